From an optimization exercise on the open Yosys and OpenROAD flow, aimed at small area, a short achievable clock period and few clock cycles; shortcuts taken in it are not production practice. Function was checked by simulation only, so behaviour that the tests miss may differ from the original. Order is by start time. A run may have started before the one above it ended, and the first run may already hold edits. The series may have gaps, and a smaller design here may also do less where the tests do not look.

==> flow/design.v <==
`timescale 1ns / 1ps
module register(clk,rst,en,d,q);
	parameter WIDTH = 16;
	input clk;
	input rst;
	input en;
	input [WIDTH-1:0] d;
	output reg [WIDTH-1:0] q;
always @(posedge clk) begin
	if(rst)
		q <= 0;
	else if(en)
		q <= d;
end
endmodule
`timescale 1ns / 1ps
module SignExtend(
	input [8:0] imm,
	output [15:0] sgnimm
    );
assign sgnimm = {{7{imm[8]}},imm};
endmodule
`timescale 1ns / 1ps
module multiplier(
	input [15:0] X,Y,
	output [31:0] SignedResult
   );
	wire [31:0] MR;
	wire [15:0] MX,MY;
	assign MX = X[15]?-X:X;
	assign MY = Y[15]?-Y:Y;
	assign MR = MX*MY;
	assign SignedResult = (X[15]^Y[15])?-MR:MR;
endmodule
`timescale 1ns / 1ps
module divider(
	input [31:0] X,
	input [15:0] Y,
	output [31:0] Q,
	output [15:0] R
	);
	wire [31:0] UQ;
	wire [15:0] UR;
	wire [31:0] MX;
	wire [15:0] MY;
	assign MX = X[31]?-X:X;
	assign MY = Y[15]?-Y:Y;
	assign UQ = (MY == 0) ? 32'hFFFFFFFF : MX/MY;
	assign Q = (X[31]^Y[15])?-UQ:UQ;
	assign UR = (MY == 0) ? MX[15:0] : MX%MY;
	assign R = X[31]?-UR:UR;
endmodule
`timescale 1ns / 1ps
module pow(
	input clk,rst,
	input start,
	output reg ready,
	input [15:0] base,expo,
	output [31:0] result,
	output reg Cflag,Oflag
    );
reg is_idle,is_idle_nxt;
reg [47:0] tmp_res,tmp_res_nxt,tmp_tmp;
reg [15:0] base_reg,base_nxt,expo_reg,expo_nxt;
assign result = tmp_res[31:0];
reg Oflag_nxt;
always @(posedge clk) begin
	if(rst) begin
		is_idle <= 1;
		tmp_res <= 0;
		base_reg <= 0;
		expo_reg <= 0;
		Oflag <= 0;
	end else begin
		is_idle <= is_idle_nxt;
		tmp_res <= tmp_res_nxt;
		base_reg <= base_nxt;
		expo_reg <= expo_nxt;
		Oflag <= Oflag_nxt;
	end
end
always @(*) begin
	is_idle_nxt = is_idle;
	base_nxt = base_reg;
	expo_nxt = expo_reg;
	Oflag_nxt = Oflag;
	tmp_res_nxt = tmp_res;
	Cflag = 0;
	ready = 0;
	tmp_tmp = 0;
	if(is_idle) begin
		ready = 0;
		if(start) begin
			is_idle_nxt = 0;
			base_nxt = base;
			expo_nxt = expo;
			tmp_res_nxt = 1;
			Oflag_nxt = 0;
		end
	end else begin  
		if(expo_reg == 0 || expo_reg[15]) begin
			if((expo_reg == 0 && base_reg == 0) || expo_reg[15])
				Cflag = 1; 
			ready=1;
			is_idle_nxt = 1;
		end else begin
			expo_nxt = expo_reg - 1;
			tmp_tmp = (tmp_res[47]?-tmp_res:tmp_res) * {32'b0,(base_reg[15]?-base_reg:base_reg)};
			tmp_res_nxt = (tmp_res[47] ^ base_reg[15])?-tmp_tmp:tmp_tmp;
			if((tmp_res_nxt&48'hFFFF80000000) != 0 && (tmp_res_nxt&48'hFFFF80000000) != 48'hFFFF80000000)
				Oflag_nxt = 1;
		end
	end
end
endmodule
`timescale 1ns / 1ps
module sqrt(
	input clk,rst,
	input start,
	output reg ready,
	input [31:0] initial_nr,
	output [15:0] result,
	output reg Cflag,Oflag
    );
reg [1:0] state_reg,state_nxt;
reg [63:0] operand,operand_nxt;
reg [15:0] res_tmp,res_tmp_nxt;
reg [7:0] cnt,cnt_nxt;
assign result = res_tmp;
always @(posedge clk) begin
	if(rst) begin
		state_reg <= 0;
		operand <= 0;
		res_tmp <= 0;
		cnt <= 0;
	end else begin
		state_reg <= state_nxt;
		operand <= operand_nxt;
		res_tmp <= res_tmp_nxt;
		cnt <= cnt_nxt;
	end
end
always @(*) begin
	state_nxt = state_reg;
	operand_nxt = operand;
	res_tmp_nxt = res_tmp;
	cnt_nxt = cnt;
	ready = 0;
	Cflag = 0;
	Oflag = 0;
	case(state_reg)
		0: begin
			if(start) begin
				state_nxt = 1;
				operand_nxt = {32'b0,initial_nr};
				res_tmp_nxt = 0;
				cnt_nxt = 16;
			end
		end
		1: begin
			operand_nxt = operand<<2;
			if(cnt == 0 || (cnt == 16 && operand[31])) begin
				if(operand[31])
					Cflag = 1;
				state_nxt = 0;
				Oflag = res_tmp[15];
				ready = 1;
			end else
				state_nxt = 2;
		end
		2: begin
			cnt_nxt = cnt - 1;
			if(operand[63:32] >= {14'b0,res_tmp,2'b01}) begin
				operand_nxt[63:32] = operand[63:32] - {14'b0,res_tmp,2'b01};
				res_tmp_nxt = {res_tmp[14:0],1'b1};
			end else begin
				res_tmp_nxt = {res_tmp[14:0],1'b0};
			end
			state_nxt = 1;
		end
	endcase
end
endmodule
`timescale 1ns / 1ps
module ALU(
	input clk,
	input rst,
	input [15:0] srcA,
	input [15:0] srcB,
	input [15:0] extra_X,
	output [15:0] res,
	output reg [15:0] extra_res,
	input [4:0] opsel,
	output reg ready,
	input Cflag,Oflag,
	output reg [3:0] flag_next
    );
reg [16:0] res_ext;
reg [16:0] shift_aid;
reg [15:0] shift_amount;
wire [16:0] sign_srcA;
assign res = res_ext[15:0];
wire [31:0] mul_result;
wire [31:0] div_result;
wire [15:0] mod_result;
assign sign_srcA = {16{srcA[15]}};
multiplier mul(srcA,srcB,mul_result);
divider    div({extra_X,srcA},srcB,div_result,mod_result);
wire pow_ready,pow_C,pow_O;
wire [31:0] pow_result;
pow p(.clk(clk), .rst(rst), 
	.start(opsel == 14),
	.ready(pow_ready),
	.base(srcA),.expo(srcB),
	.result(pow_result),
	.Cflag(pow_C),
	.Oflag(pow_O));
wire sqrt_ready,sqrt_C,sqrt_O;
wire [15:0] sqrt_result;
sqrt sq(.clk(clk), .rst(rst), 
	.start(opsel == 13),
	.ready(sqrt_ready),
	.initial_nr({extra_X,srcA}),
	.result(sqrt_result),
	.Cflag(sqrt_C),
	.Oflag(sqrt_O));
always @(*) begin
	extra_res = 0;
	res_ext = 0;
	ready = 1;
	flag_next[1] = Cflag;
	flag_next[0] = Oflag;
	flag_next[3] = 0;
	flag_next[2] = 0;
	shift_aid = 0;
	shift_amount = srcB;
	if(opsel[3] == 1)
		shift_amount = srcB & 16'h000f;
	case(opsel)
		0: res_ext = {1'b0,srcB};
		1: begin
			res_ext = srcA + srcB;
			flag_next[1] = res_ext[16];
			flag_next[0] = (srcA[15]&srcB[15]&(~res_ext[15]))|((~srcA[15])&(~srcB[15])&res_ext[15]);
			flag_next[3] = (res_ext == 0);
			flag_next[2] = res_ext[15];
		end
		2: begin
			res_ext = srcA - srcB;
			flag_next[1] = res_ext[16];
			flag_next[0] = (srcA[15]&(~srcB[15])&(~res_ext[15]))|((~srcA[15])&srcB[15]&res_ext[15]);
			flag_next[3] = (res_ext == 0);
			flag_next[2] = res_ext[15];
		end
		3: begin
			res_ext = srcA + 1;
			flag_next[1] = res_ext[16];
			flag_next[0] = (~srcA[15])&res_ext[15];
			flag_next[3] = (res_ext == 0);
			flag_next[2] = res_ext[15];
		end
		4: begin
			res_ext = srcA - 1;
			flag_next[1] = res_ext[16];
			flag_next[0] = srcA[15]&(~res_ext[15]);
			flag_next[3] = (res_ext == 0);
			flag_next[2] = res_ext[15];
		end
		8: begin
			res_ext = {1'b0, srcA & srcB};
			flag_next[3] = (res_ext == 0);
			flag_next[2] = res_ext[15];
		end
		9: begin
			res_ext = {1'b0, srcA | srcB};
			flag_next[3] = (res_ext == 0);
			flag_next[2] = res_ext[15];
		end
		10: begin
			res_ext = {1'b0, srcA ^ srcB};
			flag_next[3] = (res_ext == 0);
			flag_next[2] = res_ext[15];
		end
		11: begin
			res_ext = {1'b0, ~srcA};
			flag_next[3] = (res_ext == 0);
			flag_next[2] = res_ext[15];
		end
		12: begin
			res_ext = {1'b0,-srcA};
			flag_next[3] = (res_ext == 0);
			flag_next[2] = res_ext[15];
		end
		5: begin
			res_ext = {1'b0,mul_result[15:0]};
			extra_res = mul_result[31:16];
			flag_next[3] = (mul_result == 0);
			flag_next[2] = mul_result[31];
			flag_next[0] = (mul_result[31:15] == 0) || (mul_result[31:15] == 17'h1ffff);
			flag_next[1] = (mul_result[31:15] == 0) || (mul_result[31:15] == 17'h1ffff);
		end
		6: begin
			res_ext = {1'b0,div_result[15:0]};
			extra_res = div_result[31:16];
			flag_next[3] = (div_result == 0);
			flag_next[2] = div_result[31];
			flag_next[0] = ({extra_X,srcA} == 32'h80000000) && (srcB  == 16'hffff);
			flag_next[1] = (srcB == 0);
		end
		7: begin
			res_ext = {1'b0,mod_result};
			flag_next[3] = (mod_result == 0);
			flag_next[2] = mod_result[15];
			flag_next[0] = ({extra_X,srcA} == 32'h80000000) && (srcB  == 16'hffff);
			flag_next[1] = (srcB == 0);
		end
		14: begin
			ready = pow_ready;
			res_ext = {1'b0,pow_result[15:0]};
			extra_res = pow_result[31:16];
			flag_next[3] = (pow_result == 0);
			flag_next[2] = pow_result[31];
			flag_next[0] = pow_O;
			flag_next[1] = pow_C;
		end
		13: begin
			ready = sqrt_ready;
			res_ext = {1'b0,sqrt_result};
			flag_next[3] = (sqrt_result == 0);
			flag_next[2] = sqrt_result[15];
			flag_next[0] = sqrt_O;
			flag_next[1] = sqrt_C;
		end
		16, 24: begin
			shift_aid = ({srcA,1'b0}>>shift_amount);
			res_ext = shift_aid[16:1];
			flag_next[3] = (res_ext == 0);
			flag_next[2] = res_ext[15];
			flag_next[0] = (res_ext[15] != srcA[15]);
			flag_next[1] = shift_aid[0];
		end
		17, 25: begin
			shift_aid = ({1'b0,srcA}<<shift_amount);
			res_ext = shift_aid[15:0];
			flag_next[3] = (res_ext == 0);
			flag_next[2] = res_ext[15];
			flag_next[0] = (res_ext[15] != srcA[15]);
			flag_next[1] = shift_aid[16];
		end
		18, 26: begin
			shift_aid = ({srcA,1'b0}>>shift_amount) | (sign_srcA<<(16-shift_amount));
			res_ext = shift_aid[16:1];
			flag_next[3] = (res_ext == 0);
			flag_next[2] = res_ext[15];
			flag_next[0] = (res_ext[15] != srcA[15]);
			flag_next[1] = shift_aid[0];
		end
		19, 27: begin
			shift_aid = ({1'b0,srcA}<<shift_amount) | (sign_srcA>>(16-shift_amount));
			res_ext = shift_aid[15:0];
			flag_next[3] = (res_ext == 0);
			flag_next[2] = res_ext[15];
			flag_next[0] = (res_ext[15] != srcA[15]);
			flag_next[1] = shift_aid[16];
		end
		20, 28: begin
			res_ext = {1'b0,(srcA>>shift_amount)|(srcA<<(16-shift_amount))};
			flag_next[3] = (res_ext == 0);
			flag_next[2] = res_ext[15];
			flag_next[0] = (res_ext[15] != srcA[15]);
			flag_next[1] = res_ext[15];
		end
		21, 29: begin
			res_ext = {1'b0,(srcA<<shift_amount)|(srcA>>(16-shift_amount))};
			flag_next[3] = (res_ext == 0);
			flag_next[2] = res_ext[15];
			flag_next[0] = (res_ext[15] != srcA[15]);
			flag_next[1] = res_ext[0];
		end
		22, 30: begin
			res_ext = ({Cflag,srcA}>>shift_amount) | ({Cflag,srcA}<<(17-shift_amount));
			flag_next[1] = res_ext[16];
			flag_next[3] = (res_ext[15:0] == 0);
			flag_next[2] = res_ext[15];
			flag_next[0] = (res_ext[15] != srcA[15]);
		end
		23, 31: begin
			res_ext = ({Cflag,srcA}<<shift_amount) | ({Cflag,srcA}>>(17-shift_amount));
			flag_next[1] = res_ext[16];
			flag_next[3] = (res_ext[15:0] == 0);
			flag_next[2] = res_ext[15];
			flag_next[0] = (res_ext[15] != srcA[15]);
		end
	endcase
end
endmodule
`timescale 1ns / 1ps
module controlUnit(
	input [15:0] instr,
	output reg branch,
	output reg ret,
	output reg loadPC,
	output reg push,
	output reg op_stack,
	output reg [4:0] opsel,
	output reg [1:0] sel_srcA,
	output reg [1:0] sel_srcB,
	input ready,
	output reg [1:0] data_addr_sel,
	output reg wr_to_data_mem,
	output reg [1:0] mem_data_wr_sel,
	output reg reg_from_mem,
	output reg extra_write_X,
	output reg wr_X,
	output reg wr_Y,
	output reg wr_ACC,
	output reg save_flags,
	input [3:0] flags
);
always @(*) begin
	branch = 0;
	ret = 0;
	loadPC = ready;
	push = 0;
	op_stack = 0;
	opsel = 0;
	sel_srcA = 0;
	sel_srcB = 0;
	data_addr_sel = 0;
	wr_to_data_mem = 0;
	mem_data_wr_sel = 0;
	reg_from_mem = 0;
	extra_write_X = 0;
	wr_X = 0;
	wr_Y = 0;
	wr_ACC = 0;
	save_flags = 0;
	case(instr[15:10])
		0: begin   end
		1: begin
			if(instr[9]) begin  
				push = 1;
				op_stack = 1;
				data_addr_sel = 3;
				mem_data_wr_sel = instr[8:7];
				wr_to_data_mem = ready;
			end else begin  
				push = 0;
				op_stack = 1;
				data_addr_sel = 2;
				reg_from_mem = 1;
				if(instr[8:7] == 0)
					wr_X = ready;
				else if(instr[8:7] == 1)
					wr_Y = ready;
				else
					wr_ACC = ready;
			end
		end
		2: begin
			data_addr_sel = 1;
			reg_from_mem = 1;
			if(instr[9] == 0)
				wr_X = ready;
			else
				wr_Y = ready;
		end
		3: begin
			data_addr_sel = 1;
			if(instr[9] == 0)
				mem_data_wr_sel = 0;
			else
				mem_data_wr_sel = 1;
			wr_to_data_mem = ready;
		end
		4: begin
			data_addr_sel = 0;
			opsel = 1;
			sel_srcB = 3;
			reg_from_mem = 1;
			if(instr[9] == 0) begin
				wr_X = ready;
				sel_srcA = 1;
			end else begin
				wr_Y = ready;
				sel_srcA = 0;
			end
		end
		5: begin
			data_addr_sel = 0;
			opsel = 1;
			sel_srcB = 3;
			if(instr[9] == 0) begin
				mem_data_wr_sel = 0;
				sel_srcA = 1;
			end else begin
				mem_data_wr_sel = 1;
				sel_srcA = 0;
			end
			wr_to_data_mem = ready;
		end
		6: begin
			opsel = 0;
			sel_srcB = 3;
			reg_from_mem = 0;
			if(instr[9] == 0)
				wr_X = ready;
			else
				wr_Y = ready;
		end
		7: begin
			opsel = 0;
			reg_from_mem = 0;
			sel_srcB = instr[7:6];
			if(instr[9:8] == 2'b00) begin
				wr_X = ready;
			end else if (instr[9:8] == 2'b01) begin
				wr_Y = ready;
			end else begin
				wr_ACC = ready;
			end
		end
		8: begin
			opsel = 13;
			sel_srcA = 2;
			reg_from_mem = 0; wr_ACC = ready; save_flags = ready;
		end
		9: begin
			opsel = 14;
			sel_srcA = 2;
			sel_srcB = instr[9:8];
			wr_X = 1;
			extra_write_X = 1;
			reg_from_mem = 0; wr_ACC = ready; save_flags = ready;
		end
		16: branch = 1;
		17: branch = flags[3];
		18: branch = ~flags[3];
		19: branch = (flags[2] != flags[0]);
		20: branch = ((flags[3]==0) && (flags[0] == flags[2]));
		21: branch = ((flags[3]==1) || (flags[0] != flags[2]));
		22: branch = (flags[2] == flags[0]);
		23: branch = flags[1];
		24: branch = flags[0];
		30: begin
			push = 1;
			op_stack = 1;
			data_addr_sel = 3;
			mem_data_wr_sel = 3;
			wr_to_data_mem = ready;
			branch = 1;
		end
		31: begin
			push = 0;
			op_stack = 1;
			data_addr_sel = 2;
			ret = 1;
		end
		32: begin
			opsel = 1;
			if(instr[9] == 0)
				sel_srcA = 0;
			else
				sel_srcA = 1;
			sel_srcB = 3;
			reg_from_mem = 0; wr_ACC = ready; save_flags = ready;
		end
		33: begin
			opsel = 1;
			sel_srcA = 2;
			sel_srcB = 3;
			reg_from_mem = 0; wr_ACC = ready; save_flags = ready;
		end
		34: begin
			opsel = 1;
			sel_srcA = instr[9:8];
			sel_srcB = instr[7:6];
			reg_from_mem = 0; wr_ACC = ready; save_flags = ready;
		end
		36: begin
			opsel = 	2;
			if(instr[9] == 0)
				sel_srcA = 0;
			else
				sel_srcA = 1;
			sel_srcB = 3;
			reg_from_mem = 0; wr_ACC = ready; save_flags = ready;
		end
		37: begin
			opsel = 2;
			sel_srcA = 2;
			sel_srcB = 3;
			reg_from_mem = 0; wr_ACC = ready; save_flags = ready;
		end
		38: begin
			opsel = 2;
			sel_srcA = instr[9:8];
			sel_srcB = instr[7:6];
			reg_from_mem = 0; wr_ACC = ready; save_flags = ready;
		end
		40: begin  
			opsel = {1'b1,instr[4] | instr[1] | instr[0],instr[9:7]};
			sel_srcA = instr[6:5];
			if(instr[4]==1) begin
				sel_srcB = 3;
			end else begin
				sel_srcB = instr[3:2];
			end
			reg_from_mem = 0; wr_ACC = ready; save_flags = ready;
		end
		42: begin
			opsel = 3;
			sel_srcA = instr[9:8];
			if(instr[9:8] == 2'b00)
				wr_X = ready;
			else if(instr[9:8] == 2'b01)
				wr_Y = ready;
			else
				wr_ACC = ready;
			reg_from_mem = 0;
			save_flags = ready;
		end
		43: begin
			opsel = 4;
			sel_srcA = instr[9:8];
			if(instr[9:8] == 2'b00)
				wr_X = ready;
			else if(instr[9:8] == 2'b01)
				wr_Y = ready;
			else
				wr_ACC = ready;
			reg_from_mem = 0;
			save_flags = ready;
		end
		44: begin
			opsel = 5;
			sel_srcA = instr[9:8];
			sel_srcB = instr[7:6];
			wr_X = 1;
			extra_write_X = 1;
			reg_from_mem = 0; wr_ACC = ready; save_flags = ready;
		end
		45: begin
			opsel = 5;
			sel_srcA = 2;  sel_srcB = 3;
			wr_X = 1;
			extra_write_X = 1;
			reg_from_mem = 0; wr_ACC = ready; save_flags = ready;
		end
		46: begin
			opsel = 6;
			sel_srcA = instr[9:8];
			sel_srcB = instr[7:6];
			wr_X = 1;
			extra_write_X = 1;
			reg_from_mem = 0; wr_ACC = ready; save_flags = ready;
		end
		47: begin
			opsel = 6;
			sel_srcA = 2;  sel_srcB = 3;
			wr_X = 1;
			extra_write_X = 1;
			reg_from_mem = 0; wr_ACC = ready; save_flags = ready;
		end
		48: begin
			opsel = 7;
			sel_srcA = instr[9:8];
			sel_srcB = instr[7:6];
			reg_from_mem = 0; wr_ACC = ready; save_flags = ready;
		end
		49: begin
			opsel = 7;
			sel_srcA = 2;  sel_srcB = 3;
			reg_from_mem = 0; wr_ACC = ready; save_flags = ready;
		end
		50: begin
			opsel = 8;
			sel_srcA = instr[9:8];
			sel_srcB = instr[7:6];
			reg_from_mem = 0; wr_ACC = ready; save_flags = ready;
		end
		51: begin
			opsel = 8;
			sel_srcA = 2;  sel_srcB = 3;
			reg_from_mem = 0; wr_ACC = ready; save_flags = ready;
		end
		52: begin
			opsel = 9;
			sel_srcA = instr[9:8];
			sel_srcB = instr[7:6];
			reg_from_mem = 0; wr_ACC = ready; save_flags = ready;
		end
		53: begin
			opsel = 9;
			sel_srcA = 2;  sel_srcB = 3;
			reg_from_mem = 0; wr_ACC = ready; save_flags = ready;
		end
		54: begin
			opsel = 10;
			sel_srcA = instr[9:8];
			sel_srcB = instr[7:6];
			reg_from_mem = 0; wr_ACC = ready; save_flags = ready;
		end
		55: begin
			opsel = 10;
			sel_srcA = 2;  sel_srcB = 3;
			reg_from_mem = 0; wr_ACC = ready; save_flags = ready;
		end
		56: begin
			opsel = 11;
			sel_srcA = instr[9:8];
			reg_from_mem = 0; wr_ACC = ready; save_flags = ready;
		end
		57: begin
			opsel = 12;
			sel_srcA = instr[9:8];
			reg_from_mem = 0; wr_ACC = ready; save_flags = ready;
		end
		58: begin
			opsel = 	2;
			if(instr[9] == 0)
				sel_srcA = 0;
			else
				sel_srcA = 1;
			sel_srcB = 3;
			reg_from_mem = 0; wr_ACC = 0; save_flags = ready;
		end
		59: begin
			opsel = 2;
			sel_srcA = 2;
			sel_srcB = 3;
			reg_from_mem = 0; wr_ACC = 0; save_flags = ready;
		end
		60: begin
			opsel = 2;
			sel_srcA = instr[9:8];
			sel_srcB = instr[7:6];
			reg_from_mem = 0; wr_ACC = 0; save_flags = ready;
		end
		61: begin
			opsel = 	8;
			if(instr[9] == 0)
				sel_srcA = 0;
			else
				sel_srcA = 1;
			sel_srcB = 3;
			reg_from_mem = 0; wr_ACC = 0; save_flags = ready;
		end
		62: begin
			opsel = 8;
			sel_srcA = 2;
			sel_srcB = 3;
			reg_from_mem = 0; wr_ACC = 0; save_flags = ready;
		end
		63: begin
			opsel = 8;
			sel_srcA = instr[9:8];
			sel_srcB = instr[7:6];
			reg_from_mem = 0; wr_ACC = 0; save_flags = ready;
		end
	endcase
end
endmodule
`timescale 1ns / 1ps
module cpu(
	input clk,rst,
	output [9:0] instr_Addr,
	input [15:0] instr,
	output reg [8:0] data_Addr,
	output reg [15:0] write_data,
	input [15:0] read_data,
	output write_enable
    );
wire [15:0] sign_Imm;
wire [8:0] immediate;
assign immediate = instr[8:0];
SignExtend sgex(
	.imm(immediate),
	.sgnimm(sign_Imm)
);
wire [3:0] flag_reg,flag_next;
wire save_flags;
register #(4) FlagReg(clk,rst,save_flags,flag_next,flag_reg);
reg [15:0] srcA,srcB;
wire [15:0] res,extra_res;
reg [8:0] SP_next;
wire [8:0] SP_reg;
wire branch,ret,loadPC,reg_from_mem;
wire push,op_stack,wr_X,wr_Y,wr_ACC,extra_write_X;
wire [1:0] sel_srcA,sel_srcB,data_addr_sel,mem_data_wr_sel;
wire [4:0] opsel;
wire ready;
controlUnit cu(
	.instr(instr),
	.branch(branch),
	.ret(ret),
	.loadPC(loadPC),
	.push(push),
	.op_stack(op_stack),
	.opsel(opsel),
	.sel_srcA(sel_srcA),
	.sel_srcB(sel_srcB),
	.ready(ready),
	.data_addr_sel(data_addr_sel),
	.wr_to_data_mem(write_enable),
	.mem_data_wr_sel(mem_data_wr_sel),
	.reg_from_mem(reg_from_mem),
	.extra_write_X(extra_write_X),
	.wr_X(wr_X),
	.wr_Y(wr_Y),
	.wr_ACC(wr_ACC),
	.save_flags(save_flags),
	.flags(flag_reg)
);
wire [15:0] X_reg,Y_reg,ACC_reg;
reg [15:0] reg_next;
register X  (clk,rst,wr_X, extra_write_X?extra_res:reg_next  ,X_reg);
register Y  (clk,rst,wr_Y,reg_next,Y_reg);
register ACC(clk,rst,wr_ACC,reg_next,ACC_reg);
always @(*) begin
	if(reg_from_mem)
		reg_next = read_data;
	else
		reg_next = res;
end
wire [9:0] PC_reg,PC_reg_plus_1;
reg [9:0] PC_next;
wire [9:0] PC_branch;
assign PC_reg_plus_1 = PC_reg + 1;
register #(10) PC(clk,rst,loadPC,PC_next,PC_reg);
assign instr_Addr = PC_reg;
assign PC_branch = instr[9:0];
always @(*) begin
	PC_next = PC_reg_plus_1;
	if(ret)
		PC_next = read_data[9:0];
	else if(branch)
		PC_next = PC_branch;
end
ALU alu(
	.clk(clk),.rst(rst),
	.srcA(srcA),
	.srcB(srcB),
	.extra_X(X_reg),
	.res(res),
	.extra_res(extra_res),
	.opsel(opsel),
	.ready(ready),
	.Cflag(flag_reg[1]),
	.Oflag(flag_reg[0]),
	.flag_next(flag_next)
);
always @(*) begin
	case(sel_srcA)
		0: srcA = X_reg;
		1: srcA = Y_reg;
		2: srcA = ACC_reg;
		3: srcA = sign_Imm;
	endcase
	case(sel_srcB)
		0: srcB = X_reg;
		1: srcB = Y_reg;
		2: srcB = ACC_reg;
		3: srcB = sign_Imm;
	endcase
end
always @(*) begin
	case(mem_data_wr_sel)
		0: write_data = X_reg;
		1: write_data = Y_reg;
		2: write_data = ACC_reg;
		3: write_data = {6'b0,PC_reg_plus_1};
	endcase
	if(push)
		SP_next = SP_reg - 1;
	else
		SP_next = SP_reg + 1;
	case(data_addr_sel)
		0: data_Addr = res[8:0];
		1: data_Addr = instr[8:0];
		2: data_Addr = SP_reg;
		3: data_Addr = SP_next;
	endcase
end
register #(9) SP (clk,rst,op_stack,SP_next,SP_reg);
endmodule
==> flow/run.sh <==
#!/bin/bash
# synth_recipe.tcl (not shown) runs the flow's synth.tcl, then flattens the netlist and writes it again
# the make line also repeats each setting of config.mk as NAME=value (left out here)
make -C /OpenROAD-flow-scripts/flow DESIGN_CONFIG=/design/flow/config.mk WORK_HOME=/design/flow/orfs CLKGATE_MAP_FILE= SYNTH_SCRIPT=/design/flow/synth_recipe.tcl finish
==> flow/config.mk <==
export PLATFORM = sky130hd
export DESIGN_NAME = cpu
export DESIGN_NICKNAME = cpu
export VERILOG_FILES = /design/flow/design.v
export SDC_FILE = /design/flow/constraint.sdc
export NUM_CORES = 4
export LEC_CHECK = 0
export CAP_MARGIN = 20
export CORE_MARGIN = 2
export CORE_UTILIZATION = 40
export SLEW_MARGIN = 20
==> flow/constraint.sdc <==
create_clock -name core_clock -period 165.0 [get_ports {clk}]
set_input_delay 33.0000 -clock core_clock [delete_from_list [all_inputs] [get_ports {clk}]]
set_output_delay 33.0000 -clock core_clock [all_outputs]
set_load 0.01 [all_outputs]
==> results of run 1 <==
worst min path at each step:
| stage | slack [ns] | endpoint | cells past startpoint | startpoint |
|---|---|---|---|---|
| 2_1_floorplan | 0.43 | alu.sq.operand[11] | 2 | alu.sq.operand[11] |
| 3_3_place_gp | 0.44 | alu.sq.operand[9] | 2 | alu.sq.operand[9] |
layout by cell type, fill, tap and decap left out, types with 92 or more instances in the layout:
master    Yosys  routed
a21o_1      127     125
a21oi_1     678     620
buf_4         7     946
dfxtp_1     243     240
fa_1        726     725
ha_1        676     653
inv_1      1002     989
mux2_2       97      92
mux2i_1     110     106
nand2_1    1412    1384
nand3_1     226     208
nand4_1      95      95
nor2_1     1233    1177
nor2b_1     123     110
nor3_1      407     393
o211ai_1     97      97
o21a_1      275     271
o21ai_0     515     469
o31ai_1     177     161
xnor2_1     404     371
xor2_1      149     144
Yosys cell counts, drive strengths merged, types with 18 or more instances:
master,number
a2111oi,26
a211o,23
a211oi,97
a21boi,29
a21o,127
a21oi,681
a221oi,48
a22oi,69
a31o,21
a31oi,95
and2,61
and3,66
buf,113
clkbuf,457
clkinv,18
dfxtp,243
fa,726
ha,676
inv,1012
mux2,104
mux2i,111
nand2,1414
nand2b,78
nand3,233
nand4,97
nor2,1238
nor2b,123
nor3,421
nor3b,21
nor4,101
o2111ai,26
o211ai,100
o21a,275
o21ai,561
o21bai,67
o221ai,36
o22ai,53
o311ai,19
o31ai,182
o41ai,24
or2,80
or3,98
or4,40
xnor2,405
xor2,149
per-layer routing:
| layer | vias up | routed length [um] | track usage, % |
|---|---|---|---|
| met2 | 4592 | 165200 | 56.86 |
| met5 | - | 78 | 0 |
| met3 | 1289 | 34110 | 7.331 |
| met1 | 43070 | 145800 | 44.76 |
| li1 | 39080 | - | - |
| met4 | 12 | 27200 | 21.13 |
final cells by class:
cell class	count	area share [%]
multi-input combinational	9079	76.62
tap	2624	3.552
antenna	11	0.02978
sequential	243	5.268
timing repair buffer	1072	9.217
inverter	1030	4.191
clock buffer	42	0.9585
clock inverter	14	0.1679
stage by stage:
stage          util (%)  instance area (sq um)  instances  hold WS (ns)
6_report          47.35                  92420      14120        0.4547
5_1_grt           47.33                  92390      14100        0.4876
4_1_cts           45.29                  88400      13860        0.4572
3_5_place_dp      44.65                  87150      13790        0.4475
3_3_place_gp      44.62                  87090      13790        0.4418
2_1_floorplan         -                  79570      10920        0.4315
kinds of logic after synthesis:
| kind of cell | Yosys count |
|---|---|
| AO/OA/AOI/OAI | 2762 |
| XOR/XNOR | 554 |
| adder cells (fa/ha/maj) | 1403 |
| buffers and inverters | 1600 |
| flip-flops | 243 |
| multiplexers | 224 |
| AND/OR/NAND/NOR | 4136 |
timing repair:
action	4_1_cts	5_1_grt
gates resized for setup	33	487
endpoints found under the setup margin	9	9
pin swaps	12	279
buffers inserted	11	240
cloned	0	6
hold buffers	0	0
==> flow_summary.ini, run 1 <==
[worst_setup_path]
critical_path_class = input port to primary output
end_kind = primary output
critPathBufInv = 38
worstReg2RegEnd = FlagReg.q[3]
critical_path.startpoint_type = input port
crit_family = compound AO/OA/AOI/OAI gates
reg2reg_slack_ns = 65.69
critPathMaxStageDelay_ns = 0.63
cp_data_arrival_time_ns = 129.76
startpoint = instr[12]
path_depth = 548
crit_required_ns = 132.00
cp_common_cell = o21a_1
timing.rr.start = X.q[10]
crit_fanout = 13
r2r_cells = 548
crit_end = data_Addr[8]
crit_slowest_cell = or4b_4

[floorplan]
io_pins = 70
die_area_sq_um = 200400
die_y_um = 447.7
design.core.area_sq_um = 195200
die_x_um = 447.7
rows = 162
initial_utilization_pct = 40.34

[clock_tree]
tritoncts = done
cts_made_buffers = 30
clkTransAtPathRegs_ns = 0.07
htree_num_levels = 1
clockBufferDepth = 3
clock_latency_ns = 0.66
cts.sinks = 243
cts-root-buf = clkbuf_16

[synth]
synth_nets = 12360
synth-edff-count = 0
synth_top_area_share_pct = 18.46
ys_types = 141
synth_top_family_by_area = adder cells
synth_compound_area_share_pct = 23.47
yosysTopAreaCell = fa_1
syn_area_per_cell_sq_um = 7.209
ys_seq_area_share_pct = 6.178
ys_async_sr_fraction_pct = 0
yosys-top-cells-area = fa_1 18%, ha_1 11%, nand2_1 6.7%, dfxtp_1 6.2%, nor2_1 5.9%
ys_seq_elements = 243
synth_adder_area_share_pct = 29.21
ys.warnings.count = 9
synthXorXnorAreaFrac_pct = 6.172
synthMuxAreaShare_pct = 3.165
synthesis.area_sq_um = 78740
syn_inst = 10920
synthFlopType = dfxtp_1
yosys.area_share.simple_pct = 24.06

[cells_and_area]
top_register = alu.sq.operand
area_growth_pct = 17.38
largest_register_ffs = 64
fillerInstances = 19450
multi_input_area_sq_um = 70810
ff_latch_area_sq_um = 4868
layout.nets = 12890
drive_gt1_share_pct = 15.98
top_regs = alu.sq.operand: 64 flops, alu.p.tmp_res: 48 flops

[routing]
dr.pass1.iters = 6
ant_nets = 0
wl_um = 372400
num_vias = 88040
drc = 0
vias_per_cell = 6.237
initialDrtViolationCount = 8382
wl_per_cell_um = 26.38

[place]
gp_congestion = 1.109
port_buffers = 69
dp_slack_ns = -1.625
hpwl_um = 288800

[sta]
max_freq_mhz = 6.144
clock_skew_ns = 0.08347
fin_crit_ns = 162.76
worst-slew-pin-transition_ns = 1.339
post-route-period-util_pct = 98.65
report.final.hold_viol_count = 0
maxSlewViolCount = 0
finalWorstSetupSlack_ns = 2.235
tns_ns = 0
rsz0062_at_grt = true
setup_viol = 0
relSlewSlack_pct = 10.75

[grt]
grt_max_degree = 86
grt_pass1_vias = 85300
grt_pass1_wl_um = 547100
gr-total-overflow = 0
track_usage_pct = 35.81
grt_antenna_before_repair = 18

[worst_hold_path]
min_path_type = flip-flop to flip-flop
hold_depth = 2
whs_endpoint = alu.sq.operand[15]
min-delay-start = alu.sq.operand[15]

[job]
cap_violations = 0

[run_status]
status = no timing/DRC/antenna violations
Power of run 1 is not shown: the default activity estimate is doubtful for this run.
==> run 2: changes to the inputs <==
==> flow/design.v (replaced) <==
`timescale 1ns / 1ps
module cpu(
	input clk,rst,
	output [9:0] instr_Addr,
	input [15:0] instr,
	output reg [8:0] data_Addr,
	output reg [15:0] write_data,
	input [15:0] read_data,
	output write_enable
    );
localparam DS = 8;           
localparam DN = 32/DS;       
localparam SS = 4;           
localparam SN = 16/SS;       
integer i;
reg [9:0]  PC;
reg [15:0] IR;
reg [15:0] X, Y, ACC;
reg [3:0]  FL;               
reg [8:0]  SP;
reg        we_r;
reg        e_mem;            
assign instr_Addr   = PC;
assign write_enable = we_r;
reg        busy;
reg [2:0]  cnt;
reg        ph;               
reg        po;               
reg [16:0] R;
reg [31:0] Aq;
reg [15:0] Q;
wire [5:0]  op  = IR[15:10];
wire [15:0] imm = {{7{IR[8]}}, IR[8:0]};
wire isRI = (op==6'd32) | (op==6'd36) | (op==6'd58) | (op==6'd61);
wire isAI = (op==6'd33) | (op==6'd37) | (op==6'd59) | (op==6'd62) | (op==6'd45) |
            (op==6'd47) | (op==6'd49) | (op==6'd51) | (op==6'd53) | (op==6'd55);
wire isSH = (op==6'd40);
wire isDIV = (op==6'd46) | (op==6'd47) | (op==6'd48) | (op==6'd49);
wire isRAD = (op==6'd8);
wire isPOW = (op==6'd9);
reg [1:0] aS, bS;
always @(*) begin
	if (isRI)                 aS = {1'b0, IR[9]};
	else if (isAI | isRAD | isPOW) aS = 2'd2;
	else if (isSH)            aS = IR[6:5];
	else                      aS = IR[9:8];
	if (isRI | isAI | (op==6'd6)) bS = 2'd3;
	else if (isSH)            bS = IR[4] ? 2'd3 : IR[3:2];
	else if (isPOW)           bS = IR[9:8];
	else                      bS = IR[7:6];
end
reg [15:0] srcA, srcB;
always @(*) begin
	case (aS)
		2'd0: srcA = X;
		2'd1: srcA = Y;
		2'd2: srcA = ACC;
		default: srcA = imm;
	endcase
	case (bS)
		2'd0: srcB = X;
		2'd1: srcB = Y;
		2'd2: srcB = ACC;
		default: srcB = imm;
	endcase
end
reg        a_inv, a_cin, a_zero;
reg [15:0] a_opb;
always @(*) begin
	a_inv = 1'b0; a_cin = 1'b0; a_zero = 1'b0; a_opb = srcB;
	case (op)
		6'd36, 6'd37, 6'd38, 6'd58, 6'd59, 6'd60: begin a_inv = 1'b1; a_cin = 1'b1; end
		6'd42: begin a_opb = 16'd1; end
		6'd43: begin a_opb = 16'd1; a_inv = 1'b1; a_cin = 1'b1; end
		6'd57: begin a_opb = srcA; a_inv = 1'b1; a_cin = 1'b1; a_zero = 1'b1; end
		default: ;
	endcase
end
wire [16:0] sum = {1'b0, (a_zero ? 16'd0 : srcA)} + {a_inv, a_opb ^ {16{a_inv}}} + {16'd0, a_cin};
wire        sh_m = IR[4] | IR[1] | IR[0];
wire [15:0] shift_amount = sh_m ? (srcB & 16'h000f) : srcB;
wire [16:0] sign_srcA = {16{srcA[15]}};
reg  [16:0] shift_aid;
reg  [16:0] sh_res;
reg         sh_c;
always @(*) begin
	shift_aid = 17'd0;
	sh_res = 17'd0;
	sh_c = 1'b0;
	case (IR[9:7])
		3'd0: begin
			shift_aid = ({srcA,1'b0}>>shift_amount);
			sh_res = shift_aid[16:1];
			sh_c = shift_aid[0];
		end
		3'd1: begin
			shift_aid = ({1'b0,srcA}<<shift_amount);
			sh_res = shift_aid[15:0];
			sh_c = shift_aid[16];
		end
		3'd2: begin
			shift_aid = ({srcA,1'b0}>>shift_amount) | (sign_srcA<<(16-shift_amount));
			sh_res = shift_aid[16:1];
			sh_c = shift_aid[0];
		end
		3'd3: begin
			shift_aid = ({1'b0,srcA}<<shift_amount) | (sign_srcA>>(16-shift_amount));
			sh_res = shift_aid[15:0];
			sh_c = shift_aid[16];
		end
		3'd4: begin
			sh_res = {1'b0,(srcA>>shift_amount)|(srcA<<(16-shift_amount))};
			sh_c = sh_res[15];
		end
		3'd5: begin
			sh_res = {1'b0,(srcA<<shift_amount)|(srcA>>(16-shift_amount))};
			sh_c = sh_res[0];
		end
		3'd6: begin
			sh_res = ({FL[1],srcA}>>shift_amount) | ({FL[1],srcA}<<(17-shift_amount));
			sh_c = sh_res[16];
		end
		default: begin
			sh_res = ({FL[1],srcA}<<shift_amount) | ({FL[1],srcA}>>(17-shift_amount));
			sh_c = sh_res[16];
		end
	endcase
end
reg signed [16:0] ma, mb;
always @(*) begin
	if (busy) begin
		ma = ph ? {X[15], X} : {1'b0, ACC};
		mb = {Q[15], Q};
	end else begin
		ma = {srcA[15], srcA};
		mb = isPOW ? {srcA[15], srcA} : {srcB[15], srcB};
	end
end
wire signed [33:0] mp = ma * mb;
wire [31:0] mhi = mp[31:0] + {{15{R[16]}}, R};
wire [31:0] dvd = {X, srcA};
wire [31:0] MX  = X[15] ? -dvd : dvd;
wire [15:0] MY  = srcB[15] ? -srcB : srcB;
reg  [15:0] dr;
reg  [31:0] da;
reg  [17:0] dt;
always @(*) begin
	dr = busy ? R[15:0] : 16'd0;
	da = busy ? Aq : MX;
	for (i = 0; i < DS; i = i + 1) begin
		dt = {1'b0, dr, da[31]} - {2'b0, MY};
		if (!dt[17]) dr = dt[15:0];
		else         dr = {dr[14:0], da[31]};
		da = {da[30:0], ~dt[17]};
	end
end
wire [31:0] quo = (X[15] ^ srcB[15]) ? -da : da;
wire [15:0] rem = X[15] ? -dr : dr;
wire        d_ovf = (dvd == 32'h80000000) && (srcB == 16'hffff);
wire        d_z   = (srcB == 16'd0);
reg  [16:0] sr;
reg  [31:0] sa;
reg  [15:0] sq;
reg  [19:0] st;
always @(*) begin
	sr = busy ? R : 17'd0;
	sa = busy ? Aq : {X, ACC};
	sq = busy ? Q : 16'd0;
	for (i = 0; i < SS; i = i + 1) begin
		st = {1'b0, sr, sa[31:30]} - {2'b0, sq, 2'b01};
		if (!st[19]) sr = st[16:0];
		else         sr = {sr[14:0], sa[31:30]};
		sq = {sq[14:0], ~st[19]};
		sa = {sa[29:0], 2'b00};
	end
end
reg [15:0] X_n, Y_n, ACC_n;
reg [3:0]  FL_n;
reg [8:0]  SP_n;
reg        e_fin;
wire [15:0] logic_and = srcA & srcB;
wire [15:0] logic_or  = srcA | srcB;
wire [15:0] logic_xor = srcA ^ srcB;
wire        pe_neg  = srcB[15];
wire        pe_z    = (srcB == 16'd0);
wire        pe_one  = (srcB == 16'd1);
wire        pe_two  = (srcB == 16'd2);
wire        acc_z   = (ACC == 16'd0);
wire        hi_ovf  = ~((mhi[31:15] == 17'd0) || (mhi[31:15] == 17'h1ffff));
always @(*) begin
	X_n = X; Y_n = Y; ACC_n = ACC; FL_n = FL; SP_n = SP;
	e_fin = 1'b1;
	case (op)
		6'd1: if (IR[9]) SP_n = SP - 9'd1;
		      else begin
			SP_n = SP + 9'd1;
			case (IR[8:7])
				2'd0: X_n = read_data;
				2'd1: Y_n = read_data;
				default: ACC_n = read_data;
			endcase
		      end
		6'd2, 6'd4: if (IR[9]) Y_n = read_data; else X_n = read_data;
		6'd6: if (IR[9]) Y_n = imm; else X_n = imm;
		6'd7: case (IR[9:8])
				2'd0: X_n = srcB;
				2'd1: Y_n = srcB;
				default: ACC_n = srcB;
		      endcase
		6'd30: SP_n = SP - 9'd1;
		6'd31: SP_n = SP + 9'd1;
		6'd32, 6'd33, 6'd34: begin
			ACC_n = sum[15:0];
			FL_n = {sum == 17'd0, sum[15], sum[16],
			        (srcA[15]&srcB[15]&(~sum[15]))|((~srcA[15])&(~srcB[15])&sum[15])};
		end
		6'd36, 6'd37, 6'd38, 6'd58, 6'd59, 6'd60: begin
			if (op[4:3] == 2'b00) ACC_n = sum[15:0];
			FL_n = {sum == 17'd0, sum[15], sum[16],
			        (srcA[15]&(~srcB[15])&(~sum[15]))|((~srcA[15])&srcB[15]&sum[15])};
		end
		6'd42, 6'd43: begin
			case (IR[9:8])
				2'd0: X_n = sum[15:0];
				2'd1: Y_n = sum[15:0];
				default: ACC_n = sum[15:0];
			endcase
			FL_n = {sum == 17'd0, sum[15], sum[16],
			        op[0] ? (srcA[15] & ~sum[15]) : (~srcA[15] & sum[15])};
		end
		6'd40: begin
			ACC_n = sh_res[15:0];
			FL_n = {sh_res[15:0] == 16'd0, sh_res[15], sh_c, sh_res[15] != srcA[15]};
		end
		6'd50, 6'd51, 6'd61, 6'd62, 6'd63: begin
			if (op[4] == 1'b1 && op[3] == 1'b0) ACC_n = logic_and;
			FL_n = {logic_and == 16'd0, logic_and[15], FL[1:0]};
		end
		6'd52, 6'd53: begin
			ACC_n = logic_or;
			FL_n = {logic_or == 16'd0, logic_or[15], FL[1:0]};
		end
		6'd54, 6'd55: begin
			ACC_n = logic_xor;
			FL_n = {logic_xor == 16'd0, logic_xor[15], FL[1:0]};
		end
		6'd56: begin
			ACC_n = ~srcA;
			FL_n = {srcA == 16'hffff, ~srcA[15], FL[1:0]};
		end
		6'd57: begin
			ACC_n = sum[15:0];
			FL_n = {sum[15:0] == 16'd0, sum[15], FL[1:0]};
		end
		6'd44, 6'd45: begin
			X_n = mp[31:16]; ACC_n = mp[15:0];
			FL_n = {mp[31:0] == 32'd0, mp[31],
			        (mp[31:15] == 17'd0) || (mp[31:15] == 17'h1ffff),
			        (mp[31:15] == 17'd0) || (mp[31:15] == 17'h1ffff)};
		end
		6'd46, 6'd47: begin
			e_fin = (DN == 1) || (busy && cnt == DN-1);
			if (e_fin) begin
				X_n = quo[31:16]; ACC_n = quo[15:0];
				FL_n = {quo == 32'd0, quo[31], d_z, d_ovf};
			end
		end
		6'd48, 6'd49: begin
			e_fin = (DN == 1) || (busy && cnt == DN-1);
			if (e_fin) begin
				ACC_n = rem;
				FL_n = {rem == 16'd0, rem[15], d_z, d_ovf};
			end
		end
		6'd8: begin
			e_fin = X[15] || (SN == 1) || (busy && cnt == SN-1);
			if (e_fin) begin
				ACC_n = X[15] ? 16'd0 : sq;
				FL_n = X[15] ? 4'b1010 : {sq == 16'd0, sq[15], 1'b0, sq[15]};
			end
		end
		6'd9: begin
			if (!busy) begin
				if (pe_neg) begin
					X_n = 16'd0; ACC_n = 16'd1; FL_n = 4'b0010;
				end else if (pe_z) begin
					X_n = 16'd0; ACC_n = 16'd1; FL_n = {1'b0, 1'b0, acc_z, 1'b0};
				end else if (pe_one) begin
					X_n = {16{ACC[15]}}; ACC_n = ACC;
					FL_n = {acc_z, ACC[15], acc_z, 1'b0};
				end else begin
					X_n = mp[31:16]; ACC_n = mp[15:0];
					FL_n = {mp[31:0] == 32'd0, mp[31], acc_z, 1'b0};
				end
				e_fin = pe_neg | pe_z | pe_one | pe_two;
			end else if (!ph) begin
				ACC_n = mp[15:0];
				e_fin = 1'b0;
			end else begin
				X_n = mhi[15:0];
				e_fin = (Aq[15:0] == 16'd1);
				if (e_fin) FL_n = {{mhi[15:0], ACC} == 32'd0, mhi[15], Q == 16'd0, po | hi_ovf};
			end
		end
		default: ;
	endcase
end
wire [5:0] iop = instr[15:10];
wire       ret_stall = (iop == 6'd31) & e_mem;
wire       Zn = FL_n[3], Nn = FL_n[2], Cn = FL_n[1], On = FL_n[0];
reg        take;
always @(*) begin
	case (iop)
		6'd16: take = 1'b1;
		6'd17: take = Zn;
		6'd18: take = ~Zn;
		6'd19: take = (Nn != On);
		6'd20: take = ~Zn & (On == Nn);
		6'd21: take = Zn | (On != Nn);
		6'd22: take = (Nn == On);
		6'd23: take = Cn;
		6'd24: take = On;
		6'd30: take = 1'b1;
		default: take = 1'b0;
	endcase
end
wire [9:0]  PC1 = PC + 10'd1;
wire [15:0] st_data = instr[9] ? Y_n : X_n;
wire [8:0]  b_addr = (instr[9] ? X_n[8:0] : Y_n[8:0]) + instr[8:0];
reg  [8:0]  da_n;
reg  [15:0] wd_n;
always @(*) begin
	case (iop)
		6'd1:  da_n = instr[9] ? SP_n - 9'd1 : SP_n;
		6'd2, 6'd3: da_n = instr[8:0];
		6'd4, 6'd5: da_n = b_addr;
		6'd30: da_n = SP_n - 9'd1;
		6'd31: da_n = SP_n + 9'd1;
		default: da_n = SP_n;
	endcase
	if (iop == 6'd30) wd_n = {6'd0, PC1};
	else if (iop == 6'd1)
		case (instr[8:7])
			2'd0: wd_n = X_n;
			2'd1: wd_n = Y_n;
			2'd2: wd_n = ACC_n;
			default: wd_n = {6'd0, PC1};
		endcase
	else wd_n = st_data;
end
wire we_n  = ((iop == 6'd1) & instr[9]) | (iop == 6'd3) | (iop == 6'd5) | (iop == 6'd30);
wire mem_n = (iop == 6'd1) | (iop == 6'd2) | (iop == 6'd3) | (iop == 6'd4) | (iop == 6'd5) | (iop == 6'd30);
always @(posedge clk) begin
	if (rst) begin
		PC <= 10'd0; IR <= 16'd0;
		X <= 16'd0; Y <= 16'd0; ACC <= 16'd0; FL <= 4'd0; SP <= 9'd0;
		we_r <= 1'b0; e_mem <= 1'b0; data_Addr <= 9'd0; write_data <= 16'd0;
		busy <= 1'b0; cnt <= 3'd0; ph <= 1'b0; po <= 1'b0;
	end else begin
		X <= X_n; Y <= Y_n; ACC <= ACC_n; FL <= FL_n; SP <= SP_n;
		if (e_fin) begin
			if (ret_stall) begin
				IR <= 16'd0;
				we_r <= 1'b0;
				e_mem <= 1'b0;
				data_Addr <= SP_n;
			end else begin
				IR <= instr;
				PC <= (iop == 6'd31) ? read_data[9:0] : take ? instr[9:0] : PC1;
				we_r <= we_n;
				e_mem <= mem_n;
				data_Addr <= da_n;
				write_data <= wd_n;
			end
		end
		if (e_fin) begin
			busy <= 1'b0; cnt <= 3'd0; ph <= 1'b0;
		end else begin
			busy <= 1'b1; cnt <= cnt + 3'd1;
		end
		if (isDIV) begin
			R <= {1'b0, dr}; Aq <= da;
		end
		if (isRAD) begin
			R <= sr; Aq <= sa; Q <= sq;
		end
		if (isPOW) begin
			if (!busy) begin
				Q <= ACC; Aq[15:0] <= srcB - 16'd2; po <= 1'b0;
			end else if (!ph) begin
				R <= mp[32:16]; ph <= 1'b1;
			end else begin
				po <= po | hi_ovf; Aq[15:0] <= Aq[15:0] - 16'd1; ph <= 1'b0;
			end
		end
	end
end
endmodule
==> run 2 against run 1 <==
Against the previous run: critical path depth decreased by 373; clock-buffer cell count is 24 lower; register-to-register slack gained 56 ns; non-clock buffer count decreased by 714; fmax grew to 3.8 times the previous value; critical endpoint is now data_Addr[8].
==> flow_summary.ini, run 2 <==
[cells_and_area]
top_regs = Aq: 32 flops, R: 17 flops
final_cell_mix = 873 x nor2_1, 866 x nand2_1, 657 x a21oi_1, 570 x o21ai_0, 515 x inv_1
largest_register_ffs = 32
area_growth_pct = 8.084
fin_cells = 8909
fin_util_pct = 43.61
final_common_cell = nor2_1
layout.nets = 7955
drive_gt1_share_pct = 7.519
top_register = Aq

[worst_setup_path]
timing.rr.start = IR[10]
critical_path.startpoint_type = flip-flop
cp_common_cell = o21ai_0
crit_required_ns = 165.38
reg2reg_slack_ns = 121.76
critical_path_class = flip-flop to flip-flop
crit_fanout = 37
worstReg2RegEnd = data_Addr[8]
crit_slowest_cell = or4_1
critPathMaxStageDelay_ns = 0.92
r2r_cells = 175
cp_data_arrival_time_ns = 43.63
end_kind = flip-flop

[sta]
setup_viol = 0
worst-slew-pin-transition_ns = 1.357
tns_ns = 0
fin_crit_ns = 43.24
clock_skew_ns = 0.02310
rsz0062_at_grt = false
maxSlewViolCount = 0
report.final.hold_viol_count = 0
post-route-period-util_pct = 26.21
max_freq_mhz = 23.13
relSlewSlack_pct = 9.252
finalWorstSetupSlack_ns = 121.76

[routing]
ant_nets = 0
num_vias = 61080
dr.pass1.iters = 9
drc = 0
vias_per_cell = 6.856
wl_um = 296400
initialDrtViolationCount = 9869
wl_per_cell_um = 33.27

[synth]
synth_nets = 8013
ys_types = 119
synth_top_area_share_pct = 11.86
yosysTopAreaCell = fa_1
synth_most_common_cell = nor2_1
ys_seq_area_share_pct = 8.572
synthesis.area_sq_um = 50800
synth-edff-count = 65
synthFlopType = dfxtp_1
ys_seq_elements = 185
syn_area_per_cell_sq_um = 6.965
syn_inst = 7293
ys.warnings.count = 1
yosys-top-cells-area = fa_1 12%, ha_1 9.5%, nor2_1 6.5%, a21oi_1 6.5%, nand2_1 6.4%
synth_common_cells = 879 x nor2_1, 868 x nand2_1, 659 x a21oi_1
ys_async_sr_fraction_pct = 0

[floorplan]
rows = 130
die_area_sq_um = 129900
initial_utilization_pct = 40.35
die_y_um = 360.4
io_pins = 70
die_x_um = 360.4
design.core.area_sq_um = 125900

[clock_tree]
clockBufferDepth = 2
clock_latency_ns = 0.52
cts_made_buffers = 17
htree_num_levels = 4
hold_buffers = 0
clkTransAtPathRegs_ns = 0.09
cts.sinks = 185
post_cts_buffers = 0
cts-root-buf = clkbuf_16
tritoncts = done
post_cts_resized = 0

[worst_hold_path]
hold_depth = 1
whs_endpoint = cnt[0]
min-delay-start = cnt[0]
min_path_type = flip-flop to flip-flop

[place]
hpwl_um = 226500
dp_cells = 8863
dp_slack_ns = 122.92
port_buffers = 69
gp_congestion = 1.190

[grt]
grt_max_degree = 124
track_usage_pct = 43.92
gr-total-overflow = 0
grt_pass1_wl_um = 414600
grt_antenna_before_repair = 34
grt_pass1_vias = 55610

[job]
cap_violations = 0

[run_status]
status = no timing/DRC/antenna violations
[run 2: cells by family after synthesis]
kind of cell,after synthesis,share of synthesized area (%)
buffers and inverters,979,7.321
adder cells (fa/ha/maj),686,21.35
flip-flops,185,8.572
XOR/XNOR,361,6.254
multiplexers,241,5.128
AND/OR/NAND/NOR,2531,22.38
AO/OA/AOI/OAI,2310,29.00
[run 2: worst max-delay path by stage]
stage / from / endpoint
finish: IR[10] / data_Addr[8]
global route: IR[12] / data_Addr[8]
CTS: IR[12] / data_Addr[8]
detailed placement: IR[10] / data_Addr[8]
global placement: IR[10] / data_Addr[8]
floorplan: instr[9] / data_Addr[8]
[run 2: per-layer routing]
metal	up-vias	track usage, %	routed length (um)
met5	-	0.5179	408
met4	38	29.24	24880
met3	1227	15.37	40200
met2	4635	61.42	117000
met1	29300	56.55	113900
li1	25890	-	-
[run 2: metrics by stage]
| step | hold slack (ns) | cell area, sq um |
|---|---|---|
| 2_1_floorplan | 0.4084 | 50800 |
| 3_3_place_gp | 0.4178 | 54230 |
| 3_5_place_dp | 0.4293 | 54230 |
| 4_1_cts | 0.4416 | 54820 |
| 5_1_grt | 0.4743 | 54880 |
| 6_report | 0.4355 | 54900 |
[run 2: cell type report]
class / instances / area, sq um
antenna: 11 / 27.53
clock buffer: 18 / 429.2
clock inverter: 14 / 153.9
fill: 13280 / 70990
inverter: 544 / 2042
multi-input combinational: 6129 / 42950
sequential: 185 / 4363
tap: 1650 / 2064
timing repair buffer: 358 / 2873
[run 2: critical path, delay by kind of cell (launching register included)]
| family | cells | cell delay [ns] |
|---|---|---|
| compound gates | 111 | 23.65 |
| simple gates | 36 | 10.37 |
| xor+xnor | 3 | 0.59 |
| mux | 7 | 3.01 |
| fa+ha+maj | 11 | 3.12 |
| flops | 1 | 0.51 |
| buf+inv | 7 | 1.83 |
Testbench counts for the RTL of run 2, summed over its fixed seeds: cycles 33,786.
Power of run 2 is left out: the tool's default activity adds up to more than one toggle a clock period on the data nets, which glitch-free logic cannot reach.
==> run 3: changes to the inputs <==
==> flow/design.v (replaced) <==
`timescale 1ns / 1ps
module cpu(
	input clk,rst,
	output [9:0] instr_Addr,
	input [15:0] instr,
	output reg [8:0] data_Addr,
	output reg [15:0] write_data,
	input [15:0] read_data,
	output write_enable
    );
localparam DS = 4;           
localparam SS = 4;           
localparam SN = 16/SS;       
integer i;
reg [9:0]  PC;
reg [15:0] IR;
reg [15:0] X, Y, ACC;
reg [3:0]  FL;               
reg [8:0]  SP;
reg        we_r;
reg        e_mem;            
reg        kill;             
assign instr_Addr   = PC;
assign write_enable = we_r;
reg        busy;
reg [2:0]  cnt;
reg        ph;               
reg        po;               
reg [16:0] R;
reg [31:0] Aq;
reg [15:0] Q;
wire [5:0]  op  = kill ? 6'd0 : IR[15:10];
wire [15:0] imm = {{7{IR[8]}}, IR[8:0]};
wire isRI = (op==6'd32) | (op==6'd36) | (op==6'd58) | (op==6'd61);
wire isAI = (op==6'd33) | (op==6'd37) | (op==6'd59) | (op==6'd62) | (op==6'd45) |
            (op==6'd47) | (op==6'd49) | (op==6'd51) | (op==6'd53) | (op==6'd55);
wire c_sh  = (op==6'd40);
wire c_pop = (op==6'd1) & ~IR[9];
wire c_psh = (op==6'd1) & IR[9];
wire c_ld  = (op==6'd2) | (op==6'd4);
wire c_mvi = (op==6'd6);
wire c_mvr = (op==6'd7);
wire c_rad = (op==6'd8);
wire c_pow = (op==6'd9);
wire c_jmp = (op==6'd30);
wire c_ret = (op==6'd31);
wire c_add = (op==6'd32) | (op==6'd33) | (op==6'd34);
wire c_sub = (op==6'd36) | (op==6'd37) | (op==6'd38);
wire c_cmp = (op==6'd58) | (op==6'd59) | (op==6'd60);
wire c_inc = (op==6'd42);
wire c_dec = (op==6'd43);
wire c_mul = (op==6'd44) | (op==6'd45);
wire c_div = (op==6'd46) | (op==6'd47);
wire c_mod = (op==6'd48) | (op==6'd49);
wire c_and = (op==6'd50) | (op==6'd51);
wire c_or  = (op==6'd52) | (op==6'd53);
wire c_xor = (op==6'd54) | (op==6'd55);
wire c_not = (op==6'd56);
wire c_neg = (op==6'd57);
wire c_tst = (op==6'd61) | (op==6'd62) | (op==6'd63);
wire isDIV = c_div | c_mod;
reg [1:0] aS, bS;
always @(*) begin
	if (isRI)                 aS = {1'b0, IR[9]};
	else if (isAI | c_rad | c_pow) aS = 2'd2;
	else if (c_sh)            aS = IR[6:5];
	else                      aS = IR[9:8];
	if (isRI | isAI | c_mvi)  bS = 2'd3;
	else if (c_sh)            bS = IR[4] ? 2'd3 : IR[3:2];
	else if (c_pow)           bS = IR[9:8];
	else                      bS = IR[7:6];
end
reg [15:0] srcA, srcB;
always @(*) begin
	case (aS)
		2'd0: srcA = X;
		2'd1: srcA = Y;
		2'd2: srcA = ACC;
		default: srcA = imm;
	endcase
	case (bS)
		2'd0: srcB = X;
		2'd1: srcB = Y;
		2'd2: srcB = ACC;
		default: srcB = imm;
	endcase
end
wire        a_inv = c_sub | c_cmp | c_dec | c_neg;
wire [15:0] a_opa = c_neg ? 16'd0 : srcA;
wire [15:0] a_opb = (c_inc | c_dec) ? 16'd1 : c_neg ? srcA : srcB;
wire [15:0] a_b2  = a_opb ^ {16{a_inv}};
wire [16:0] sum = {1'b0, a_opa} + {a_inv, a_b2} + {16'd0, a_inv};
wire        a_ovf = (srcA[15] == a_b2[15]) & (sum[15] != srcA[15]);
wire [2:0]  sh_md = IR[9:7];
wire        sh_m  = IR[4] | IR[1] | IR[0];
wire [4:0]  sh_n  = sh_m ? {1'b0, srcB[3:0]} : (srcB[15:5] != 11'd0) ? 5'd31 : srcB[4:0];
wire        sh_s  = srcA[15];
wire [4:0]  sh_k  = sh_md[0] ? 5'd17 - sh_n : sh_n;
reg  [33:0] sh_w;
always @(*) begin
	case (sh_md)
		3'd0: sh_w = {17'd0, srcA, 1'b0};
		3'd1: sh_w = {1'b0, srcA, 17'd0};
		3'd2: sh_w = {{17{sh_s}}, srcA, 1'b0};
		3'd3: sh_w = {1'b0, srcA, {17{sh_s}}};
		3'd4: sh_w = {2'b00, srcA, srcA};
		3'd5: sh_w = {1'b0, srcA, srcA, 1'b0};
		default: sh_w = {FL[1], srcA, FL[1], srcA};
	endcase
end
wire [33:0] sh_wk = sh_w >> sh_k;
wire [16:0] sh_o  = sh_wk[16:0];
wire        sh_z  = (sh_n >= 5'd18) | ((sh_n == 5'd17) & ~(sh_md[2] & sh_md[1]));
reg  [15:0] sh_res;
reg         sh_c;
always @(*) begin
	case (sh_md)
		3'd0, 3'd2: begin sh_res = sh_o[16:1]; sh_c = sh_o[0]; end
		3'd4: begin sh_res = sh_o[15:0]; sh_c = sh_o[15]; end
		3'd5: begin sh_res = sh_o[15:0]; sh_c = sh_o[0]; end
		default: begin sh_res = sh_o[15:0]; sh_c = sh_o[16]; end
	endcase
	if (sh_md == 3'd2 && sh_n == 5'd16) sh_res[15] = 1'b0;
	if (sh_z) begin sh_res = 16'd0; sh_c = 1'b0; end
end
wire        pe_neg = srcB[15];
wire        pe_le0 = pe_neg | (srcB == 16'd0);
wire        pe_le1 = pe_le0 | (srcB == 16'd1);
wire        pe_le2 = pe_le1 | (srcB == 16'd2);
reg  [16:0] ma, mb;
reg  [33:0] madd;
always @(*) begin
	if (busy) begin
		ma = ph ? {X[15], X} : {1'b0, ACC};
		mb = {Q[15], Q};
		madd = ph ? {{17{R[16]}}, R} : 34'd0;
	end else begin
		ma = (c_pow & pe_le0) ? 17'd1 : {srcA[15], srcA};
		mb = c_pow ? (pe_le1 ? 17'd1 : {srcA[15], srcA}) : {srcB[15], srcB};
		madd = 34'd0;
	end
end
reg [33:0] ms, mc, mrow, mns, mnc, mp;
reg        mcy;
integer    mi, mj;
always @(*) begin
	ms = madd; mc = 34'd0;
	for (mj = 0; mj < 17; mj = mj + 1) begin
		mrow = 34'd0;
		for (mi = 0; mi < 17; mi = mi + 1) begin
			if ((mi == 16) ^ (mj == 16)) mrow[mi+mj] = ~(ma[mi] & mb[mj]);
			else mrow[mi+mj] = ma[mi] & mb[mj];
		end
		if (mj == 0) begin mrow[17] = 1'b1; mrow[33] = 1'b1; end
		mns = ms ^ mc ^ mrow;
		mnc = ((ms & mc) | (ms & mrow) | (mc & mrow)) << 1;
		ms = mns; mc = mnc;
	end
	mcy = 1'b0;
	for (mi = 0; mi < 34; mi = mi + 1) begin
		mp[mi] = ms[mi] ^ mc[mi] ^ mcy;
		mcy = (ms[mi] & mc[mi]) | (mcy & (ms[mi] ^ mc[mi]));
	end
end
wire m_fit = (mp[31:15] == 17'd0) || (mp[31:15] == 17'h1ffff);
function [31:0] cneg32;          
	input [31:0] x; input s;
	integer k; reg p;
	begin
		p = 1'b0;
		for (k = 0; k < 32; k = k + 1) begin
			cneg32[k] = x[k] ^ (s & p);
			p = p | x[k];
		end
	end
endfunction
function [15:0] cneg16;
	input [15:0] x; input s;
	integer k; reg p;
	begin
		p = 1'b0;
		for (k = 0; k < 16; k = k + 1) begin
			cneg16[k] = x[k] ^ (s & p);
			p = p | x[k];
		end
	end
endfunction
wire [31:0] dvd = {X, srcA};
wire [31:0] MX  = cneg32(dvd, X[15]);
wire [15:0] MY  = cneg16(srcB, srcB[15]);
wire        sk16 = MX[31:16] < MY;
wire        sk24 = (MX[31:24] == 8'd0) && (MX[23:8] < MY);
reg  [15:0] dr;
reg  [31:0] da;
reg  [17:0] dt;
always @(*) begin
	if (busy) begin
		dr = R[15:0]; da = Aq;
	end else if (sk24) begin
		dr = MX[23:8]; da = {MX[7:0], 24'd0};
	end else if (sk16) begin
		dr = MX[31:16]; da = {MX[15:0], 16'd0};
	end else begin
		dr = 16'd0; da = MX;
	end
	for (i = 0; i < DS; i = i + 1) begin
		dt = {1'b0, dr, da[31]} - {2'b0, MY};
		if (!dt[17]) dr = dt[15:0];
		else         dr = {dr[14:0], da[31]};
		da = {da[30:0], ~dt[17]};
	end
end
wire [31:0] quo = cneg32(da, X[15] ^ srcB[15]);
wire [15:0] rem = cneg16(dr, X[15]);
wire        d_ovf = (dvd == 32'h80000000) && (srcB == 16'hffff);
wire        d_z   = (srcB == 16'd0);
wire [2:0]  d_first = sk24 ? 3'd1 : sk16 ? 3'd3 : 3'd7;
reg  [16:0] sr;
reg  [31:0] sa;
reg  [15:0] sq;
reg  [19:0] st;
always @(*) begin
	sr = busy ? R : 17'd0;
	sa = busy ? Aq : {X, ACC};
	sq = busy ? Q : 16'd0;
	for (i = 0; i < SS; i = i + 1) begin
		st = {1'b0, sr, sa[31:30]} - {2'b0, sq, 2'b01};
		if (!st[19]) sr = st[16:0];
		else         sr = {sr[14:0], sa[31:30]};
		sq = {sq[14:0], ~st[19]};
		sa = {sa[29:0], 2'b00};
	end
end
reg e_fin;
always @(*) begin
	if (isDIV)      e_fin = busy && cnt == 3'd0;
	else if (c_rad) e_fin = X[15] || (busy && cnt == SN-1);
	else if (c_pow) e_fin = busy ? (ph && Aq[15:0] == 16'd3) : pe_le2;
	else            e_fin = 1'b1;
end
wire s_sum = c_add | c_sub | c_cmp | c_inc | c_dec | c_neg;
wire s_and = c_and | c_tst;
wire [15:0] alu16 = ({16{s_sum}} & sum[15:0]) |
                    ({16{c_sh}}  & sh_res[15:0]) |
                    ({16{s_and}} & (srcA & srcB)) |
                    ({16{c_or}}  & (srcA | srcB)) |
                    ({16{c_xor}} & (srcA ^ srcB)) |
                    ({16{c_not}} & ~srcA);
wire pow_st = c_pow & ~busy;
wire pow_p0 = c_pow & busy & ~ph;
wire pow_p1 = c_pow & busy & ph;
wire s_mp   = c_mul | pow_st;                    
wire rad_x  = X[15];
wire [15:0] vA = ({16{s_sum | c_sh | s_and | c_or | c_xor | c_not}} & alu16) |
                 ({16{s_mp | pow_p0}} & mp[15:0]) |
                 ({16{c_div}} & quo[15:0]) |
                 ({16{c_mod}} & rem) |
                 ({16{c_rad & ~rad_x}} & sq) |
                 ({16{pow_p1}} & ACC);
wire [15:0] vX = ({16{s_mp}} & mp[31:16]) |
                 ({16{c_div}} & quo[31:16]) |
                 ({16{pow_p1}} & mp[15:0]);
wire is32 = s_mp | c_div | pow_p1;
wire d_x   = IR[9:8] == 2'd0;
wire d_y   = IR[9:8] == 2'd1;
wire d_a   = IR[9];
wire p_x   = IR[8:7] == 2'd0;
wire p_y   = IR[8:7] == 2'd1;
wire wX_rd = (c_pop & p_x) | (c_ld & ~IR[9]);
wire wY_rd = (c_pop & p_y) | (c_ld & IR[9]);
wire wA_rd = c_pop & ~p_x & ~p_y;
wire wX_b  = (c_mvi & ~IR[9]) | (c_mvr & d_x);
wire wY_b  = (c_mvi & IR[9]) | (c_mvr & d_y);
wire wA_b  = c_mvr & d_a;
wire wX_s  = (c_inc | c_dec) & d_x;
wire wY_s  = (c_inc | c_dec) & d_y;
wire wA_v  = ((c_inc | c_dec) & d_a) | c_add | c_sub | c_sh | c_and | c_or | c_xor |
             c_not | c_neg | c_mul | pow_st | pow_p0 | ((c_div | c_mod | c_rad) & e_fin);
wire wX_v  = c_mul | pow_st | pow_p1 | (c_div & e_fin);
wire hX    = ~(wX_rd | wX_b | wX_s | wX_v);
wire hY    = ~(wY_rd | wY_b | wY_s);
wire hA    = ~(wA_rd | wA_b | wA_v);
wire [15:0] X_alt = ({16{wX_b}} & srcB) | ({16{wX_s}} & sum[15:0]) | ({16{wX_v}} & vX) | ({16{hX}} & X);
wire [15:0] Y_alt = ({16{wY_b}} & srcB) | ({16{wY_s}} & sum[15:0]) | ({16{hY}} & Y);
wire [15:0] A_alt = ({16{wA_b}} & srcB) | ({16{wA_v}} & vA) | ({16{hA}} & ACC);
wire [15:0] X_n   = ({16{wX_rd}} & read_data) | ({16{wX_b}} & srcB) | ({16{wX_s}} & sum[15:0]) |
                    ({16{wX_v}} & vX) | ({16{hX}} & X);
wire [15:0] Y_n   = ({16{wY_rd}} & read_data) | ({16{wY_b}} & srcB) | ({16{wY_s}} & sum[15:0]) |
                    ({16{hY}} & Y);
wire [15:0] ACC_n = ({16{wA_rd}} & read_data) | ({16{wA_b}} & srcB) | ({16{wA_v}} & vA) |
                    ({16{hA}} & ACC);
wire f_ar  = c_add | c_sub | c_cmp | c_inc | c_dec;
wire f_lg  = s_and | c_or | c_xor | c_not | c_neg;
wire f_set = f_ar | f_lg | c_sh | c_mul | (isDIV & e_fin) | (c_rad & e_fin) | (c_pow & e_fin);
wire vz16  = (vA == 16'd0);
wire vzx   = (vX == 16'd0);
wire f_Z   = vz16 & (~is32 | vzx) & ~(f_ar & sum[16]);
wire f_N   = is32 ? vX[15] : vA[15];
wire f_C   = (f_ar & sum[16]) | (c_sh & sh_c) | (c_mul & m_fit) | (isDIV & d_z) |
             (c_rad & rad_x) | (pow_st & (pe_neg | (ACC == 16'd0))) | (pow_p1 & (Q == 16'd0)) |
             (f_lg & FL[1]);
wire f_O   = (f_ar & a_ovf) | (c_sh & (sh_res[15] != srcA[15])) | (c_mul & m_fit) |
             (isDIV & d_ovf) | (c_rad & ~rad_x & sq[15]) | (pow_p1 & (po | ~m_fit)) |
             (f_lg & FL[0]);
wire [3:0] FL_n = f_set ? {f_Z, f_N, f_C, f_O} : FL;
wire       sp_dec = c_psh | c_jmp;
wire [8:0] SP_n = SP + {{8{sp_dec}}, sp_dec | c_pop | c_ret};
wire [5:0] iop = instr[15:10];
wire       ret_stall = (iop == 6'd31) & e_mem;
wire       Zn = FL_n[3], Nn = FL_n[2], Cn = FL_n[1], On = FL_n[0];
reg        take;
always @(*) begin
	case (iop)
		6'd16: take = 1'b1;
		6'd17: take = Zn;
		6'd18: take = ~Zn;
		6'd19: take = (Nn != On);
		6'd20: take = ~Zn & (On == Nn);
		6'd21: take = Zn | (On != Nn);
		6'd22: take = (Nn == On);
		6'd23: take = Cn;
		6'd24: take = On;
		6'd30: take = 1'b1;
		default: take = 1'b0;
	endcase
end
wire [9:0]  PC1 = PC + 10'd1;
wire        i_psh = (iop == 6'd1) & instr[9];
wire        i_st  = (iop == 6'd3) | (iop == 6'd5);
wire        rX = i_psh ? (instr[8:7] == 2'd0) : i_st & ~instr[9];
wire        rY = i_psh ? (instr[8:7] == 2'd1) : i_st &  instr[9];
wire        rA = i_psh & (instr[8:7] == 2'd2);
wire        rP = (iop == 6'd30) | (i_psh & (instr[8:7] == 2'd3));
wire        rd_hit = (rX & wX_rd) | (rY & wY_rd) | (rA & wA_rd);
wire [15:0] wd_reg = ({16{rX}} & X_alt) | ({16{rY}} & Y_alt) | ({16{rA}} & A_alt) | ({16{rP}} & {6'd0, PC1});
wire [15:0] wd_n   = rd_hit ? read_data : wd_reg;
wire        b_hit  = instr[9] ? wX_rd : wY_rd;
wire [8:0]  b_reg  = (instr[9] ? X_alt[8:0] : Y_alt[8:0]) + instr[8:0];
wire [8:0]  b_rd   = read_data[8:0] + instr[8:0];
wire [8:0]  b_addr = b_hit ? b_rd : b_reg;
wire [8:0]  sp_m1  = SP_n - 9'd1;
wire [8:0]  sp_p1  = SP_n + 9'd1;
reg  [8:0]  da_n;
always @(*) begin
	case (iop)
		6'd1:  da_n = instr[9] ? sp_m1 : SP_n;
		6'd2, 6'd3: da_n = instr[8:0];
		6'd4, 6'd5: da_n = b_addr;
		6'd30: da_n = sp_m1;
		6'd31: da_n = e_mem ? SP_n : sp_p1;
		default: da_n = SP_n;
	endcase
end
wire we_n  = ((iop == 6'd1) & instr[9]) | (iop == 6'd3) | (iop == 6'd5) | (iop == 6'd30);
wire mem_n = (iop == 6'd1) | (iop == 6'd2) | (iop == 6'd3) | (iop == 6'd4) | (iop == 6'd5) | (iop == 6'd30);
always @(posedge clk) begin
	if (rst) begin
		PC <= 10'd0; IR <= 16'd0;
		X <= 16'd0; Y <= 16'd0; ACC <= 16'd0; FL <= 4'd0; SP <= 9'd0;
		we_r <= 1'b0; e_mem <= 1'b0; kill <= 1'b0; data_Addr <= 9'd0; write_data <= 16'd0;
		busy <= 1'b0; cnt <= 3'd0; ph <= 1'b0; po <= 1'b0;
	end else begin
		X <= X_n; Y <= Y_n; ACC <= ACC_n; FL <= FL_n; SP <= SP_n;
		if (e_fin) begin
			IR <= instr;
			kill <= ret_stall;
			PC <= ret_stall ? PC : (iop == 6'd31) ? read_data[9:0] : take ? instr[9:0] : PC1;
			we_r <= we_n;
			e_mem <= mem_n;
			data_Addr <= da_n;
			write_data <= wd_n;
		end
		if (e_fin) begin
			busy <= 1'b0; cnt <= 3'd0; ph <= 1'b0;
		end else begin
			busy <= 1'b1;
			if (isDIV) cnt <= busy ? cnt - 3'd1 : d_first - 3'd1;
			else       cnt <= cnt + 3'd1;
		end
		if (isDIV) begin
			R <= {1'b0, dr}; Aq <= da;
		end
		if (c_rad) begin
			R <= sr; Aq <= sa; Q <= sq;
		end
		if (c_pow) begin
			if (!busy) begin
				Q <= ACC; Aq[15:0] <= srcB; po <= 1'b0;
			end else if (!ph) begin
				R <= mp[32:16]; ph <= 1'b1;
			end else begin
				po <= po | ~m_fit; Aq[15:0] <= Aq[15:0] - 16'd1; ph <= 1'b0;
			end
		end
	end
end
endmodule
--- a/flow/config.mk
+++ b/flow/config.mk
@@ -5,6 +5,7 @@
 export SDC_FILE = /design/flow/constraint.sdc
 export NUM_CORES = 4
 export LEC_CHECK = 0
+export ABC_AREA = 1
 export CAP_MARGIN = 20
 export CORE_MARGIN = 2
 export CORE_UTILIZATION = 40
==> run 3 against run 2 <==
Against the previous run: die area down 26%; critical endpoint unchanged; critical path depth decreased by 153; fmax is 16% higher; clock-buffer cell count fell by 1.
==> flow_summary.ini, run 3 <==
[place]
dpl_cell_area_sq_um = 39730
hpwl_um = 142200
port_buffers = 69
gp_congestion = 1.142

[grt]
gr-total-overflow = 0
track_usage_pct = 36.04
grtUsageMet2_pct = 53.28
grt_max_degree = 64
grt_pass1_wl_um = 260100
top_usage_layer = met2
grtUsageMet1_pct = 47.20
global_route.usage.met3_pct = 9.592
grt_antenna_before_repair = 8
grt_pass1_vias = 38620

[floorplan]
initial_utilization_pct = 40.33
io_pins = 70
rows = 112
design.core.area_sq_um = 93190
die_area_sq_um = 96440
die_y_um = 310.5
die_x_um = 310.5

[cells_and_area]
fin_util_pct = 43.31
area_growth_pct = 7.387
layout.nets = 6240
fin_area_sq_um = 40360
final_common_cell = nand2_1
ff_latch_area_sq_um = 4379
drive_gt1_share_pct = 5.447
final_cell_mix = 1301 x nand2_1, 774 x inv_1, 554 x o21ai_0, 431 x nor2_1, 318 x a21oi_1
top_register = Aq
multi_input_area_sq_um = 29150
top_regs = Aq: 32 flops, R: 17 flops
largest_register_ffs = 32
fillerInstances = 10040

[synth]
yosysTopAreaCell = fa_1
ys_seq_elements = 186
syn_area_per_cell_sq_um = 6.593
yosys-top-cells-area = fa_1 15%, nand2_1 13%, ha_1 9.0%, inv_1 7.7%, o21ai_0 7.4%
ys_seq_area_share_pct = 11.64
ys_async_sr_fraction_pct = 0
synth-edff-count = 65
syn_inst = 5701
ys_types = 78
synth_top_area_share_pct = 14.75
synthFlopType = dfxtp_1
synthesis.area_sq_um = 37590
synth_most_common_cell = nand2_1
synth_common_cells = 1301 x nand2_1, 775 x inv_1, 556 x o21ai_0
ys.warnings.count = 1
synth_nets = 6281

[routing]
vias_per_cell = 6.053
num_vias = 41970
dr.pass1.iters = 9
initialDrtViolationCount = 6481
drc = 0
ant_nets = 0
wl_per_cell_um = 25.80
wl_um = 178900

[worst_setup_path]
end_kind = flip-flop
worstReg2RegEnd = data_Addr[8]
critPathBufInv = 6
reg2reg_slack_ns = 138.43
crit_chain = clkdlybuf4s50_1, inv_1, o21ai_0, clkinv_1, a22oi_1, ha_1, inv_1, fa_1, o31ai_1, inv_1, nor2_1, nor2_1, nor2_1, nor2_1, nor2_1, o21ai_0, nand2_1, xor2_1, inv_1, nor2_1, o21ai_0, a32o_1
cp_data_arrival_time_ns = 37.80
critical_path.startpoint_type = input port
crit_slowest_cell = clkdlybuf4s50_1
timing.rr.start = IR[10]
critical_path_class = input port to flip-flop
crit_fanout = 18
cp_common_cell = nor2_1
critPathMaxStageDelay_ns = 0.90
crit_family = buffers and inverters
crit_required_ns = 165.42
r2r_cells = 156

[sta]
clock_skew_ns = 0.02314
fin_crit_ns = 37.38
rsz0062_at_grt = false
relSlewSlack_pct = 23.68
setup_viol = 0
post-route-period-util_pct = 22.66
worst-slew-pin-transition_ns = 1.141
maxSlewViolCount = 0
max_freq_mhz = 26.75
report.final.hold_viol_count = 0
whs_ns = 0.4721
tns_ns = 0

[job]
cap_violations = 0

[clock_tree]
clkTransAtPathRegs_ns = 0.08
cts_made_buffers = 17
post_cts_buffers = 0
cts.sinks = 186
tritoncts = done
clockBufferDepth = 2
hold_buffers = 0
htree_num_levels = 4
post_cts_resized = 0
clock_latency_ns = 0.53
cts-root-buf = clkbuf_16

[worst_hold_path]
hold_depth = 1
min-delay-start = write_data[5]
whs_endpoint = write_data[5]
min_path_type = flip-flop to flip-flop

[run_status]
status = no timing/DRC/antenna violations
==> run 3: cell count changes after synthesis, moves of 144 or more <==
cell	previous run	this run
nand3_1	122	300
inv_1	516	775
mux2i_1	161	17
nor2_1	879	435
clkbuf_1	358	186
xnor2_1	268	67
a21oi_1	659	318
nand2_1	868	1301
==> run 3: layout make-up <==
type / instances / share of cell area, %
timing repair buffer: 184 / 3.850
clock buffer: 17 / 1.054
clock inverter: 15 / 0.4340
tap: 1254 / 3.887
antenna: 7 / 0.04340
inverter: 823 / 7.663
multi-input combinational: 4448 / 72.22
sequential: 186 / 10.85
==> run 3: stage by stage <==
step	worst slack (ns)	instances
6_report	127.62	6934
3_5_place_dp	127.17	6894
5_1_grt	127.16	6927
3_3_place_gp	127.36	6894
2_1_floorplan	128.97	5701
4_1_cts	127.71	6926
==> run 3: per-layer routing <==
| layer | share of wire [%] | up-vias |
|---|---|---|
| li1 | - | 18960 |
| met1 | 40 | 19990 |
| met2 | 42 | 2434 |
| met3 | 11 | 582 |
| met4 | 6.9 | 6 |
| met5 | 0.022 | - |
==> run 3: cell families (layout without fill, tap and decap cells) <==
group | count (synthesis) | in the layout | share of synthesized area (%)
AND/OR/NAND/NOR | 2297 | 2297 | 26.40
AO/OA/AOI/OAI | 1386 | 1386 | 22.05
buffers and inverters | 1067 | 1039 | 11.04
adder cells (fa/ha/maj) | 547 | 547 | 23.73
XOR/XNOR | 201 | 201 | 4.684
flip-flops | 186 | 186 | 11.64
multiplexers | 17 | 17 | 0.4527
other | 0 | 7 | 0
==> run 3: worst max path at each step <==
| stage | from | to | slack (ns) | cells past startpoint |
|---|---|---|---|---|
| CTS | instr[9] | data_Addr[8] | 127.71 | 22 |
| floorplan | instr[9] | data_Addr[8] | 128.97 | 22 |
| finish | instr[9] | data_Addr[8] | 127.62 | 22 |
| detailed placement | instr[9] | data_Addr[8] | 127.17 | 22 |
| global placement | instr[9] | data_Addr[8] | 127.36 | 22 |
| global route | instr[9] | data_Addr[8] | 127.16 | 23 |
Power of run 3 is left out for the same reason.
==> run 4: changes to the inputs <==
--- a/flow/design.v
+++ b/flow/design.v
@@ -28,7 +28,6 @@
 reg        po;               
 reg [16:0] R;
 reg [31:0] Aq;
-reg [15:0] Q;
 wire [5:0]  op  = kill ? 6'd0 : IR[15:10];
 wire [15:0] imm = {{7{IR[8]}}, IR[8:0]};
 wire isRI = (op==6'd32) | (op==6'd36) | (op==6'd58) | (op==6'd61);
@@ -89,7 +88,17 @@
 wire [15:0] a_opa = c_neg ? 16'd0 : srcA;
 wire [15:0] a_opb = (c_inc | c_dec) ? 16'd1 : c_neg ? srcA : srcB;
 wire [15:0] a_b2  = a_opb ^ {16{a_inv}};
-wire [16:0] sum = {1'b0, a_opa} + {a_inv, a_b2} + {16'd0, a_inv};
+reg  [16:0] sum;
+reg         a_cy;
+integer     ai;
+always @(*) begin                
+	a_cy = a_inv;
+	for (ai = 0; ai < 16; ai = ai + 1) begin
+		sum[ai] = a_opa[ai] ^ a_b2[ai] ^ a_cy;
+		a_cy = (a_opa[ai] & a_b2[ai]) | (a_cy & (a_opa[ai] ^ a_b2[ai]));
+	end
+	sum[16] = a_inv ^ a_cy;
+end
 wire        a_ovf = (srcA[15] == a_b2[15]) & (sum[15] != srcA[15]);
 wire [2:0]  sh_md = IR[9:7];
 wire        sh_m  = IR[4] | IR[1] | IR[0];
@@ -127,16 +136,16 @@
 wire        pe_le0 = pe_neg | (srcB == 16'd0);
 wire        pe_le1 = pe_le0 | (srcB == 16'd1);
 wire        pe_le2 = pe_le1 | (srcB == 16'd2);
-reg  [16:0] ma, mb;
+reg  [15:0] ma, mb;
 reg  [33:0] madd;
 always @(*) begin
 	if (busy) begin
-		ma = ph ? {X[15], X} : {1'b0, ACC};
-		mb = {Q[15], Q};
-		madd = ph ? {{17{R[16]}}, R} : 34'd0;
+		ma = ph ? X : ACC;
+		mb = Aq[31:16];
+		madd = ph ? {{17{R[16]}}, R} : (ACC[15] ? {{2{Aq[31]}}, Aq[31:16], 16'd0} : 34'd0);
 	end else begin
-		ma = (c_pow & pe_le0) ? 17'd1 : {srcA[15], srcA};
-		mb = c_pow ? (pe_le1 ? 17'd1 : {srcA[15], srcA}) : {srcB[15], srcB};
+		ma = (c_pow & pe_le0) ? 16'd1 : srcA;
+		mb = c_pow ? (pe_le1 ? 16'd1 : srcA) : srcB;
 		madd = 34'd0;
 	end
 end
@@ -145,13 +154,13 @@
 integer    mi, mj;
 always @(*) begin
 	ms = madd; mc = 34'd0;
-	for (mj = 0; mj < 17; mj = mj + 1) begin
+	for (mj = 0; mj < 16; mj = mj + 1) begin
 		mrow = 34'd0;
-		for (mi = 0; mi < 17; mi = mi + 1) begin
-			if ((mi == 16) ^ (mj == 16)) mrow[mi+mj] = ~(ma[mi] & mb[mj]);
+		for (mi = 0; mi < 16; mi = mi + 1) begin
+			if ((mi == 15) ^ (mj == 15)) mrow[mi+mj] = ~(ma[mi] & mb[mj]);
 			else mrow[mi+mj] = ma[mi] & mb[mj];
 		end
-		if (mj == 0) begin mrow[17] = 1'b1; mrow[33] = 1'b1; end
+		if (mj == 0) begin mrow[16] = 1'b1; mrow[31] = 1'b1; mrow[32] = 1'b1; mrow[33] = 1'b1; end
 		mns = ms ^ mc ^ mrow;
 		mnc = ((ms & mc) | (ms & mrow) | (mc & mrow)) << 1;
 		ms = mns; mc = mnc;
@@ -190,47 +199,54 @@
 wire [15:0] MY  = cneg16(srcB, srcB[15]);
 wire        sk16 = MX[31:16] < MY;
 wire        sk24 = (MX[31:24] == 8'd0) && (MX[23:8] < MY);
-reg  [15:0] dr;
-reg  [31:0] da;
-reg  [17:0] dt;
+reg  [16:0] e_r0, e_r;
+reg  [31:0] e_a0;
+reg  [15:0] e_q;
+reg  [3:0]  e_qd;
+reg  [18:0] e_m, e_d;
+reg  [19:0] e_t;
+reg         e_ge;
+integer     j;
 always @(*) begin
 	if (busy) begin
-		dr = R[15:0]; da = Aq;
+		e_r0 = R; e_a0 = Aq;
+	end else if (c_rad) begin
+		e_r0 = 17'd0; e_a0 = {X, ACC};
 	end else if (sk24) begin
-		dr = MX[23:8]; da = {MX[7:0], 24'd0};
+		e_r0 = {1'b0, MX[23:8]}; e_a0 = {MX[7:0], 24'd0};
 	end else if (sk16) begin
-		dr = MX[31:16]; da = {MX[15:0], 16'd0};
+		e_r0 = {1'b0, MX[31:16]}; e_a0 = {MX[15:0], 16'd0};
 	end else begin
-		dr = 16'd0; da = MX;
+		e_r0 = 17'd0; e_a0 = MX;
 	end
-	for (i = 0; i < DS; i = i + 1) begin
-		dt = {1'b0, dr, da[31]} - {2'b0, MY};
-		if (!dt[17]) dr = dt[15:0];
-		else         dr = {dr[14:0], da[31]};
-		da = {da[30:0], ~dt[17]};
+	e_q = busy ? ACC : 16'd0;
+	e_r = e_r0;
+	e_qd = 4'd0;
+	for (j = 0; j < DS; j = j + 1) begin
+		if (c_rad) begin
+			e_m = {e_r[16:0], e_a0[31-2*j], e_a0[30-2*j]};
+			e_d = {1'b0, e_q, 2'b01};
+		end else begin
+			e_m = {2'b00, e_r[15:0], e_a0[31-j]};
+			e_d = {3'b000, MY};
+		end
+		e_t  = {1'b0, e_m} - {1'b0, e_d};
+		e_ge = ~e_t[19];
+		e_r  = e_ge ? e_t[16:0] : e_m[16:0];
+		e_q  = {e_q[14:0], e_ge};
+		e_qd = {e_qd[2:0], e_ge};
 	end
 end
+wire [31:0] da = {e_a0[27:0], e_qd};
+wire [15:0] dr = e_r[15:0];
+wire [15:0] sq = e_q;
+wire [31:0] sa = {e_a0[23:0], 8'd0};
+wire [16:0] sr = e_r;
 wire [31:0] quo = cneg32(da, X[15] ^ srcB[15]);
 wire [15:0] rem = cneg16(dr, X[15]);
 wire        d_ovf = (dvd == 32'h80000000) && (srcB == 16'hffff);
 wire        d_z   = (srcB == 16'd0);
 wire [2:0]  d_first = sk24 ? 3'd1 : sk16 ? 3'd3 : 3'd7;
-reg  [16:0] sr;
-reg  [31:0] sa;
-reg  [15:0] sq;
-reg  [19:0] st;
-always @(*) begin
-	sr = busy ? R : 17'd0;
-	sa = busy ? Aq : {X, ACC};
-	sq = busy ? Q : 16'd0;
-	for (i = 0; i < SS; i = i + 1) begin
-		st = {1'b0, sr, sa[31:30]} - {2'b0, sq, 2'b01};
-		if (!st[19]) sr = st[16:0];
-		else         sr = {sr[14:0], sa[31:30]};
-		sq = {sq[14:0], ~st[19]};
-		sa = {sa[29:0], 2'b00};
-	end
-end
 reg e_fin;
 always @(*) begin
 	if (isDIV)      e_fin = busy && cnt == 3'd0;
@@ -275,7 +291,7 @@
 wire wX_s  = (c_inc | c_dec) & d_x;
 wire wY_s  = (c_inc | c_dec) & d_y;
 wire wA_v  = ((c_inc | c_dec) & d_a) | c_add | c_sub | c_sh | c_and | c_or | c_xor |
-             c_not | c_neg | c_mul | pow_st | pow_p0 | ((c_div | c_mod | c_rad) & e_fin);
+             c_not | c_neg | c_mul | pow_st | pow_p0 | ((c_div | c_mod) & e_fin) | c_rad;
 wire wX_v  = c_mul | pow_st | pow_p1 | (c_div & e_fin);
 wire hX    = ~(wX_rd | wX_b | wX_s | wX_v);
 wire hY    = ~(wY_rd | wY_b | wY_s);
@@ -283,12 +299,9 @@
 wire [15:0] X_alt = ({16{wX_b}} & srcB) | ({16{wX_s}} & sum[15:0]) | ({16{wX_v}} & vX) | ({16{hX}} & X);
 wire [15:0] Y_alt = ({16{wY_b}} & srcB) | ({16{wY_s}} & sum[15:0]) | ({16{hY}} & Y);
 wire [15:0] A_alt = ({16{wA_b}} & srcB) | ({16{wA_v}} & vA) | ({16{hA}} & ACC);
-wire [15:0] X_n   = ({16{wX_rd}} & read_data) | ({16{wX_b}} & srcB) | ({16{wX_s}} & sum[15:0]) |
-                    ({16{wX_v}} & vX) | ({16{hX}} & X);
-wire [15:0] Y_n   = ({16{wY_rd}} & read_data) | ({16{wY_b}} & srcB) | ({16{wY_s}} & sum[15:0]) |
-                    ({16{hY}} & Y);
-wire [15:0] ACC_n = ({16{wA_rd}} & read_data) | ({16{wA_b}} & srcB) | ({16{wA_v}} & vA) |
-                    ({16{hA}} & ACC);
+wire [15:0] X_n   = X_alt | ({16{wX_rd}} & read_data);
+wire [15:0] Y_n   = Y_alt | ({16{wY_rd}} & read_data);
+wire [15:0] ACC_n = A_alt | ({16{wA_rd}} & read_data);
 wire f_ar  = c_add | c_sub | c_cmp | c_inc | c_dec;
 wire f_lg  = s_and | c_or | c_xor | c_not | c_neg;
 wire f_set = f_ar | f_lg | c_sh | c_mul | (isDIV & e_fin) | (c_rad & e_fin) | (c_pow & e_fin);
@@ -297,7 +310,7 @@
 wire f_Z   = vz16 & (~is32 | vzx) & ~(f_ar & sum[16]);
 wire f_N   = is32 ? vX[15] : vA[15];
 wire f_C   = (f_ar & sum[16]) | (c_sh & sh_c) | (c_mul & m_fit) | (isDIV & d_z) |
-             (c_rad & rad_x) | (pow_st & (pe_neg | (ACC == 16'd0))) | (pow_p1 & (Q == 16'd0)) |
+             (c_rad & rad_x) | (pow_st & (pe_neg | (ACC == 16'd0))) | (pow_p1 & (Aq[31:16] == 16'd0)) |
              (f_lg & FL[1]);
 wire f_O   = (f_ar & a_ovf) | (c_sh & (sh_res[15] != srcA[15])) | (c_mul & m_fit) |
              (isDIV & d_ovf) | (c_rad & ~rad_x & sq[15]) | (pow_p1 & (po | ~m_fit)) |
@@ -334,10 +347,10 @@
 wire        rd_hit = (rX & wX_rd) | (rY & wY_rd) | (rA & wA_rd);
 wire [15:0] wd_reg = ({16{rX}} & X_alt) | ({16{rY}} & Y_alt) | ({16{rA}} & A_alt) | ({16{rP}} & {6'd0, PC1});
 wire [15:0] wd_n   = rd_hit ? read_data : wd_reg;
-wire        b_hit  = instr[9] ? wX_rd : wY_rd;
-wire [8:0]  b_reg  = (instr[9] ? X_alt[8:0] : Y_alt[8:0]) + instr[8:0];
+wire [8:0]  b_x    = X_alt[8:0] + instr[8:0];
+wire [8:0]  b_y    = Y_alt[8:0] + instr[8:0];
 wire [8:0]  b_rd   = read_data[8:0] + instr[8:0];
-wire [8:0]  b_addr = b_hit ? b_rd : b_reg;
+wire [8:0]  b_addr = instr[9] ? (wX_rd ? b_rd : b_x) : (wY_rd ? b_rd : b_y);
 wire [8:0]  sp_m1  = SP_n - 9'd1;
 wire [8:0]  sp_p1  = SP_n + 9'd1;
 reg  [8:0]  da_n;
@@ -381,11 +394,11 @@
 			R <= {1'b0, dr}; Aq <= da;
 		end
 		if (c_rad) begin
-			R <= sr; Aq <= sa; Q <= sq;
+			R <= sr; Aq <= sa;
 		end
 		if (c_pow) begin
 			if (!busy) begin
-				Q <= ACC; Aq[15:0] <= srcB; po <= 1'b0;
+				Aq[31:16] <= ACC; Aq[15:0] <= srcB; po <= 1'b0;
 			end else if (!ph) begin
 				R <= mp[32:16]; ph <= 1'b1;
 			end else begin
==> run 4 against run 3 <==
Against the previous run: design area decreased by 4.9%; synthesized cell count decreased by 2.8%; non-clock buffer count is 6 higher; core utilization increased by 0.074 points; clock skew rose by 0.0047 ns; routed wire length increased by 8.5%; die area decreased by 4.8%; final cell count down 3.7%; sequential share of layout area shrank 0.71 points; clock-buffer cell count up 2.
==> flow_summary.ini, run 4 <==
[floorplan]
rows = 109
die_x_um = 303.0
initial_utilization_pct = 40.40
io_pins = 70
die_y_um = 303.0
design.core.area_sq_um = 88510
die_area_sq_um = 91800

[sta]
max_freq_mhz = 27.53
whs_ns = 0.4744
maxSlewViolCount = 0
rsz0062_at_grt = false
fin_crit_ns = 36.32
relSlewSlack_pct = 15.33
post-route-period-util_pct = 22.02
setup_viol = 0
clock_skew_ns = 0.02781
finalWorstSetupSlack_ns = 128.68
tns_ns = 0
worst-slew-pin-transition_ns = 1.267
report.final.hold_viol_count = 0

[cells_and_area]
top_register = Aq
final_cell_mix = 1221 x nand2_1, 713 x inv_1, 535 x o21ai_0, 476 x nor2_1, 341 x a21oi_1
layout.nets = 6010
area_growth_pct = 7.405
final_common_cell = nand2_1
top_regs = Aq: 32 flops, R: 17 flops
drive_gt1_share_pct = 6.719
fin_area_sq_um = 38400
largest_register_ffs = 32
fillerInstances = 9560

[job]
cap_violations = 0

[routing]
ant_nets = 0
dr.pass1.iters = 7
drc = 0
num_vias = 41700
wl_per_cell_um = 29.06
initialDrtViolationCount = 6498
wl_um = 194000
vias_per_cell = 6.245

[worst_hold_path]
min_path_type = flip-flop to flip-flop

[synth]
syn_inst = 5543
synth_top_area_share_pct = 15.56
synth_common_cells = 1222 x nand2_1, 716 x inv_1, 536 x o21ai_0
synth-edff-count = 49
synthesis.area_sq_um = 35760
synth_nets = 6059
ys_seq_area_share_pct = 10.89
yosysTopAreaCell = fa_1
yosys-top-cells-area = fa_1 16%, nand2_1 13%, inv_1 7.5%, o21ai_0 7.5%, ha_1 7.1%
synth_most_common_cell = nand2_1
ys_types = 75
syn_area_per_cell_sq_um = 6.451
ys_seq_elements = 170
ys.warnings.count = 1
ys_async_sr_fraction_pct = 0
synthFlopType = dfxtp_1

[clock_tree]
clock_latency_ns = 0.49
post_cts_resized = 0
hold_buffers = 0
cts.sinks = 170
tritoncts = done
clockBufferDepth = 2
cts-root-buf = clkbuf_16
clkTransAtPathRegs_ns = 0.08
post_cts_buffers = 0
cts_made_buffers = 17
htree_num_levels = 4

[grt]
track_usage_pct = 41.43
grt_pass1_vias = 37660
grt_antenna_before_repair = 15
grt_pass1_wl_um = 273600
gr-total-overflow = 0
grt_max_degree = 80

[place]
hpwl_um = 155400
dpl_cell_area_sq_um = 37800
port_buffers = 69
gp_congestion = 1.114
dp_slack_ns = 127.97

[worst_setup_path]
crit_fanout = 29
end_kind = flip-flop
critical_path_class = input port to flip-flop
cp_data_arrival_time_ns = 36.69
crit_required_ns = 165.36
critical_path.startpoint_type = input port

[run_status]
status = no timing/DRC/antenna violations
==> run 4: cell types whose count changed in the layout (fill, tap and decap cells not counted), moves of 23 or more <==
| cell | previous run | this run |
|---|---|---|
| a21oi_1 | 318 | 341 |
| a22oi_1 | 59 | 35 |
| ha_1 | 269 | 204 |
| nand2_2 | 24 | 51 |
| inv_1 | 774 | 713 |
| nor2_1 | 431 | 476 |
| xnor2_1 | 67 | 37 |
| nand2_1 | 1301 | 1221 |
==> run 4: per-layer routing <==
| layer | vias to the layer above | global-route usage, % | routed length [um] |
|---|---|---|---|
| li1 | 18380 | - | - |
| met1 | 20010 | 59.28 | 82710 |
| met2 | 2857 | 57.92 | 76480 |
| met3 | 435 | 11.22 | 24740 |
| met4 | 14 | 17.71 | 10010 |
| met5 | - | 0 | 90 |
==> run 4: through the flow <==
step           instances  utilization (%)
3_3_place_gp        6640            42.71
6_report            6677            43.39
3_5_place_dp        6640            42.71
2_1_floorplan       5543                -
5_1_grt             6672            43.37
4_1_cts             6672            43.36
==> run 4: path summary, 6_finish.rpt <==
path	start	endpoint	slack (ns)	cells after the start
max	instr[9]	write_data[6]	128.68	9
min	data_Addr[1]	data_Addr[1]	0.47	2
max reg2reg	kill	PC[2]	138.92	80
min reg2reg	data_Addr[1]	data_Addr[1]	0.47	2
==> run 4: worst max-delay path: stages <==
cell,delay (ns)
clkdlybuf4s50_1,0.77
inv_1,0.41
nor2_1,0.34
inv_1,0.16
o32ai_4,0.64
nand2_1,0.14
nand3_1,0.80
a21oi_1,0.17
a22o_1,0.24
==> run 4: kinds of logic (layout without fill, tap and decap cells) <==
kind of cell	count (synthesis)	in the layout	share of synthesized area (%)
and+or+nand+nor	2299	2299	28.01
muxes	23	23	0.6439
AOI/OAI and AO/OA	1391	1391	22.96
DFF	170	170	10.89
other	0	5	0
buffers and inverters	1029	993	11.14
xor gates and xnor gates	149	149	3.650
adders and majority gates	482	482	22.70
==> run 4: cell type report <==
class	count	area, sq um	share of cell area, %
well taps	1165	1458	3.796
repair buffers	190	1599	4.164
clock inverters	13	133.9	0.3486
clock buffers	19	442.9	1.153
flip-flops and latches	170	3895	10.14
multi-input cells	4344	27960	72.81
diodes	5	12.51	0.03258
inverters	771	2902	7.555
Testbench counts for the RTL of run 4, summed over its fixed seeds: cycles 34,444.
Power of run 4 is left out for the same reason.
==> run 5: changes to the inputs <==
--- a/flow/design.v
+++ b/flow/design.v
@@ -338,12 +338,12 @@
 	endcase
 end
 wire [9:0]  PC1 = PC + 10'd1;
-wire        i_psh = (iop == 6'd1) & instr[9];
-wire        i_st  = (iop == 6'd3) | (iop == 6'd5);
-wire        rX = i_psh ? (instr[8:7] == 2'd0) : i_st & ~instr[9];
-wire        rY = i_psh ? (instr[8:7] == 2'd1) : i_st &  instr[9];
-wire        rA = i_psh & (instr[8:7] == 2'd2);
-wire        rP = (iop == 6'd30) | (i_psh & (instr[8:7] == 2'd3));
+wire        i_j   = iop[4];
+wire        i_st  = iop[1] | iop[2];
+wire        rX = ~i_j & (i_st ? ~instr[9] : (instr[8:7] == 2'd0));
+wire        rY = ~i_j & (i_st ?  instr[9] : (instr[8:7] == 2'd1));
+wire        rA = ~i_j & ~i_st & (instr[8:7] == 2'd2);
+wire        rP = i_j | (~i_st & (instr[8:7] == 2'd3));
 wire        rd_hit = (rX & wX_rd) | (rY & wY_rd) | (rA & wA_rd);
 wire [15:0] wd_reg = ({16{rX}} & X_alt) | ({16{rY}} & Y_alt) | ({16{rA}} & A_alt) | ({16{rP}} & {6'd0, PC1});
 wire [15:0] wd_n   = rd_hit ? read_data : wd_reg;
--- a/flow/config.mk
+++ b/flow/config.mk
@@ -6,7 +6,7 @@
 export NUM_CORES = 4
 export LEC_CHECK = 0
 export ABC_AREA = 1
-export CAP_MARGIN = 20
+export CAP_MARGIN = 30
 export CORE_MARGIN = 2
 export CORE_UTILIZATION = 40
 export SLEW_MARGIN = 20
==> run 5 against run 4 <==
Against the previous run: global-route usage down 0.28 points; die area is 0.48% higher; via count decreased by 0.15%; worst hold slack barely moved; routed wire length increased by 0.63%; clock skew shrank 0.011 ns; clock-buffer cell count decreased by 1; first-iteration DRC count shrank 2.6%; flip-flop and latch count stayed put.
==> flow_summary.ini, run 5 <==
[sta]
maxSlewViolCount = 0
tns_ns = 0
post-route-period-util_pct = 21.75
rsz0062_at_grt = false
worst-slew-pin-transition_ns = 1.075
setup_viol = 0
clock_skew_ns = 0.01711
fin_crit_ns = 35.88
report.final.hold_viol_count = 0
max_freq_mhz = 27.87
relSlewSlack_pct = 27.57

[worst_setup_path]
cp_data_arrival_time_ns = 36.27
critical_path.startpoint_type = input port
r2r_cells = 127
crit_fanout = 7
critical_path_class = input port to flip-flop
timing.rr.start = kill
crit_required_ns = 165.39
reg2reg_slack_ns = 138.62
worstReg2RegEnd = PC[7]
end_kind = flip-flop

[cells_and_area]
ff_latch_area_sq_um = 3896
top_regs = Aq: 32 flops, R: 17 flops
fillerInstances = 9637
fin_area_sq_um = 38550
largest_register_ffs = 32
area_growth_pct = 7.306
fin_util_pct = 43.49
top_register = Aq
layout.nets = 6039
fin_cells = 6706
final_common_cell = nand2_1
multi_input_area_sq_um = 28110
drive_gt1_share_pct = 6.900
final_cell_mix = 1300 x nand2_1, 686 x inv_1, 529 x o21ai_0, 489 x nor2_1, 336 x a21oi_1

[floorplan]
rows = 109
die_x_um = 303.7
die_area_sq_um = 92240
initial_utilization_pct = 40.53
die_y_um = 303.7
design.core.area_sq_um = 88650
io_pins = 70

[synth]
yosysTopAreaCell = fa_1
ys_async_sr_fraction_pct = 0
synth_nets = 6089
synthesis.area_sq_um = 35930
synth-edff-count = 49
synth_top_area_share_pct = 15.49
ys.warnings.count = 1
syn_inst = 5573
yosys-top-cells-area = fa_1 15%, nand2_1 14%, o21ai_0 7.4%, inv_1 7.2%, ha_1 7.1%
ys_seq_area_share_pct = 10.84
ys_types = 81
synthFlopType = dfxtp_1
ys_seq_elements = 170
syn_area_per_cell_sq_um = 6.447
synth_common_cells = 1300 x nand2_1, 687 x inv_1, 529 x o21ai_0
synth_most_common_cell = nand2_1

[place]
dp_cells = 6664
gp_congestion = 1.123
dpl_cell_area_sq_um = 37880
port_buffers = 69
hpwl_um = 157400

[routing]
initialDrtViolationCount = 6332
wl_per_cell_um = 29.12
dr.pass1.iters = 9
drc = 0
wl_um = 195300
ant_nets = 0
vias_per_cell = 6.208
num_vias = 41630

[worst_hold_path]
hold_depth = 2
min-delay-start = data_Addr[2]
whs_endpoint = data_Addr[2]
min_path_type = flip-flop to flip-flop

[clock_tree]
clockBufferDepth = 2
hold_buffers = 0
tritoncts = done
cts-root-buf = clkbuf_16
cts.sinks = 170
clock_latency_ns = 0.48
cts_made_buffers = 17
post_cts_buffers = 0
htree_num_levels = 4
post_cts_resized = 0
clkTransAtPathRegs_ns = 0.08

[grt]
grt_pass1_vias = 37960
grt_antenna_before_repair = 21
track_usage_pct = 41.15
gr-total-overflow = 0
grt_max_degree = 56
grt_pass1_wl_um = 277100

[run_status]
status = no timing/DRC/antenna violations

[job]
cap_violations = 0
-- run 5: critical path, stage by stage --
cell and delay [ns]:
clkdlybuf4s50_1 0.72, inv_1 0.23, fa_1 0.48, o21ai_0 0.29, a21oi_1 0.11, o21ai_0 0.20
and2_1 0.17, nor2_1 0.04, nor2_1 0.09, nor2_1 0.06, xor2_1 0.16, xor2_1 0.17
nand2_1 0.07, a22oi_1 0.17, a21oi_1 0.08, o31ai_1 0.20
-- run 5: how the worst max path moves through the flow --
stage	depth (start not counted)	from	slack, ns	to
2_1_floorplan	13	instr[14]	129.22	PC[0]
3_3_place_gp	9	instr[9]	128.47	write_data[10]
3_5_place_dp	16	instr[1]	128.61	data_Addr[8]
4_1_cts	16	instr[1]	129.13	data_Addr[8]
5_1_grt	16	instr[1]	128.59	data_Addr[8]
6_report	16	instr[1]	129.12	data_Addr[8]
-- run 5: logic make-up after synthesis --
kind of cell,share of synthesized area (%)
adders and majority gates,22.59
and+or+nand+nor,29.21
DFF,10.84
AOI/OAI and AO/OA,22.27
xor gates and xnor gates,3.632
buffers and inverters,11.17
muxes,0.2786
-- run 5: layer usage --
layer  part of all wire (%)  global-route usage, %
met1                     43                  58.86
met2                     39                  57.32
met3                     13                  12.42
met4                    4.5                  16.05
met5                  0.053                      0
-- run 5: through the flow --
stage	worst slack (ns)	hold WS, ns
2_1_floorplan	129.22	0.4528
3_3_place_gp	128.47	0.4623
3_5_place_dp	128.61	0.4463
4_1_cts	129.13	0.4846
5_1_grt	128.59	0.5012
6_report	129.12	0.4746
-- run 5: area by class of cell --
class	count	area share [%]
diodes	5	0.03245
clock buffers	18	1.139
clock inverters	14	0.4057
inverters	746	7.305
multi-input cells	4393	72.92
flip-flops and latches	170	10.11
well taps	1165	3.781
repair buffers	195	4.313
Testbench counts for the RTL of run 5, summed over its fixed seeds: cycles 34,444.
Power of run 5 is left out for the same reason.
==> run 6: changes to the inputs <==
==> flow/flow/run.sh (new file) <==
#!/bin/bash
# The standard layout (standard.sh, unchanged synthesis and steps), with one
# difference: the buffer that ORFS puts on every input and output port is a
# sky130_fd_sc_hd__buf_4 instead of the default choice. make's full output goes
# to standard.log here; each ORFS step keeps its own log under orfs/logs/.
set -euo pipefail
export BUFFER_PORTS_ARGS="-buffer_cell sky130_fd_sc_hd__buf_4"
bash standard.sh > standard.log 2>&1
==> flow/standard.sh (new file) <==
#!/bin/bash
# synth_recipe.tcl (not shown) runs the flow's synth.tcl, then flattens the netlist and writes it again
# the make line also repeats each setting of config.mk as NAME=value (left out here)
make -C /OpenROAD-flow-scripts/flow DESIGN_CONFIG=/design/flow/config.mk WORK_HOME=/design/flow/orfs CLKGATE_MAP_FILE= SYNTH_SCRIPT=/design/flow/synth_recipe.tcl "${@:-finish}"
removed: flow/run.sh
==> run 6 against run 5 <==
Against the previous run: area after synthesis did not move; fmax increased by 1.6%; sequential share of layout area rose by 0.058 points; core utilization is 0.25 points lower; critical endpoint is now write_data[11]; final cell count shrank 0.25%; clock skew decreased by 0.0022 ns; critical path type unchanged; worst hold slack better by 0.0055 ns; via count is 0.25% lower.
==> flow_summary.ini, run 6 <==
[run_status]
status = no timing/DRC/antenna violations

[synth]
synth_nets = 6089
syn_area_per_cell_sq_um = 6.447
ys_seq_elements = 170
ys_types = 81
ys_async_sr_fraction_pct = 0
ys_seq_area_share_pct = 10.84
syn_inst = 5573
ys.warnings.count = 1
yosysTopAreaCell = fa_1
synth-edff-count = 49
synth_top_area_share_pct = 15.49
yosys-top-cells-area = fa_1 15%, nand2_1 14%, o21ai_0 7.4%, inv_1 7.2%, ha_1 7.1%
synth_common_cells = 1300 x nand2_1, 687 x inv_1, 529 x o21ai_0
synthFlopType = dfxtp_1
synth_most_common_cell = nand2_1
synthesis.area_sq_um = 35930

[sta]
setup_viol = 0
rsz0062_at_grt = false
post-route-period-util_pct = 21.41
report.final.hold_viol_count = 0
fin_crit_ns = 35.32
maxSlewViolCount = 0
worst-slew-pin-transition_ns = 1.079
max_freq_mhz = 28.31
clock_skew_ns = 0.01486
tns_ns = 0
relSlewSlack_pct = 27.29

[place]
gp_congestion = 1.158
hpwl_um = 147600
port_buffers = 69

[routing]
initialDrtViolationCount = 6453
vias_per_cell = 6.209
num_vias = 41530
drc = 0
wl_um = 184300
dr.pass1.iters = 10
ant_nets = 0
wl_per_cell_um = 27.56

[floorplan]
design.core.area_sq_um = 88650
die_area_sq_um = 92240
rows = 109
die_x_um = 303.7
initial_utilization_pct = 40.53
io_pins = 70
die_y_um = 303.7

[worst_setup_path]
crit_chain = buf_4, clkinv_2, nand2_1, clkinv_1, buf_16, a22o_1
crit_fanout = 36
crit_slowest_cell = nand2_1
critical_path_class = input port to flip-flop
critPathMaxStageDelay_ns = 0.74
critical_path.startpoint_type = input port
critPathBufInv = 4
crit_family = buffers and inverters
cp_data_arrival_time_ns = 35.70
crit_required_ns = 165.38
end_kind = flip-flop

[clock_tree]
cts-root-buf = clkbuf_16
post_cts_resized = 0
post_cts_buffers = 0
tritoncts = done
cts.sinks = 170
clockBufferDepth = 2
hold_buffers = 0
clock_latency_ns = 0.49
cts_made_buffers = 17
clkTransAtPathRegs_ns = 0.08
htree_num_levels = 4

[grt]
grtUsageMet2_pct = 53.27
grt_max_degree = 75
grtUsageMet1_pct = 55.06
grt_antenna_before_repair = 10
track_usage_pct = 38.76
grt_pass1_vias = 37760
top_usage_layer = met1
grt_pass1_wl_um = 265500
gr-total-overflow = 0
global_route.usage.met3_pct = 11.60

[cells_and_area]
largest_register_ffs = 32
drive_gt1_share_pct = 7.879
final_cell_mix = 1300 x nand2_1, 686 x inv_1, 529 x o21ai_0, 488 x nor2_1, 336 x a21oi_1
area_growth_pct = 6.690
top_regs = Aq: 32 flops, R: 17 flops
top_register = Aq
fillerInstances = 9541
layout.nets = 6024
final_common_cell = nand2_1

[worst_hold_path]
min_path_type = flip-flop to flip-flop

[job]
cap_violations = 0
-- run 6: path summary, 6_finish.rpt --
path | from | endpoint | slack [ns] | cells after the start
worst max-delay path | rst | write_data[11] | 129.68 | 6
worst max register to register | kill | data_Addr[8] | 138.03 | 122
worst min-delay path | data_Addr[0] | data_Addr[0] | 0.48 | 2
worst min register to register | data_Addr[0] | data_Addr[0] | 0.48 | 2
-- run 6: routing by layer --
layer,part of all wire [%],wire length (um)
met1,43,78570
met2,38,70760
met3,13,24230
met4,5.8,10740
met5,0.022,41
-- run 6: logic make-up after synthesis --
family / after synthesis / synth area share [%]
AOI/OAI and AO/OA: 1359 / 22.27
xor gates and xnor gates: 149 / 3.632
adders and majority gates: 482 / 22.59
buffers and inverters: 1010 / 11.17
DFF: 170 / 10.84
muxes: 10 / 0.2786
and+or+nand+nor: 2393 / 29.21
-- run 6: cell type report --
type                       instances  area, sq um  share of cell area [%]
tap                             1165         1458                   3.803
antenna                            3        7.507                 0.01958
clock inverter                    15        186.4                  0.4863
multi-input combinational       4393        28100                   73.30
clock buffer                      17        425.4                   1.110
inverter                         746         2816                   7.347
timing repair buffer             180         1445                   3.770
sequential                       170         3896                   10.16
-- run 6: metrics by stage --
stage / area [sq um] / hold WS, ns / setup slack, ns / utilization, % / std cells
after floorplan: 35930 / 0.4528 / 129.22 / - / 5573
after global placement: 37530 / 0.4587 / 128.72 / 42.33 / 6642
after detailed placement: 37630 / 0.4499 / 128.66 / 42.45 / 6650
after CTS: 38250 / 0.4781 / 129.16 / 43.14 / 6682
after global routing: 38330 / 0.4994 / 129.46 / 43.23 / 6686
final: 38330 / 0.4801 / 129.68 / 43.24 / 6689
-- run 6: worst reg2reg max path, delay by kind of cell, from the launching register on --
family          cells  cell delay, ns
xor+xnor            3            0.98
fa+ha+maj           6            2.03
flops               1            0.47
compound gates     41            8.79
simple gates       57            9.88
buf+inv            15            4.72
Power of run 6 is left out for the same reason.
==> run 7: changes to the inputs <==
==> flow/flow/run.sh (replaced) <==
#!/bin/bash
# The standard layout (standard.sh, unchanged synthesis and steps), with two
# differences in how the layout is made:
#  - the buffer that ORFS puts on every input and output port is a
#    sky130_fd_sc_hd__buf_4 instead of the default choice;
#  - ORFS's timing repair (floorplan, CTS and global-route steps) aims for
#    130.5 ns of setup slack (SETUP_SLACK_MARGIN) instead of 0. The SDC is
#    the standard flow's, at the design's 165 ns period; the margin only makes the
#    resizer also work on paths longer than 34.5 ns.
# make's full output goes to standard.log here; each ORFS step keeps its own
# log under orfs/logs/.
set -euo pipefail
export BUFFER_PORTS_ARGS="-buffer_cell sky130_fd_sc_hd__buf_4"
export SETUP_SLACK_MARGIN=130.5
bash standard.sh > standard.log 2>&1
==> run 7 against run 6 <==
Against the previous run: clock-buffer cell count unchanged; flip-flop and latch count unchanged; register-to-register slack improved by 1.3 ns; fmax increased by 1.1%; die area unchanged; design area increased by 1.4%; first-iteration DRC count decreased by 3.1%; routed wire length increased by 4.7%; critical endpoint is now data_Addr[8].
==> flow_summary.ini, run 7 <==
[grt]
grt_pass1_vias = 38120
grt_antenna_before_repair = 15
grt_pass1_wl_um = 274700
gr-total-overflow = 0
grt_max_degree = 70
track_usage_pct = 40.49

[routing]
dr.pass1.iters = 9
wl_um = 192900
ant_nets = 0
drc = 0
wl_per_cell_um = 28.70
num_vias = 41870
initialDrtViolationCount = 6256
vias_per_cell = 6.229

[cells_and_area]
final_common_cell = nand2_1
top_regs = Aq: 32 flops, R: 17 flops
top_register = Aq
area_growth_pct = 8.201
largest_register_ffs = 32
layout.nets = 6055
final_cell_mix = 1294 x nand2_1, 677 x inv_1, 511 x o21ai_0, 484 x nor2_1, 330 x a21oi_1
drive_gt1_share_pct = 9.348

[sta]
report.final.hold_viol_count = 0
setup_viol = 0
whs_ns = 0.4762
rsz0062_at_grt = true
fin_crit_ns = 34.93
post-route-period-util_pct = 21.17
maxSlewViolCount = 0
clock_skew_ns = 0.02031
max_freq_mhz = 28.63
worst-slew-pin-transition_ns = 1.169
tns_ns = 0
relSlewSlack_pct = 21.85

[synth]
synthesis.area_sq_um = 35930
synthFlopType = dfxtp_1
yosys-top-cells-area = fa_1 15%, nand2_1 14%, o21ai_0 7.4%, inv_1 7.2%, ha_1 7.1%
ys.warnings.count = 1
synth_most_common_cell = nand2_1
synth_top_area_share_pct = 15.49
yosysTopAreaCell = fa_1
ys_seq_area_share_pct = 10.84
synth_nets = 6089
ys_types = 81
syn_inst = 5573
synth-edff-count = 49
synth_common_cells = 1300 x nand2_1, 687 x inv_1, 529 x o21ai_0
syn_area_per_cell_sq_um = 6.447
ys_seq_elements = 170
ys_async_sr_fraction_pct = 0

[worst_setup_path]
crit_family = compound AO/OA/AOI/OAI gates
critical_path.startpoint_type = input port
critPathMaxStageDelay_ns = 0.37
crit_chain = buf_12, ha_2, fa_2, nand3_1, nand2_1, a21oi_2, o21ai_1, a21o_1, a21oi_1, xor2_1, a21oi_1, a22oi_2, a21oi_2, o31ai_1
timing.rr.start = kill
critPathBufInv = 1
r2r_cells = 123
crit_fanout = 5
cp_data_arrival_time_ns = 35.32
worstReg2RegEnd = PC[6]
crit_slowest_cell = fa_2
end_kind = flip-flop
crit_required_ns = 165.39
reg2reg_slack_ns = 139.36
critical_path_class = input port to flip-flop

[clock_tree]
tritoncts = done
cts_made_buffers = 17
cts.sinks = 170
htree_num_levels = 4
clock_latency_ns = 0.49
hold_buffers = 0
cts-root-buf = clkbuf_16
clockBufferDepth = 2
clkTransAtPathRegs_ns = 0.08

[floorplan]
design.core.area_sq_um = 88650
die_x_um = 303.7
io_pins = 70
initial_utilization_pct = 40.53
die_area_sq_um = 92240
die_y_um = 303.7
rows = 109

[place]
gp_congestion = 1.121
port_buffers = 69
hpwl_um = 153200

[worst_hold_path]
whs_endpoint = data_Addr[0]
min_path_type = flip-flop to flip-flop
hold_depth = 2
min-delay-start = data_Addr[0]

[run_status]
status = no timing/DRC/antenna violations

[job]
cap_violations = 0
==> run 7: cell counts after synthesis <==
Identical to the previous run, type by type.
==> run 7: timing repair <==
item	CTS	global route
setup endpoints to repair	37	35
cloned	1	2
hold endpoints to repair	0	0
gates resized for setup	25	23
pin swaps	23	27
buffers inserted	10	20
==> run 7: per-layer routing <==
| metal | part of all wire [%] | up-vias | global-route usage [%] |
|---|---|---|---|
| met1 | 42 | 20060 | 56.68 |
| met5 | 0.050 | - | 0 |
| met4 | 5.2 | 14 | 17.97 |
| met3 | 13 | 484 | 12.71 |
| li1 | - | 18500 | - |
| met2 | 40 | 2817 | 56.54 |
==> run 7: area by class of cell <==
class | count | area, sq um
fillers | 9631 | 49770
diodes | 5 | 12.51
clock inverters | 15 | 206.4
flip-flops and latches | 170 | 3896
inverters | 746 | 2839
repair buffers | 209 | 1643
multi-input cells | 4394 | 28390
well taps | 1165 | 1458
repair inverters | 1 | 7.507
clock buffers | 17 | 425.4
==> run 7: cells by family after synthesis <==
family,count (synthesis),share of synthesized area [%]
buf+inv,1010,11.17
flops,170,10.84
simple gates,2393,29.21
compound gates,1359,22.27
xor+xnor,149,3.632
fa+ha+maj,482,22.59
mux,10,0.2786
==> run 7: worst max-delay path by stage <==
| stage | start | endpoint | slack, ns | cells after the start |
|---|---|---|---|---|
| after floorplan | instr[0] | data_Addr[8] | 130.02 | 16 |
| after detailed placement | rst | write_data[11] | 128.89 | 5 |
| after global routing | instr[3] | data_Addr[8] | 129.95 | 16 |
| after global placement | rst | write_data[0] | 128.98 | 5 |
| after CTS | instr[0] | data_Addr[8] | 130.10 | 17 |
| final | instr[0] | data_Addr[8] | 130.08 | 14 |
==> run 7: per-stage QoR <==
step                      instance area (sq um)  instances  setup slack (ns)  util (%)
after global routing                      38860       6717            129.95     43.84
after global placement                    37690       6644            128.98     42.52
final                                     38880       6722            130.08     43.85
after CTS                                 38560       6691            130.10     43.50
after detailed placement                  37750       6648            128.89     42.58
after floorplan                           36120       5573            130.02         -
==> run 7: tightest hold or removal path, stage by stage (launching register included) <==
cell,delay (ns)
dfxtp_1,0.32
nand2_1,0.06
o21ai_1,0.06
Power of run 7 is left out for the same reason.
==> run 8: changes to the inputs <==
--- a/flow/design.v
+++ b/flow/design.v
@@ -350,20 +350,19 @@
 wire [8:0]  b_x    = X_alt[8:0] + instr[8:0];
 wire [8:0]  b_y    = Y_alt[8:0] + instr[8:0];
 wire [8:0]  b_rd   = read_data[8:0] + instr[8:0];
-wire [8:0]  b_addr = instr[9] ? (wX_rd ? b_rd : b_x) : (wY_rd ? b_rd : b_y);
 wire [8:0]  sp_m1  = SP_n - 9'd1;
 wire [8:0]  sp_p1  = SP_n + 9'd1;
-reg  [8:0]  da_n;
-always @(*) begin
-	case (iop)
-		6'd1:  da_n = instr[9] ? sp_m1 : SP_n;
-		6'd2, 6'd3: da_n = instr[8:0];
-		6'd4, 6'd5: da_n = b_addr;
-		6'd30: da_n = sp_m1;
-		6'd31: da_n = e_mem ? SP_n : sp_p1;
-		default: da_n = SP_n;
-	endcase
-end
+wire        i_b    = (iop == 6'd4) | (iop == 6'd5);
+wire        a_bx   = i_b &  instr[9] & ~wX_rd;
+wire        a_by   = i_b & ~instr[9] & ~wY_rd;
+wire        a_brd  = i_b & (instr[9] ? wX_rd : wY_rd);
+wire        a_imm  = (iop == 6'd2) | (iop == 6'd3);
+wire        a_m1   = ((iop == 6'd1) & instr[9]) | (iop == 6'd30);
+wire        a_p1   = (iop == 6'd31) & ~e_mem;
+wire        a_sp   = ~(i_b | a_imm | a_m1 | a_p1);
+wire [8:0]  da_n   = ({9{a_bx}} & b_x) | ({9{a_by}} & b_y) | ({9{a_brd}} & b_rd) |
+                     ({9{a_imm}} & instr[8:0]) | ({9{a_m1}} & sp_m1) | ({9{a_p1}} & sp_p1) |
+                     ({9{a_sp}} & SP_n);
 wire we_n  = ((iop == 6'd1) & instr[9]) | (iop == 6'd3) | (iop == 6'd5) | (iop == 6'd30);
 wire mem_n = (iop == 6'd1) | (iop == 6'd2) | (iop == 6'd3) | (iop == 6'd4) | (iop == 6'd5) | (iop == 6'd30);
 always @(posedge clk) begin
==> flow/flow/run.sh (replaced) <==
#!/bin/bash
# The standard layout (standard.sh, unchanged synthesis and steps), with one
# difference: the buffer that ORFS puts on every input and output port is a
# sky130_fd_sc_hd__buf_4 instead of the default choice. make's full output goes
# to standard.log here; each ORFS step keeps its own log under orfs/logs/.
set -euo pipefail
export BUFFER_PORTS_ARGS="-buffer_cell sky130_fd_sc_hd__buf_4"
bash standard.sh > standard.log 2>&1
==> run 8 against run 7 <==
Against the previous run: setup slack got worse by 0.77 ns; clock skew fell by 0.0070 ns; critical path depth rose by 1; final cell count fell by 2.0%; core utilization fell by 0.42 points; critical path type unchanged; critical endpoint is now data_Addr[6].
==> flow_summary.ini, run 8 <==
[synth]
ys.warnings.count = 1
yosysTopAreaCell = fa_1
synth_common_cells = 1219 x nand2_1, 671 x inv_1, 574 x nor2_1
synth_nets = 5975
synth_top_area_share_pct = 15.80
syn_inst = 5459
ys_types = 72
synthFlopType = dfxtp_1
syn_area_per_cell_sq_um = 6.453
ys_seq_area_share_pct = 11.05
synth-edff-count = 49
ys_seq_elements = 170
synth_most_common_cell = nand2_1
ys_async_sr_fraction_pct = 0
synthesis.area_sq_um = 35230
yosys-top-cells-area = fa_1 16%, nand2_1 13%, ha_1 7.2%, inv_1 7.1%, o21ai_0 7.1%

[grt]
track_usage_pct = 41.39
grt_max_degree = 68
gr-total-overflow = 0
grt_antenna_before_repair = 11
grt_pass1_vias = 37600
grt_pass1_wl_um = 271500

[sta]
max_freq_mhz = 28.02
tns_ns = 0
setup_viol = 0
fin_crit_ns = 35.69
worst-slew-pin-transition_ns = 1.123
rsz0062_at_grt = false
clock_skew_ns = 0.01331
report.final.hold_viol_count = 0
maxSlewViolCount = 0
relSlewSlack_pct = 24.32
post-route-period-util_pct = 21.63

[cells_and_area]
area_growth_pct = 7.310
top_register = Aq
drive_gt1_share_pct = 7.468
top_regs = Aq: 32 flops, R: 17 flops
layout.nets = 5926
final_common_cell = nand2_1
final_cell_mix = 1218 x nand2_1, 670 x inv_1, 570 x nor2_1, 499 x o21ai_0, 305 x a21oi_1
largest_register_ffs = 32
fin_util_pct = 43.44

[worst_setup_path]
crit_slowest_cell = nor2_1
critical_path_class = input port to flip-flop
cp_data_arrival_time_ns = 36.04
end_kind = flip-flop
crit_fanout = 12
crit_chain = buf_4, inv_1, nor2_1, inv_1, nor3_1, buf_4, inv_1, nor2_1, inv_1, nand2_1, nor2_1, inv_1, o211ai_1, a2111oi_0, o21ai_0
crit_required_ns = 165.35
critPathMaxStageDelay_ns = 0.45
cp_common_cell = inv_1
critPathBufInv = 7
critical_path.startpoint_type = input port
crit_family = simple AND/OR/NAND/NOR gates

[job]
cap_violations = 0

[routing]
wl_per_cell_um = 29.04
vias_per_cell = 6.259
dr.pass1.iters = 8
drc = 0
initialDrtViolationCount = 6471
wl_um = 191200
num_vias = 41220
ant_nets = 0

[place]
gp_congestion = 1.129
hpwl_um = 152700
port_buffers = 69

[floorplan]
die_area_sq_um = 90460
design.core.area_sq_um = 87020
io_pins = 70
die_x_um = 300.8
die_y_um = 300.8
initial_utilization_pct = 40.48
rows = 108

[clock_tree]
tritoncts = done
clockBufferDepth = 2
htree_num_levels = 4
cts-root-buf = clkbuf_16
cts.sinks = 170
cts_made_buffers = 17
hold_buffers = 0
clkTransAtPathRegs_ns = 0.09
clock_latency_ns = 0.49
post_cts_buffers = 0
post_cts_resized = 0

[worst_hold_path]
min_path_type = flip-flop to flip-flop

[run_status]
status = no timing/DRC/antenna violations
## run 8: cell types whose count changed after synthesis, sizes merged, moves of 13 or more
| cell | previous run | this run |
|---|---|---|
| nand4 | 55 | 73 |
| nand3 | 341 | 278 |
| a32oi | 10 | 23 |
| nor2 | 526 | 601 |
| nand2 | 1363 | 1271 |
| inv | 716 | 693 |
| o221ai | 39 | 53 |
| o21ai | 577 | 542 |
| a21oi | 346 | 318 |
## run 8: stage by stage
step / cell area, sq um / worst slack, ns / cells / hold WS (ns)
finish: 37800 / 129.31 / 6586 / 0.4742
detailed placement: 37100 / 128.35 / 6543 / 0.4564
global placement: 37030 / 128.40 / 6535 / 0.4522
CTS: 37730 / 128.89 / 6575 / 0.4689
floorplan: 35230 / 129.48 / 5459 / 0.4441
global route: 37780 / 129.16 / 6578 / 0.5302
## run 8: area by class of cell
type | count | area [sq um]
Timing Repair Buffer | 187 | 1436
Inverter | 733 | 2756
Clock inverter | 15 | 206.4
Sequential cell | 170 | 3895
Tap cell | 1155 | 1445
Fill cell | 9524 | 49220
Antenna cell | 8 | 20.02
Multi-Input combinational cell | 4301 | 27620
Clock buffer | 17 | 425.4
## run 8: worst min-delay path: stages, from the launching register on
cell and delay [ns]:
dfxtp_1 0.32, nand2_1 0.06, a21oi_1 0.06
## run 8: worst paths after layout
kind,from,end,slack (ns),cells after the start
min,po,po,0.47,2
max reg2reg,IR[10],PC[9],139.50,81
max,instr[14],data_Addr[6],129.31,15
min reg2reg,po,po,0.47,2
## run 8: cell families after synthesis
logic type,after synthesis,share of synthesized area [%]
AOI/OAI and AO/OA,1308,22.27
xor gates and xnor gates,149,3.726
adders and majority gates,482,23.04
buffers and inverters,988,10.74
DFF,170,11.05
muxes,20,0.5683
and+or+nand+nor,2342,28.59
## run 8: routing by layer
metal / part of all wire, % / vias up / GRT usage (%)
met2: 39 / 2716 / 57.09
met4: 5.1 / 8 / 18.01
met1: 43 / 19880 / 58.69
met5: 0.025 / - / 0
met3: 13 / 482 / 12.94
li1: - / 18130 / -
Testbench counts for the RTL of run 8, summed over its fixed seeds: cycles 34,444.
Power of run 8 is left out for the same reason.
==> run 9: changes to the inputs <==
--- a/flow/design.v
+++ b/flow/design.v
@@ -198,7 +198,6 @@
 wire [31:0] MX  = cneg32(dvd, X[15]);
 wire [15:0] MY  = cneg16(srcB, srcB[15]);
 wire        sk16 = MX[31:16] < MY;
-wire        sk24 = (MX[31:24] == 8'd0) && (MX[23:8] < MY);
 reg  [16:0] e_r0, e_r;
 reg  [31:0] e_a0;
 reg  [15:0] e_q;
@@ -212,8 +211,6 @@
 		e_r0 = R; e_a0 = Aq;
 	end else if (c_rad) begin
 		e_r0 = 17'd0; e_a0 = {X, ACC};
-	end else if (sk24) begin
-		e_r0 = {1'b0, MX[23:8]}; e_a0 = {MX[7:0], 24'd0};
 	end else if (sk16) begin
 		e_r0 = {1'b0, MX[31:16]}; e_a0 = {MX[15:0], 16'd0};
 	end else begin
@@ -246,7 +243,7 @@
 wire [15:0] rem = cneg16(dr, X[15]);
 wire        d_ovf = (dvd == 32'h80000000) && (srcB == 16'hffff);
 wire        d_z   = (srcB == 16'd0);
-wire [2:0]  d_first = sk24 ? 3'd1 : sk16 ? 3'd3 : 3'd7;
+wire [2:0]  d_first = sk16 ? 3'd3 : 3'd7;
 reg e_fin;
 always @(*) begin
 	if (isDIV)      e_fin = busy && cnt == 3'd0;
==> run 9 against run 8 <==
Against the previous run: still clean on timing, DRC and antenna; via count fell by 4.3%; non-clock buffer count shrank 17; worst hold slack got worse by 0.0074 ns; global-route usage down 2.2 points; synthesized cell count shrank 2.2%; die area is 1.9% lower; clock-buffer cell count rose by 5; critical path type unchanged.
==> flow_summary.ini, run 9 <==
[clock_tree]
clkTransAtPathRegs_ns = 0.08
tritoncts = done
hold_buffers = 0
htree_num_levels = 4
cts.sinks = 170
post_cts_buffers = 0
cts_made_buffers = 17
post_cts_resized = 0
clock_latency_ns = 0.52
clockBufferDepth = 2
cts-root-buf = clkbuf_16

[worst_setup_path]
crit_required_ns = 165.41
startpoint = instr[0]
crit_fanout = 6
timing.rr.start = kill
crit_family = compound AO/OA/AOI/OAI gates
cp_data_arrival_time_ns = 35.69
reg2reg_slack_ns = 138.12
cp_common_cell = nor2_1
crit_chain = buf_4, ha_1, fa_1, nand2_1, inv_1, o21ai_0, nand2_1, a21oi_1, nor2_1, nor2_1, nor2_1, or2_2, a21oi_1, xnor2_1, a221oi_1, o2111ai_1, nor2_1, a21oi_1
path_depth = 18
worstReg2RegEnd = PC[0]
critPathBufInv = 2
end_kind = flip-flop
r2r_cells = 127
critPathMaxStageDelay_ns = 0.39
critical_path.startpoint_type = input port
crit_slowest_cell = fa_1
crit_end = data_Addr[8]
critical_path_class = input port to flip-flop

[routing]
wl_um = 177800
initialDrtViolationCount = 5548
ant_nets = 0
drc = 0
vias_per_cell = 6.122
num_vias = 39470
dr.pass1.iters = 6
wl_per_cell_um = 27.58

[floorplan]
die_y_um = 297.8
die_x_um = 297.8
initial_utilization_pct = 40.43
design.core.area_sq_um = 85410
die_area_sq_um = 88690
rows = 107
io_pins = 70

[synth]
ys_seq_elements = 170
synth_top_area_share_pct = 16.12
ys.warnings.count = 1
yosysTopAreaCell = fa_1
synth_common_cells = 1261 x nand2_1, 690 x inv_1, 525 x nor2_1
synth_most_common_cell = nand2_1
ys_types = 79
synth-edff-count = 49
synthesis.area_sq_um = 34530
yosys-top-cells-area = fa_1 16%, nand2_1 14%, inv_1 7.5%, dfxtp_1 7.0%, ha_1 6.9%
syn_area_per_cell_sq_um = 6.468
synth_nets = 5841
syn_inst = 5339
ys_async_sr_fraction_pct = 0
ys_seq_area_share_pct = 11.28
synthFlopType = dfxtp_1

[cells_and_area]
area_growth_pct = 7.019
largest_register_ffs = 32
top_register = Aq
final_common_cell = nand2_1
layout.nets = 5790
top_regs = Aq: 32 flops, R: 17 flops
drive_gt1_share_pct = 7.489
fillerInstances = 9395
final_cell_mix = 1261 x nand2_1, 688 x inv_1, 519 x nor2_1, 453 x o21ai_0, 283 x a21oi_1

[sta]
report.final.hold_viol_count = 0
tns_ns = 0
rsz0062_at_grt = false
clock_skew_ns = 0.02252
max_freq_mhz = 28.34
fin_crit_ns = 35.29
setup_viol = 0
post-route-period-util_pct = 21.39
maxSlewViolCount = 0
relSlewSlack_pct = 28.13
worst-slew-pin-transition_ns = 1.070

[grt]
track_usage_pct = 39.24
grt_pass1_wl_um = 256100
grt_max_degree = 71
grt_antenna_before_repair = 7
gr-total-overflow = 0
grt_pass1_vias = 36320

[worst_hold_path]
min_path_type = flip-flop to flip-flop

[place]
gp_congestion = 1.080
hpwl_um = 142000
port_buffers = 69

[run_status]
status = no timing/DRC/antenna violations

[job]
cap_violations = 0
## run 9: changes by cell type after synthesis, sizes merged, moves of 13 or more
cell,previous run,this run
nor2,601,553
o21ai,542,504
nand2,1271,1308
o211ai,50,24
a21oi,318,295
inv,693,715
ha,204,190
o22ai,87,73
a211oi,21,8
## run 9: metal layers
metal | share of wire, % | up-vias | track usage, % | routed length [um]
li1 | - | 17630 | - | -
met1 | 43 | 18970 | 55.26 | 75870
met2 | 40 | 2418 | 54.69 | 70680
met3 | 12 | 441 | 11.63 | 22100
met4 | 5.1 | 10 | 17.84 | 9097
met5 | 0.048 | - | 0 | 86
## run 9: through the flow
stage / hold WS [ns] / util (%) / std cells / setup WS, ns / cell area (sq um)
floorplan: 0.4507 / - / 5339 / 129.69 / 34530
global placement: 0.4433 / 42.50 / 6408 / 129.25 / 36300
detailed placement: 0.4558 / 42.51 / 6410 / 129.21 / 36310
CTS: 0.4696 / 43.24 / 6442 / 129.76 / 36930
global route: 0.5060 / 43.26 / 6446 / 129.39 / 36950
finish: 0.4668 / 43.26 / 6447 / 129.71 / 36950
## run 9: kinds of logic after synthesis
group,after synthesis,synth area share (%)
muxes,12,0.3479
xor gates and xnor gates,139,3.526
buffers and inverters,990,11.02
and+or+nand+nor,2342,29.45
AOI/OAI and AO/OA,1218,21.38
DFF,170,11.28
adders and majority gates,468,23.00
## run 9: worst min-delay path by stage
stage / startpoint / endpoint / depth (start not counted)
3_3_place_gp: we_r / we_r / 2
2_1_floorplan: e_mem / e_mem / 2
3_5_place_dp: data_Addr[3] / data_Addr[3] / 2
5_1_grt: data_Addr[3] / data_Addr[3] / 2
4_1_cts: data_Addr[3] / data_Addr[3] / 2
6_report: data_Addr[3] / data_Addr[3] / 2
## run 9: area by class of cell
| type | count | area, sq um | share of cell area (%) |
|---|---|---|---|
| clock buffer | 22 | 494.2 | 1.337 |
| tap | 1144 | 1431 | 3.873 |
| clock inverter | 10 | 123.9 | 0.3352 |
| timing repair buffer | 170 | 1271 | 3.440 |
| multi-input combinational | 4179 | 26900 | 72.81 |
| inverter | 750 | 2829 | 7.655 |
| sequential | 170 | 3895 | 10.54 |
| antenna | 2 | 5.005 | 0.01354 |
## run 9: worst min-delay path: stages (launching register included)
cell and delay [ns]:
dfxtp_1 0.33, nand2_1 0.06, nand2_1 0.04
Testbench counts for the RTL of run 9, summed over its fixed seeds: cycles 34,718.
Power of run 9 is left out for the same reason.
==> run 10: changes to the inputs <==
--- a/flow/design.v
+++ b/flow/design.v
@@ -341,27 +341,26 @@
 wire        rY = ~i_j & (i_st ?  instr[9] : (instr[8:7] == 2'd1));
 wire        rA = ~i_j & ~i_st & (instr[8:7] == 2'd2);
 wire        rP = i_j | (~i_st & (instr[8:7] == 2'd3));
-wire        rd_hit = (rX & wX_rd) | (rY & wY_rd) | (rA & wA_rd);
-wire [15:0] wd_reg = ({16{rX}} & X_alt) | ({16{rY}} & Y_alt) | ({16{rA}} & A_alt) | ({16{rP}} & {6'd0, PC1});
-wire [15:0] wd_n   = rd_hit ? read_data : wd_reg;
+wire [15:0] wd_n   = ({16{rX}} & X_alt) | ({16{rY}} & Y_alt) | ({16{rA}} & A_alt) | ({16{rP}} & {6'd0, PC1});
 wire [8:0]  b_x    = X_alt[8:0] + instr[8:0];
 wire [8:0]  b_y    = Y_alt[8:0] + instr[8:0];
-wire [8:0]  b_rd   = read_data[8:0] + instr[8:0];
 wire [8:0]  sp_m1  = SP_n - 9'd1;
 wire [8:0]  sp_p1  = SP_n + 9'd1;
 wire        i_b    = (iop == 6'd4) | (iop == 6'd5);
-wire        a_bx   = i_b &  instr[9] & ~wX_rd;
-wire        a_by   = i_b & ~instr[9] & ~wY_rd;
-wire        a_brd  = i_b & (instr[9] ? wX_rd : wY_rd);
+wire        a_bx   = i_b &  instr[9];
+wire        a_by   = i_b & ~instr[9];
 wire        a_imm  = (iop == 6'd2) | (iop == 6'd3);
 wire        a_m1   = ((iop == 6'd1) & instr[9]) | (iop == 6'd30);
 wire        a_p1   = (iop == 6'd31) & ~e_mem;
 wire        a_sp   = ~(i_b | a_imm | a_m1 | a_p1);
-wire [8:0]  da_n   = ({9{a_bx}} & b_x) | ({9{a_by}} & b_y) | ({9{a_brd}} & b_rd) |
+wire [8:0]  da_n   = ({9{a_bx}} & b_x) | ({9{a_by}} & b_y) |
                      ({9{a_imm}} & instr[8:0]) | ({9{a_m1}} & sp_m1) | ({9{a_p1}} & sp_p1) |
                      ({9{a_sp}} & SP_n);
 wire we_n  = ((iop == 6'd1) & instr[9]) | (iop == 6'd3) | (iop == 6'd5) | (iop == 6'd30);
 wire mem_n = (iop == 6'd1) | (iop == 6'd2) | (iop == 6'd3) | (iop == 6'd4) | (iop == 6'd5) | (iop == 6'd30);
+wire ld_hz = (i_b & (instr[9] ? wX_rd : wY_rd)) |
+             (we_n & ((rX & wX_rd) | (rY & wY_rd) | (rA & wA_rd)));
+wire f_hold = ret_stall | ld_hz;
 always @(posedge clk) begin
 	if (rst) begin
 		PC <= 10'd0; IR <= 16'd0;
@@ -372,10 +371,10 @@
 		X <= X_n; Y <= Y_n; ACC <= ACC_n; FL <= FL_n; SP <= SP_n;
 		if (e_fin) begin
 			IR <= instr;
-			kill <= ret_stall;
-			PC <= ret_stall ? PC : (iop == 6'd31) ? read_data[9:0] : take ? instr[9:0] : PC1;
-			we_r <= we_n;
-			e_mem <= mem_n;
+			kill <= f_hold;
+			PC <= f_hold ? PC : (iop == 6'd31) ? read_data[9:0] : take ? instr[9:0] : PC1;
+			we_r <= we_n & ~ld_hz;
+			e_mem <= mem_n & ~ld_hz;
 			data_Addr <= da_n;
 			write_data <= wd_n;
 		end
==> run 10 against run 9 <==
Against the previous run: design area fell by 0.39%; synthesized cell count fell by 0.58%; register-to-register slack improved by 0.73 ns; core utilization barely moved.
==> flow_summary.ini, run 10 <==
[worst_setup_path]
timing.rr.start = kill
reg2reg_slack_ns = 138.85
crit_chain = buf_4, inv_1, nor2_1, nand3_1, nor2_1, inv_1, nor2_1, nor2_1, nand2_1, inv_1, nand2_1, o2111ai_1, a221oi_1, a21oi_1
crit_family = simple AND/OR/NAND/NOR gates
startpoint = instr[14]
worstReg2RegEnd = data_Addr[8]
critical_path_class = input port to flip-flop
cp_data_arrival_time_ns = 36.25
crit_end = data_Addr[6]
critical_path.startpoint_type = input port
end_kind = flip-flop
crit_slowest_cell = nor2_1
crit_fanout = 12
crit_required_ns = 165.38
critPathBufInv = 4
cp_common_cell = nor2_1
path_depth = 14
r2r_cells = 138
critPathMaxStageDelay_ns = 0.69

[routing]
wl_per_cell_um = 28.10
num_vias = 39440
wl_um = 180600
wl_met1_um = 76260
drc = 0
maxUsedRoutingLayer = met5
initialDrtViolationCount = 5622
wl_met3_um = 22520
wl_met2_um = 71410
dr.pass1.iters = 6
vias_per_cell = 6.135
ant_nets = 0

[grt]
grt_antenna_before_repair = 8
track_usage_pct = 39.83
grt_pass1_vias = 36720
grt_max_degree = 88
grt_pass1_wl_um = 259200
gr-total-overflow = 0

[cells_and_area]
top_regs = Aq: 32 flops, R: 17 flops
area_growth_pct = 7.224
final_cell_mix = 1113 x nand2_1, 723 x inv_1, 548 x nor2_1, 533 x o21ai_0, 283 x a21oi_1
fin_cells = 6428
layout.nets = 5761
final_common_cell = nand2_1
drive_gt1_share_pct = 7.820
fillerInstances = 9367
top_register = Aq
largest_register_ffs = 32

[synth]
syn_area_per_cell_sq_um = 6.467
synth_most_common_cell = nand2_1
yosysTopAreaCell = fa_1
yosys-top-cells-area = fa_1 16%, nand2_1 12%, inv_1 7.9%, o21ai_0 7.8%, dfxtp_1 7.1%
synth_top_area_share_pct = 16.15
synthesis.area_sq_um = 34330
synth_common_cells = 1113 x nand2_1, 725 x inv_1, 554 x nor2_1
synth_nets = 5801
ys_seq_elements = 170
syn_inst = 5308
ys_async_sr_fraction_pct = 0
ys.warnings.count = 1
ys_types = 80
ys_seq_area_share_pct = 11.34
synthFlopType = dfxtp_1
synth-edff-count = 49

[clock_tree]
post_cts_buffers = 0
clock_latency_ns = 0.53
tritoncts = done
hold_buffers = 0
clockBufferDepth = 2
cts_made_buffers = 17
htree_num_levels = 4
cts.sinks = 170
cts-root-buf = clkbuf_16
clkTransAtPathRegs_ns = 0.09
post_cts_resized = 0

[worst_hold_path]
hold_depth = 2
min_path_type = flip-flop to flip-flop

[sta]
max_freq_mhz = 27.88
maxSlewViolCount = 0
rsz0062_at_grt = false
relSlewSlack_pct = 24.31
fin_crit_ns = 35.87
tns_ns = 0
post-route-period-util_pct = 21.74
report.final.hold_viol_count = 0
setup_viol = 0
clock_skew_ns = 0.03632
worst-slew-pin-transition_ns = 1.123

[run_status]
status = no timing/DRC/antenna violations

[place]
port_buffers = 69
gp_congestion = 1.065
hpwl_um = 142900
dp_cells = 6389

[floorplan]
design.core.area_sq_um = 85150
die_area_sq_um = 88180
rows = 107
io_pins = 70
initial_utilization_pct = 40.32
die_x_um = 297.0
die_y_um = 297.0

[job]
cap_violations = 0
[run 10: cell count changes after synthesis, sizes merged, moves of 16 or more]
| cell | change |
|---|---|
| a221oi | -20 |
| a22oi | +21 |
| a31oi | +16 |
| inv | +30 |
| nand2 | -147 |
| nor2 | +28 |
| o21ai | +90 |
[run 10: how the worst min path moves through the flow]
| stage | from | endpoint |
|---|---|---|
| floorplan | po | po |
| global placement | po | po |
| detailed placement | po | po |
| CTS | po | po |
| global route | po | po |
| finish | po | po |
[run 10: layer usage]
layer  GRT usage, %  vias up
met5         0.3247        -
met4          19.13        8
met3          12.50      520
met2          55.65     2451
met1          55.13    18920
li1               -    17540
[run 10: cells by family (layout without fill, tap and decap cells)]
logic type               count (synthesis)  in the layout  share of synthesized area (%)
AND/OR/NAND/NOR                       2202           2202                          27.73
AO/OA/AOI/OAI                         1306           1306                          22.62
buffers and inverters                 1018            991                          11.56
adder cells (fa/ha/maj)                459            459                          22.79
flip-flops                             170            170                          11.34
XOR/XNOR                               136            136                          3.470
multiplexers                            17             17                         0.4957
other                                    0              3                              0
[run 10: area by class of cell]
class | count | area, sq um | share of cell area (%)
Multi-Input combinational cell | 4120 | 26540 | 72.11
Sequential cell | 170 | 3895 | 10.58
Inverter | 771 | 2900 | 7.879
Timing Repair Buffer | 188 | 1431 | 3.889
Tap cell | 1144 | 1431 | 3.889
Clock buffer | 17 | 425.4 | 1.156
Clock inverter | 15 | 176.4 | 0.4793
Antenna cell | 3 | 7.507 | 0.02039
[run 10: tightest hold or removal path, cell delays in order (launching register included)]
cell and delay, ns:
dfxtp_1 0.32, nand2_1 0.06, a21oi_1 0.05
[run 10: metrics by stage]
step / worst slack, ns / hold WS, ns / area, sq um / utilization, %
6_report: 129.13 / 0.4744 / 36810 / 43.23
5_1_grt: 128.85 / 0.5148 / 36800 / 43.22
4_1_cts: 129.21 / 0.4767 / 36760 / 43.17
3_5_place_dp: 128.68 / 0.4652 / 36150 / 42.46
3_3_place_gp: 128.76 / 0.4541 / 36110 / 42.40
2_1_floorplan: 129.74 / 0.4453 / 34330 / -
Testbench counts for the RTL of run 10, summed over its fixed seeds: cycles 34,829.
Power of run 10 is left out for the same reason.
==> run 11: changes to the inputs <==
--- a/flow/design.v
+++ b/flow/design.v
@@ -341,26 +341,27 @@
 wire        rY = ~i_j & (i_st ?  instr[9] : (instr[8:7] == 2'd1));
 wire        rA = ~i_j & ~i_st & (instr[8:7] == 2'd2);
 wire        rP = i_j | (~i_st & (instr[8:7] == 2'd3));
-wire [15:0] wd_n   = ({16{rX}} & X_alt) | ({16{rY}} & Y_alt) | ({16{rA}} & A_alt) | ({16{rP}} & {6'd0, PC1});
+wire        rd_hit = (rX & wX_rd) | (rY & wY_rd) | (rA & wA_rd);
+wire [15:0] wd_reg = ({16{rX}} & X_alt) | ({16{rY}} & Y_alt) | ({16{rA}} & A_alt) | ({16{rP}} & {6'd0, PC1});
+wire [15:0] wd_n   = rd_hit ? read_data : wd_reg;
 wire [8:0]  b_x    = X_alt[8:0] + instr[8:0];
 wire [8:0]  b_y    = Y_alt[8:0] + instr[8:0];
+wire [8:0]  b_rd   = read_data[8:0] + instr[8:0];
 wire [8:0]  sp_m1  = SP_n - 9'd1;
 wire [8:0]  sp_p1  = SP_n + 9'd1;
 wire        i_b    = (iop == 6'd4) | (iop == 6'd5);
-wire        a_bx   = i_b &  instr[9];
-wire        a_by   = i_b & ~instr[9];
+wire        a_bx   = i_b &  instr[9] & ~wX_rd;
+wire        a_by   = i_b & ~instr[9] & ~wY_rd;
+wire        a_brd  = i_b & (instr[9] ? wX_rd : wY_rd);
 wire        a_imm  = (iop == 6'd2) | (iop == 6'd3);
 wire        a_m1   = ((iop == 6'd1) & instr[9]) | (iop == 6'd30);
 wire        a_p1   = (iop == 6'd31) & ~e_mem;
 wire        a_sp   = ~(i_b | a_imm | a_m1 | a_p1);
-wire [8:0]  da_n   = ({9{a_bx}} & b_x) | ({9{a_by}} & b_y) |
+wire [8:0]  da_n   = ({9{a_bx}} & b_x) | ({9{a_by}} & b_y) | ({9{a_brd}} & b_rd) |
                      ({9{a_imm}} & instr[8:0]) | ({9{a_m1}} & sp_m1) | ({9{a_p1}} & sp_p1) |
                      ({9{a_sp}} & SP_n);
 wire we_n  = ((iop == 6'd1) & instr[9]) | (iop == 6'd3) | (iop == 6'd5) | (iop == 6'd30);
 wire mem_n = (iop == 6'd1) | (iop == 6'd2) | (iop == 6'd3) | (iop == 6'd4) | (iop == 6'd5) | (iop == 6'd30);
-wire ld_hz = (i_b & (instr[9] ? wX_rd : wY_rd)) |
-             (we_n & ((rX & wX_rd) | (rY & wY_rd) | (rA & wA_rd)));
-wire f_hold = ret_stall | ld_hz;
 always @(posedge clk) begin
 	if (rst) begin
 		PC <= 10'd0; IR <= 16'd0;
@@ -371,10 +372,10 @@
 		X <= X_n; Y <= Y_n; ACC <= ACC_n; FL <= FL_n; SP <= SP_n;
 		if (e_fin) begin
 			IR <= instr;
-			kill <= f_hold;
-			PC <= f_hold ? PC : (iop == 6'd31) ? read_data[9:0] : take ? instr[9:0] : PC1;
-			we_r <= we_n & ~ld_hz;
-			e_mem <= mem_n & ~ld_hz;
+			kill <= ret_stall;
+			PC <= ret_stall ? PC : (iop == 6'd31) ? read_data[9:0] : take ? instr[9:0] : PC1;
+			we_r <= we_n;
+			e_mem <= mem_n;
 			data_Addr <= da_n;
 			write_data <= wd_n;
 		end
==> flow/flow/run.sh (replaced) <==
#!/bin/bash
# The standard layout (standard.sh, unchanged synthesis and steps), with two
# differences in how the layout is made:
#  - the buffer that ORFS puts on every input and output port is a
#    sky130_fd_sc_hd__buf_4 instead of the default choice;
#  - ORFS's timing repair (floorplan, CTS and global-route steps) aims for
#    130 ns of setup slack (SETUP_SLACK_MARGIN) instead of 0. The SDC is
#    the standard flow's, at the design's 165 ns period; the margin only makes the
#    resizer also work on paths longer than 35 ns.
# make's full output goes to standard.log here; each ORFS step keeps its own
# log under orfs/logs/.
set -euo pipefail
export BUFFER_PORTS_ARGS="-buffer_cell sky130_fd_sc_hd__buf_4"
export SETUP_SLACK_MARGIN=130
bash standard.sh > standard.log 2>&1
==> run 11 against run 10 <==
Against the previous run: via count rose by 0.54%; fmax rose by 2.6%; critical path depth increased by 4; die area is 0.58% higher; critical path type unchanged; design area increased by 1.1%; sequential share of layout area shrank 0.11 points; final cell count rose by 0.53%; still clean.
==> flow_summary.ini, run 11 <==
[worst_setup_path]
critPathBufInv = 2
crit_slowest_cell = fa_2
r2r_cells = 128
critPathMaxStageDelay_ns = 0.34
crit_required_ns = 165.40
cp_common_cell = nor2_2
crit_fanout = 6
crit_family = compound AO/OA/AOI/OAI gates
end_kind = flip-flop
path_depth = 18
critical_path_class = input port to flip-flop
cp_data_arrival_time_ns = 35.38
crit_chain = buf_12, ha_4, fa_2, nand2_2, inv_2, o21ai_1, nand2_1, a21oi_2, nor2_2, nor2_2, nor2_2, or2_4, a21oi_2, xnor2_1, a221oi_1, o2111ai_1, nor2_1, a21oi_1
critical_path.startpoint_type = input port

[place]
hpwl_um = 141700
gp_congestion = 1.063
dp_cells = 6407
port_buffers = 69

[synth]
yosysTopAreaCell = fa_1
yosys-top-cells-area = fa_1 16%, nand2_1 14%, inv_1 7.5%, dfxtp_1 7.0%, ha_1 6.9%
synth_nets = 5841
synthFlopType = dfxtp_1
syn_area_per_cell_sq_um = 6.468
synth-edff-count = 49
ys_types = 79
synthesis.area_sq_um = 34530
syn_inst = 5339
ys_seq_area_share_pct = 11.28
synth_top_area_share_pct = 16.12
synth_most_common_cell = nand2_1
ys.warnings.count = 1
ys_seq_elements = 170
synth_common_cells = 1261 x nand2_1, 690 x inv_1, 525 x nor2_1
ys_async_sr_fraction_pct = 0

[sta]
max_freq_mhz = 28.59
relSlewSlack_pct = 31.57
report.final.hold_viol_count = 0
fin_crit_ns = 34.97
post-route-period-util_pct = 21.20
clock_skew_ns = 0.03463
maxSlewViolCount = 0
rsz0062_at_grt = true
setup_viol = 0
tns_ns = 0
worst-slew-pin-transition_ns = 1.017

[routing]
ant_nets = 0
dr.pass1.iters = 6
num_vias = 39650
vias_per_cell = 6.135
wl_um = 178300
wl_per_cell_um = 27.60
drc = 0
initialDrtViolationCount = 5672

[clock_tree]
clkTransAtPathRegs_ns = 0.08
clock_latency_ns = 0.54
cts.sinks = 170
cts-root-buf = clkbuf_16
htree_num_levels = 4
tritoncts = done
clockBufferDepth = 2
cts_made_buffers = 17

[cells_and_area]
layout.nets = 5801
final_common_cell = nand2_1
final_cell_mix = 1259 x nand2_1, 684 x inv_1, 510 x nor2_1, 446 x o21ai_0, 279 x a21oi_1
fillerInstances = 9416
top_regs = Aq: 32 flops, R: 17 flops
ff_latch_area_sq_um = 3895
area_growth_pct = 7.740
top_register = Aq
fin_cells = 6462
multi_input_area_sq_um = 27070
largest_register_ffs = 32
drive_gt1_share_pct = 8.283

[job]
cap_violations = 0

[floorplan]
initial_utilization_pct = 40.43
design.core.area_sq_um = 85410
die_x_um = 297.8
die_area_sq_um = 88690
rows = 107
io_pins = 70
die_y_um = 297.8

[grt]
grt_pass1_vias = 36620
grt_pass1_wl_um = 257100
track_usage_pct = 39.31
gr-total-overflow = 0
grt_max_degree = 72
grt_antenna_before_repair = 7

[worst_hold_path]
hold_depth = 2
min_path_type = flip-flop to flip-flop

[run_status]
status = no timing/DRC/antenna violations
[run 11: changes by cell type after synthesis, moves of 21 or more]
cell | before | now
o21ai_0 | 533 | 454
a22oi_1 | 64 | 43
a221oi_1 | 19 | 41
nand2_1 | 1113 | 1261
nor2_1 | 554 | 525
inv_1 | 725 | 690
[run 11: stage by stage]
step / utilization, % / hold slack, ns / worst slack [ns] / cell area, sq um
2_1_floorplan: - / 0.4528 / 129.79 / 34560
3_3_place_gp: 42.51 / 0.4432 / 129.02 / 36310
3_5_place_dp: 42.54 / 0.4556 / 129.04 / 36330
4_1_cts: 43.29 / 0.4745 / 130.01 / 36970
5_1_grt: 43.54 / 0.5046 / 129.85 / 37190
6_report: 43.56 / 0.4659 / 130.03 / 37200
[run 11: layout make-up]
cell class                 count  share of cell area, %
tap                         1144                  3.847
antenna                        6                0.04036
timing repair buffer         181                  3.689
sequential                   170                  10.47
multi-input combinational   4179                  72.76
clock inverter                14                 0.4204
clock buffer                  18                  1.154
inverter                     750                  7.624
[run 11: worst reg2reg max path, delay by kind of cell, from the launching register on]
| family | cells | cell delay, ns |
|---|---|---|
| AOI/OAI and AO/OA | 37 | 7.24 |
| xor gates and xnor gates | 1 | 0.59 |
| adders and majority gates | 5 | 1.79 |
| buffers and inverters | 14 | 3.60 |
| DFF | 1 | 0.52 |
| and+or+nand+nor | 71 | 12.52 |
[run 11: per-layer routing]
layer / share of wire (%) / global-route usage, %
met1: 42 / 55.07
met2: 40 / 55.40
met3: 13 / 11.84
met4: 5.1 / 17.05
met5: 0.047 / 0
[run 11: worst paths after layout]
check                                   from      endpoint  slack (ns)
worst max-delay path                instr[0]  data_Addr[8]      130.03
worst max register to register        IR[10]         PC[0]      138.63
worst min-delay path            data_Addr[3]  data_Addr[3]        0.47
worst min register to register  data_Addr[3]  data_Addr[3]        0.47
[run 11: logic make-up (layout without fill, tap and decap cells)]
logic type               count (synthesis)  after routing  share of synthesized area, %
other                                    0              6                             0
flip-flops                             170            170                         11.28
AND/OR/NAND/NOR                       2342           2342                         29.45
adder cells (fa/ha/maj)                468            468                         23.00
AO/OA/AOI/OAI                         1218           1218                         21.38
XOR/XNOR                               139            139                         3.526
buffers and inverters                  990            963                         11.02
multiplexers                            12             12                        0.3479
[run 11: timing repair]
item | in CTS | in global routing
pin swaps | 10 | 31
resized for setup | 11 | 35
endpoints found under the setup margin | 8 | 18
setup buffers | 3 | 10
hold buffers | 0 | 0
Testbench counts for the RTL of run 11, summed over its fixed seeds: cycles 34,718.
Power of run 11 is left out for the same reason.
==> run 12: changes to the inputs <==
--- a/flow/design.v
+++ b/flow/design.v
@@ -341,27 +341,26 @@
 wire        rY = ~i_j & (i_st ?  instr[9] : (instr[8:7] == 2'd1));
 wire        rA = ~i_j & ~i_st & (instr[8:7] == 2'd2);
 wire        rP = i_j | (~i_st & (instr[8:7] == 2'd3));
-wire        rd_hit = (rX & wX_rd) | (rY & wY_rd) | (rA & wA_rd);
-wire [15:0] wd_reg = ({16{rX}} & X_alt) | ({16{rY}} & Y_alt) | ({16{rA}} & A_alt) | ({16{rP}} & {6'd0, PC1});
-wire [15:0] wd_n   = rd_hit ? read_data : wd_reg;
+wire [15:0] wd_n   = ({16{rX}} & X_alt) | ({16{rY}} & Y_alt) | ({16{rA}} & A_alt) | ({16{rP}} & {6'd0, PC1});
 wire [8:0]  b_x    = X_alt[8:0] + instr[8:0];
 wire [8:0]  b_y    = Y_alt[8:0] + instr[8:0];
-wire [8:0]  b_rd   = read_data[8:0] + instr[8:0];
 wire [8:0]  sp_m1  = SP_n - 9'd1;
 wire [8:0]  sp_p1  = SP_n + 9'd1;
 wire        i_b    = (iop == 6'd4) | (iop == 6'd5);
-wire        a_bx   = i_b &  instr[9] & ~wX_rd;
-wire        a_by   = i_b & ~instr[9] & ~wY_rd;
-wire        a_brd  = i_b & (instr[9] ? wX_rd : wY_rd);
+wire        a_bx   = i_b &  instr[9];
+wire        a_by   = i_b & ~instr[9];
 wire        a_imm  = (iop == 6'd2) | (iop == 6'd3);
 wire        a_m1   = ((iop == 6'd1) & instr[9]) | (iop == 6'd30);
 wire        a_p1   = (iop == 6'd31) & ~e_mem;
 wire        a_sp   = ~(i_b | a_imm | a_m1 | a_p1);
-wire [8:0]  da_n   = ({9{a_bx}} & b_x) | ({9{a_by}} & b_y) | ({9{a_brd}} & b_rd) |
+wire [8:0]  da_n   = ({9{a_bx}} & b_x) | ({9{a_by}} & b_y) |
                      ({9{a_imm}} & instr[8:0]) | ({9{a_m1}} & sp_m1) | ({9{a_p1}} & sp_p1) |
                      ({9{a_sp}} & SP_n);
 wire we_n  = ((iop == 6'd1) & instr[9]) | (iop == 6'd3) | (iop == 6'd5) | (iop == 6'd30);
 wire mem_n = (iop == 6'd1) | (iop == 6'd2) | (iop == 6'd3) | (iop == 6'd4) | (iop == 6'd5) | (iop == 6'd30);
+wire ld_hz = (i_b & (instr[9] ? wX_rd : wY_rd)) |
+             (we_n & ((rX & wX_rd) | (rY & wY_rd) | (rA & wA_rd)));
+wire f_hold = ret_stall | ld_hz;
 always @(posedge clk) begin
 	if (rst) begin
 		PC <= 10'd0; IR <= 16'd0;
@@ -372,10 +371,10 @@
 		X <= X_n; Y <= Y_n; ACC <= ACC_n; FL <= FL_n; SP <= SP_n;
 		if (e_fin) begin
 			IR <= instr;
-			kill <= ret_stall;
-			PC <= ret_stall ? PC : (iop == 6'd31) ? read_data[9:0] : take ? instr[9:0] : PC1;
-			we_r <= we_n;
-			e_mem <= mem_n;
+			kill <= f_hold;
+			PC <= f_hold ? PC : (iop == 6'd31) ? read_data[9:0] : take ? instr[9:0] : PC1;
+			we_r <= we_n & ~ld_hz;
+			e_mem <= mem_n & ~ld_hz;
 			data_Addr <= da_n;
 			write_data <= wd_n;
 		end
==> run 12 against run 11 <==
Against the previous run: sequential share of layout area up 0.071 points; fmax up 0.38%; clock-buffer cell count down 1; setup slack better by 0.13 ns; area after synthesis down 0.58%; first-iteration DRC count up 0.25%; worst hold slack better by 0.013 ns; flip-flop and latch count unchanged; register-to-register slack better by 0.36 ns; final cell count down 0.51%; non-clock buffer count up 8; clock skew down 0.0050 ns.
==> flow_summary.ini, run 12 <==
[cells_and_area]
fin_util_pct = 43.40
layout.nets = 5762
top_register = Aq
drive_gt1_share_pct = 8.198
top_regs = Aq: 32 flops, R: 17 flops
fillerInstances = 9339
final_cell_mix = 1113 x nand2_1, 719 x inv_1, 542 x nor2_1, 532 x o21ai_0, 281 x a21oi_1
area_growth_pct = 7.639
largest_register_ffs = 32
final_common_cell = nand2_1

[sta]
post-route-period-util_pct = 21.12
report.final.hold_viol_count = 0
max_freq_mhz = 28.70
clock_skew_ns = 0.02965
maxSlewViolCount = 0
setup_viol = 0
fin_crit_ns = 34.84
rsz0062_at_grt = false
relSlewSlack_pct = 24.34
worst-slew-pin-transition_ns = 1.123
tns_ns = 0

[routing]
initialDrtViolationCount = 5686
wl_per_cell_um = 28.21
wl_met1_um = 76680
drc = 0
wl_um = 181400
wl_met2_um = 71960
maxUsedRoutingLayer = met5
vias_per_cell = 6.154
ant_nets = 0
wl_met3_um = 22830
num_vias = 39570
dr.pass1.iters = 6

[floorplan]
die_x_um = 297.0
die_y_um = 297.0
initial_utilization_pct = 40.32
io_pins = 70
die_area_sq_um = 88180
design.core.area_sq_um = 85150
rows = 107

[place]
port_buffers = 69
gp_congestion = 1.063
hpwl_um = 143000

[worst_setup_path]
r2r_cells = 140
crit_required_ns = 165.38
reg2reg_slack_ns = 138.99
crit_fanout = 20
worstReg2RegEnd = PC[1]
timing.rr.start = kill
critical_path.startpoint_type = input port
end_kind = flip-flop
cp_data_arrival_time_ns = 35.22
critical_path_class = input port to flip-flop

[worst_hold_path]
whs_endpoint = po
min-delay-start = po
hold_depth = 2
min_path_type = flip-flop to flip-flop

[synth]
synthesis.area_sq_um = 34330
synth_top_area_share_pct = 16.15
synth-edff-count = 49
ys_async_sr_fraction_pct = 0
syn_area_per_cell_sq_um = 6.467
ys_seq_area_share_pct = 11.34
synth_common_cells = 1113 x nand2_1, 725 x inv_1, 554 x nor2_1
ys.warnings.count = 1
yosys-top-cells-area = fa_1 16%, nand2_1 12%, inv_1 7.9%, o21ai_0 7.8%, dfxtp_1 7.1%
ys_types = 80
synth_nets = 5801
synth_most_common_cell = nand2_1
syn_inst = 5308
ys_seq_elements = 170
yosysTopAreaCell = fa_1
synthFlopType = dfxtp_1

[clock_tree]
cts.sinks = 170
tritoncts = done
clkTransAtPathRegs_ns = 0.10
cts-root-buf = clkbuf_16
clock_latency_ns = 0.53
htree_num_levels = 4
cts_made_buffers = 17
clockBufferDepth = 2

[job]
cap_violations = 0

[grt]
grt_antenna_before_repair = 9
gr-total-overflow = 0
track_usage_pct = 40.06
grt_max_degree = 93
grt_pass1_wl_um = 260000
grt_pass1_vias = 36560

[run_status]
status = no timing/DRC/antenna violations
==> run 12: cell type report <==
cell class                      count  area, sq um  area share (%)
Multi-Input combinational cell   4120        26630           72.08
Sequential cell                   170         3895           10.54
Inverter                          771         2908           7.869
Timing Repair Buffer              189         1455           3.938
Tap cell                         1144         1431           3.874
Clock buffer                       17        425.4           1.151
Clock inverter                     15        196.4          0.5316
Antenna cell                        3        7.507         0.02032
==> run 12: worst max path at each step <==
stage,from,slack (ns),end,cells past startpoint
6_report,instr[14],130.16,PC[1],15
5_1_grt,instr[0],130.00,data_Addr[8],18
4_1_cts,instr[12],130.03,PC[1],14
3_5_place_dp,instr[14],128.71,data_Addr[6],14
3_3_place_gp,instr[14],128.78,data_Addr[5],14
2_1_floorplan,instr[0],129.99,data_Addr[8],17
==> run 12: repair_timing <==
item	in CTS	in global routing
gates resized for setup	4	13
setup endpoints to repair	19	16
hold buffers	0	0
setup buffers	1	5
pin swaps	1	5
==> run 12: critical path, cell delays in order <==
cell      delay, ns
buf_4          0.15
nor2_1         0.10
inv_1          0.09
nor3_4         0.36
inv_1          0.13
nand2_1        0.11
inv_1          0.06
o21ai_0        0.29
o21ai_0        0.16
o221ai_1       0.14
nor3_2         0.10
inv_2          0.27
a21oi_1        0.08
nand2_1        0.10
a21oi_2        0.05
==> run 12: cells by family (layout without fill, tap and decap cells) <==
family	Yosys count	after routing	share of synthesized area (%)
other	0	3	0
AOI/OAI and AO/OA	1306	1306	22.62
xor gates and xnor gates	136	136	3.470
adders and majority gates	459	459	22.79
DFF	170	170	11.34
muxes	17	17	0.4957
buffers and inverters	1018	992	11.56
and+or+nand+nor	2202	2202	27.73
==> run 12: through the flow <==
step | instances | hold WS (ns) | setup slack (ns) | area (sq um)
floorplan | 5308 | 0.4453 | 129.99 | 34370
global placement | 6382 | 0.4523 | 128.78 | 36130
detailed placement | 6385 | 0.4645 | 128.71 | 36180
CTS | 6418 | 0.4791 | 130.03 | 36820
global route | 6427 | 0.5153 | 130.00 | 36950
finish | 6429 | 0.4785 | 130.16 | 36950
==> run 12: per-layer routing <==
layer  vias up  global-route usage, %
met2      2553                  56.22
met5         -                      0
li1      17540                      -
met4         8                  18.30
met3       494                  11.81
met1     18970                  56.10
Testbench counts for the RTL of run 12, summed over its fixed seeds: cycles 34,829.
Power of run 12 is left out for the same reason.

separate check: timing with driven ports:
In the flow no input, the clock included, has a driving cell. The finished layouts below were timed again as built, in two steps.
Step 1 sets driving cells, clkbuf_16 on the clock port and buf_2 on the other inputs (assumed; they add their load-dependent delay and slew).
Step 2 also shifts input and output timing later by t, the mid clock arrival at the registers, as if the neighbouring blocks saw the same clock.
a / b / c = ideal ports / drivers / drivers and shift; a / b = the first two.
| run | t, ns | setup slack, ns | pins driven straight from the clock port |
|---|---|---|---|
| run 1 | 0.694 | 2.235 / 2.208 / 2.208 | 1 |
| run 2 | 0.577 | 121.757 / 121.757 / 121.757 | 1 |
| run 3 | 0.581 | 127.618 / 127.655 / 127.075 | 1 |
| run 4 | 0.542 | 128.675 / 128.708 / 128.166 | 1 |
| run 5 | 0.540 | 129.119 / 129.157 / 128.618 | 1 |
| run 6 | 0.544 | 129.680 / 129.716 / 129.172 | 1 |
| run 7 | 0.539 | 130.075 / 130.089 / 129.550 | 1 |
| run 8 | 0.538 | 129.306 / 129.339 / 128.801 | 1 |
| run 9 | 0.578 | 129.712 / 129.758 / 129.180 | 1 |
| run 10 | 0.583 | 129.126 / 129.168 / 128.584 | 1 |
| run 11 | 0.588 | 130.026 / 130.049 / 129.461 | 1 |
| run 12 | 0.586 | 130.159 / 130.211 / 129.625 | 1 |
After both steps every run listed still meets setup and hold. The setup slack of run 11, which loses most, moves by +0.023 ns with the drivers and by -0.565 ns with both steps.
